Background: an optimization exercise with open tools, aiming at small area. Do not read the settings as production practice.
RTL that was checked went through simulation tests only; none was proved equivalent to the original.
The runs stand in the order in which they began. Some may have run side by side, so a run need not build on the results above it, and the first need not be the original design.
Not every run is shown, and edits may drop behaviour that the tests do not exercise.
Function not checked in runs 5 to 7: the RTL went through the layout flow alone.

<file path="design/flow/design.v">
`timescale 1ns/1ns
`default_nettype none
module top (input wire clk,
	    input wire rst,
	    input wire mic_data_1,
	    input wire mic_data_2,
            output wire serial_tx,
	    output wire mic_clk_1,
	    output wire mic_clk_2,
	    output wire sel_2,
            output wire serial_split);
assign sel_2 = 1;
wire [31:0] CIC_to_serial_1;
wire [31:0] CIC_to_serial_2;
wire load_data_1;
wire clk_3MHz;
wire pdm_ce;
assign mic_clk_1 = clk_3MHz;
assign mic_clk_2 = clk_3MHz;
wire serial_conn;
assign serial_tx = serial_conn;
assign serial_split = clk_3MHz;
divider #(4) PDM1 ( .clk_in(clk), .rst(rst), .clk_out(clk_3MHz), .rise(pdm_ce));
centralCIC #(24) CIC ( .clk(clk), .ce(pdm_ce), .rst(rst), .d_in_1(mic_data_1),  .d_in_2(mic_data_2), .d_out_1(CIC_to_serial_1), .d_out_2(CIC_to_serial_2), .load(load_data_1));
serialtransmission SERIAL1 (.clk(clk), .rst(rst), .d_clk(load_data_1), .d_in_1(CIC_to_serial_1), .d_in_2(CIC_to_serial_2), .tx(serial_conn));
endmodule
module divider #(parameter M = 4)
                (input wire clk_in, input wire rst, output wire clk_out, output wire rise);
localparam N = $clog2(M);
reg [N-1:0] divcounter;
always @(posedge clk_in)
  if (rst)
    divcounter <= 0;
  else
    divcounter <= (divcounter == M - 1) ? 0 : divcounter + 1;
assign clk_out = divcounter[N-1];
assign rise = (divcounter == (1 << (N-1)) - 1);
endmodule
module centralCIC #(parameter width = 64)
		       (input wire        clk,
			input wire        ce,
			input wire        rst,
			input wire        d_in_1,
			input wire        d_in_2,
			output reg [31:0] d_out_1,
			output reg [31:0] d_out_2,
		        output reg        load);
parameter decimation_ratio = 256;  
reg [9:0] counter;
reg [width-1:0] d_tmp_1, d_d_tmp_1, d_tmp_2, d_d_tmp_2;
reg [width-1:0] d1_1;
reg [width-1:0] d2_1;
reg [width-1:0] d3_1;
reg [width-1:0] d1_2;
reg [width-1:0] d2_2;
reg [width-1:0] d3_2;
reg [width-1:0] d6_1, d_d6_1;
reg [width-1:0] d7_1, d_d7_1;
reg [width-1:0] d8_1;
reg [width-1:0] d6_2, d_d6_2;
reg [width-1:0] d7_2, d_d7_2;
reg [width-1:0] d8_2;
reg [7:0] count;
reg v_comb;   
always @(posedge clk)
begin
  if (rst)
  begin
    d1_1 <= 0;
    d2_1 <= 0;
    d3_1 <= 0;
    d1_2 <= 0;
    d2_2 <= 0;
    d3_2 <= 0;
    d_tmp_1 <= 0;
    d_tmp_2 <= 0;
    count <= 8'b0;
    load <= 1'b1;
    v_comb <= 1'b0;
  end else if (ce)
  begin
  d1_1 <= d1_1 + d_in_1;
  d2_1 <= d1_1 + d2_1;
  d3_1 <= d2_1 + d3_1;
  d1_2 <= d1_2 + d_in_2;
  d2_2 <= d1_2 + d2_2;
  d3_2 <= d2_2 + d3_2;
  if (count == decimation_ratio - 1)
  begin
    count <= 8'b0;
    d_tmp_1 <= d3_1;
    d_tmp_2 <= d3_2;
    load <= 1'b0;  
    v_comb <= 1'b1;
  end else
  begin
    load <= 1'b1;
    count <= count + 1;
    v_comb <= 1'b0;
  end
  end
end
always @(posedge clk)   
begin
  if (rst)
  begin
    counter <= 0;
    d6_1 <= 0;
    d7_1 <= 0;
    d8_1 <= 0;
    d_d_tmp_1 <= 0;
    d_d6_1 <= 0;
    d_d7_1 <= 0;
    d_out_1 <= {32{1'b1}};
    d6_2 <= 0;
    d7_2 <= 0;
    d8_2 <= 0;
    d_d_tmp_2 <= 0;
    d_d6_2 <= 0;
    d_d7_2 <= 0;
    d_out_2 <= {32{1'b1}};
  end else if (ce && v_comb)
  begin
    d_d_tmp_1 <= d_tmp_1;
    d_d_tmp_2 <= d_tmp_2;
    d6_1 <= d_tmp_1 - d_d_tmp_1;
    d6_2 <= d_tmp_2 - d_d_tmp_2;
    d_d6_1 <= d6_1;
    d_d6_2 <= d6_2;
    d7_1 <= d6_1 - d_d6_1;
    d7_2 <= d6_2 - d_d6_2;
    d_d7_1 <= d7_1;
    d_d7_2 <= d7_2;
    d8_1 <= d7_1 - d_d7_1;
    d8_2 <= d7_2 - d_d7_2;
    d_out_2 <= {{(32-width){1'b0}}, d8_2};
    if (counter == 511)
    begin
      d_out_1 <= {32{1'b1}};
      counter <= 10'b0;
    end else begin
      counter <= counter + 1;
      d_out_1 <= {{(32-width){1'b0}}, d8_1};
    end
  end
end
endmodule
module serialtransmission(input wire        clk,     
                          input wire        rst,
                          input wire        d_clk,   
	                  input wire [31:0] d_in_1,  
	                  input wire [31:0] d_in_2,  
                          output wire       tx       
              );
parameter BAUD = 15;
reg [9:0] counter;
reg [39:0] data;
reg load;
reg start;
reg transmitting;
wire baud_ce;
wire clk_baud;
wire start_next = (load == 0 && transmitting == 0) ? 1'b1 :
                  (transmitting == 1) ? 1'b0 : start;
always @(posedge clk)
begin
  if (rst)
  begin
    load <= 1'b1;
    start <= 1'b0;
    data <= 40'b1000000000100000000010000000001000000000;
  end else
  begin
  load <= d_clk;
  if (transmitting == 1) start <= 0;
  if (load == 0)
  begin
    data <= {1'b1, d_in_1[23:16], 1'b0, 1'b1, d_in_1[15:8], 1'b0, 1'b1, d_in_2[23:16], 1'b0, 1'b1, d_in_2[15:8], 1'b0};   
    if (transmitting == 0) start <= 1;
  end
  end
end
always @(posedge clk)
begin
  if (rst)
  begin
    counter <= 0;
    transmitting <= 1'b0;
  end else if (baud_ce)
  begin
  if (start_next == 1)
  begin
    counter <= 0;      
    transmitting <= 1;
  end
  if (transmitting)
  begin
    if (counter < 40) counter <= counter + 1;  
    else
    begin
      transmitting <= 0;
      counter <= 0;
    end
  end
  end
end
assign tx = (transmitting && counter < 40) ? data[counter] : 1;
divider #(BAUD) BAUD0 ( .clk_in(clk), .rst(rst), .clk_out(clk_baud), .rise(baud_ce));
endmodule
</file>
<file path="design/flow/run.sh">
#!/bin/bash
# synth_recipe.tcl (not shown) runs the flow's synth.tcl, then flattens the netlist and writes it again
# the make line also repeats each setting of config.mk as NAME=value (left out here)
make -C /OpenROAD-flow-scripts/flow DESIGN_CONFIG=/design/flow/config.mk WORK_HOME=/design/flow/orfs CLKGATE_MAP_FILE= SYNTH_SCRIPT=/design/flow/synth_recipe.tcl finish
</file>
<file path="design/flow/config.mk">
export PLATFORM = sky130hd
export DESIGN_NAME = top
export DESIGN_NICKNAME = top
export VERILOG_FILES = /design/flow/design.v
export SDC_FILE = /design/flow/constraint.sdc
export NUM_CORES = 4
export LEC_CHECK = 0
export CAP_MARGIN = 20
export CORE_MARGIN = 2
export CORE_UTILIZATION = 40
export SLEW_MARGIN = 20
</file>
<file path="design/flow/constraint.sdc">
create_clock -name core_clock -period 10.0 [get_ports {clk}]
set_input_delay 2.0000 -clock core_clock [delete_from_list [all_inputs] [get_ports {clk}]]
set_output_delay 2.0000 -clock core_clock [all_outputs]
set_load 0.01 [all_outputs]
</file>
==> flow_summary.json, run 1 <==
{
  "worstMarginPinSlew_ns": 1.02,
  "finalCritPeriodShare_pct": 52.0,
  "cts_tree": "done",
  "cp.required_ns": 8.00,
  "period_minus_slack_ns": 5.20,
  "ys_ff_latch": 567,
  "antennaDiodeCount": 0,
  "arrival_ns": 3.20,
  "worstHoldEndpoint": "CIC.d8_1[20]",
  "io_pins": 9,
  "worstSetupStartpointType": "flip-flop",
  "h-tree-depth": 3,
  "synth_area_um2": 31300,
  "yosysUniqueCellTypes": 81,
  "synth-edff-count": 0,
  "die_area_um2": 80600,
  "grt_pass1_wl_um": 111000,
  "start_util_pct": 40.5,
  "post_cts_buffers": 0,
  "first_pass_iters": 5,
  "drv_slew": 0,
  "die_y_um": 284,
  "cts_sinks": 567,
  "rows": 102,
  "status": "timing/DRC/antenna clean",
  "hpwlAfterDp_um": 44000,
  "hp-start": "CIC.d8_1[20]",
  "reg2reg_depth": 10,
  "largest_reg_flops": 32,
  "fin_setup_tns_ns": 0,
  "end_kind": "primary output",
  "clk_path_buf_depth": 3,
  "rsz0062_at_grt": "no",
  "crit_fanout": 17,
  "r2r-start": "PDM1.divcounter[1]",
  "placeableCoreArea_um2": 77500,
  "path_clk_slew_ns": 0.06,
  "cts_hold_buf": 0,
  "final_cell_mix": "nand2_1, dfxtp_1, a21oi_1, nor2_1, ha_1",
  "ys_seq_area_share_pct": 36.2,
  "path_class": "flip-flop to primary output",
  "r2r_end": "CIC.d1_2[23]",
  "vias_per_cell": 5.05,
  "clock_skew_ns": 0.0219,
  "fmax_ghz": 0.192,
  "cts_resized": 0,
  "ant_nets": 0,
  "final_common_cell": "nand2_1",
  "routedWlPerCell_um": 13.0,
  "gp_congestion": 0.863,
  "fin_nets": 4144,
  "drt_iter0_markers": 1355,
  "syn_area_per_cell_um2": 7.86,
  "ys.flop_type": "dfxtp_1",
  "top_register": "SERIAL1.data",
  "synthCells": 3987,
  "die_w_um": 284,
  "root_buffer": "clkbuf_16",
  "grt-ovfl-total": 0,
  "portBuffers": 7,
  "grt_max_degree": 203,
  "wl_um": 64600,
  "whs_path_depth": 2,
  "grtUsageTotal_pct": 15.7,
  "drcViolationCount": 0,
  "clkLatencyLatePin_ns": 0.61,
  "hold_path.class": "flip-flop to flip-flop",
  "synth_nets": 4238,
  "hold_viol_final": 0,
  "cts_buffers": 68,
  "ff2ff_setup_slack_ns": 6.72,
  "slew_headroom_pct": 32.3,
  "drive_gt1_share_pct": 3.88,
  "setup_viol": 0,
  "antenna_found_initial": 0,
  "async_reset_ff_share_pct": 0,
  "num_vias": 25163,
  "maxCapViolCount": 0,
  "grt_pass1_vias": 23260,
  "yosys_warnings": 4,
  "area_delta_synth_final_pct": 9.97
}
## layer usage
layer | routed length [um] | GRT usage [%]
met5 | 0 | 0
met4 | 1460 | 4.39
met3 | 1760 | 2.50
met2 | 28700 | 25.9
met1 | 32700 | 21.3
## worst max-delay path, cell delays in order, from the launching register on
cell,delay (ns)
dfxtp_1,0.74
mux4_2,0.58
mux4_2,0.45
nand2_1,0.08
o21ai_1,0.06
o21ai_1,0.14
nand2_1,0.07
clkdlybuf4s50_1,0.49
## layout make-up
class	count	area (um2)
fillers	7899	43000
multi-input cells	3024	18500
flip-flops and latches	567	11400
clock buffers	96	2030
well taps	1040	1300
inverters	208	781
clock inverters	20	239
repair buffers	24	228
## cells in the mapped netlist, types with 42 or more instances
cell type	n	area, um2
o21ai_0	68	340
a21oi_1	444	2220
nor2_1	296	1110
xnor2_1	103	902
nor3_1	43	215
mux2i_1	78	781
ha_1	239	2990
a31oi_1	42	263
dfxtp_1	567	11400
xor2_1	113	990
a21o_1	93	698
o21ai_1	157	786
nand2_1	754	2830
nand3_1	82	410
a211oi_1	53	398
clkbuf_1	162	608
inv_1	207	777
nand4_1	42	263
## cell families after synthesis
group                      after synthesis  synth area share, %
and+or+nand+nor                       1417                 19.7
AOI/OAI and AO/OA                     1057                 20.3
DFF                                    567                 36.2
buffers and inverters                  396                 4.78
adders and majority gates              247                 10.1
xor gates and xnor gates               216                 6.04
muxes                                   86                 2.96
other                                    1               0.0120
## stage by stage
step	utilization (%)	hold WS (ns)	area, um2	cells	setup WS, ns
floorplan	-	0.411	31300	3987	6.12
global placement	41.6	0.433	32200	4863	5.36
detailed placement	41.6	0.437	32200	4863	5.38
CTS	44.5	0.446	34500	4979	4.74
global route	44.5	0.468	34500	4979	4.59
finish	44.5	0.443	34500	4979	4.80
## worst max-delay path by stage
stage	startpoint	to	slack, ns	depth (start not counted)
finish	SERIAL1.counter[0]	serial_tx	4.80	7
global route	SERIAL1.counter[0]	serial_tx	4.59	7
CTS	SERIAL1.counter[0]	serial_tx	4.74	7
detailed placement	SERIAL1.counter[0]	serial_tx	5.38	7
global placement	SERIAL1.counter[0]	serial_tx	5.36	7
floorplan	SERIAL1.counter[0]	serial_tx	6.12	7
Power of run 1 is not shown: the default activity estimate is doubtful for this run.
==> inputs of run 2 (changes only) <==
==> design/flow/design.v (replaced) <==
`timescale 1ns/1ns
`default_nettype none
module top (input wire clk,
            input wire rst,
            input wire mic_data_1,
            input wire mic_data_2,
            output wire serial_tx,
            output wire mic_clk_1,
            output wire mic_clk_2,
            output wire sel_2,
            output wire serial_split);
assign sel_2 = 1'b1;
reg [18:0] tc;
always @(posedge clk)
  if (rst) tc <= 19'd3;
  else     tc <= tc + 19'd1;
wire [1:0] j  = tc[1:0];
wire [7:0] p  = tc[9:2];
wire       j0 = (j == 2'd0);
wire       p0 = (p == 8'd0);
wire       p255 = (p == 8'hff);
wire pdm_clk = tc[1] ^ tc[0];
assign mic_clk_1 = pdm_clk;
assign mic_clk_2 = pdm_clk;
assign serial_split = pdm_clk;
reg fresh;
always @(posedge clk)
  if (rst) fresh <= 1'b1;
  else if (tc[2:0] == 3'd7) fresh <= 1'b0;
reg init;
always @(posedge clk)
  if (rst) init <= 1'b1;
  else if (tc[12]) init <= 1'b0;
reg u1h, u2h;
always @(posedge clk)
  if (j0) begin
    u1h <= mic_data_1;
    u2h <= mic_data_2;
  end
wire u1 = j0 ? mic_data_1 : u1h;
wire u2 = j0 ? mic_data_2 : u2h;
wire [8:0] q = {1'b0, p} - 9'd127;
reg  [3:0] dH_d, E_d, Hc_d;
always @* begin
  case (j)
    2'd0: begin dH_d = q[3:0];    E_d = 4'h0;             Hc_d = fresh ? 4'h1 : 4'h0; end
    2'd1: begin dH_d = q[7:4];    E_d = {q[0], 3'b100};   Hc_d = fresh ? 4'h4 : 4'hc; end
    2'd2: begin dH_d = {4{q[8]}}; E_d = q[4:1];           Hc_d = 4'hf; end
    default: begin dH_d = {4{q[8]}}; E_d = q[8:5];        Hc_d = 4'h3; end
  endcase
end
reg [15:0] hr;           
reg hcy, fcy, lcy, mcy;  
wire [3:0] hbase = (fresh | p0) ? Hc_d : hr[3:0];
wire [4:0] hsum  = hbase + dH_d + (j0 ? 1'b0 : hcy);
wire [3:0] Hn    = hsum[3:0];
wire [4:0] wfs   = Hn + E_d + (j0 ? 1'b0 : fcy);
wire [3:0] nE    = ~E_d;
wire [4:0] wls   = Hn + nE + (j0 ? 1'b1 : lcy);
wire [3:0] h2    = {Hn[2:0], j0 ? 1'b0 : hr[15]};
wire [3:0] nh2   = ~h2;
wire [4:0] wms   = nh2 + (j0 ? 1'b1 : mcy);
wire [3:0] Wf = wfs[3:0];
wire [3:0] Wl = wls[3:0];
wire [3:0] Wm = wms[3:0];
always @(posedge clk) begin
  hr  <= {Hn, hr[15:4]};
  hcy <= hsum[4];
  fcy <= wfs[4];
  lcy <= wls[4];
  mcy <= wms[4];
end
wire [15:0] c1_hi, c1_lo, c2_hi, c2_lo;
cicwin W1 (.clk(clk), .fresh(fresh), .j0(j0), .p0(p0), .u(u1),
           .Wf(Wf), .Wm(Wm), .Wl(Wl), .c_lo(c1_lo), .c_hi(c1_hi));
cicwin W2 (.clk(clk), .fresh(fresh), .j0(j0), .p0(p0), .u(u2),
           .Wf(Wf), .Wm(Wm), .Wl(Wl), .c_lo(c2_lo), .c_hi(c2_hi));
reg [47:0] sh;    
reg [47:0] sl;    
wire wr_h = p255;
wire wr_l = p255 & j[1];
wire [3:0] sh_in = {c2_hi[1:0], c1_hi[1:0]};
wire [7:0] sl_in = {c2_lo[3:0], c1_lo[3:0]};
always @(posedge clk) begin
  sh <= {wr_h ? sh_in : sh[3:0], sh[47:4]};
  sl <= {wr_l ? sl_in : sl[7:0], sl[47:8]};
end
reg [3:0] th0, th1, th2, th3;
reg [7:0] tl0, tl1;
always @(posedge clk) begin
  if (wr_h && j == 2'd0) th0 <= sh[3:0];
  if (wr_h && j == 2'd1) th1 <= sh[3:0];
  if (wr_h && j == 2'd2) th2 <= sh[3:0];
  if (wr_h && j == 2'd3) th3 <= sh[3:0];
  if (wr_l && j == 2'd2) tl0 <= sl[7:0];
  if (wr_l && j == 2'd3) tl1 <= sl[7:0];
end
wire [7:0] m1_lo = {tl1[3:0], tl0[3:0]};
wire [7:0] m2_lo = {tl1[7:4], tl0[7:4]};
wire [7:0] m1_hi = {th3[1:0], th2[1:0], th1[1:0], th0[1:0]};
wire [7:0] m2_hi = {th3[3:2], th2[3:2], th1[3:2], th0[3:2]};
reg [3:0] baud;
always @(posedge clk)
  if (rst) baud <= 4'd0;
  else     baud <= (baud == 4'd14) ? 4'd0 : baud + 4'd1;
wire baud_ce = (baud == 4'd7);
wire sload_n = ~fresh & ((tc[9:3] == 7'd0) ? (tc[2:1] != 2'd0) : (tc[9:1] == 9'd2));
reg start, transmitting;
reg [5:0] counter;
wire start_next = transmitting ? 1'b0 : (sload_n ? 1'b1 : start);
always @(posedge clk)
  if (rst) start <= 1'b0;
  else     start <= start_next;
always @(posedge clk)
  if (rst) begin
    counter <= 6'd0;
    transmitting <= 1'b0;
  end else if (baud_ce) begin
    if (start_next) begin
      counter <= 6'd0;
      transmitting <= 1'b1;
    end
    if (transmitting) begin
      if (counter < 6'd40) counter <= counter + 6'd1;
      else begin
        transmitting <= 1'b0;
        counter <= 6'd0;
      end
    end
  end
wire mk   = (tc[18:10] == 9'd0);    
wire [7:0] d1_lo = init ? 8'h00 : (mk ? 8'hff : m1_lo);
wire [7:0] d1_hi = init ? 8'h00 : (mk ? 8'hff : m1_hi);
wire [7:0] d2_lo = init ? 8'h00 : m2_lo;
wire [7:0] d2_hi = init ? 8'h00 : m2_hi;
wire [39:0] data = {1'b1, d1_hi, 1'b0, 1'b1, d1_lo, 1'b0, 1'b1, d2_hi, 1'b0, 1'b1, d2_lo, 1'b0};
assign serial_tx = (transmitting && counter < 6'd40) ? data[counter] : 1'b1;
endmodule
module cicwin (input wire clk,
               input wire fresh,
               input wire j0,
               input wire p0,
               input wire u,
               input wire [3:0] Wf,
               input wire [3:0] Wm,
               input wire [3:0] Wl,
               output wire [15:0] c_lo,
               output wire [15:0] c_hi);
reg [15:0] al, bl, cl;        
reg [7:0]  ah, bh, ch;        
reg alc, blc, clc, ahc, bhc, chc;
wire keep = ~fresh & ~p0;
wire move = ~fresh & p0;
wire [3:0] a_b  = keep ? al[3:0] : 4'h0;
wire [3:0] b_b  = keep ? bl[3:0] : (move ? al[3:0] : 4'h0);
wire [3:0] c_b  = keep ? cl[3:0] : (move ? bl[3:0] : 4'h0);
wire [1:0] a_hb = keep ? ah[1:0] : 2'h0;
wire [1:0] b_hb = keep ? bh[1:0] : (move ? ah[1:0] : 2'h0);
wire [1:0] c_hb = keep ? ch[1:0] : (move ? bh[1:0] : 2'h0);
wire a_hci = j0 ? (keep & alc) : ahc;
wire b_hci = j0 ? ((keep & blc) | (move & alc)) : bhc;
wire c_hci = j0 ? ((keep & clc) | (move & blc)) : chc;
wire [4:0] a_s = a_b + (u ? Wf : 4'h0) + (j0 ? 1'b0 : alc);
wire [4:0] b_s = b_b + (u ? Wm : 4'h0) + (j0 ? 1'b0 : blc);
wire [4:0] c_s = c_b + (u ? Wl : 4'h0) + (j0 ? 1'b0 : clc);
wire [2:0] a_hs = a_hb + a_hci;
wire [2:0] b_hs = b_hb + b_hci;
wire [2:0] c_hs = c_hb + c_hci;
always @(posedge clk) begin
  al <= {a_s[3:0], al[15:4]};
  bl <= {b_s[3:0], bl[15:4]};
  cl <= {c_s[3:0], cl[15:4]};
  ah <= {a_hs[1:0], ah[7:2]};
  bh <= {b_hs[1:0], bh[7:2]};
  ch <= {c_hs[1:0], ch[7:2]};
  alc <= a_s[4]; blc <= b_s[4]; clc <= c_s[4];
  ahc <= a_hs[2]; bhc <= b_hs[2]; chc <= c_hs[2];
end
assign c_lo = cl;
assign c_hi = {8'h00, ch};
endmodule
==> run 2 against run 1 <==
Against the previous run: clock skew shrank 0.013 ns; clock-buffer cell count shrank 55; synthesized cell count shrank 77%; wire length shrank 71%; global-route usage shrank 2.3 points; register-to-register slack lost 1.8 ns; via count shrank 76%; setup slack gained 0.084 ns; final cell count shrank 73%; worst hold slack lost 0.13 ns; sequential share of layout area grew 23 points; fmax grew 1.6%.
==> flow_summary.json, run 2 <==
{
  "status": "timing/DRC/antenna clean",
  "slowest_stage": "ha_1",
  "hold_viol_final": 0,
  "area_delta_synth_final_pct": 13.5,
  "cp_top_family": "adder cells",
  "drive_gt1_share_pct": 9.35,
  "path_cells": "inv_1 > ha_1 > inv_1 > o21ai_0 > fa_1 > inv_1 > fa_1 > xnor2_1 > ha_1 > inv_1 > nor2_1 > nor2_1 > xor2_1 > nor2_1 > ha_1 > xnor2_1",
  "grt_pass1_vias": 6006,
  "fin_setup_tns_ns": 0,
  "synth_area_um2": 11100,
  "drt_iter0_markers": 299,
  "start_util_pct": 40.4,
  "clock_skew_ns": 0.00857,
  "clkLatencyLatePin_ns": 0.54,
  "ys_ff_latch": 339,
  "final_cell_mix": "dfxtp_1, nand2_1, inv_1, nor2_1, ha_1",
  "synth_top_area_share_pct": 55.3,
  "yosysMostFrequentCell": "dfxtp_1",
  "grt_pass1_wl_um": 31200,
  "fmax_ghz": 0.195,
  "max_stage_delay_ns": 0.76,
  "hpwlAfterDp_um": 12500,
  "synth_nets": 992,
  "ys.flop_type": "dfxtp_1",
  "antennaDiodeCount": 0,
  "portBuffers": 7,
  "root_buffer": "clkbuf_16",
  "post_cts_buffers": 0,
  "hold_path.class": "flip-flop to flip-flop",
  "cts_hold_buf": 0,
  "rsz0062_at_grt": "no",
  "clk_path_buf_depth": 3,
  "finalCritPeriodShare_pct": 51.2,
  "first_pass_iters": 4,
  "final_common_cell": "dfxtp_1",
  "die_area_um2": 29100,
  "cts_tree": "done",
  "cts_buffers": 31,
  "vias_per_cell": 4.50,
  "setup_viol": 0,
  "drcViolationCount": 0,
  "end_kind": "flip-flop",
  "async_reset_ff_share_pct": 0,
  "slew_headroom_pct": 43.0,
  "io_pins": 9,
  "die_y_um": 171,
  "yosysUniqueCellTypes": 61,
  "yosys_warnings": 2,
  "path_class": "flip-flop to flip-flop",
  "ant_nets": 0,
  "period_minus_slack_ns": 5.12,
  "maxCapViolCount": 0,
  "yosysTopAreaCell": "dfxtp_1",
  "grt_max_degree": 34,
  "routedWlPerCell_um": 13.9,
  "fin_nets": 1003,
  "ff2ff_setup_slack_ns": 4.88,
  "syn_area_per_cell_um2": 12.1,
  "arrival_ns": 5.58,
  "crit_top_cell": "inv_1",
  "rows": 61,
  "reg_top3": "sh: 48 flops, sl: 48 flops, tc: 19 flops",
  "synth_top_cells_by_area": "dfxtp_1, edfxtp_1, ha_1",
  "ys_seq_area_share_pct": 63.9,
  "grtUsageTotal_pct": 13.4,
  "gp_congestion": 0.822,
  "antenna_found_initial": 0,
  "die_w_um": 171,
  "crit_fanout": 18,
  "drv_slew": 0,
  "wl_um": 18400,
  "placeableCoreArea_um2": 27600,
  "cp.required_ns": 10.46,
  "synthCells": 918,
  "cts_resized": 0,
  "worstMarginPinSlew_ns": 0.854,
  "h-tree-depth": 1,
  "cp_num_buf_inv": 4,
  "cts_sinks": 339,
  "worstSetupStartpointType": "flip-flop",
  "grt-ovfl-total": 0,
  "path_clk_slew_ns": 0.06,
  "num_vias": 5979,
  "yosys-top-cells-count": "dfxtp_1, nand2_1, inv_1",
  "synth-edff-count": 32
}
[run 2: changes by cell type after synthesis, sizes merged, moves of 66 or more]
cell	change
a21o	-76
xnor2	-82
inv	-155
nor2	-244
mux2i	-66
clkbuf	-141
xor2	-93
o21ai	-205
nand2	-673
nand3	-68
dfxtp	-260
a21oi	-400
ha	-187
[run 2: area by class of cell]
class / count / area [um2]
fill: 2508 / 14900
clock buffer: 41 / 886
tap: 378 / 473
inverter: 53 / 199
clock inverter: 15 / 196
multi-input combinational: 492 / 3650
timing repair buffer: 12 / 108
sequential: 339 / 7110
[run 2: per-stage QoR]
stage / instances / instance area [um2] / utilization (%) / setup WS (ns) / hold WS, ns
floorplan: 918 / 11100 / - / 5.86 / 0.310
global placement: 1274 / 11500 / 41.9 / 4.92 / 0.310
detailed placement: 1274 / 11500 / 41.9 / 4.82 / 0.312
CTS: 1330 / 12600 / 45.8 / 4.83 / 0.325
global route: 1330 / 12600 / 45.8 / 4.31 / 0.326
finish: 1330 / 12600 / 45.8 / 4.88 / 0.318
[run 2: per-layer routing]
| metal | GRT usage, % | vias up | wire [um] |
|---|---|---|---|
| li1 | - | 3077 | - |
| met1 | 18.7 | 2821 | 9150 |
| met2 | 21.7 | 62 | 8320 |
| met3 | 2.50 | 19 | 720 |
| met4 | 3.20 | 0 | 236 |
| met5 | 0 | - | 0 |
[run 2: logic make-up after synthesis]
| kind of cell | share of synthesized area (%) |
|---|---|
| simple gates | 10.2 |
| compound gates | 6.95 |
| xor+xnor | 3.23 |
| flops | 63.9 |
| mux | 3.31 |
| fa+ha+maj | 9.09 |
| other cells | 0.0337 |
| buf+inv | 3.23 |
[run 2: path summary, 6_finish.rpt]
kind | end | start | depth (start not counted)
worst min-delay path | W1.ch[2] | W1.ch[4] | 0
worst max register to register | W2.al[15] | tc[1] | 16
worst max-delay path | W2.al[15] | tc[1] | 16
worst min register to register | W1.ch[2] | W1.ch[4] | 0
Power of run 2 is not shown: the default activity estimate is doubtful for this run.
==> inputs of run 3 (changes only) <==
--- a/design/flow/config.mk
+++ b/design/flow/config.mk
@@ -10,2 +10,3 @@
 export CORE_UTILIZATION = 40
+export CTS_BUF_LIST = sky130_fd_sc_hd__clkbuf_2
 export SLEW_MARGIN = 20
==> run 3 against run 2 <==
Against the previous run: via count rose by 5.6%; global-route usage rose by 0.47 points; setup slack lost 0.19 ns; synthesized cell count stayed put; non-clock buffer count unchanged; worst hold slack lost 0.025 ns; critical path depth is 11 lower; critical path type is now flip-flop to primary output; largest cell class unchanged; highest routed layer unchanged.
==> flow_summary.json, run 3 <==
{
  "path_class": "flip-flop to primary output",
  "cts_resized": 0,
  "root_buffer": "clkbuf_2",
  "cts_buffers": 80,
  "grtUsageTotal_pct": 13.9,
  "multiInputGateArea_um2": 3650,
  "worstSetupStartpointType": "flip-flop",
  "die_w_um": 171,
  "crit_fanout": 17,
  "gp_congestion": 0.822,
  "rows": 61,
  "ys_ff_latch": 339,
  "maxCapViolCount": 0,
  "fin_area_um2": 12200,
  "ant_nets": 0,
  "max_stage_delay_ns": 0.77,
  "cts_hold_buf": 0,
  "yosys.area_share.simple_pct": 10.2,
  "synth-edff-count": 32,
  "ys.flop_type": "dfxtp_1",
  "drcViolationCount": 0,
  "rsz0062_at_grt": "no",
  "worstMarginPinSlew_ns": 0.869,
  "path_cells": "mux2_2 > a311o_1 > o311ai_0 > o311ai_1 > clkdlybuf4s50_1",
  "nFillCells": 2615,
  "yosys_warnings": 2,
  "period_minus_slack_ns": 5.31,
  "finalCritPeriodShare_pct": 53.1,
  "final_cell_mix": "dfxtp_1, clkbuf_2, nand2_1, inv_1",
  "routedWlPerCell_um": 13.3,
  "synthCells": 918,
  "drt_iter0_markers": 328,
  "place_ws_ns": 4.82,
  "fin_nets": 1052,
  "area_delta_synth_final_pct": 10.1,
  "post_cts_buffers": 0,
  "fmax_ghz": 0.188,
  "yosys-top-cells-count": "dfxtp_1, nand2_1, inv_1",
  "synth_top_cells_by_area": "dfxtp_1, edfxtp_1, ha_1",
  "status": "timing/DRC/antenna clean",
  "hold_path.class": "flip-flop to flip-flop",
  "synthXorXnorAreaFrac_pct": 3.23,
  "fin_ws_ns": 4.69,
  "die_y_um": 171,
  "start_util_pct": 40.4,
  "portBuffers": 7,
  "synth_area_um2": 11100,
  "synth_compound_area_share_pct": 6.95,
  "setup_viol": 0,
  "ys_seq_area_share_pct": 63.9,
  "clkLatencyLatePin_ns": 0.84,
  "drive_gt1_share_pct": 15.7,
  "clock_skew_ns": 0.0482,
  "register_area_um2": 7110,
  "drv_slew": 0,
  "vias_per_cell": 4.46,
  "yosysTopAreaCell": "dfxtp_1",
  "end_kind": "primary output",
  "cts_sinks": 339,
  "synthAdderAreaFrac_pct": 9.09,
  "reg_top3": "sh: 48 flops, sl: 48 flops, tc: 19 flops",
  "antenna_found_initial": 1,
  "die_area_um2": 29100,
  "yosysUniqueCellTypes": 61,
  "grt_pass1_wl_um": 31800,
  "cp.required_ns": 8.00,
  "synth_nets": 992,
  "place_area_um2": 11500,
  "arrival_ns": 3.31,
  "grt_max_degree": 34,
  "async_reset_ff_share_pct": 0,
  "final_common_cell": "dfxtp_1",
  "h-tree-depth": 3,
  "syn_area_per_cell_um2": 12.1,
  "io_pins": 9,
  "fin_setup_tns_ns": 0,
  "first_pass_iters": 4,
  "wl_um": 18800,
  "slowest_stage": "dfxtp_1",
  "path_clk_slew_ns": 0.10,
  "synth_top_area_share_pct": 55.3,
  "grt_pass1_vias": 6476,
  "placeableCoreArea_um2": 27600,
  "hpwlAfterDp_um": 12500,
  "synth_mux_area_share_pct": 3.31,
  "grt-ovfl-total": 0,
  "yosysMostFrequentCell": "dfxtp_1",
  "slew_headroom_pct": 42.1,
  "hold_viol_final": 0,
  "cts_tree": "done",
  "clk_path_buf_depth": 3,
  "synth_top_family_by_area": "simple AND/OR/NAND/NOR gates",
  "num_vias": 6316
}
## run 3: cell counts after synthesis
Identical to the previous run, type by type.
## run 3: cells by family (layout without fill, tap and decap cells)
kind of cell	count (synthesis)	after routing
other cells	1	2
flops	339	339
xor+xnor	41	41
buf+inv	87	205
simple gates	230	230
fa+ha+maj	70	70
compound gates	119	119
mux	31	31
## run 3: critical path, delay by kind of cell (launching register included)
kind                   cells  cell delay (ns)
AO/OA/AOI/OAI              3             0.79
buffers and inverters      1             0.50
flip-flops                 1             0.77
multiplexers               1             0.41
## run 3: routing by layer
layer  routed length (um)  track usage, %
met2                 8630            21.9
met3                  835            4.02
met1                 8990            18.0
met5                    0               0
met4                  312            5.43
## run 3: cell type report
cell class                      instances  share of cell area (%)
Sequential cell                       339                    58.0
Multi-Input combinational cell        492                    29.8
Clock buffer                          116                    4.74
Tap cell                              378                    3.86
Inverter                               53                    1.62
Clock inverter                         24                    1.00
Timing Repair Buffer                   12                   0.879
Antenna cell                            1                  0.0204
## run 3: final timing paths
check	end	start	slack [ns]	cells after the start
worst max-delay path	serial_tx	counter[1]	4.69	5
worst min-delay path	sh[32]	sh[36]	0.29	0
worst max register to register	W2.al[15]	tc[1]	4.81	16
worst min register to register	sh[32]	sh[36]	0.29	0
## run 3: per-stage QoR
step           util, %  hold WS, ns  std cells
2_1_floorplan        -        0.310        918
3_3_place_gp      41.9        0.310       1274
3_5_place_dp      41.9        0.312       1274
4_1_cts           44.4        0.294       1414
5_1_grt           44.4        0.309       1415
6_report          44.4        0.293       1415
Power of run 3 is not shown: the default activity estimate is doubtful for this run.
==> inputs of run 4 (changes only) <==
--- a/design/flow/config.mk
+++ b/design/flow/config.mk
@@ -10,3 +10,3 @@
 export CORE_UTILIZATION = 40
-export CTS_BUF_LIST = sky130_fd_sc_hd__clkbuf_2
+export CTS_BUF_LIST = sky130_fd_sc_hd__clkbuf_4
 export SLEW_MARGIN = 20
==> run 4 against run 3 <==
Against the previous run: setup slack better by 0.14 ns; final cell count shrank 0.28%; register-to-register slack improved by 0.02 ns; synthesized cell count unchanged; fmax increased by 2.7%; worst hold slack worse by 0.0032 ns; via count down 0.11%; sequential share of layout area shrank 1.3 points; critical path depth grew 11; largest cell class unchanged.
==> flow_summary.json, run 4 <==
{
  "drive_gt1_share_pct": 15.5,
  "ys_seq_area_share_pct": 63.9,
  "ys_ff_latch": 339,
  "synth_top_cells_by_area": "dfxtp_1, edfxtp_1, ha_1",
  "rows": 61,
  "reg_top3": "sh: 48 flops, sl: 48 flops, tc: 19 flops",
  "worstMarginPinSlew_ns": 0.858,
  "clk_path_buf_depth": 3,
  "fin_ws_ns": 4.83,
  "setup_viol": 0,
  "cts_resized": 0,
  "worstSetupStartpointType": "flip-flop",
  "grt_pass1_wl_um": 31900,
  "gp_congestion": 0.822,
  "hold_viol_final": 0,
  "hold_path.class": "flip-flop to flip-flop",
  "grt_pass1_vias": 6456,
  "grt-ovfl-total": 0,
  "arrival_ns": 5.73,
  "io_pins": 9,
  "slew_headroom_pct": 42.8,
  "synth-edff-count": 32,
  "clkLatencyLatePin_ns": 0.68,
  "die_y_um": 171,
  "grtUsageTotal_pct": 13.9,
  "first_pass_iters": 4,
  "die_area_um2": 29100,
  "place_ws_ns": 4.82,
  "clock_skew_ns": 0.0405,
  "fmax_ghz": 0.193,
  "hpwlAfterDp_um": 12500,
  "synth_top_area_share_pct": 55.3,
  "syn_area_per_cell_um2": 12.1,
  "status": "timing/DRC/antenna clean",
  "cp.required_ns": 10.56,
  "root_buffer": "clkbuf_4",
  "finalCritPeriodShare_pct": 51.7,
  "post_cts_buffers": 0,
  "yosysUniqueCellTypes": 61,
  "cts_tree": "done",
  "yosysMostFrequentCell": "dfxtp_1",
  "async_reset_ff_share_pct": 0,
  "fin_setup_tns_ns": 0,
  "yosys_warnings": 2,
  "cts_hold_buf": 0,
  "drv_slew": 0,
  "fin_nets": 1052,
  "synth_nets": 992,
  "rsz0062_at_grt": "no",
  "num_vias": 6309,
  "grt_max_degree": 34,
  "synth_area_um2": 11100,
  "yosysTopAreaCell": "dfxtp_1",
  "antenna_found_initial": 1,
  "h-tree-depth": 3,
  "placed_cells": 1274,
  "ys.flop_type": "dfxtp_1",
  "drcViolationCount": 0,
  "stdcell_count": 1411,
  "path_clk_slew_ns": 0.07,
  "placeableCoreArea_um2": 27600,
  "vias_per_cell": 4.47,
  "cts_sinks": 339,
  "period_minus_slack_ns": 5.17,
  "crit_fanout": 18,
  "synthCells": 918,
  "maxCapViolCount": 0,
  "start_util_pct": 40.4,
  "path_class": "flip-flop to flip-flop",
  "final_cell_mix": "dfxtp_1, clkbuf_4, nand2_1, inv_1",
  "wl_um": 18700,
  "end_kind": "flip-flop",
  "final_common_cell": "dfxtp_1",
  "area_delta_synth_final_pct": 12.7,
  "ant_nets": 0,
  "yosys-top-cells-count": "dfxtp_1, nand2_1, inv_1",
  "cts_buffers": 80,
  "die_w_um": 171,
  "drt_iter0_markers": 327,
  "portBuffers": 7,
  "routedWlPerCell_um": 13.3
}
==> run 4: changes by cell type in the layout (fill, tap and decap cells not counted), sizes merged <==
cell,change
clkinv,-1
clkinvlp,-2
bufinv,+1
clkbuf,-2
==> run 4: logic make-up (layout without fill, tap and decap cells) <==
logic type	Yosys count	after routing	synth area share (%)
multiplexers	31	31	3.31
other	1	2	0.0337
buffers and inverters	87	201	3.23
AND/OR/NAND/NOR	230	230	10.2
adder cells (fa/ha/maj)	70	70	9.09
flip-flops	339	339	63.9
AO/OA/AOI/OAI	119	119	6.95
XOR/XNOR	41	41	3.23
==> run 4: worst paths after layout <==
| kind | start | end | slack, ns | cells past startpoint |
|---|---|---|---|---|
| min | W2.ah[7] | W2.ah[5] | 0.29 | 0 |
| max reg2reg | tc[1] | W2.al[15] | 4.83 | 16 |
| min reg2reg | W2.ah[7] | W2.ah[5] | 0.29 | 0 |
| max | tc[1] | W2.al[15] | 4.83 | 16 |
==> run 4: per-layer routing <==
| metal | global-route usage [%] | up-vias | share of wire (%) |
|---|---|---|---|
| met5 | 0 | - | 0 |
| met3 | 3.75 | 38 | 3.9 |
| met4 | 6.02 | 0 | 2.2 |
| met1 | 18.2 | 2937 | 49 |
| met2 | 21.6 | 104 | 45 |
| li1 | - | 3230 | - |
==> run 4: stage by stage <==
step / hold WS [ns] / cell area [um2] / util, %
global placement: 0.310 / 11500 / 41.9
detailed placement: 0.312 / 11500 / 41.9
finish: 0.290 / 12500 / 45.5
floorplan: 0.310 / 11100 / -
global route: 0.295 / 12500 / 45.5
CTS: 0.291 / 12500 / 45.5
==> run 4: cell type report <==
cell class / instances / area [um2]
inverters: 53 / 199
clock inverters: 22 / 138
well taps: 378 / 473
fillers: 2571 / 15000
flip-flops and latches: 339 / 7110
repair buffers: 12 / 108
multi-input cells: 492 / 3650
diodes: 1 / 2.50
clock buffers: 114 / 856
==> run 4: critical path, stage by stage (launching register included) <==
cell	delay, ns
dfxtp_1	0.41
inv_1	0.23
ha_1	0.77
inv_1	0.54
o21ai_0	0.38
fa_1	0.26
inv_1	0.06
fa_1	0.39
xnor2_1	0.53
ha_1	0.41
inv_1	0.12
nor2_1	0.05
nor2_1	0.10
xor2_1	0.22
nor2_1	0.08
ha_1	0.33
xnor2_1	0.19
Power of run 4 is not shown: the default activity estimate is doubtful for this run.
==> inputs of run 5 (changes only) <==
--- a/design/flow/design.v
+++ b/design/flow/design.v
@@ -87,16 +87,8 @@
 end
-reg [3:0] th0, th1, th2, th3;
-reg [7:0] tl0, tl1;
+reg [15:0] th;    
+reg [15:0] tl;    
 always @(posedge clk) begin
-  if (wr_h && j == 2'd0) th0 <= sh[3:0];
-  if (wr_h && j == 2'd1) th1 <= sh[3:0];
-  if (wr_h && j == 2'd2) th2 <= sh[3:0];
-  if (wr_h && j == 2'd3) th3 <= sh[3:0];
-  if (wr_l && j == 2'd2) tl0 <= sl[7:0];
-  if (wr_l && j == 2'd3) tl1 <= sl[7:0];
+  th <= {wr_h ? sh[3:0] : th[3:0], th[15:4]};
+  tl <= {wr_l ? sl[7:0] : tl[7:0], tl[15:8]};
 end
-wire [7:0] m1_lo = {tl1[3:0], tl0[3:0]};
-wire [7:0] m2_lo = {tl1[7:4], tl0[7:4]};
-wire [7:0] m1_hi = {th3[1:0], th2[1:0], th1[1:0], th0[1:0]};
-wire [7:0] m2_hi = {th3[3:2], th2[3:2], th1[3:2], th0[3:2]};
 reg [3:0] baud;
@@ -106,33 +98,42 @@
 wire baud_ce = (baud == 4'd7);
-wire sload_n = ~fresh & ((tc[9:3] == 7'd0) ? (tc[2:1] != 2'd0) : (tc[9:1] == 9'd2));
-reg start, transmitting;
-reg [5:0] counter;
-wire start_next = transmitting ? 1'b0 : (sload_n ? 1'b1 : start);
-always @(posedge clk)
-  if (rst) start <= 1'b0;
-  else     start <= start_next;
+wire start_now = (tc[9:5] == 5'd0) && (tc[4:0] >= 5'd2) && (tc[4:0] <= 5'd16) &&
+                 !(init && tc[18:10] == 9'd0);
+reg transmitting;
+reg [3:0] pos;
+reg [1:0] chr;
 always @(posedge clk)
   if (rst) begin
-    counter <= 6'd0;
     transmitting <= 1'b0;
+    pos <= 4'd0;
+    chr <= 2'd0;
   end else if (baud_ce) begin
-    if (start_next) begin
-      counter <= 6'd0;
+    if (start_now) begin
       transmitting <= 1'b1;
-    end
-    if (transmitting) begin
-      if (counter < 6'd40) counter <= counter + 6'd1;
-      else begin
+      pos <= 4'd0;
+      chr <= 2'd0;
+    end else if (transmitting) begin
+      if (pos == 4'd10) begin
         transmitting <= 1'b0;
-        counter <= 6'd0;
-      end
+        pos <= 4'd0;
+        chr <= 2'd0;
+      end else if (pos == 4'd9 && chr != 2'd3) begin
+        pos <= 4'd0;
+        chr <= chr + 2'd1;
+      end else
+        pos <= pos + 4'd1;
     end
   end
+wire [2:0] b = pos[2:0];
+wire [3:0] tl_lane = chr[1] ? tl[3:0] : tl[7:4];
+wire [1:0] th_lane = chr[1] ? th[1:0] : th[3:2];
+wire fetch = chr[0] ? (j == b[2:1]) : (j[0] == b[2]);
+wire fbit  = chr[0] ? th_lane[b[0]] : tl_lane[b[1:0]];
+reg nb, txb;
+always @(posedge clk) begin
+  if (fetch)   nb  <= fbit;
+  if (baud_ce) txb <= nb;
+end
 wire mk   = (tc[18:10] == 9'd0);    
-wire [7:0] d1_lo = init ? 8'h00 : (mk ? 8'hff : m1_lo);
-wire [7:0] d1_hi = init ? 8'h00 : (mk ? 8'hff : m1_hi);
-wire [7:0] d2_lo = init ? 8'h00 : m2_lo;
-wire [7:0] d2_hi = init ? 8'h00 : m2_hi;
-wire [39:0] data = {1'b1, d1_hi, 1'b0, 1'b1, d1_lo, 1'b0, 1'b1, d2_hi, 1'b0, 1'b1, d2_lo, 1'b0};
-assign serial_tx = (transmitting && counter < 6'd40) ? data[counter] : 1'b1;
+wire dbit = init ? 1'b0 : ((mk & chr[1]) | txb);
+assign serial_tx = !transmitting || (pos >= 4'd9) || ((pos != 4'd0) && dbit);
 endmodule
--- a/design/flow/config.mk
+++ b/design/flow/config.mk
@@ -10,3 +10,2 @@
 export CORE_UTILIZATION = 40
-export CTS_BUF_LIST = sky130_fd_sc_hd__clkbuf_4
 export SLEW_MARGIN = 20
==> run 5 against run 4 <==
Against the previous run: sequential share of layout area is 1.8 points lower; non-clock buffer count is 2 higher; worst hold slack better by 0.032 ns; clock-buffer cell count is 64 lower; register-to-register slack better by 0.53 ns; flip-flop and latch count is 1 higher; highest routed layer unchanged; largest cell class unchanged; die area is 2.5% lower.
==> flow_summary.json, run 5 <==
{
  "crit_top_cell": "ha_1",
  "clkLatencyLatePin_ns": 0.51,
  "portBuffers": 7,
  "yosysMostFrequentCell": "dfxtp_1",
  "ff2ff_setup_slack_ns": 5.36,
  "rows": 60,
  "hpwlAfterDp_um": 12200,
  "grtUsageTotal_pct": 13.1,
  "hold_path.class": "flip-flop to flip-flop",
  "critPathLaunch": "tc[2]",
  "clock_skew_ns": 0.0202,
  "yosysTopAreaCell": "dfxtp_1",
  "io_pins": 9,
  "drive_gt1_share_pct": 10.3,
  "max_stage_delay_ns": 0.46,
  "gp_congestion": 0.824,
  "fin_ws_ns": 5.36,
  "drcViolationCount": 0,
  "synth_nets": 987,
  "period_minus_slack_ns": 4.64,
  "drv_slew": 0,
  "first_pass_iters": 4,
  "rsz0062_at_grt": "no",
  "clk_path_buf_depth": 3,
  "cts_tree": "done",
  "status": "timing/DRC/antenna clean",
  "cp_num_buf_inv": 3,
  "place_ws_ns": 5.27,
  "drt_iter0_markers": 295,
  "h-tree-depth": 2,
  "vias_per_cell": 4.56,
  "start_util_pct": 40.4,
  "post_cts_buffers": 0,
  "synth-edff-count": 2,
  "reg_top3": "sh: 48 flops, sl: 48 flops, tc: 19 flops",
  "antenna_found_initial": 0,
  "end_kind": "flip-flop",
  "grt-ovfl-total": 0,
  "cp_top_family": "adder cells",
  "die_y_um": 169,
  "wl_um": 18200,
  "yosys-top-cells-count": "dfxtp_1, nand2_1, ha_1",
  "setup_viol": 0,
  "r2r_end": "W2.clc",
  "synth_top_cells_by_area": "dfxtp_1, ha_1, fa_1",
  "grt_pass1_wl_um": 29600,
  "async_reset_ff_share_pct": 0,
  "path_cells": "inv_1 > ha_1 > nor2b_1 > and3_1 > buf_4 > nor2_1 > buf_4 > mux2_2 > ha_1 > xor2_1 > ha_1 > xnor2_1 > nor2_1 > ha_1 > nor2b_1 > o21ai_0 > nand2b_1",
  "final_common_cell": "dfxtp_1",
  "path_clk_slew_ns": 0.06,
  "root_buffer": "clkbuf_16",
  "cp.required_ns": 10.41,
  "synth_top_area_share_pct": 62.5,
  "synth_area_um2": 10800,
  "fmax_ghz": 0.216,
  "worstMarginPinSlew_ns": 0.752,
  "ys_seq_area_share_pct": 63.0,
  "maxCapViolCount": 0,
  "syn_area_per_cell_um2": 11.9,
  "hp-start": "W2.bl[15]",
  "fin_setup_tns_ns": 0,
  "cts_resized": 0,
  "ys_ff_latch": 340,
  "cts_hold_buf": 0,
  "r2r-start": "tc[2]",
  "whs_path_depth": 0,
  "cts_buffers": 34,
  "placeableCoreArea_um2": 26800,
  "worstSetupStartpointType": "flip-flop",
  "die_area_um2": 28400,
  "grt_pass1_vias": 5683,
  "hold_viol_final": 0,
  "die_w_um": 169,
  "fin_nets": 1005,
  "ant_nets": 0,
  "cts_sinks": 340,
  "nFillCells": 2430,
  "arrival_ns": 5.05,
  "synthCells": 908,
  "ys.flop_type": "dfxtp_1",
  "slowest_stage": "xor2_1",
  "reg2reg_depth": 17,
  "area_delta_synth_final_pct": 14.8,
  "routedWlPerCell_um": 14.0,
  "slew_headroom_pct": 48.4,
  "grt_max_degree": 31,
  "crit_fanout": 30,
  "finalCritPeriodShare_pct": 46.4,
  "worstHoldEndpoint": "W2.bl[11]",
  "num_vias": 5892,
  "path_class": "flip-flop to flip-flop",
  "antennaDiodeCount": 0,
  "yosysUniqueCellTypes": 56,
  "yosys_warnings": 2,
  "final_cell_mix": "dfxtp_1, nand2_1, ha_1, nor2_1, inv_1"
}
## run 5: changes by cell type after synthesis, sizes merged, moves of 5 or more
cell	previous run	this run
and2	16	11
a21o	17	23
mux2	16	25
nor2b	16	10
inv	53	47
ha	52	57
dfxtp	307	338
nor3	11	3
edfxtp	32	2
## run 5: how the worst max path moves through the flow
| stage | slack (ns) | end | cells past startpoint |
|---|---|---|---|
| after floorplan | 5.89 | W1.alc | 14 |
| after global placement | 5.35 | W2.blc | 9 |
| after detailed placement | 5.27 | W2.blc | 9 |
| after CTS | 5.36 | serial_tx | 5 |
| after global routing | 5.04 | W2.clc | 18 |
| final | 5.36 | W2.clc | 17 |
## run 5: through the flow
step | hold slack, ns | cell area, um2 | std cells | utilization, %
3_3_place_gp | 0.310 | 11200 | 1231 | 41.9
3_5_place_dp | 0.312 | 11200 | 1231 | 41.9
6_report | 0.322 | 12400 | 1293 | 46.4
2_1_floorplan | 0.310 | 10800 | 908 | -
4_1_cts | 0.321 | 12400 | 1293 | 46.4
5_1_grt | 0.325 | 12400 | 1293 | 46.4
## run 5: layout make-up
cell class	count	area [um2]	area share, %
clock buffers	50	1040	8.40
clock inverters	12	144	1.16
inverters	47	176	1.42
multi-input cells	489	3690	29.7
flip-flops and latches	340	6830	54.9
well taps	341	427	3.43
repair buffers	14	123	0.986
## run 5: layer usage
metal	vias up	share of wire, %	GRT usage [%]
met2	88	42	19.8
met5	-	0	0
met4	0	2.6	4.91
li1	3024	-	-
met1	2747	51	18.6
met3	33	4.3	2.81
## run 5: logic make-up after synthesis
family                     count (synthesis)  share of synthesized area, %
DFF                                      340                          63.0
and+or+nand+nor                          224                          10.1
AOI/OAI and AO/OA                        108                          6.34
buffers and inverters                     79                          2.95
adders and majority gates                 75                          9.91
xor gates and xnor gates                  43                          3.48
muxes                                     38                          4.15
other                                      1                        0.0346
## run 5: worst register-to-register path: cells and delay by family (launching register included)
kind,cells,cell delay (ns)
compound gates,1,0.15
simple gates,6,0.86
xor+xnor,2,0.74
fa+ha+maj,4,1.34
mux,1,0.36
buf+inv,3,0.65
flops,1,0.45
Power of run 5 is not shown: the default activity estimate is doubtful for this run.
==> inputs of run 6 (changes only) <==
--- a/design/flow/config.mk
+++ b/design/flow/config.mk
@@ -10,2 +10,5 @@
 export CORE_UTILIZATION = 40
+export CTS_BUF_LIST = sky130_fd_sc_hd__clkbuf_8
+export CTS_CLUSTER_DIAMETER = 60
+export CTS_CLUSTER_SIZE = 20
 export SLEW_MARGIN = 20
==> run 6 against run 5 <==
Against the previous run: setup slack got worse by 0.026 ns; register-to-register slack got worse by 0.02 ns; core utilization decreased by 2.9 points; global-route usage decreased by 0.61 points; cell area decreased by 6.3%; area after synthesis unchanged; clock skew increased by 0.012 ns; critical path type is now flip-flop to primary output; critical endpoint is now serial_tx; largest cell class unchanged.
==> flow_summary.json, run 6 <==
{
  "cts_resized": 0,
  "finalCritPeriodShare_pct": 46.7,
  "hold_path.class": "flip-flop to flip-flop",
  "yosys-top-cells-count": "dfxtp_1, nand2_1, ha_1",
  "clock_skew_ns": 0.0326,
  "yosys_warnings": 2,
  "status": "timing/DRC/antenna clean",
  "reg_top3": "sh: 48 flops, sl: 48 flops, tc: 19 flops",
  "register_area_um2": 6830,
  "end_kind": "primary output",
  "multiInputGateArea_um2": 3690,
  "antenna_found_initial": 0,
  "wl_um": 17600,
  "worstMarginPinSlew_ns": 0.777,
  "h-tree-depth": 1,
  "drv_slew": 0,
  "fin_area_um2": 11600,
  "io_pins": 9,
  "utilization_pct": 43.5,
  "period_minus_slack_ns": 4.67,
  "fin_nets": 994,
  "yosysUniqueCellTypes": 56,
  "cp.required_ns": 8.00,
  "cts_buffers": 23,
  "ant_nets": 0,
  "synthCells": 908,
  "die_y_um": 169,
  "synth_area_um2": 10800,
  "placeableCoreArea_um2": 26800,
  "synth_top_area_share_pct": 62.5,
  "nFillCells": 2528,
  "cts_sinks": 340,
  "grt_pass1_vias": 5481,
  "start_util_pct": 40.4,
  "grt-ovfl-total": 0,
  "grtUsageTotal_pct": 12.5,
  "synth_nets": 987,
  "gp_congestion": 0.824,
  "syn_area_per_cell_um2": 11.9,
  "die_w_um": 169,
  "synth_top_cells_by_area": "dfxtp_1, ha_1, fa_1",
  "ys_ff_latch": 340,
  "slew_headroom_pct": 46.7,
  "routedWlPerCell_um": 13.9,
  "antennaDiodeCount": 0,
  "crit_fanout": 7,
  "arrival_ns": 2.67,
  "worstSetupStartpointType": "flip-flop",
  "drt_iter0_markers": 312,
  "yosysTopAreaCell": "dfxtp_1",
  "maxCapViolCount": 0,
  "path_class": "flip-flop to primary output",
  "final_cell_mix": "dfxtp_1, nand2_1, ha_1, nor2_1, inv_1",
  "hold_viol_final": 0,
  "setup_viol": 0,
  "drive_gt1_share_pct": 7.91,
  "fin_setup_tns_ns": 0,
  "yosysMostFrequentCell": "dfxtp_1",
  "clkLatencyLatePin_ns": 0.56,
  "ys.flop_type": "dfxtp_1",
  "async_reset_ff_share_pct": 0,
  "clk_path_buf_depth": 3,
  "final_common_cell": "dfxtp_1",
  "rsz0062_at_grt": "no",
  "root_buffer": "clkbuf_8",
  "cts_tree": "done",
  "area_delta_synth_final_pct": 7.55,
  "stdcell_count": 1264,
  "num_vias": 5841,
  "cts_hold_buf": 0,
  "drcViolationCount": 0,
  "vias_per_cell": 4.62,
  "synth-edff-count": 2,
  "first_pass_iters": 5,
  "place_area_um2": 11200,
  "placed_cells": 1231,
  "hpwlAfterDp_um": 12200,
  "portBuffers": 7,
  "grt_max_degree": 31,
  "post_cts_buffers": 0,
  "die_area_um2": 28400,
  "rows": 60,
  "ys_seq_area_share_pct": 63.0,
  "grt_pass1_wl_um": 28700,
  "path_clk_slew_ns": 0.12,
  "fmax_ghz": 0.214
}
[run 6: cell counts after synthesis]
No cell type changed its count.
[run 6: per-stage QoR]
step           hold slack, ns  setup slack (ns)
2_1_floorplan           0.310              5.89
3_3_place_gp            0.310              5.35
3_5_place_dp            0.312              5.27
4_1_cts                 0.331              5.28
5_1_grt                 0.331              5.02
6_report                0.329              5.33
[run 6: kinds of logic (layout without fill, tap and decap cells)]
| logic type | count (synthesis) | count (layout) | synth area share (%) |
|---|---|---|---|
| buffers and inverters | 79 | 94 | 2.95 |
| and+or+nand+nor | 224 | 224 | 10.1 |
| AOI/OAI and AO/OA | 108 | 108 | 6.34 |
| DFF | 340 | 340 | 63.0 |
| muxes | 38 | 38 | 4.15 |
| other | 1 | 1 | 0.0346 |
| adders and majority gates | 75 | 75 | 9.91 |
| xor gates and xnor gates | 43 | 43 | 3.48 |
[run 6: critical path, stage by stage, from the launching register on]
cell	delay [ns]
dfxtp_1	0.41
or4_4	0.57
nor2_1	0.11
a31oi_1	0.10
o311ai_1	0.34
clkdlybuf4s50_1	0.61
[run 6: worst paths after layout]
path	startpoint	end	slack [ns]	cells after the start
setup reg to reg	tc[2]	W2.clc	5.34	17
hold / removal	sh[27]	sh[23]	0.33	0
hold reg to reg	sh[27]	sh[23]	0.33	0
setup / recovery	tc[10]	serial_tx	5.33	5
[run 6: cell type report]
cell class / instances / share of cell area (%)
clock inverters: 10 / 0.763
clock buffers: 23 / 2.72
repair buffers: 14 / 1.05
multi-input cells: 489 / 31.7
flip-flops and latches: 340 / 58.6
well taps: 341 / 3.66
inverters: 47 / 1.51
[run 6: metal layers]
| layer | share of wire [%] | up-vias | track usage [%] | wire length [um] |
|---|---|---|---|---|
| li1 | - | 2982 | - | - |
| met5 | 0 | - | 0 | 0 |
| met3 | 3.0 | 23 | 1.96 | 536 |
| met2 | 43 | 74 | 19.0 | 7550 |
| met1 | 52 | 2762 | 18.6 | 9110 |
| met4 | 2.1 | 0 | 3.45 | 371 |
Power of run 6 is not shown: the default activity estimate is doubtful for this run.
==> inputs of run 7 (changes only) <==
--- a/design/flow/config.mk
+++ b/design/flow/config.mk
@@ -9,6 +9,6 @@
 export CORE_MARGIN = 2
-export CORE_UTILIZATION = 40
+export CORE_UTILIZATION = 65
 export CTS_BUF_LIST = sky130_fd_sc_hd__clkbuf_8
-export CTS_CLUSTER_DIAMETER = 60
-export CTS_CLUSTER_SIZE = 20
+export CTS_CLUSTER_DIAMETER = 40
+export CTS_CLUSTER_SIZE = 16
 export SLEW_MARGIN = 20
==> run 7 against run 6 <==
Against the previous run: setup slack improved by 0.056 ns; area after synthesis did not move; still clean; worst hold slack got worse by 0.020 ns; critical path depth increased by 13; first-iteration DRC count shrank 0.96%; core utilization rose by 28 points; non-clock buffer count down 2.
==> flow_summary.json, run 7 <==
{
  "worstSetupStartpointType": "flip-flop",
  "drt_iter0_markers": 309,
  "path_cells": "inv_1 > ha_1 > nor2b_1 > and3_1 > buf_4 > nor2_1 > mux2i_1 > fa_1 > inv_1 > fa_1 > inv_1 > fa_1 > xnor2_1 > nor2_1 > ha_1 > nor2b_1 > o21ai_0 > nand2b_1",
  "cts_resized": 0,
  "finalCritPeriodShare_pct": 46.1,
  "io_pins": 9,
  "reg2reg_depth": 18,
  "grt-ovfl-total": 0,
  "slowest_stage": "fa_1",
  "worstHoldEndpoint": "W1.cl[0]",
  "path_clk_slew_ns": 0.09,
  "root_buffer": "clkbuf_8",
  "h-tree-depth": 2,
  "antenna_found_initial": 0,
  "cts_buffers": 35,
  "yosys-top-cells-count": "dfxtp_1, nand2_1, ha_1",
  "clkLatencyLatePin_ns": 0.54,
  "num_vias": 6057,
  "antennaDiodeCount": 0,
  "slew_headroom_pct": 36.6,
  "ys_seq_area_share_pct": 63.0,
  "synth-edff-count": 2,
  "drv_slew": 0,
  "r2r_end": "W2.clc",
  "gp_congestion": 0.886,
  "path_class": "flip-flop to flip-flop",
  "start_util_pct": 66.0,
  "hold_viol_final": 0,
  "setup_viol": 0,
  "vias_per_cell": 5.20,
  "grtUsageTotal_pct": 20.8,
  "yosys_warnings": 2,
  "cts_hold_buf": 0,
  "wl_um": 17500,
  "synth_top_cells_by_area": "dfxtp_1, ha_1, fa_1",
  "status": "timing/DRC/antenna clean",
  "cts_sinks": 340,
  "grt_pass1_wl_um": 29600,
  "clk_path_buf_depth": 3,
  "routedWlPerCell_um": 15.0,
  "crit_fanout": 30,
  "end_kind": "flip-flop",
  "drcViolationCount": 0,
  "final_common_cell": "dfxtp_1",
  "fmax_ghz": 0.217,
  "syn_area_per_cell_um2": 11.9,
  "maxCapViolCount": 0,
  "cts_tree": "done",
  "ys_ff_latch": 340,
  "worstMarginPinSlew_ns": 0.925,
  "cp_num_buf_inv": 4,
  "hpwlAfterDp_um": 11900,
  "final_cell_mix": "dfxtp_1, nand2_1, ha_1, nor2_1, inv_1",
  "synthCells": 908,
  "drive_gt1_share_pct": 10.3,
  "yosysUniqueCellTypes": 56,
  "yosysMostFrequentCell": "dfxtp_1",
  "rsz0062_at_grt": "no",
  "r2r-start": "tc[2]",
  "clock_skew_ns": 0.0303,
  "arrival_ns": 5.02,
  "post_cts_buffers": 0,
  "async_reset_ff_share_pct": 0,
  "area_delta_synth_final_pct": 8.68,
  "hold_path.class": "flip-flop to flip-flop",
  "period_minus_slack_ns": 4.61,
  "whs_path_depth": 0,
  "placeableCoreArea_um2": 16400,
  "critPathLaunch": "tc[2]",
  "rows": 47,
  "fin_nets": 1004,
  "first_pass_iters": 4,
  "cp.required_ns": 10.41,
  "portBuffers": 7,
  "synth_area_um2": 10800,
  "yosysTopAreaCell": "dfxtp_1",
  "grt_pass1_vias": 6173,
  "grt_max_degree": 31,
  "ant_nets": 0,
  "ys.flop_type": "dfxtp_1",
  "cp_top_family": "adder cells",
  "die_area_um2": 17700,
  "synth_top_area_share_pct": 62.5,
  "ff2ff_setup_slack_ns": 5.39,
  "fin_setup_tns_ns": 0,
  "die_y_um": 133,
  "die_w_um": 133,
  "max_stage_delay_ns": 0.68,
  "reg_top3": "sh: 48 flops, sl: 48 flops, tc: 19 flops",
  "hp-start": "W1.cl[4]",
  "synth_nets": 987
}
-- run 7: cell counts after synthesis --
No cell type changed its count.
-- run 7: worst register-to-register path: cells and delay by family, from the launching register on --
family          cells  cell delay (ns)
mux                 1             0.26
flops               1             0.45
buf+inv             4             0.57
compound gates      1             0.18
xor+xnor            1             0.22
simple gates        6             0.88
fa+ha+maj           5             1.95
-- run 7: stage by stage --
stage          cell area (um2)  util [%]  std cells  hold WS (ns)  setup slack, ns
2_1_floorplan            10800         -        908         0.310             5.89
3_3_place_gp             11100      67.5       1108         0.310             5.37
3_5_place_dp             11100      67.5       1108         0.312             5.34
4_1_cts                  11800      71.7       1165         0.309             5.43
5_1_grt                  11800      71.7       1165         0.315             5.06
6_report                 11800      71.7       1165         0.309             5.39
-- run 7: cell type report --
class / count / area [um2]
clock buffer: 40 / 551
clock inverter: 17 / 148
fill: 1134 / 4640
inverter: 47 / 176
multi-input combinational: 489 / 3690
sequential: 340 / 6830
tap: 220 / 275
timing repair buffer: 12 / 103
-- run 7: per-layer routing --
metal / up-vias / global-route usage (%) / share of wire (%)
met5: - / 0 / 0
met4: 0 / 7.68 / 2.4
met3: 42 / 4.19 / 4.3
met2: 124 / 34.0 / 47
met1: 2869 / 27.8 / 46
li1: 3022 / - / -
-- run 7: worst max path at each step --
stage	slack [ns]	end	cells after the start
2_1_floorplan	5.89	W1.alc	14
3_3_place_gp	5.37	W1.blc	7
3_5_place_dp	5.34	W1.blc	7
4_1_cts	5.43	W2.clc	18
5_1_grt	5.06	W1.alc	18
6_report	5.39	W2.clc	18
-- run 7: cell families (layout without fill, tap and decap cells) --
family	Yosys count	count (layout)	share of synthesized area [%]
simple gates	224	224	10.1
xor+xnor	43	43	3.48
other cells	1	1	0.0346
compound gates	108	108	6.34
fa+ha+maj	75	75	9.91
mux	38	38	4.15
flops	340	340	63.0
buf+inv	79	116	2.95
Power of run 7 is not shown: the default activity estimate is doubtful for this run.
==> inputs of run 8 (changes only) <==
--- a/design/flow/design.v
+++ b/design/flow/design.v
@@ -14,9 +14,8 @@
 always @(posedge clk)
-  if (rst) tc <= 19'd3;
+  if (rst) tc <= 19'd7;
   else     tc <= tc + 19'd1;
 wire [1:0] j  = tc[1:0];
-wire [7:0] p  = tc[9:2];
 wire       j0 = (j == 2'd0);
-wire       p0 = (p == 8'd0);
-wire       p255 = (p == 8'hff);
+wire       p0 = (tc[9:2] == 8'd1);
+wire       p255 = (tc[9:2] == 8'd0);
 wire pdm_clk = tc[1] ^ tc[0];
@@ -28,3 +27,3 @@
   if (rst) fresh <= 1'b1;
-  else if (tc[2:0] == 3'd7) fresh <= 1'b0;
+  else if (tc[2:0] == 3'd3) fresh <= 1'b0;
 reg init;
@@ -41,3 +40,3 @@
 wire u2 = j0 ? mic_data_2 : u2h;
-wire [8:0] q = {1'b0, p} - 9'd127;
+wire [8:0] q = {~tc[9] & (tc[8:2] != 7'd0), ~tc[9], tc[8:2]};
 reg  [3:0] dH_d, E_d, Hc_d;
@@ -52,21 +51,15 @@
 reg [15:0] hr;           
-reg hcy, fcy, lcy, mcy;  
+reg hcy, fcy, lcy;       
 wire [3:0] hbase = (fresh | p0) ? Hc_d : hr[3:0];
-wire [4:0] hsum  = hbase + dH_d + (j0 ? 1'b0 : hcy);
-wire [3:0] Hn    = hsum[3:0];
-wire [4:0] wfs   = Hn + E_d + (j0 ? 1'b0 : fcy);
-wire [3:0] nE    = ~E_d;
-wire [4:0] wls   = Hn + nE + (j0 ? 1'b1 : lcy);
-wire [3:0] h2    = {Hn[2:0], j0 ? 1'b0 : hr[15]};
-wire [3:0] nh2   = ~h2;
-wire [4:0] wms   = nh2 + (j0 ? 1'b1 : mcy);
-wire [3:0] Wf = wfs[3:0];
-wire [3:0] Wl = wls[3:0];
-wire [3:0] Wm = wms[3:0];
+wire [3:0] Hn, Wf, Wl;
+wire hco, fco, lco;
+add4 HU (.a(hbase), .b(dH_d), .ci(~j0 & hcy), .s(Hn), .co(hco));
+add4 FU (.a(Hn), .b(E_d), .ci(~j0 & fcy), .s(Wf), .co(fco));
+add4 LU (.a(Hn), .b(~E_d), .ci(j0 | lcy), .s(Wl), .co(lco));
+wire [3:0] Wm = ~{Hn[2:0], ~j0 & hr[15]};
 always @(posedge clk) begin
   hr  <= {Hn, hr[15:4]};
-  hcy <= hsum[4];
-  fcy <= wfs[4];
-  lcy <= wls[4];
-  mcy <= wms[4];
+  hcy <= hco;
+  fcy <= fco;
+  lcy <= lco;
 end
@@ -98,3 +91,3 @@
 wire baud_ce = (baud == 4'd7);
-wire start_now = (tc[9:5] == 5'd0) && (tc[4:0] >= 5'd2) && (tc[4:0] <= 5'd16) &&
+wire start_now = (tc[9:5] == 5'd0) && (tc[4:0] >= 5'd6) && (tc[4:0] <= 5'd20) &&
                  !(init && tc[18:10] == 9'd0);
@@ -104,7 +97,5 @@
 always @(posedge clk)
-  if (rst) begin
+  if (rst)
     transmitting <= 1'b0;
-    pos <= 4'd0;
-    chr <= 2'd0;
-  end else if (baud_ce) begin
+  else if (baud_ce) begin
     if (start_now) begin
@@ -139,2 +130,12 @@
 endmodule
+module add4 (input wire [3:0] a, input wire [3:0] b, input wire ci, output wire [3:0] s, output wire co);
+wire [4:0] c;
+assign c[0] = ci;
+genvar i;
+generate for (i = 0; i < 4; i = i + 1) begin : g
+  assign s[i] = a[i] ^ b[i] ^ c[i];
+  assign c[i+1] = (a[i] & b[i]) | (c[i] & (a[i] ^ b[i]));
+end endgenerate
+assign co = c[4];
+endmodule
 module cicwin (input wire clk,
@@ -149,4 +150,4 @@
                output wire [15:0] c_hi);
-reg [15:0] al, bl, cl;        
-reg [7:0]  ah, bh, ch;        
+reg [15:0] al, bl, cl;
+reg [7:0]  ah, bh, ch;
 reg alc, blc, clc, ahc, bhc, chc;
@@ -163,17 +164,21 @@
 wire c_hci = j0 ? ((keep & clc) | (move & blc)) : chc;
-wire [4:0] a_s = a_b + (u ? Wf : 4'h0) + (j0 ? 1'b0 : alc);
-wire [4:0] b_s = b_b + (u ? Wm : 4'h0) + (j0 ? 1'b0 : blc);
-wire [4:0] c_s = c_b + (u ? Wl : 4'h0) + (j0 ? 1'b0 : clc);
-wire [2:0] a_hs = a_hb + a_hci;
-wire [2:0] b_hs = b_hb + b_hci;
-wire [2:0] c_hs = c_hb + c_hci;
+wire [3:0] a_s, b_s, c_s;
+wire a_co, b_co, c_co;
+add4 A (.a(a_b), .b(Wf & {4{u}}), .ci(~j0 & alc), .s(a_s), .co(a_co));
+add4 B (.a(b_b), .b(Wm & {4{u}}), .ci(j0 ? u : blc), .s(b_s), .co(b_co));
+add4 C (.a(c_b), .b(Wl & {4{u}}), .ci(~j0 & clc), .s(c_s), .co(c_co));
+wire [1:0] a_hs = {a_hb[1] ^ (a_hb[0] & a_hci), a_hb[0] ^ a_hci};
+wire [1:0] b_hs = {b_hb[1] ^ (b_hb[0] & b_hci), b_hb[0] ^ b_hci};
+wire [1:0] c_hs = {c_hb[1] ^ (c_hb[0] & c_hci), c_hb[0] ^ c_hci};
 always @(posedge clk) begin
-  al <= {a_s[3:0], al[15:4]};
-  bl <= {b_s[3:0], bl[15:4]};
-  cl <= {c_s[3:0], cl[15:4]};
-  ah <= {a_hs[1:0], ah[7:2]};
-  bh <= {b_hs[1:0], bh[7:2]};
-  ch <= {c_hs[1:0], ch[7:2]};
-  alc <= a_s[4]; blc <= b_s[4]; clc <= c_s[4];
-  ahc <= a_hs[2]; bhc <= b_hs[2]; chc <= c_hs[2];
+  al <= {a_s, al[15:4]};
+  bl <= {b_s, bl[15:4]};
+  cl <= {c_s, cl[15:4]};
+  ah <= {a_hs, ah[7:2]};
+  bh <= {b_hs, bh[7:2]};
+  ch <= {c_hs, ch[7:2]};
+  alc <= a_co; blc <= b_co; clc <= c_co;
+  ahc <= a_hb[1] & a_hb[0] & a_hci;
+  bhc <= b_hb[1] & b_hb[0] & b_hci;
+  chc <= c_hb[1] & c_hb[0] & c_hci;
 end
--- a/design/flow/config.mk
+++ b/design/flow/config.mk
@@ -9,6 +9,6 @@
 export CORE_MARGIN = 2
-export CORE_UTILIZATION = 65
+export CORE_UTILIZATION = 40
 export CTS_BUF_LIST = sky130_fd_sc_hd__clkbuf_8
-export CTS_CLUSTER_DIAMETER = 40
-export CTS_CLUSTER_SIZE = 16
+export CTS_CLUSTER_DIAMETER = 60
+export CTS_CLUSTER_SIZE = 20
 export SLEW_MARGIN = 20
==> run 8 against run 7 <==
Against the previous run: via count fell by 12%; core utilization fell by 28 points; synthesized cell count fell by 8.3%.
==> flow_summary.json, run 8 <==
{
  "syn_area_per_cell_um2": 12.6,
  "first_pass_iters": 4,
  "drv_slew": 0,
  "cts_sinks": 339,
  "final_cell_mix": "dfxtp_1, nand2_1, inv_1, fa_1, nor2_1",
  "grt_pass1_vias": 5423,
  "vias_per_cell": 4.54,
  "path_cells": "inv_1 > ha_1 > buf_4 > and3_1 > or4_1 > o21ai_0 > fa_1 > inv_1 > fa_1 > fa_1 > inv_1 > fa_1 > fa_1 > nand2b_1 > fa_1 > inv_1",
  "finalCritPeriodShare_pct": 53.0,
  "worstSetupPathDepth": 16,
  "cp_num_buf_inv": 5,
  "die_w_um": 166,
  "gp_congestion": 0.816,
  "hold_viol_final": 0,
  "r2r_end": "W1.cl[15]",
  "cp.required_ns": 10.45,
  "path_class": "flip-flop to flip-flop",
  "crit_top_cell": "fa_1",
  "portBuffers": 7,
  "ff2ff_setup_slack_ns": 4.70,
  "synth_nets": 892,
  "maxCapViolCount": 0,
  "clk_path_buf_depth": 3,
  "ys.flop_type": "dfxtp_1",
  "fin_setup_tns_ns": 0,
  "async_reset_ff_share_pct": 0,
  "crit_fanout": 27,
  "worstSetupStartpointType": "flip-flop",
  "status": "timing/DRC/antenna clean",
  "reg_top3": "sh: 48 flops, sl: 48 flops, tc: 19 flops",
  "h-tree-depth": 1,
  "register_area_um2": 6870,
  "arrival_ns": 5.75,
  "cts_buffers": 22,
  "slowest_stage": "fa_1",
  "grt_pass1_wl_um": 28200,
  "yosys_warnings": 2,
  "nFillCells": 2407,
  "rsz0062_at_grt": "no",
  "reg2reg_depth": 16,
  "end_kind": "flip-flop",
  "grt_max_degree": 37,
  "wl_um": 16700,
  "yosysMostFrequentCell": "dfxtp_1",
  "multiInputGateArea_um2": 3250,
  "slew_headroom_pct": 44.2,
  "placeableCoreArea_um2": 25900,
  "antenna_found_initial": 0,
  "cts_resized": 0,
  "area_delta_synth_final_pct": 7.35,
  "endpoint": "W1.cl[15]",
  "r2r-start": "tc[1]",
  "antennaDiodeCount": 0,
  "worstMarginPinSlew_ns": 0.828,
  "grt-ovfl-total": 0,
  "grt_use_met3_pct": 2.17,
  "io_pins": 9,
  "post_cts_buffers": 0,
  "max_stage_delay_ns": 0.70,
  "synth_top_cells_by_area": "dfxtp_1, fa_1, nand2_1",
  "setup_viol": 0,
  "yosysTopAreaCell": "dfxtp_1",
  "yosysUniqueCellTypes": 60,
  "met1_usage_pct": 18.3,
  "period_minus_slack_ns": 5.30,
  "cp_top_family": "adder cells",
  "die_y_um": 166,
  "top_usage_layer": "met2",
  "hpwlAfterDp_um": 11600,
  "drcViolationCount": 0,
  "ys_ff_latch": 339,
  "rows": 59,
  "ant_nets": 0,
  "cts_hold_buf": 0,
  "yosys-top-cells-count": "dfxtp_1, nand2_1, inv_1",
  "num_vias": 5348,
  "routedWlPerCell_um": 14.2,
  "critPathLaunch": "tc[1]",
  "ys_seq_area_share_pct": 65.3,
  "drt_iter0_markers": 258,
  "cts_tree": "done",
  "drive_gt1_share_pct": 9.13,
  "start_util_pct": 40.6,
  "clock_skew_ns": 0.0192,
  "die_area_um2": 27600,
  "root_buffer": "clkbuf_8",
  "synth_top_area_share_pct": 63.0,
  "use_met2_pct": 19.2,
  "grtUsageTotal_pct": 12.6,
  "synth_area_um2": 10500,
  "fin_nets": 893,
  "synth-edff-count": 8,
  "synthCells": 833,
  "clkLatencyLatePin_ns": 0.56,
  "final_common_cell": "dfxtp_1",
  "fmax_ghz": 0.189,
  "hold_path.class": "flip-flop to flip-flop",
  "path_clk_slew_ns": 0.11
}
run 8: changes by cell type in the layout (fill, tap and decap cells not counted), moves of 9 or more:
cell	before	now
xor2_1	20	7
fa_1	18	36
a21oi_1	41	27
xnor2_1	23	14
a21o_1	23	8
mux2_4	0	10
clkbuf_8	40	24
nor2_1	52	35
ha_1	57	19
run 8: metrics by stage:
step           cell area, um2  std cells  setup WS [ns]  util, %  hold slack (ns)
6_report                11300       1178           4.70     43.6            0.323
5_1_grt                 11300       1178           4.34     43.6            0.330
4_1_cts                 11300       1178           4.68     43.6            0.334
3_5_place_dp            10800       1145           4.71     41.8            0.312
3_3_place_gp            10800       1145           4.71     41.8            0.310
2_1_floorplan           10500        833           5.31        -            0.310
run 8: layout make-up:
class / count / share of cell area [%]
multi-input combinational: 409 / 28.8
clock buffer: 24 / 2.92
sequential: 339 / 60.8
tap: 335 / 3.71
inverter: 51 / 1.70
clock inverter: 9 / 1.23
timing repair buffer: 11 / 0.886
run 8: worst min path at each step:
stage	startpoint	to	slack, ns	cells after the start
final	W2.cl[15]	W2.cl[11]	0.32	0
after global routing	W2.cl[15]	W2.cl[11]	0.33	0
after CTS	sh[32]	sh[28]	0.33	0
after detailed placement	W1.ch[3]	W1.ch[1]	0.31	0
after global placement	sl[33]	sl[25]	0.31	0
after floorplan	W1.ah[2]	W1.ah[0]	0.31	0
run 8: cell families (layout without fill, tap and decap cells):
| family | after synthesis | after routing | share of synthesized area, % |
|---|---|---|---|
| AO/OA/AOI/OAI | 69 | 69 | 4.19 |
| AND/OR/NAND/NOR | 218 | 218 | 10.4 |
| multiplexers | 45 | 45 | 5.34 |
| buffers and inverters | 85 | 95 | 3.87 |
| other | 1 | 1 | 0.0356 |
| flip-flops | 339 | 339 | 65.3 |
| adder cells (fa/ha/maj) | 55 | 55 | 9.11 |
| XOR/XNOR | 21 | 21 | 1.75 |
run 8: metal layers:
layer	vias to the layer above	part of all wire [%]	wire (um)
met3	25	3.2	538
met2	72	43	7200
li1	2684	-	-
met5	-	0	0
met4	0	2.7	459
met1	2567	51	8490
Power of run 8 is not shown: the default activity estimate is doubtful for this run.
==> inputs of run 9 (changes only) <==
--- a/design/flow/config.mk
+++ b/design/flow/config.mk
@@ -11,4 +11,4 @@
 export CTS_BUF_LIST = sky130_fd_sc_hd__clkbuf_8
-export CTS_CLUSTER_DIAMETER = 60
-export CTS_CLUSTER_SIZE = 20
+export CTS_CLUSTER_DIAMETER = 50
+export CTS_CLUSTER_SIZE = 16
 export SLEW_MARGIN = 20
==> run 9 against run 8 <==
Against the previous run: register-to-register slack hardly changed; wire length is 0.89% higher; clock skew is 0.0022 ns higher; synthesized cell count stayed put; critical path type unchanged; final cell count is 0.42% higher; clock-buffer cell count is 4 higher; still clean on timing, DRC and antenna; area after synthesis stayed put.
==> flow_summary.json, run 9 <==
{
  "status": "timing/DRC/antenna clean",
  "drt_iter0_markers": 271,
  "maxCapViolCount": 0,
  "grt_max_degree": 37,
  "wl_met1_um": 8680,
  "ys.flop_type": "dfxtp_1",
  "r2r-start": "tc[1]",
  "cts_tree": "done",
  "cts_sinks": 339,
  "arrival_ns": 5.77,
  "ff2ff_setup_slack_ns": 4.69,
  "io_pins": 9,
  "worstSetupStartpointType": "flip-flop",
  "fin_ws_ns": 4.69,
  "wl_um": 16800,
  "grt-ovfl-total": 0,
  "final_common_cell": "dfxtp_1",
  "die_w_um": 166,
  "post_cts_buffers": 0,
  "vias_per_cell": 4.53,
  "async_reset_ff_share_pct": 0,
  "synthCells": 833,
  "drive_gt1_share_pct": 9.79,
  "yosys-top-cells-count": "dfxtp_1, nand2_1, inv_1",
  "place_ws_ns": 4.71,
  "yosysMostFrequentCell": "dfxtp_1",
  "crit_fanout": 27,
  "clkLatencyLatePin_ns": 0.56,
  "whs_path_depth": 0,
  "synth_top_area_share_pct": 63.0,
  "synth_area_um2": 10500,
  "drcViolationCount": 0,
  "setup_viol": 0,
  "ys_seq_area_share_pct": 65.3,
  "clk_path_buf_depth": 3,
  "reg2reg_depth": 16,
  "path_clk_slew_ns": 0.09,
  "route.met3.wl_um": 538,
  "placeableCoreArea_um2": 25900,
  "root_buffer": "clkbuf_8",
  "period_minus_slack_ns": 5.31,
  "h-tree-depth": 1,
  "antennaDiodeCount": 0,
  "slew_headroom_pct": 41.3,
  "cts_hold_buf": 0,
  "routed.top_layer": "met4",
  "grtUsageTotal_pct": 12.5,
  "cts_resized": 0,
  "synth_nets": 892,
  "first_pass_iters": 4,
  "fmax_ghz": 0.188,
  "syn_area_per_cell_um2": 12.6,
  "routedWlPerCell_um": 14.2,
  "cts_buffers": 27,
  "area_delta_synth_final_pct": 7.46,
  "die_y_um": 166,
  "synth_top_cells_by_area": "dfxtp_1, fa_1, nand2_1",
  "fin_nets": 898,
  "die_area_um2": 27600,
  "r2r_end": "W1.cl[15]",
  "end_kind": "flip-flop",
  "wl_met2_um": 7140,
  "grt_pass1_vias": 5432,
  "yosysTopAreaCell": "dfxtp_1",
  "hp-start": "W1.al[4]",
  "num_vias": 5363,
  "path_class": "flip-flop to flip-flop",
  "antenna_found_initial": 0,
  "ant_nets": 0,
  "worstMarginPinSlew_ns": 0.872,
  "drv_slew": 0,
  "gp_congestion": 0.816,
  "rsz0062_at_grt": "no",
  "rows": 59,
  "yosys_warnings": 2,
  "reg_top3": "sh: 48 flops, sl: 48 flops, tc: 19 flops",
  "start_util_pct": 40.6,
  "finalCritPeriodShare_pct": 53.1,
  "synth-edff-count": 8,
  "hold_path.class": "flip-flop to flip-flop",
  "fin_setup_tns_ns": 0,
  "worstHoldEndpoint": "W1.al[0]",
  "hold_viol_final": 0,
  "clock_skew_ns": 0.0214,
  "ys_ff_latch": 339,
  "hpwlAfterDp_um": 11600,
  "final_cell_mix": "dfxtp_1, nand2_1, inv_1, fa_1, nor2_1",
  "cp.required_ns": 10.47,
  "yosysUniqueCellTypes": 60,
  "grt_pass1_wl_um": 28200,
  "portBuffers": 7
}
run 9: cell counts after synthesis:
No cell type changed its count.
run 9: worst max path at each step:
| stage | startpoint | to | slack (ns) | cells after the start |
|---|---|---|---|---|
| 2_1_floorplan | tc[7] | W1.cl[15] | 5.31 | 15 |
| 3_3_place_gp | tc[1] | W1.cl[15] | 4.71 | 16 |
| 3_5_place_dp | tc[1] | W1.cl[15] | 4.71 | 16 |
| 4_1_cts | tc[1] | W1.cl[15] | 4.67 | 16 |
| 5_1_grt | tc[1] | W2.cl[15] | 4.36 | 16 |
| 6_report | tc[1] | W1.cl[15] | 4.69 | 16 |
run 9: worst max-delay path: stages, from the launching register on:
cell	delay [ns]
dfxtp_1	0.67
inv_1	0.18
ha_1	0.21
buf_4	0.23
and3_1	0.21
or4_1	0.48
o21ai_0	0.14
fa_1	0.23
inv_1	0.05
fa_1	0.39
fa_1	0.70
inv_1	0.11
fa_1	0.44
fa_1	0.45
nand2b_1	0.18
fa_1	0.51
inv_1	0.03
run 9: metrics by stage:
| step | cell area, um2 | util (%) | instances | hold slack [ns] |
|---|---|---|---|---|
| detailed placement | 10800 | 41.8 | 1145 | 0.312 |
| floorplan | 10500 | - | 833 | 0.310 |
| finish | 11300 | 43.6 | 1183 | 0.324 |
| CTS | 11300 | 43.6 | 1183 | 0.327 |
| global placement | 10800 | 41.8 | 1145 | 0.310 |
| global route | 11300 | 43.6 | 1183 | 0.323 |
run 9: kinds of logic after synthesis:
kind of cell,count (synthesis),synth area share (%)
adders and majority gates,55,9.11
muxes,45,5.34
and+or+nand+nor,218,10.4
xor gates and xnor gates,21,1.75
buffers and inverters,85,3.87
other,1,0.0356
AOI/OAI and AO/OA,69,4.19
DFF,339,65.3
run 9: per-layer routing:
metal  global-route usage, %  vias up
li1                        -     2695
met4                    3.71        0
met2                    18.9       64
met1                    18.5     2573
met5                       0        -
met3                    2.17       31
run 9: final cells by class:
cell class	instances	area, um2
Multi-Input combinational cell	409	3250
Tap cell	335	419
Clock inverter	10	95.1
Timing Repair Buffer	11	100
Inverter	51	191
Sequential cell	339	6870
Clock buffer	28	385
Fill cell	2413	14600
Power of run 9 is not shown: the default activity estimate is doubtful for this run.
==> inputs of run 10 (changes only) <==
--- a/design/flow/design.v
+++ b/design/flow/design.v
@@ -135,4 +135,3 @@
 generate for (i = 0; i < 4; i = i + 1) begin : g
-  assign s[i] = a[i] ^ b[i] ^ c[i];
-  assign c[i+1] = (a[i] & b[i]) | (c[i] & (a[i] ^ b[i]));
+  assign {c[i+1], s[i]} = a[i] + b[i] + c[i];
 end endgenerate
==> run 10 against run 9 <==
Against the previous run: still clean; worst hold slack got worse by 0.0033 ns; fmax fell by 5.6%; sequential share of layout area is 0.13 points lower; final cell count unchanged; critical path depth unchanged; clock-buffer cell count up 4; clock skew grew 0.0036 ns.
==> flow_summary.json, run 10 <==
{
  "status": "timing/DRC/antenna clean",
  "ys_ff_latch": 339,
  "gp_congestion": 0.808,
  "fin_ws_ns": 4.38,
  "hpwlAfterDp_um": 11400,
  "yosysTopAreaCell": "dfxtp_1",
  "die_y_um": 165,
  "clock_skew_ns": 0.0251,
  "nFillCells": 2398,
  "crit_fanout": 27,
  "drcViolationCount": 0,
  "grt_pass1_vias": 5220,
  "synth_nets": 886,
  "path_clk_slew_ns": 0.10,
  "io_pins": 9,
  "crit_top_cell": "fa_1",
  "root_buffer": "clkbuf_8",
  "ant_nets": 0,
  "synth-edff-count": 8,
  "die_w_um": 165,
  "drv_slew": 0,
  "end_kind": "flip-flop",
  "start_util_pct": 40.3,
  "placeableCoreArea_um2": 25800,
  "vias_per_cell": 4.60,
  "antennaDiodeCount": 0,
  "slowest_stage": "nor4_1",
  "cp.required_ns": 10.46,
  "wl_um": 16700,
  "synth_top_cells_by_area": "dfxtp_1, fa_1, nand2_1",
  "die_area_um2": 27300,
  "yosysUniqueCellTypes": 58,
  "slew_headroom_pct": 29.6,
  "hold_viol_final": 0,
  "register_area_um2": 6870,
  "hold_path.class": "flip-flop to flip-flop",
  "rows": 59,
  "yosysMostFrequentCell": "dfxtp_1",
  "maxCapViolCount": 0,
  "drive_gt1_share_pct": 9.20,
  "clkLatencyLatePin_ns": 0.57,
  "path_cells": "inv_1 > ha_1 > nor4_1 > a221oi_1 > fa_1 > fa_1 > inv_1 > xnor2_1 > ha_1 > o21bai_1 > xor2_1 > ha_1 > a21oi_1 > fa_1 > nor2_1 > fa_1",
  "drt_iter0_markers": 283,
  "antenna_found_initial": 0,
  "ys_seq_area_share_pct": 65.9,
  "rsz0062_at_grt": "no",
  "syn_area_per_cell_um2": 12.6,
  "cts_hold_buf": 0,
  "num_vias": 5440,
  "path_class": "flip-flop to flip-flop",
  "synth_area_um2": 10400,
  "first_pass_iters": 4,
  "portBuffers": 7,
  "area_delta_synth_final_pct": 8.77,
  "cts_tree": "done",
  "fmax_ghz": 0.178,
  "grt_max_degree": 28,
  "fin_setup_tns_ns": 0,
  "multiInputGateArea_um2": 3210,
  "fin_nets": 894,
  "grtUsageTotal_pct": 12.8,
  "ys.flop_type": "dfxtp_1",
  "final_cell_mix": "dfxtp_1, nand2_1, inv_1, fa_1, clkbuf_8",
  "place_ws_ns": 4.45,
  "finalCritPeriodShare_pct": 56.2,
  "yosys-top-cells-count": "dfxtp_1, nand2_1, inv_1",
  "arrival_ns": 6.08,
  "final_common_cell": "dfxtp_1",
  "h-tree-depth": 1,
  "worstMarginPinSlew_ns": 1.06,
  "reg_top3": "sh: 48 flops, sl: 48 flops, tc: 19 flops",
  "cts_buffers": 29,
  "grt_pass1_wl_um": 27500,
  "period_minus_slack_ns": 5.62,
  "post_cts_buffers": 0,
  "worstSetupStartpointType": "flip-flop",
  "yosys_warnings": 2,
  "routedWlPerCell_um": 14.1,
  "setup_viol": 0,
  "clk_path_buf_depth": 3,
  "async_reset_ff_share_pct": 0,
  "cts_resized": 0,
  "cts_sinks": 339,
  "synthCells": 826,
  "max_stage_delay_ns": 0.71,
  "synth_top_area_share_pct": 63.6,
  "grt-ovfl-total": 0
}
==> run 10: cell count changes after synthesis, sizes merged, moves of 6 or more <==
cell    delta
nor2       -7
and2      +11
a21o       -7
o21ai      +7
mux2       +6
nand2     -10
nand2b     -9
==> run 10: final cells by class <==
type                       instances  area share, %
inverter                          48           1.59
clock inverter                    13           1.07
timing repair buffer              10          0.817
clock buffer                      32           3.89
multi-input combinational        406           28.3
sequential                       339           60.6
tap                              335           3.70
==> run 10: per-stage QoR <==
step / utilization (%) / area (um2) / hold WS (ns) / std cells
2_1_floorplan: - / 10400 / 0.310 / 826
5_1_grt: 43.8 / 11300 / 0.317 / 1183
6_report: 43.8 / 11300 / 0.321 / 1183
3_5_place_dp: 41.7 / 10800 / 0.312 / 1138
3_3_place_gp: 41.7 / 10800 / 0.310 / 1138
4_1_cts: 43.8 / 11300 / 0.322 / 1183
==> run 10: final timing paths <==
path | startpoint | end | slack, ns | cells after the start
worst min register to register | hr[8] | hr[4] | 0.32 | 0
worst min-delay path | hr[8] | hr[4] | 0.32 | 0
worst max-delay path | tc[1] | W2.al[15] | 4.38 | 16
worst max register to register | tc[1] | W2.al[15] | 4.38 | 16
==> run 10: critical path, delay by kind of cell, from the launching register on <==
| family | cells | cell delay [ns] |
|---|---|---|
| AO/OA/AOI/OAI | 3 | 0.48 |
| XOR/XNOR | 2 | 0.30 |
| adder cells (fa/ha/maj) | 7 | 2.99 |
| buffers and inverters | 2 | 0.28 |
| flip-flops | 1 | 0.56 |
| AND/OR/NAND/NOR | 2 | 0.90 |
==> run 10: logic make-up (layout without fill, tap and decap cells) <==
group                      count (synthesis)  in the layout  synth area share [%]
AOI/OAI and AO/OA                         78             78                  4.60
xor gates and xnor gates                  20             20                  1.68
buffers and inverters                     81            103                  3.27
and+or+nand+nor                          203            203                  9.98
adders and majority gates                 56             56                  9.11
other                                      1              1                0.0360
muxes                                     48             48                  5.39
DFF                                      339            339                  65.9
==> run 10: metal layers <==
layer	wire length, um	GRT usage, %	vias up
met1	8330	18.8	2605
met5	0	0	-
met4	516	4.39	0
met2	7270	19.0	78
met3	579	2.25	38
li1	-	-	2719
Power of run 10 is not shown: the default activity estimate is doubtful for this run.
==> inputs of run 11 (changes only) <==
==> design/flow/flow/run.sh (new file) <==
#!/bin/bash
# Layout flow: the standard layout, except that synthesis maps the logic
# with an area-oriented ABC script (no buffering or upsizing in ABC).  The
# synthesis is otherwise ORFS's own with the standard flow's synthesis script, so the
# registers are the standard synthesis's.
set -euo pipefail
W=$PWD
rm -rf "$W/scripts_area"
cp -r "$FLOW_HOME/scripts" "$W/scripts_area"
printf 'strash\ndc2\ndch -f\namap\n' > "$W/scripts_area/abc_area.script"
make -C "$FLOW_HOME" DESIGN_CONFIG="$W/config.mk" WORK_HOME="$W/orfs" CLKGATE_MAP_FILE= \
  SYNTH_SCRIPT="$W/synth_recipe.tcl" SCRIPTS_DIR="$W/scripts_area" ABC_AREA=1 synth \
  > "$W/synth_area.log" 2>&1
bash standard.sh > "$W/layout.log" 2>&1
==> design/flow/standard.sh (new file) <==
#!/bin/bash
# synth_recipe.tcl (not shown) runs the flow's synth.tcl, then flattens the netlist and writes it again
# the make line also repeats each setting of config.mk as NAME=value (left out here)
make -C /OpenROAD-flow-scripts/flow DESIGN_CONFIG=/design/flow/config.mk WORK_HOME=/design/flow/orfs CLKGATE_MAP_FILE= SYNTH_SCRIPT=/design/flow/synth_recipe.tcl "${@:-finish}"
removed: design/flow/run.sh
==> run 11 against run 10 <==
Against the previous run: still clean on timing, DRC and antenna; critical path depth rose by 8; clock-buffer cell count down 1; core utilization grew 0.96 points; synthesized cell count shrank 0.12%; first-iteration DRC count up 1.8%; fmax is 6.4% lower; wire length down 3.2%; sequential share of layout area up 2.6 points.
==> flow_summary.json, run 11 <==
{
  "ys.flop_type": "dfxtp_1",
  "io_pins": 9,
  "die_w_um": 161,
  "place_area_um2": 10400,
  "cp.required_ns": 10.46,
  "h-tree-depth": 1,
  "synth-edff-count": 8,
  "path_class": "flip-flop to flip-flop",
  "cts_hold_buf": 0,
  "clk_path_buf_depth": 3,
  "arrival_ns": 6.46,
  "synth_top_cells_by_area": "dfxtp_1, fa_1, clkinv_1",
  "yosys-top-cells-count": "dfxtp_1, clkinv_1, nor2_1",
  "fin_setup_tns_ns": 0,
  "start_util_pct": 40.7,
  "synth_area_um2": 9880,
  "num_vias": 5474,
  "fin_nets": 922,
  "fin_ws_ns": 4.00,
  "first_pass_iters": 4,
  "finalCritPeriodShare_pct": 60.0,
  "drive_gt1_share_pct": 4.81,
  "rows": 57,
  "place_ws_ns": 3.98,
  "yosys_warnings": 2,
  "fmax_ghz": 0.167,
  "grt_pass1_wl_um": 26600,
  "grt_use_met3_pct": 2.34,
  "maxCapViolCount": 0,
  "async_reset_ff_share_pct": 0,
  "yosysMostFrequentCell": "dfxtp_1",
  "area_delta_synth_final_pct": 10.0,
  "drv_slew": 0,
  "drcViolationCount": 0,
  "reg_top3": "sh: 48 flops, sl: 48 flops, tc: 19 flops",
  "period_minus_slack_ns": 6.00,
  "fin_area_um2": 10900,
  "placeableCoreArea_um2": 24200,
  "end_kind": "flip-flop",
  "synthCells": 825,
  "hold_viol_final": 0,
  "yosysUniqueCellTypes": 33,
  "clock_skew_ns": 0.0341,
  "antenna_found_initial": 0,
  "final_cell_mix": "dfxtp_1, clkinv_1, nor2_1, nand2_1, o22ai_1",
  "cts_resized": 0,
  "grtUsageTotal_pct": 12.7,
  "ys_seq_area_share_pct": 69.5,
  "path_clk_slew_ns": 0.09,
  "routedWlPerCell_um": 13.5,
  "cts_sinks": 339,
  "grt-ovfl-total": 0,
  "hold_path.class": "flip-flop to flip-flop",
  "final_common_cell": "dfxtp_1",
  "vias_per_cell": 4.57,
  "drt_iter0_markers": 288,
  "yosysTopAreaCell": "dfxtp_1",
  "met1_usage_pct": 18.5,
  "synth_top_area_share_pct": 67.1,
  "grt_pass1_vias": 5205,
  "ys_ff_latch": 339,
  "syn_area_per_cell_um2": 12.0,
  "die_area_um2": 26000,
  "setup_viol": 0,
  "status": "timing/DRC/antenna clean",
  "root_buffer": "clkbuf_8",
  "use_met2_pct": 19.3,
  "cts_tree": "done",
  "synth_nets": 885,
  "portBuffers": 7,
  "whs_path_depth": 0,
  "wl_um": 16200,
  "worstSetupStartpointType": "flip-flop",
  "worstMarginPinSlew_ns": 0.993,
  "gp_congestion": 0.889,
  "top_usage_layer": "met2",
  "die_y_um": 161,
  "reg2reg_depth": 24,
  "slew_headroom_pct": 33.7,
  "post_cts_buffers": 0,
  "grt_max_degree": 34,
  "antennaDiodeCount": 0,
  "ant_nets": 0,
  "rsz0062_at_grt": "no",
  "clkLatencyLatePin_ns": 0.58,
  "hpwlAfterDp_um": 11000,
  "cts_buffers": 28,
  "crit_fanout": 33
}
==> run 11: cell count changes in the layout (fill, tap and decap cells not counted), sizes merged, moves of 25 or more <==
cell    delta
nor2      +52
nand2     -25
inv       -48
mux2      -35
clkinv   +112
o22ai     +37
==> run 11: layout make-up <==
class | count | area, um2
fill | 2305 | 13400
sequential | 339 | 6870
multi-input combinational | 369 | 2560
inverter | 114 | 428
clock buffer | 31 | 427
tap | 324 | 405
timing repair buffer | 10 | 92.6
clock inverter | 11 | 87.6
==> run 11: critical path: stages, from the launching register on <==
cell	delay, ns
dfxtp_1	0.32
clkinv_1	0.11
nand3_1	0.11
nor3_1	0.25
nor3b_1	0.85
nor2_1	0.08
buf_4	0.26
clkinv_1	0.06
buf_4	0.34
o22ai_1	0.16
fa_1	0.61
nor2_1	0.20
a21oi_1	0.06
ha_1	0.19
nor2_1	0.15
a22oi_1	0.09
ha_1	0.19
a21oi_1	0.18
clkinv_1	0.12
a22oi_1	0.21
ha_1	0.17
a21oi_1	0.05
fa_1	0.51
nor2_1	0.17
fa_1	0.44
==> run 11: final timing paths <==
check	from	end	slack, ns
setup / recovery	tc[7]	W1.al[15]	4.00
hold / removal	W1.cl[14]	W1.cl[10]	0.30
setup reg to reg	tc[7]	W1.al[15]	4.00
hold reg to reg	W1.cl[14]	W1.cl[10]	0.30
==> run 11: routing by layer <==
layer,vias to the layer above,part of all wire (%)
met3,39,3.5
met1,2579,51
met4,0,3.0
met5,-,0
li1,2769,-
met2,87,43
==> run 11: stage by stage <==
step	util [%]	instances	hold WS (ns)
floorplan	-	825	0.310
global placement	42.7	1156	0.310
detailed placement	42.7	1156	0.312
CTS	44.8	1198	0.314
global route	44.8	1198	0.331
finish	44.8	1198	0.304
==> run 11: kinds of logic after synthesis <==
| family | after synthesis | synth area share (%) |
|---|---|---|
| DFF | 339 | 69.5 |
| and+or+nand+nor | 173 | 7.34 |
| AOI/OAI and AO/OA | 139 | 8.93 |
| buffers and inverters | 117 | 4.56 |
| adders and majority gates | 56 | 9.60 |
| other | 1 | 0.0380 |
Power of run 11 is not shown: the default activity estimate is doubtful for this run.
==> inputs of run 12 (changes only) <==
==> design/flow/flow/run.sh (replaced) <==
#!/bin/bash
# Layout flow: the standard layout, except that
#  - synthesis maps the logic with an area-oriented ABC script (no buffering
#    or upsizing in ABC); it is otherwise ORFS's synthesis with the standard flow's
#    synthesis script, so the registers are the standard synthesis's;
#  - clock tree synthesis inserts no dummy loads.
set -euo pipefail
W=$PWD
rm -rf "$W/scripts_area"
cp -r "$FLOW_HOME/scripts" "$W/scripts_area"
printf 'strash\ndc2\ndch -f\namap\n' > "$W/scripts_area/abc_area.script"
make -C "$FLOW_HOME" DESIGN_CONFIG="$W/config.mk" WORK_HOME="$W/orfs" CLKGATE_MAP_FILE= \
  SYNTH_SCRIPT="$W/synth_recipe.tcl" SCRIPTS_DIR="$W/scripts_area" ABC_AREA=1 synth \
  > "$W/synth_area.log" 2>&1
export CTS_ARGS="-sink_clustering_enable -repair_clock_nets -sink_clustering_size 16 -sink_clustering_max_diameter 50 -buf_list sky130_fd_sc_hd__clkbuf_8 -dont_use_dummy_load"
bash standard.sh > "$W/layout.log" 2>&1
==> run 12 against run 11 <==
Against the previous run: first-iteration DRC count down 11%; critical path depth unchanged; fmax down 0.89%; register-to-register slack worse by 0.05 ns; wire length down 0.75%.
==> flow_summary.json, run 12 <==
{
  "top_usage_layer": "met2",
  "portBuffers": 7,
  "use_met2_pct": 19.3,
  "fmax_ghz": 0.165,
  "h-tree-depth": 1,
  "slew_headroom_pct": 32.7,
  "post_cts_buffers": 0,
  "worstMarginPinSlew_ns": 1.01,
  "yosysMostFrequentCell": "dfxtp_1",
  "final_common_cell": "dfxtp_1",
  "crit_fanout": 33,
  "placed_cells": 1156,
  "synth_nets": 885,
  "drt_iter0_markers": 257,
  "synth_area_um2": 9880,
  "syn_area_per_cell_um2": 12.0,
  "start_util_pct": 40.7,
  "num_vias": 5423,
  "fin_nets": 922,
  "io_pins": 9,
  "grt_pass1_wl_um": 26600,
  "hpwlAfterDp_um": 11000,
  "vias_per_cell": 4.58,
  "worstSetupStartpointType": "flip-flop",
  "synth_top_area_share_pct": 67.1,
  "register_area_um2": 6870,
  "finalCritPeriodShare_pct": 60.6,
  "maxCapViolCount": 0,
  "cts_buffers": 28,
  "path_clk_slew_ns": 0.09,
  "grt_max_degree": 34,
  "ys_seq_area_share_pct": 69.5,
  "cts_tree": "done",
  "synth_top_cells_by_area": "dfxtp_1, fa_1, clkinv_1",
  "placeableCoreArea_um2": 24200,
  "grtUsageTotal_pct": 12.7,
  "ys.flop_type": "dfxtp_1",
  "end_kind": "flip-flop",
  "first_pass_iters": 4,
  "synth-edff-count": 8,
  "gp_congestion": 0.889,
  "antennaDiodeCount": 0,
  "yosys-top-cells-count": "dfxtp_1, clkinv_1, nor2_1",
  "met1_usage_pct": 18.5,
  "grt_pass1_vias": 5185,
  "final_cell_mix": "dfxtp_1, clkinv_1, nor2_1, nand2_1, o22ai_1",
  "multiInputGateArea_um2": 2560,
  "rsz0062_at_grt": "no",
  "clkLatencyLatePin_ns": 0.58,
  "cp.required_ns": 10.42,
  "wl_um": 16000,
  "cts_sinks": 339,
  "yosysUniqueCellTypes": 33,
  "antenna_found_initial": 0,
  "yosysTopAreaCell": "dfxtp_1",
  "die_area_um2": 26000,
  "rows": 57,
  "drive_gt1_share_pct": 3.60,
  "hold_path.class": "flip-flop to flip-flop",
  "grt_use_met3_pct": 2.26,
  "ant_nets": 0,
  "grt-ovfl-total": 0,
  "clk_path_buf_depth": 3,
  "period_minus_slack_ns": 6.06,
  "fin_setup_tns_ns": 0,
  "drcViolationCount": 0,
  "arrival_ns": 6.48,
  "synthCells": 825,
  "die_y_um": 161,
  "routedWlPerCell_um": 13.5,
  "die_w_um": 161,
  "drv_slew": 0,
  "cts_resized": 0,
  "async_reset_ff_share_pct": 0,
  "area_delta_synth_final_pct": 8.72,
  "ff2ff_setup_slack_ns": 3.94,
  "clock_skew_ns": 0.0449,
  "path_class": "flip-flop to flip-flop",
  "ys_ff_latch": 339,
  "cts_hold_buf": 0,
  "hold_viol_final": 0,
  "stdcell_count": 1184,
  "setup_viol": 0,
  "nFillCells": 2315,
  "yosys_warnings": 2,
  "root_buffer": "clkbuf_8",
  "reg_top3": "sh: 48 flops, sl: 48 flops, tc: 19 flops",
  "status": "timing/DRC/antenna clean"
}
run 12: layout make-up:
class	count	area share (%)
well taps	324	3.78
clock buffers	28	3.59
flip-flops and latches	339	64.0
repair buffers	10	0.862
multi-input cells	369	23.8
inverters	114	3.99
run 12: path summary, 6_finish.rpt:
check,start,end,depth (start not counted)
setup / recovery,tc[6],W1.al[15],24
setup reg to reg,tc[6],W1.al[15],24
hold reg to reg,W1.cl[14],W1.cl[10],0
hold / removal,W1.cl[14],W1.cl[10],0
run 12: cells by family (layout without fill, tap and decap cells):
group | after synthesis | count (layout) | share of synthesized area [%]
fa+ha+maj | 56 | 56 | 9.60
flops | 339 | 339 | 69.5
buf+inv | 117 | 152 | 4.56
other cells | 1 | 1 | 0.0380
compound gates | 139 | 139 | 8.93
simple gates | 173 | 173 | 7.34
run 12: through the flow:
stage                     utilization, %  hold WS (ns)  setup slack (ns)  area (um2)
after floorplan                        -         0.310              4.19        9880
after global placement              42.7         0.310              4.12       10400
after detailed placement            42.7         0.312              3.98       10400
after CTS                           44.3         0.298              3.92       10700
after global routing                44.3         0.309              3.30       10700
final                               44.3         0.301              3.94       10700
run 12: critical path, stage by stage (launching register included):
cell and delay (ns):
dfxtp_1 0.32, clkinv_1 0.12, nand3_1 0.11, nor3_1 0.26, nor3b_1 0.86, nor2_1 0.08
buf_4 0.26, clkinv_1 0.06, buf_4 0.34, o22ai_1 0.16, fa_1 0.61, nor2_1 0.20
a21oi_1 0.06, ha_1 0.19, nor2_1 0.15, a22oi_1 0.09, ha_1 0.19, a21oi_1 0.18
clkinv_1 0.11, a22oi_1 0.21, ha_1 0.17, a21oi_1 0.05, fa_1 0.51, nor2_1 0.17
fa_1 0.44
run 12: routing by layer:
metal / part of all wire (%) / up-vias / wire length, um
li1: - / 2760 / -
met1: 51 / 2531 / 8160
met2: 43 / 96 / 6830
met3: 3.8 / 36 / 609
met4: 2.7 / 0 / 437
met5: 0 / - / 0
Power of run 12 is not shown: the default activity estimate is doubtful for this run.
==> inputs of run 13 (changes only) <==
==> design/flow/config.mk (replaced) <==
export PLATFORM = sky130hd
export DESIGN_NAME = top
export DESIGN_NICKNAME = top
export VERILOG_FILES = /design/flow/design.v
export SDC_FILE = /design/flow/constraint.sdc
export NUM_CORES = 4
export LEC_CHECK = 0
export CAP_MARGIN = 0
export CORE_MARGIN = 2
export CORE_UTILIZATION = 40
export SLEW_MARGIN = 0
==> run 13 against run 12 <==
Against the previous run: clock-buffer cell count unchanged; die area unchanged; final cell count unchanged; synthesized cell count unchanged; setup slack unchanged; global-route usage unchanged; core utilization unchanged; fmax unchanged; sequential share of layout area unchanged.
==> flow_summary.json, run 13 <==
{
  "fin_nets": 922,
  "drive_gt1_share_pct": 3.60,
  "path_class": "flip-flop to flip-flop",
  "hold_viol_final": 0,
  "ant_nets": 0,
  "status": "timing/DRC/antenna clean",
  "grt_pass1_vias": 5185,
  "area_delta_synth_final_pct": 8.72,
  "ys_ff_latch": 339,
  "h-tree-depth": 1,
  "crit_fanout": 33,
  "antennaDiodeCount": 0,
  "synthCells": 825,
  "first_pass_iters": 4,
  "route.met3.wl_um": 609,
  "end_kind": "flip-flop",
  "synth_top_family_by_area": "adder cells",
  "rsz0062_at_grt": "no",
  "gp_congestion": 0.889,
  "drt_iter0_markers": 257,
  "fmax_ghz": 0.165,
  "final_common_cell": "dfxtp_1",
  "grtUsageTotal_pct": 12.7,
  "yosysUniqueCellTypes": 33,
  "root_buffer": "clkbuf_8",
  "finalCritPeriodShare_pct": 60.6,
  "antenna_found_initial": 0,
  "synth_top_area_share_pct": 67.1,
  "routed.top_layer": "met4",
  "synth_nets": 885,
  "worstMarginPinSlew_ns": 1.01,
  "yosys-top-cells-count": "dfxtp_1, clkinv_1, nor2_1",
  "clkLatencyLatePin_ns": 0.58,
  "clk_path_buf_depth": 3,
  "wl_met1_um": 8160,
  "placeableCoreArea_um2": 24200,
  "yosys_warnings": 2,
  "wl_met2_um": 6830,
  "hold_path.class": "flip-flop to flip-flop",
  "ys_seq_area_share_pct": 69.5,
  "rows": 57,
  "period_minus_slack_ns": 6.06,
  "yosysMostFrequentCell": "dfxtp_1",
  "post_cts_buffers": 0,
  "wl_um": 16000,
  "vias_per_cell": 4.58,
  "routedWlPerCell_um": 13.5,
  "cts_buffers": 28,
  "die_w_um": 161,
  "critPathLaunch": "tc[6]",
  "hpwlAfterDp_um": 11000,
  "final_cell_mix": "dfxtp_1, clkinv_1, nor2_1, nand2_1, o22ai_1",
  "portBuffers": 7,
  "setup_viol": 0,
  "cp.required_ns": 10.42,
  "die_area_um2": 26000,
  "nFillCells": 2315,
  "synth_compound_area_share_pct": 8.93,
  "reg_top3": "sh: 48 flops, sl: 48 flops, tc: 19 flops",
  "start_util_pct": 40.7,
  "synth_area_um2": 9880,
  "synth-edff-count": 8,
  "worstSetupStartpointType": "flip-flop",
  "drv_slew": 0,
  "synth_mux_area_share_pct": 0,
  "path_clk_slew_ns": 0.09,
  "yosys.area_share.simple_pct": 7.34,
  "grt-ovfl-total": 0,
  "die_y_um": 161,
  "cts_sinks": 339,
  "synth_top_cells_by_area": "dfxtp_1, fa_1, clkinv_1",
  "yosysTopAreaCell": "dfxtp_1",
  "maxCapViolCount": 0,
  "grt_max_degree": 34,
  "async_reset_ff_share_pct": 0,
  "clock_skew_ns": 0.0449,
  "hp-start": "W1.cl[14]",
  "synthAdderAreaFrac_pct": 9.60,
  "cts_resized": 0,
  "arrival_ns": 6.48,
  "cts_hold_buf": 0,
  "slew_headroom_pct": 32.7,
  "ys.flop_type": "dfxtp_1",
  "syn_area_per_cell_um2": 12.0,
  "r2r-start": "tc[6]",
  "synthXorXnorAreaFrac_pct": 0,
  "num_vias": 5423,
  "drcViolationCount": 0,
  "cts_tree": "done",
  "fin_setup_tns_ns": 0,
  "grt_pass1_wl_um": 26600,
  "io_pins": 9
}
## run 13: kinds of logic (layout without fill, tap and decap cells)
family | Yosys count | in the layout
AO/OA/AOI/OAI | 139 | 139
adder cells (fa/ha/maj) | 56 | 56
buffers and inverters | 117 | 152
flip-flops | 339 | 339
other | 1 | 1
AND/OR/NAND/NOR | 173 | 173
## run 13: metrics by stage
step                      std cells  utilization, %  hold slack (ns)  worst slack, ns  area, um2
after global routing           1184            44.3            0.309             3.30      10700
after global placement         1156            42.7            0.310             4.12      10400
after floorplan                 825               -            0.310             4.19       9880
final                          1184            44.3            0.301             3.94      10700
after CTS                      1184            44.3            0.298             3.92      10700
after detailed placement       1156            42.7            0.312             3.98      10400
## run 13: final timing paths
kind               end  slack [ns]  cells past startpoint
max          W1.al[15]        3.94                     24
min          W1.cl[10]        0.30                      0
max reg2reg  W1.al[15]        3.94                     24
min reg2reg  W1.cl[10]        0.30                      0
## run 13: per-layer routing
layer | vias to the layer above | global-route usage (%)
met5 | - | 0
met1 | 2531 | 18.5
met4 | 0 | 4.06
met3 | 36 | 2.26
met2 | 96 | 19.3
li1 | 2760 | -
## run 13: cell type report
cell class                      instances  area, um2  area share (%)
Sequential cell                       339       6870            64.0
Multi-Input combinational cell        369       2560            23.8
Inverter                              114        428            3.99
Tap cell                              324        405            3.78
Clock buffer                           28        385            3.59
Timing Repair Buffer                   10       92.6           0.862
## run 13: critical path: stages, from the launching register on
cell and delay, ns:
dfxtp_1 0.32, clkinv_1 0.12, nand3_1 0.11, nor3_1 0.26, nor3b_1 0.86, nor2_1 0.08
buf_4 0.26, clkinv_1 0.06, buf_4 0.34, o22ai_1 0.16, fa_1 0.61, nor2_1 0.20
a21oi_1 0.06, ha_1 0.19, nor2_1 0.15, a22oi_1 0.09, ha_1 0.19, a21oi_1 0.18
clkinv_1 0.11, a22oi_1 0.21, ha_1 0.17, a21oi_1 0.05, fa_1 0.51, nor2_1 0.17
fa_1 0.44
Power of run 13 is not shown: the default activity estimate is doubtful for this run.
==> inputs of run 14 (changes only) <==
--- a/design/flow/flow/run.sh
+++ b/design/flow/flow/run.sh
@@ -14,3 +14,3 @@
   > "$W/synth_area.log" 2>&1
-export CTS_ARGS="-sink_clustering_enable -repair_clock_nets -sink_clustering_size 16 -sink_clustering_max_diameter 50 -buf_list sky130_fd_sc_hd__clkbuf_8 -dont_use_dummy_load"
+export CTS_ARGS="-sink_clustering_enable -repair_clock_nets -sink_clustering_size 24 -sink_clustering_max_diameter 60 -buf_list sky130_fd_sc_hd__clkbuf_16 -dont_use_dummy_load"
 bash standard.sh > "$W/layout.log" 2>&1
--- a/design/flow/config.mk
+++ b/design/flow/config.mk
@@ -7,5 +7,8 @@
 export LEC_CHECK = 0
-export CAP_MARGIN = 0
+export CAP_MARGIN = 20
 export CORE_MARGIN = 2
 export CORE_UTILIZATION = 40
-export SLEW_MARGIN = 0
+export CTS_BUF_LIST = sky130_fd_sc_hd__clkbuf_8
+export CTS_CLUSTER_DIAMETER = 50
+export CTS_CLUSTER_SIZE = 16
+export SLEW_MARGIN = 20
==> run 14 against run 13 <==
Against the previous run: clock-buffer cell count shrank 8; critical path depth is the same; clock skew shrank 0.0071 ns; global-route usage shrank 0.19 points; register-to-register slack gained 0.08 ns; still clean on timing, DRC and antenna; sequential share of layout area shrank 0.68 points.
==> flow_summary.json, run 14 <==
{
  "status": "timing/DRC/antenna clean",
  "yosys-top-cells-count": "dfxtp_1, clkinv_1, nor2_1",
  "drive_gt1_share_pct": 2.70,
  "end_kind": "flip-flop",
  "worstMarginPinSlew_ns": 0.974,
  "start_util_pct": 40.7,
  "crit_fanout": 33,
  "reg_top3": "sh: 48 flops, sl: 48 flops, tc: 19 flops",
  "antenna_found_initial": 0,
  "die_w_um": 161,
  "drv_slew": 0,
  "grt_pass1_wl_um": 26200,
  "reg2reg_depth": 24,
  "grt_pass1_vias": 5066,
  "hpwlAfterDp_um": 11000,
  "cts_hold_buf": 0,
  "num_vias": 5419,
  "synth-edff-count": 8,
  "nFillCells": 2300,
  "wl_um": 15900,
  "slew_headroom_pct": 34.9,
  "setup_viol": 0,
  "clkLatencyLatePin_ns": 0.52,
  "ys.flop_type": "dfxtp_1",
  "endpoint": "W1.al[15]",
  "synthCells": 825,
  "arrival_ns": 6.38,
  "yosys.area_share.simple_pct": 7.34,
  "r2r-start": "tc[7]",
  "critPathLaunch": "tc[7]",
  "clk_path_buf_depth": 3,
  "r2r_end": "W1.al[15]",
  "routedWlPerCell_um": 13.5,
  "drt_iter0_markers": 262,
  "rows": 57,
  "fin_setup_tns_ns": 0,
  "vias_per_cell": 4.61,
  "gp_congestion": 0.889,
  "final_common_cell": "dfxtp_1",
  "synth_top_area_share_pct": 67.1,
  "yosys_warnings": 2,
  "io_pins": 9,
  "fmax_ghz": 0.167,
  "path_clk_slew_ns": 0.09,
  "finalCritPeriodShare_pct": 59.8,
  "cts_tree": "done",
  "fin_nets": 914,
  "synth_top_family_by_area": "adder cells",
  "yosysUniqueCellTypes": 33,
  "ys_seq_area_share_pct": 69.5,
  "die_area_um2": 26000,
  "portBuffers": 7,
  "area_delta_synth_final_pct": 9.88,
  "hold_viol_final": 0,
  "path_class": "flip-flop to flip-flop",
  "grt-ovfl-total": 0,
  "hold_path.class": "flip-flop to flip-flop",
  "cts_buffers": 20,
  "grt_max_degree": 34,
  "grtUsageTotal_pct": 12.5,
  "die_y_um": 161,
  "final_cell_mix": "dfxtp_1, clkinv_1, nor2_1, nand2_1, o22ai_1",
  "first_pass_iters": 5,
  "ant_nets": 0,
  "synth_nets": 885,
  "placeableCoreArea_um2": 24200,
  "period_minus_slack_ns": 5.98,
  "drcViolationCount": 0,
  "post_cts_buffers": 0,
  "maxCapViolCount": 0,
  "synth_mux_area_share_pct": 0,
  "async_reset_ff_share_pct": 0,
  "antennaDiodeCount": 0,
  "worstSetupStartpointType": "flip-flop",
  "cts_resized": 0,
  "synth_compound_area_share_pct": 8.93,
  "synth_area_um2": 9880,
  "root_buffer": "clkbuf_16",
  "cts_sinks": 339,
  "ff2ff_setup_slack_ns": 4.02,
  "yosysMostFrequentCell": "dfxtp_1",
  "synth_top_cells_by_area": "dfxtp_1, fa_1, clkinv_1",
  "rsz0062_at_grt": "no",
  "h-tree-depth": 1,
  "synthAdderAreaFrac_pct": 9.60,
  "ys_ff_latch": 339,
  "clock_skew_ns": 0.0377,
  "syn_area_per_cell_um2": 12.0,
  "synthXorXnorAreaFrac_pct": 0,
  "cp.required_ns": 10.40,
  "yosysTopAreaCell": "dfxtp_1"
}
-- run 14: routing by layer --
| metal | vias up | wire, um | track usage [%] |
|---|---|---|---|
| li1 | 2748 | - | - |
| met1 | 2554 | 8070 | 18.6 |
| met2 | 93 | 6850 | 19.1 |
| met3 | 24 | 597 | 2.08 |
| met4 | 0 | 364 | 3.25 |
| met5 | - | 0 | 0 |
-- run 14: stage by stage --
stage          util, %  std cells  hold WS, ns  setup WS (ns)  instance area (um2)
3_5_place_dp      42.7       1156        0.312           3.98                10400
2_1_floorplan        -        825        0.310           4.19                 9880
3_3_place_gp      42.7       1156        0.310           4.12                10400
6_report          44.8       1176        0.305           4.02                10900
4_1_cts           44.8       1176        0.304           3.99                10900
5_1_grt           44.8       1176        0.306           3.37                10900
-- run 14: how the worst min path moves through the flow --
stage | start | end | slack [ns] | cells after the start
2_1_floorplan | W1.ah[2] | W1.ah[0] | 0.31 | 0
3_3_place_gp | W2.bl[10] | W2.bl[6] | 0.31 | 0
3_5_place_dp | W2.bh[6] | W2.bh[4] | 0.31 | 0
4_1_cts | sh[30] | sh[26] | 0.30 | 0
5_1_grt | sh[38] | sh[34] | 0.31 | 0
6_report | sh[38] | sh[34] | 0.30 | 0
-- run 14: area by class of cell --
class / instances / area, um2 / share of cell area [%]
Multi-Input combinational cell: 369 / 2560 / 23.6
Inverter: 114 / 428 / 3.94
Sequential cell: 339 / 6870 / 63.3
Clock buffer: 20 / 500 / 4.61
Tap cell: 324 / 405 / 3.74
Timing Repair Buffer: 10 / 92.6 / 0.853
-- run 14: kinds of logic after synthesis --
group | after synthesis
AOI/OAI and AO/OA | 139
adders and majority gates | 56
and+or+nand+nor | 173
other | 1
DFF | 339
buffers and inverters | 117
-- run 14: critical path, cell delays in order, from the launching register on --
cell and delay (ns):
dfxtp_1 0.31, clkinv_1 0.11, nand3_1 0.11, nor3_1 0.26, nor3b_1 0.83, nor2_1 0.09
buf_4 0.26, clkinv_1 0.06, buf_4 0.33, o22ai_1 0.16, fa_1 0.61, nor2_1 0.20
a21oi_1 0.07, ha_1 0.19, nor2_1 0.15, a22oi_1 0.09, ha_1 0.19, a21oi_1 0.18
clkinv_1 0.12, a22oi_1 0.21, ha_1 0.17, a21oi_1 0.05, fa_1 0.51, nor2_1 0.17
fa_1 0.44
Power of run 14 is not shown: the default activity estimate is doubtful for this run.
==> inputs of run 15 (changes only) <==
--- a/design/flow/flow/run.sh
+++ b/design/flow/flow/run.sh
@@ -14,3 +14,3 @@
   > "$W/synth_area.log" 2>&1
-export CTS_ARGS="-sink_clustering_enable -repair_clock_nets -sink_clustering_size 24 -sink_clustering_max_diameter 60 -buf_list sky130_fd_sc_hd__clkbuf_16 -dont_use_dummy_load"
+export CTS_ARGS="-sink_clustering_enable -repair_clock_nets -sink_clustering_size 20 -sink_clustering_max_diameter 60 -buf_list sky130_fd_sc_hd__clkbuf_8 -dont_use_dummy_load"
 bash standard.sh > "$W/layout.log" 2>&1
==> run 15 against run 14 <==
Against the previous run: worst hold slack lost 0.0049 ns; clock-buffer cell count grew 1; flip-flop and latch count is the same; core utilization shrank 0.87 points; final cell count is essentially flat; die area is the same; setup slack lost 0.037 ns; critical path depth is the same; synthesized cell count is the same; clock skew grew 0.0051 ns; via count shrank 0.52%; critical endpoint unchanged.
==> flow_summary.json, run 15 <==
{
  "clkLatencyLatePin_ns": 0.55,
  "drv_slew": 0,
  "antennaDiodeCount": 0,
  "wl_um": 15900,
  "grt_pass1_vias": 5055,
  "setup_viol": 0,
  "h-tree-depth": 1,
  "fin_setup_tns_ns": 0,
  "cts_sinks": 339,
  "yosysUniqueCellTypes": 33,
  "area_delta_synth_final_pct": 7.74,
  "status": "timing/DRC/antenna clean",
  "num_vias": 5391,
  "synth-edff-count": 8,
  "rsz0062_at_grt": "no",
  "portBuffers": 7,
  "path_class": "flip-flop to flip-flop",
  "hpwlAfterDp_um": 11000,
  "period_minus_slack_ns": 6.01,
  "antenna_found_initial": 0,
  "clock_skew_ns": 0.0428,
  "drive_gt1_share_pct": 2.81,
  "cts_buffers": 21,
  "arrival_ns": 6.45,
  "synth_nets": 885,
  "drcViolationCount": 0,
  "yosys_warnings": 2,
  "multiInputGateArea_um2": 2560,
  "path_cells": "clkinv_1 > nand3_1 > nor3_1 > nor3b_1 > nor2_1 > buf_4 > clkinv_1 > buf_4 > o22ai_1 > fa_1 > nor2_1 > a21oi_1 > ha_1 > nor2_1 > a22oi_1 > ha_1 > a21oi_1 > clkinv_1 > a22oi_1 > ha_1 > a21oi_1 > fa_1 > nor2_1 > fa_1",
  "fin_nets": 915,
  "grtUsageTotal_pct": 12.5,
  "ys_ff_latch": 339,
  "post_cts_buffers": 0,
  "routedWlPerCell_um": 13.5,
  "grt-ovfl-total": 0,
  "slowest_stage": "nor3b_1",
  "async_reset_ff_share_pct": 0,
  "drt_iter0_markers": 213,
  "hold_path.class": "flip-flop to flip-flop",
  "grt_max_degree": 34,
  "final_common_cell": "dfxtp_1",
  "cts_tree": "done",
  "rows": 57,
  "worstMarginPinSlew_ns": 0.975,
  "fmax_ghz": 0.166,
  "path_clk_slew_ns": 0.12,
  "ant_nets": 0,
  "yosysMostFrequentCell": "dfxtp_1",
  "synth_area_um2": 9880,
  "holdWs_ns": 0.300,
  "root_buffer": "clkbuf_8",
  "crit_top_cell": "nor2_1",
  "nFillCells": 2327,
  "gp_congestion": 0.889,
  "grt_pass1_wl_um": 26000,
  "ys.flop_type": "dfxtp_1",
  "die_y_um": 161,
  "yosysTopAreaCell": "dfxtp_1",
  "yosys-top-cells-count": "dfxtp_1, clkinv_1, nor2_1",
  "crit_fanout": 33,
  "max_stage_delay_ns": 0.83,
  "finalCritPeriodShare_pct": 60.1,
  "io_pins": 9,
  "hold_viol_final": 0,
  "vias_per_cell": 4.58,
  "reg_top3": "sh: 48 flops, sl: 48 flops, tc: 19 flops",
  "ys_seq_area_share_pct": 69.5,
  "slew_headroom_pct": 34.9,
  "synth_top_area_share_pct": 67.1,
  "register_area_um2": 6870,
  "placeableCoreArea_um2": 24200,
  "final_cell_mix": "dfxtp_1, clkinv_1, nor2_1, nand2_1, o22ai_1",
  "start_util_pct": 40.7,
  "die_area_um2": 26000,
  "syn_area_per_cell_um2": 12.0,
  "clk_path_buf_depth": 3,
  "end_kind": "flip-flop",
  "die_w_um": 161,
  "first_pass_iters": 4,
  "synth_top_cells_by_area": "dfxtp_1, fa_1, clkinv_1",
  "cts_hold_buf": 0,
  "cp.required_ns": 10.44,
  "maxCapViolCount": 0,
  "worstSetupStartpointType": "flip-flop",
  "synthCells": 825,
  "cts_resized": 0
}
[run 15: final timing paths]
check / start / to / slack [ns] / cells after the start
hold / removal: sh[38] / sh[34] / 0.30 / 0
hold reg to reg: sh[38] / sh[34] / 0.30 / 0
setup / recovery: tc[7] / W1.al[15] / 3.99 / 24
setup reg to reg: tc[7] / W1.al[15] / 3.99 / 24
[run 15: critical path, delay by kind of cell (launching register included)]
kind,cells,cell delay (ns)
flops,1,0.33
simple gates,7,1.81
compound gates,6,0.75
buf+inv,5,0.90
fa+ha+maj,6,2.10
[run 15: per-layer routing]
| layer | vias to the layer above | GRT usage [%] | part of all wire [%] |
|---|---|---|---|
| li1 | 2746 | - | - |
| met1 | 2535 | 18.5 | 51 |
| met2 | 89 | 19.0 | 43 |
| met3 | 21 | 2.13 | 3.4 |
| met4 | 0 | 3.33 | 2.3 |
| met5 | - | 0 | 0 |
[run 15: layout make-up]
cell class,count,share of cell area [%]
tap,324,3.81
inverter,114,4.02
sequential,339,64.5
timing repair buffer,10,0.870
multi-input combinational,369,24.0
clock buffer,21,2.72
[run 15: cells by family (layout without fill, tap and decap cells)]
logic type | count (synthesis) | after routing | synth area share [%]
flip-flops | 339 | 339 | 69.5
AND/OR/NAND/NOR | 173 | 173 | 7.34
AO/OA/AOI/OAI | 139 | 139 | 8.93
buffers and inverters | 117 | 145 | 4.56
adder cells (fa/ha/maj) | 56 | 56 | 9.60
other | 1 | 1 | 0.0380
[run 15: through the flow]
| step | util [%] | instances | worst slack [ns] | area, um2 |
|---|---|---|---|---|
| after floorplan | - | 825 | 4.19 | 9880 |
| after global placement | 42.7 | 1156 | 4.12 | 10400 |
| after detailed placement | 42.7 | 1156 | 3.98 | 10400 |
| after CTS | 43.9 | 1177 | 3.95 | 10600 |
| after global routing | 43.9 | 1177 | 3.33 | 10600 |
| final | 43.9 | 1177 | 3.99 | 10600 |
Power of run 15 is not shown: the default activity estimate is doubtful for this run.
==> inputs of run 16 (changes only) <==
--- a/design/flow/flow/run.sh
+++ b/design/flow/flow/run.sh
@@ -14,3 +14,3 @@
   > "$W/synth_area.log" 2>&1
-export CTS_ARGS="-sink_clustering_enable -repair_clock_nets -sink_clustering_size 20 -sink_clustering_max_diameter 60 -buf_list sky130_fd_sc_hd__clkbuf_8 -dont_use_dummy_load"
+export CTS_ARGS="-sink_clustering_enable -repair_clock_nets -sink_clustering_size 8 -sink_clustering_max_diameter 30 -buf_list sky130_fd_sc_hd__clkbuf_4 -dont_use_dummy_load"
 bash standard.sh > "$W/layout.log" 2>&1
==> run 16 against run 15 <==
Against the previous run: wire length is 2.5% higher; critical path depth stayed put; global-route usage is 0.58 points higher; synthesized cell count stayed put; area after synthesis stayed put; clock-buffer cell count is 34 higher; worst hold slack worse by 0.030 ns; critical path type unchanged; largest cell class unchanged; highest routed layer unchanged.
==> flow_summary.json, run 16 <==
{
  "status": "timing/DRC/antenna clean",
  "h-tree-depth": 2,
  "hold_viol_final": 0,
  "clock_skew_ns": 0.0934,
  "cts_buffers": 55,
  "drive_gt1_share_pct": 6.54,
  "fmax_ghz": 0.166,
  "routedWlPerCell_um": 13.4,
  "die_area_um2": 26000,
  "yosysUniqueCellTypes": 33,
  "num_vias": 5568,
  "grtUsageTotal_pct": 13.0,
  "max_stage_delay_ns": 0.85,
  "period_minus_slack_ns": 6.03,
  "ys_ff_latch": 339,
  "synth_area_um2": 9880,
  "ff2ff_setup_slack_ns": 3.97,
  "hold_path.class": "flip-flop to flip-flop",
  "cts_tree": "done",
  "first_pass_iters": 4,
  "worstSetupStartpointType": "flip-flop",
  "fin_area_um2": 10800,
  "grt-ovfl-total": 0,
  "grt_max_degree": 34,
  "place_area_um2": 10400,
  "clkLatencyLatePin_ns": 0.68,
  "die_w_um": 161,
  "synth_top_cells_by_area": "dfxtp_1, fa_1, clkinv_1",
  "drcViolationCount": 0,
  "async_reset_ff_share_pct": 0,
  "die_y_um": 161,
  "ys_seq_area_share_pct": 69.5,
  "ys.flop_type": "dfxtp_1",
  "grt_pass1_wl_um": 26900,
  "yosysMostFrequentCell": "dfxtp_1",
  "fin_setup_tns_ns": 0,
  "drv_slew": 0,
  "final_cell_mix": "dfxtp_1, clkinv_1, nor2_1, clkbuf_4, nand2_1",
  "arrival_ns": 6.52,
  "crit_top_cell": "nor2_1",
  "cts_hold_buf": 0,
  "setup_viol": 0,
  "endpoint": "W1.al[15]",
  "yosys-top-cells-count": "dfxtp_1, clkinv_1, nor2_1",
  "r2r_end": "W1.al[15]",
  "path_clk_slew_ns": 0.08,
  "finalCritPeriodShare_pct": 60.3,
  "cp.required_ns": 10.49,
  "crit_fanout": 33,
  "rows": 57,
  "start_util_pct": 40.7,
  "slew_headroom_pct": 33.6,
  "area_delta_synth_final_pct": 9.02,
  "yosysTopAreaCell": "dfxtp_1",
  "vias_per_cell": 4.59,
  "reg2reg_depth": 24,
  "holdWs_ns": 0.269,
  "worstMarginPinSlew_ns": 0.994,
  "r2r-start": "tc[6]",
  "grt_pass1_vias": 5415,
  "rsz0062_at_grt": "no",
  "clk_path_buf_depth": 3,
  "yosys_warnings": 2,
  "path_class": "flip-flop to flip-flop",
  "synth_nets": 885,
  "synth-edff-count": 8,
  "synthCells": 825,
  "placeableCoreArea_um2": 24200,
  "wl_um": 16300,
  "post_cts_buffers": 0,
  "nFillCells": 2322,
  "cts_resized": 0,
  "end_kind": "flip-flop",
  "hpwlAfterDp_um": 11000,
  "drt_iter0_markers": 207,
  "maxCapViolCount": 0,
  "fin_nets": 949,
  "ant_nets": 0,
  "cts_sinks": 339,
  "slowest_stage": "nor3b_1",
  "final_common_cell": "dfxtp_1",
  "io_pins": 9,
  "portBuffers": 7,
  "synth_top_area_share_pct": 67.1,
  "critPathLaunch": "tc[6]",
  "root_buffer": "clkbuf_4",
  "antenna_found_initial": 1,
  "gp_congestion": 0.889,
  "reg_top3": "sh: 48 flops, sl: 48 flops, tc: 19 flops",
  "path_cells": "clkinv_1 > nand3_1 > nor3_1 > nor3b_1 > nor2_1 > buf_4 > clkinv_1 > buf_4 > o22ai_1 > fa_1 > nor2_1 > a21oi_1 > ha_1 > nor2_1 > a22oi_1 > ha_1 > a21oi_1 > clkinv_1 > a22oi_1 > ha_1 > a21oi_1 > fa_1 > nor2_1 > fa_1",
  "syn_area_per_cell_um2": 12.0
}
run 16: cell counts after synthesis:
No cell type changed its count.
run 16: worst max-delay path: cells and delay by family, from the launching register on:
kind / cells / cell delay (ns)
buf+inv: 5 / 0.90
compound gates: 6 / 0.76
flops: 1 / 0.31
fa+ha+maj: 6 / 2.11
simple gates: 7 / 1.83
run 16: layout make-up:
class                           count  area (um2)  area share (%)
Multi-Input combinational cell    369        2560            23.8
Timing Repair Buffer               10        92.6           0.860
Clock buffer                       55         413            3.83
Inverter                          114         428            3.97
Sequential cell                   339        6870            63.8
Antenna cell                        1        2.50          0.0232
Tap cell                          324         405            3.77
run 16: kinds of logic (layout without fill, tap and decap cells):
kind of cell               after synthesis  in the layout  share of synthesized area (%)
DFF                                    339            339                           69.5
and+or+nand+nor                        173            173                           7.34
AOI/OAI and AO/OA                      139            139                           8.93
buffers and inverters                  117            179                           4.56
adders and majority gates               56             56                           9.60
other                                    1              2                         0.0380
run 16: per-stage QoR:
stage / utilization [%] / setup slack [ns] / std cells
floorplan: - / 4.19 / 825
global placement: 42.7 / 4.12 / 1156
detailed placement: 42.7 / 3.98 / 1156
CTS: 44.4 / 3.95 / 1211
global route: 44.4 / 3.34 / 1212
finish: 44.4 / 3.97 / 1212
run 16: metal layers:
metal	up-vias	share of wire (%)	track usage, %
met5	-	0	0
met4	0	2.3	5.03
met3	31	4.2	3.72
met2	93	43	19.3
met1	2612	50	18.1
li1	2832	-	-
run 16: worst min path at each step:
stage	start	endpoint	slack, ns	cells after the start
2_1_floorplan	W1.ah[2]	W1.ah[0]	0.31	0
3_3_place_gp	W2.bl[10]	W2.bl[6]	0.31	0
3_5_place_dp	W2.bh[6]	W2.bh[4]	0.31	0
4_1_cts	W1.al[6]	W1.al[2]	0.28	0
5_1_grt	W1.al[6]	W1.al[2]	0.28	0
6_report	W1.al[6]	W1.al[2]	0.27	0
Power of run 16 is not shown: the default activity estimate is doubtful for this run.
==> inputs of run 17 (changes only) <==
--- a/design/flow/flow/run.sh
+++ b/design/flow/flow/run.sh
@@ -14,3 +14,3 @@
   > "$W/synth_area.log" 2>&1
-export CTS_ARGS="-sink_clustering_enable -repair_clock_nets -sink_clustering_size 8 -sink_clustering_max_diameter 30 -buf_list sky130_fd_sc_hd__clkbuf_4 -dont_use_dummy_load"
+export CTS_ARGS="-sink_clustering_enable -repair_clock_nets -sink_clustering_size 20 -sink_clustering_max_diameter 45 -buf_list sky130_fd_sc_hd__clkbuf_8 -dont_use_dummy_load"
 bash standard.sh > "$W/layout.log" 2>&1
==> run 17 against run 16 <==
Against the previous run: first-iteration DRC count is 32% higher; core utilization decreased by 0.18 points; clock skew shrank 0.034 ns; worst hold slack improved by 0.025 ns; final cell count down 2.4%; non-clock buffer count is the same.
==> flow_summary.json, run 17 <==
{
  "first_pass_iters": 4,
  "cp.required_ns": 10.40,
  "fin_ws_ns": 3.99,
  "grt_pass1_vias": 5133,
  "grt_max_degree": 34,
  "cts_tree": "done",
  "setup_viol": 0,
  "hold_path.class": "flip-flop to flip-flop",
  "slew_headroom_pct": 33.4,
  "worstMarginPinSlew_ns": 0.996,
  "hpwlAfterDp_um": 11000,
  "path_class": "flip-flop to flip-flop",
  "synthCells": 825,
  "ys_ff_latch": 339,
  "async_reset_ff_share_pct": 0,
  "cts_sinks": 339,
  "status": "timing/DRC/antenna clean",
  "place_ws_ns": 3.98,
  "drv_slew": 0,
  "grt-ovfl-total": 0,
  "yosys-top-cells-count": "dfxtp_1, clkinv_1, nor2_1",
  "gp_congestion": 0.889,
  "area_delta_synth_final_pct": 8.58,
  "ys_seq_area_share_pct": 69.5,
  "worstSetupStartpointType": "flip-flop",
  "root_buffer": "clkbuf_8",
  "vias_per_cell": 4.57,
  "crit_fanout": 33,
  "reg_top3": "sh: 48 flops, sl: 48 flops, tc: 19 flops",
  "die_area_um2": 26000,
  "synth_area_um2": 9880,
  "ff2ff_setup_slack_ns": 3.99,
  "antennaDiodeCount": 0,
  "cts_hold_buf": 0,
  "period_minus_slack_ns": 6.01,
  "rows": 57,
  "placed_cells": 1156,
  "fmax_ghz": 0.166,
  "stdcell_count": 1183,
  "yosysMostFrequentCell": "dfxtp_1",
  "start_util_pct": 40.7,
  "wl_um": 15900,
  "ys.flop_type": "dfxtp_1",
  "fin_nets": 921,
  "drt_iter0_markers": 274,
  "cts_resized": 0,
  "clock_skew_ns": 0.0598,
  "synth-edff-count": 8,
  "path_clk_slew_ns": 0.09,
  "slowest_stage": "nor3b_1",
  "grtUsageTotal_pct": 12.5,
  "syn_area_per_cell_um2": 12.0,
  "arrival_ns": 6.41,
  "num_vias": 5407,
  "final_cell_mix": "dfxtp_1, clkinv_1, nor2_1, nand2_1, o22ai_1",
  "synth_nets": 885,
  "rsz0062_at_grt": "no",
  "reg2reg_depth": 25,
  "routedWlPerCell_um": 13.4,
  "die_w_um": 161,
  "ant_nets": 0,
  "synth_top_cells_by_area": "dfxtp_1, fa_1, clkinv_1",
  "grt_pass1_wl_um": 26200,
  "clk_path_buf_depth": 3,
  "synth_top_area_share_pct": 67.1,
  "endpoint": "W1.al[15]",
  "final_common_cell": "dfxtp_1",
  "drive_gt1_share_pct": 3.49,
  "io_pins": 9,
  "r2r_end": "W1.al[15]",
  "yosysTopAreaCell": "dfxtp_1",
  "antenna_found_initial": 0,
  "yosys_warnings": 2,
  "clkLatencyLatePin_ns": 0.57,
  "max_stage_delay_ns": 0.85,
  "portBuffers": 7,
  "fin_setup_tns_ns": 0,
  "h-tree-depth": 1,
  "r2r-start": "tc[7]",
  "die_y_um": 161,
  "hold_viol_final": 0,
  "post_cts_buffers": 0,
  "end_kind": "flip-flop",
  "finalCritPeriodShare_pct": 60.1,
  "yosysUniqueCellTypes": 33,
  "critPathLaunch": "tc[7]",
  "drcViolationCount": 0,
  "cts_buffers": 27,
  "placeableCoreArea_um2": 24200,
  "maxCapViolCount": 0
}
-- run 17: area by class of cell --
cell class	instances	area (um2)
repair buffers	10	92.6
flip-flops and latches	339	6870
fillers	2308	13500
well taps	324	405
inverters	114	428
multi-input cells	369	2560
clock buffers	27	372
-- run 17: routing by layer --
metal	wire length, um	share of wire (%)	vias up	GRT usage [%]
met5	0	0	-	0
met4	445	2.8	0	3.73
met3	572	3.6	31	2.29
met2	6740	42	82	19.0
met1	8140	51	2537	18.3
li1	-	-	2757	-
-- run 17: how the worst min path moves through the flow --
stage / startpoint / endpoint / slack, ns / cells past startpoint
5_1_grt: hr[13] / hr[9] / 0.30 / 0
4_1_cts: W1.cl[15] / W1.cl[11] / 0.29 / 0
3_5_place_dp: W2.bh[6] / W2.bh[4] / 0.31 / 0
2_1_floorplan: W1.ah[2] / W1.ah[0] / 0.31 / 0
6_report: W1.cl[15] / W1.cl[11] / 0.29 / 0
3_3_place_gp: W2.bl[10] / W2.bl[6] / 0.31 / 0
-- run 17: kinds of logic (layout without fill, tap and decap cells) --
| logic type | Yosys count | after routing | synth area share [%] |
|---|---|---|---|
| buf+inv | 117 | 151 | 4.56 |
| compound gates | 139 | 139 | 8.93 |
| fa+ha+maj | 56 | 56 | 9.60 |
| other cells | 1 | 1 | 0.0380 |
| flops | 339 | 339 | 69.5 |
| simple gates | 173 | 173 | 7.34 |
-- run 17: worst max-delay path, delay by kind of cell (launching register included) --
family / cells / cell delay [ns]
fa+ha+maj: 6 / 2.16
simple gates: 7 / 1.65
buf+inv: 6 / 0.94
compound gates: 6 / 0.82
flops: 1 / 0.31
-- run 17: stage by stage --
stage | hold slack [ns] | util [%] | instance area [um2]
finish | 0.294 | 44.2 | 10700
global route | 0.297 | 44.2 | 10700
CTS | 0.290 | 44.2 | 10700
detailed placement | 0.312 | 42.7 | 10400
global placement | 0.310 | 42.7 | 10400
floorplan | 0.310 | - | 9880
Power of run 17 is not shown: the default activity estimate is doubtful for this run.
==> inputs of run 18 (changes only) <==
--- a/design/flow/flow/run.sh
+++ b/design/flow/flow/run.sh
@@ -14,3 +14,3 @@
   > "$W/synth_area.log" 2>&1
-export CTS_ARGS="-sink_clustering_enable -repair_clock_nets -sink_clustering_size 20 -sink_clustering_max_diameter 45 -buf_list sky130_fd_sc_hd__clkbuf_8 -dont_use_dummy_load"
+export CTS_ARGS="-sink_clustering_enable -repair_clock_nets -sink_clustering_size 10 -sink_clustering_max_diameter 40 -buf_list sky130_fd_sc_hd__clkbuf_8 -sink_clustering_buffer sky130_fd_sc_hd__clkbuf_4 -dont_use_dummy_load"
 bash standard.sh > "$W/layout.log" 2>&1
==> run 18 against run 17 <==
Against the previous run: critical path depth decreased by 1; register-to-register slack got worse by 0.02 ns; critical path type unchanged; via count increased by 1.9%; area after synthesis unchanged.
==> flow_summary.json, run 18 <==
{
  "grt_pass1_vias": 5319,
  "grt_max_degree": 34,
  "path_class": "flip-flop to flip-flop",
  "ys.flop_type": "dfxtp_1",
  "root_buffer": "clkbuf_8",
  "area_delta_synth_final_pct": 8.32,
  "synthCells": 825,
  "ant_nets": 0,
  "grt-ovfl-total": 0,
  "final_common_cell": "dfxtp_1",
  "cts_sinks": 339,
  "antenna_found_initial": 0,
  "crit_fanout": 33,
  "worstMarginPinSlew_ns": 1.01,
  "drive_gt1_share_pct": 5.15,
  "cts_tree": "done",
  "hpwlAfterDp_um": 11000,
  "synth_nets": 885,
  "path_clk_slew_ns": 0.11,
  "cts_resized": 0,
  "finalCritPeriodShare_pct": 60.3,
  "gp_congestion": 0.889,
  "slew_headroom_pct": 32.6,
  "rsz0062_at_grt": "no",
  "first_pass_iters": 4,
  "io_pins": 9,
  "yosysTopAreaCell": "dfxtp_1",
  "hold_viol_final": 0,
  "start_util_pct": 40.7,
  "yosysUniqueCellTypes": 33,
  "clock_skew_ns": 0.0622,
  "worstSetupStartpointType": "flip-flop",
  "placeableCoreArea_um2": 24200,
  "portBuffers": 7,
  "synth_top_area_share_pct": 67.1,
  "fin_setup_tns_ns": 0,
  "hold_path.class": "flip-flop to flip-flop",
  "drt_iter0_markers": 248,
  "yosysMostFrequentCell": "dfxtp_1",
  "routedWlPerCell_um": 13.5,
  "ys_seq_area_share_pct": 69.5,
  "final_cell_mix": "dfxtp_1, clkinv_1, nor2_1, nand2_1",
  "vias_per_cell": 4.60,
  "h-tree-depth": 2,
  "reg_top3": "sh: 48 flops, sl: 48 flops, tc: 19 flops",
  "wl_um": 16200,
  "grt_pass1_wl_um": 26800,
  "fin_nets": 936,
  "async_reset_ff_share_pct": 0,
  "setup_viol": 0,
  "period_minus_slack_ns": 6.03,
  "antennaDiodeCount": 0,
  "clk_path_buf_depth": 3,
  "cts_buffers": 42,
  "post_cts_buffers": 0,
  "cp.required_ns": 10.38,
  "cts_hold_buf": 0,
  "ys_ff_latch": 339,
  "fmax_ghz": 0.166,
  "arrival_ns": 6.41,
  "drv_slew": 0,
  "synth_top_cells_by_area": "dfxtp_1, fa_1, clkinv_1",
  "synth_area_um2": 9880,
  "die_area_um2": 26000,
  "syn_area_per_cell_um2": 12.0,
  "die_w_um": 161,
  "rows": 57,
  "num_vias": 5512,
  "yosys_warnings": 2,
  "drcViolationCount": 0,
  "whs_path_depth": 0,
  "grtUsageTotal_pct": 12.9,
  "yosys-top-cells-count": "dfxtp_1, clkinv_1, nor2_1",
  "maxCapViolCount": 0,
  "status": "timing/DRC/antenna clean",
  "clkLatencyLatePin_ns": 0.54,
  "reg2reg_depth": 24,
  "synth-edff-count": 8,
  "end_kind": "flip-flop",
  "die_y_um": 161
}
-- run 18: final timing paths --
check / startpoint / endpoint / slack [ns]
max reg2reg: tc[7] / W1.al[15] / 3.97
min: sl[46] / sl[38] / 0.29
max: tc[7] / W1.al[15] / 3.97
min reg2reg: sl[46] / sl[38] / 0.29
-- run 18: worst max-delay path: stages (launching register included) --
cell	delay, ns
dfxtp_1	0.33
clkinv_1	0.12
nand3_1	0.11
nor3_1	0.25
nor3b_1	0.86
nor2_1	0.08
buf_4	0.26
clkinv_1	0.06
buf_4	0.34
o22ai_1	0.16
fa_1	0.61
nor2_1	0.19
a21oi_1	0.06
ha_1	0.19
nor2_1	0.15
a22oi_1	0.09
ha_1	0.19
a21oi_1	0.18
clkinv_1	0.12
a22oi_1	0.21
ha_1	0.17
a21oi_1	0.05
fa_1	0.50
nor2_1	0.17
fa_1	0.44
-- run 18: cells by family (layout without fill, tap and decap cells) --
family	after synthesis	in the layout	synth area share (%)
flip-flops	339	339	69.5
AO/OA/AOI/OAI	139	139	8.93
AND/OR/NAND/NOR	173	173	7.34
adder cells (fa/ha/maj)	56	56	9.60
buffers and inverters	117	166	4.56
other	1	1	0.0380
-- run 18: area by class of cell --
class | count | area (um2)
Tap cell | 324 | 405
Fill cell | 2334 | 13600
Sequential cell | 339 | 6870
Inverter | 114 | 428
Clock buffer | 42 | 347
Timing Repair Buffer | 10 | 92.6
Multi-Input combinational cell | 369 | 2560
-- run 18: per-stage QoR --
stage | hold WS [ns] | cell area, um2 | cells | utilization, % | setup slack (ns)
finish | 0.292 | 10700 | 1198 | 44.1 | 3.97
global route | 0.295 | 10700 | 1198 | 44.1 | 3.31
CTS | 0.295 | 10700 | 1198 | 44.1 | 3.94
detailed placement | 0.312 | 10400 | 1156 | 42.7 | 3.98
global placement | 0.310 | 10400 | 1156 | 42.7 | 4.12
floorplan | 0.310 | 9880 | 825 | - | 4.19
-- run 18: routing by layer --
metal  share of wire (%)  global-route usage, %  vias to the layer above
li1                    -                      -                     2799
met1                  51                   18.4                     2590
met2                  43                   19.4                       90
met3                 3.4                   2.82                       33
met4                 2.2                   4.99                        0
met5                   0                      0                        -
Power of run 18 is not shown: the default activity estimate is doubtful for this run.
==> inputs of run 19 (changes only) <==
--- a/design/flow/flow/run.sh
+++ b/design/flow/flow/run.sh
@@ -14,3 +14,3 @@
   > "$W/synth_area.log" 2>&1
-export CTS_ARGS="-sink_clustering_enable -repair_clock_nets -sink_clustering_size 10 -sink_clustering_max_diameter 40 -buf_list sky130_fd_sc_hd__clkbuf_8 -sink_clustering_buffer sky130_fd_sc_hd__clkbuf_4 -dont_use_dummy_load"
+export CTS_ARGS="-sink_clustering_enable -repair_clock_nets -sink_clustering_size 20 -sink_clustering_max_diameter 60 -buf_list sky130_fd_sc_hd__clkbuf_8 -dont_use_dummy_load"
 bash standard.sh > "$W/layout.log" 2>&1
--- a/design/flow/config.mk
+++ b/design/flow/config.mk
@@ -9,6 +9,4 @@
 export CORE_MARGIN = 2
-export CORE_UTILIZATION = 40
-export CTS_BUF_LIST = sky130_fd_sc_hd__clkbuf_8
-export CTS_CLUSTER_DIAMETER = 50
-export CTS_CLUSTER_SIZE = 16
+export CORE_UTILIZATION = 60
+export PLACE_DENSITY = 0.75
 export SLEW_MARGIN = 20
==> run 19 against run 18 <==
Against the previous run: cell area fell by 1.9%; clock skew decreased by 0.030 ns; flip-flop and latch count is the same; global-route usage up 6.2 points; critical path depth decreased by 3; critical path type unchanged.
==> flow_summary.json, run 19 <==
{
  "antenna_found_initial": 0,
  "synth_top_cells_by_area": "dfxtp_1, fa_1, clkinv_1",
  "antennaDiodeCount": 0,
  "maxCapViolCount": 0,
  "r2r-start": "tc[7]",
  "arrival_ns": 6.50,
  "start_util_pct": 61.7,
  "rsz0062_at_grt": "no",
  "fin_nets": 913,
  "rows": 46,
  "h-tree-depth": 1,
  "grt_max_degree": 34,
  "grt_pass1_wl_um": 27000,
  "cts_buffers": 21,
  "clk_path_buf_depth": 3,
  "status": "timing/DRC/antenna clean",
  "clkLatencyLatePin_ns": 0.54,
  "whs_path_depth": 0,
  "io_pins": 9,
  "yosys_warnings": 2,
  "ys_seq_area_share_pct": 69.5,
  "drv_slew": 0,
  "yosysTopAreaCell": "dfxtp_1",
  "first_pass_iters": 5,
  "r2r_end": "W2.al[15]",
  "cp.required_ns": 10.40,
  "wl_um": 16300,
  "path_class": "flip-flop to flip-flop",
  "final_cell_mix": "dfxtp_1, clkinv_1, nor2_1, nand2_1, o22ai_1",
  "path_cells": "clkinv_1 > nand3_1 > nor3_1 > nor3b_1 > nor2_1 > buf_4 > clkinv_1 > o22ai_1 > fa_1 > fa_1 > clkinv_1 > a22oi_1 > ha_1 > a21oi_1 > clkinv_1 > a22oi_1 > ha_1 > a21oi_1 > fa_1 > nor2_1 > fa_1",
  "hold_viol_final": 0,
  "max_stage_delay_ns": 0.78,
  "worstHoldEndpoint": "W2.cl[1]",
  "hp-start": "W2.cl[5]",
  "reg2reg_depth": 21,
  "worstMarginPinSlew_ns": 0.967,
  "die_y_um": 132,
  "drt_iter0_markers": 382,
  "end_kind": "flip-flop",
  "drcViolationCount": 0,
  "ff2ff_setup_slack_ns": 3.90,
  "multiInputGateArea_um2": 2560,
  "nFillCells": 1261,
  "die_w_um": 132,
  "yosys-top-cells-count": "dfxtp_1, clkinv_1, nor2_1",
  "synth-edff-count": 8,
  "synth_area_um2": 9880,
  "yosysUniqueCellTypes": 33,
  "hold_path.class": "flip-flop to flip-flop",
  "synth_nets": 885,
  "gp_congestion": 0.955,
  "ant_nets": 0,
  "reg_top3": "sh: 48 flops, sl: 48 flops, tc: 19 flops",
  "grtUsageTotal_pct": 19.2,
  "die_area_um2": 17500,
  "worstSetupStartpointType": "flip-flop",
  "cts_resized": 0,
  "final_common_cell": "dfxtp_1",
  "setup_viol": 0,
  "cts_hold_buf": 0,
  "fmax_ghz": 0.164,
  "yosysMostFrequentCell": "dfxtp_1",
  "period_minus_slack_ns": 6.10,
  "placeableCoreArea_um2": 16000,
  "ys.flop_type": "dfxtp_1",
  "finalCritPeriodShare_pct": 61.0,
  "portBuffers": 7,
  "routedWlPerCell_um": 15.3,
  "clock_skew_ns": 0.0322,
  "post_cts_buffers": 0,
  "root_buffer": "clkbuf_8",
  "grt_pass1_vias": 5565,
  "fin_setup_tns_ns": 0,
  "grt-ovfl-total": 0,
  "crit_fanout": 33,
  "cts_tree": "done",
  "vias_per_cell": 5.25,
  "drive_gt1_share_pct": 2.59,
  "synthCells": 825,
  "slew_headroom_pct": 35.1,
  "path_clk_slew_ns": 0.11,
  "area_delta_synth_final_pct": 6.22,
  "cts_sinks": 339,
  "cp_top_family": "adder cells",
  "ys_ff_latch": 339,
  "num_vias": 5607,
  "cp_num_buf_inv": 5,
  "slowest_stage": "nor3b_1",
  "hpwlAfterDp_um": 11600,
  "register_area_um2": 6870,
  "synth_top_area_share_pct": 67.1,
  "syn_area_per_cell_um2": 12.0,
  "async_reset_ff_share_pct": 0
}
run 19: cell counts after synthesis:
Identical to the previous run, type by type.
run 19: metrics by stage:
| step | util [%] | cells | area [um2] | hold slack (ns) | setup WS, ns |
|---|---|---|---|---|---|
| 6_report | 65.6 | 1067 | 10500 | 0.313 | 3.90 |
| 5_1_grt | 65.6 | 1067 | 10500 | 0.318 | 3.34 |
| 4_1_cts | 65.6 | 1067 | 10500 | 0.317 | 3.98 |
| 3_5_place_dp | 63.8 | 1046 | 10200 | 0.312 | 3.99 |
| 3_3_place_gp | 63.8 | 1046 | 10200 | 0.310 | 4.24 |
| 2_1_floorplan | - | 825 | 9880 | 0.310 | 4.19 |
run 19: cell type report:
| type | count | share of cell area, % |
|---|---|---|
| Clock buffer | 21 | 2.76 |
| Timing Repair Buffer | 8 | 0.740 |
| Sequential cell | 339 | 65.5 |
| Inverter | 114 | 4.08 |
| Tap cell | 216 | 2.58 |
| Multi-Input combinational cell | 369 | 24.4 |
run 19: layer usage:
metal	global-route usage (%)	part of all wire [%]	up-vias	wire length (um)
li1	-	-	2747	-
met1	26.4	46	2684	7490
met2	31.0	46	136	7540
met3	3.15	4.6	40	758
met4	6.93	3.2	0	521
met5	0	0	-	0
run 19: kinds of logic (layout without fill, tap and decap cells):
group / Yosys count / after routing / share of synthesized area (%)
flops: 339 / 339 / 69.5
compound gates: 139 / 139 / 8.93
buf+inv: 117 / 143 / 4.56
other cells: 1 / 1 / 0.0380
fa+ha+maj: 56 / 56 / 9.60
simple gates: 173 / 173 / 7.34
run 19: how the worst max path moves through the flow:
stage,endpoint,startpoint,cells past startpoint,slack [ns]
3_5_place_dp,W2.al[15],tc[7],21,3.99
3_3_place_gp,W2.al[15],tc[6],24,4.24
6_report,W2.al[15],tc[7],21,3.90
2_1_floorplan,W1.al[15],tc[7],23,4.19
5_1_grt,W2.al[15],tc[7],24,3.34
4_1_cts,W2.al[15],tc[7],21,3.98
Power of run 19 is not shown: the default activity estimate is doubtful for this run.
==> inputs of run 20 (changes only) <==
--- a/design/flow/config.mk
+++ b/design/flow/config.mk
@@ -9,4 +9,4 @@
 export CORE_MARGIN = 2
-export CORE_UTILIZATION = 60
-export PLACE_DENSITY = 0.75
+export CORE_UTILIZATION = 40
+export PLACE_DENSITY = 0.8
 export SLEW_MARGIN = 20
==> run 20 against run 19 <==
Against the previous run: clock skew grew 0.015 ns; non-clock buffer count grew 1; critical path depth grew 2; clock-buffer cell count shrank 1; worst hold slack gained 0.0028 ns; fmax grew 0.20%; via count shrank 0.96%; area after synthesis is the same; global-route usage shrank 6.7 points; first-iteration DRC count grew 1.8%.
==> flow_summary.json, run 20 <==
{
  "crit_top_cell": "nor2_1",
  "syn_area_per_cell_um2": 12.0,
  "antenna_found_initial": 0,
  "ys_seq_area_share_pct": 69.5,
  "max_stage_delay_ns": 0.80,
  "portBuffers": 7,
  "drive_gt1_share_pct": 2.59,
  "worstSetupStartpointType": "flip-flop",
  "path_clk_slew_ns": 0.12,
  "grtUsageTotal_pct": 12.4,
  "clock_skew_ns": 0.0470,
  "synth_top_cells_by_area": "dfxtp_1, fa_1, clkinv_1",
  "hpwlAfterDp_um": 11400,
  "cp_top_family": "adder cells",
  "yosysMostFrequentCell": "dfxtp_1",
  "gp_congestion": 0.905,
  "synth_top_area_share_pct": 67.1,
  "clk_path_buf_depth": 3,
  "placeableCoreArea_um2": 24200,
  "synth-edff-count": 8,
  "cts_hold_buf": 0,
  "antennaDiodeCount": 0,
  "finalCritPeriodShare_pct": 60.9,
  "hold_path.class": "flip-flop to flip-flop",
  "cp_num_buf_inv": 4,
  "ys_ff_latch": 339,
  "placed_cells": 1155,
  "path_cells": "clkinv_1 > nand3_1 > nor3_1 > nor3b_1 > nor2_1 > buf_4 > clkinv_1 > o22ai_1 > fa_1 > nor2_1 > a21oi_1 > ha_1 > nor2_1 > a22oi_1 > ha_1 > a21oi_1 > clkinv_1 > a22oi_1 > ha_1 > a21oi_1 > fa_1 > nor2_1 > fa_1",
  "end_kind": "flip-flop",
  "cts_tree": "done",
  "utilization_pct": 43.8,
  "stdcell_count": 1175,
  "holdWs_ns": 0.315,
  "grt_pass1_vias": 5417,
  "routedWlPerCell_um": 13.6,
  "vias_per_cell": 4.73,
  "fin_setup_tns_ns": 0,
  "cts_buffers": 20,
  "arrival_ns": 6.51,
  "h-tree-depth": 1,
  "fin_nets": 913,
  "cp.required_ns": 10.42,
  "yosys-top-cells-count": "dfxtp_1, clkinv_1, nor2_1",
  "start_util_pct": 40.7,
  "yosys_warnings": 2,
  "ys.flop_type": "dfxtp_1",
  "post_cts_buffers": 0,
  "ant_nets": 0,
  "cts_sinks": 339,
  "first_pass_iters": 5,
  "fmax_ghz": 0.164,
  "die_w_um": 161,
  "async_reset_ff_share_pct": 0,
  "synthCells": 825,
  "yosysUniqueCellTypes": 33,
  "final_cell_mix": "dfxtp_1, clkinv_1, nor2_1, nand2_1, o22ai_1",
  "path_class": "flip-flop to flip-flop",
  "period_minus_slack_ns": 6.09,
  "grt-ovfl-total": 0,
  "synth_area_um2": 9880,
  "setup_viol": 0,
  "wl_um": 16000,
  "hold_viol_final": 0,
  "slew_headroom_pct": 35.5,
  "root_buffer": "clkbuf_8",
  "yosysTopAreaCell": "dfxtp_1",
  "final_common_cell": "dfxtp_1",
  "grt_max_degree": 34,
  "die_area_um2": 26000,
  "slowest_stage": "clkinv_1",
  "reg_top3": "sh: 48 flops, sl: 48 flops, tc: 19 flops",
  "worstMarginPinSlew_ns": 0.962,
  "area_delta_synth_final_pct": 7.53,
  "io_pins": 9,
  "drcViolationCount": 0,
  "maxCapViolCount": 0,
  "rows": 57,
  "num_vias": 5553,
  "status": "timing/DRC/antenna clean",
  "synth_nets": 885,
  "die_y_um": 161,
  "clkLatencyLatePin_ns": 0.55,
  "cts_resized": 0,
  "crit_fanout": 33,
  "rsz0062_at_grt": "no",
  "drt_iter0_markers": 389,
  "grt_pass1_wl_um": 26500,
  "drv_slew": 0
}
==> run 20: cells by family after synthesis <==
family | after synthesis | share of synthesized area, %
and+or+nand+nor | 173 | 7.34
DFF | 339 | 69.5
AOI/OAI and AO/OA | 139 | 8.93
buffers and inverters | 117 | 4.56
other | 1 | 0.0380
adders and majority gates | 56 | 9.60
==> run 20: layout make-up <==
class	count	area (um2)
Inverter	114	428
Sequential cell	339	6870
Fill cell	2196	13600
Multi-Input combinational cell	369	2560
Tap cell	324	405
Timing Repair Buffer	9	85.1
Clock buffer	20	275
==> run 20: per-layer routing <==
layer	vias to the layer above	wire length [um]	GRT usage, %
met1	2618	7470	17.7
li1	2732	-	-
met5	-	0	0
met2	169	7270	19.9
met3	34	914	2.03
met4	0	365	2.96
==> run 20: worst paths after layout <==
check,startpoint,endpoint,slack [ns],depth (start not counted)
worst max-delay path,tc[6],W2.al[15],3.91,23
worst min-delay path,W1.cl[8],W1.cl[4],0.32,0
worst max register to register,tc[6],W2.al[15],3.91,23
worst min register to register,W1.cl[8],W1.cl[4],0.32,0
==> run 20: through the flow <==
stage               area (um2)  setup slack, ns
global placement         10300             4.31
floorplan                 9880             4.19
CTS                      10600             3.97
detailed placement       10300             3.99
global route             10600             3.51
finish                   10600             3.91
==> run 20: worst reg2reg max path: stages (launching register included) <==
cell and delay, ns:
dfxtp_1 0.36, clkinv_1 0.17, nand3_1 0.17, nor3_1 0.08, nor3b_1 0.22, nor2_1 0.12
buf_4 0.26, clkinv_1 0.81, o22ai_1 0.47, fa_1 0.59, nor2_1 0.19, a21oi_1 0.06
ha_1 0.19, nor2_1 0.16, a22oi_1 0.09, ha_1 0.21, a21oi_1 0.19, clkinv_1 0.12
a22oi_1 0.21, ha_1 0.17, a21oi_1 0.05, fa_1 0.50, nor2_1 0.16, fa_1 0.44
Power of run 20 is not shown: the default activity estimate is doubtful for this run.
==> inputs of run 21 (changes only) <==
--- a/design/flow/design.v
+++ b/design/flow/design.v
@@ -77,4 +77,4 @@
 always @(posedge clk) begin
-  sh <= {wr_h ? sh_in : sh[3:0], sh[47:4]};
-  sl <= {wr_l ? sl_in : sl[7:0], sl[47:8]};
+  sh <= {~(wr_h ? sh_in : sh[3:0]), sh[47:4]};
+  sl <= {~(wr_l ? sl_in : sl[7:0]), sl[47:8]};
 end
@@ -83,4 +83,4 @@
 always @(posedge clk) begin
-  th <= {wr_h ? sh[3:0] : th[3:0], th[15:4]};
-  tl <= {wr_l ? sl[7:0] : tl[7:0], tl[15:8]};
+  th <= {~(wr_h ? sh[3:0] : th[3:0]), th[15:4]};
+  tl <= {~(wr_l ? sl[7:0] : tl[7:0]), tl[15:8]};
 end
@@ -120,3 +120,3 @@
 wire fetch = chr[0] ? (j == b[2:1]) : (j[0] == b[2]);
-wire fbit  = chr[0] ? th_lane[b[0]] : tl_lane[b[1:0]];
+wire fbit  = chr[0] ? (th_lane[b[0]] ^ tc[2]) : (tl_lane[b[1:0]] ^ ~tc[1]);
 reg nb, txb;
--- a/design/flow/config.mk
+++ b/design/flow/config.mk
@@ -9,4 +9,4 @@
 export CORE_MARGIN = 2
-export CORE_UTILIZATION = 40
-export PLACE_DENSITY = 0.8
+export CORE_UTILIZATION = 60
+export PLACE_DENSITY = 0.75
 export SLEW_MARGIN = 20
==> run 21 against run 20 <==
Against the previous run: fmax increased by 2.6%; highest routed layer unchanged; still clean; wire length up 2.6%; via count is 1.1% lower; final cell count shrank 12%.
==> flow_summary.json, run 21 <==
{
  "status": "timing/DRC/antenna clean",
  "grt_pass1_vias": 5509,
  "rsz0062_at_grt": "no",
  "finalCritPeriodShare_pct": 59.3,
  "ant_nets": 0,
  "root_buffer": "clkbuf_8",
  "gp_congestion": 0.900,
  "syn_area_per_cell_um2": 12.4,
  "slew_headroom_pct": 47.0,
  "cp_num_buf_inv": 4,
  "portBuffers": 7,
  "yosysUniqueCellTypes": 34,
  "grt-ovfl-total": 0,
  "fin_setup_tns_ns": 0,
  "fin_nets": 882,
  "synth-edff-count": 8,
  "yosys-top-cells-count": "dfxtp_1, clkinv_1, nor2_1",
  "placeableCoreArea_um2": 15900,
  "hpwlAfterDp_um": 11600,
  "h-tree-depth": 1,
  "cts_buffers": 21,
  "area_delta_synth_final_pct": 6.45,
  "die_y_um": 132,
  "io_pins": 9,
  "num_vias": 5491,
  "reg_top3": "sh: 48 flops, sl: 48 flops, tc: 19 flops",
  "cts_sinks": 339,
  "clock_skew_ns": 0.0391,
  "cts_tree": "done",
  "synthCells": 792,
  "drcViolationCount": 0,
  "synth_top_area_share_pct": 67.6,
  "arrival_ns": 6.35,
  "cp.required_ns": 10.42,
  "antenna_found_initial": 0,
  "grtUsageTotal_pct": 19.3,
  "cts_hold_buf": 0,
  "ys.flop_type": "dfxtp_1",
  "path_cells": "clkinv_1 > ha_1 > clkinv_1 > nand2_1 > o21ai_0 > o22ai_1 > fa_1 > clkinv_1 > a22oi_1 > ha_1 > a21oi_1 > clkinv_1 > a22oi_1 > ha_1 > a21oi_1 > nor2_1 > a21oi_1 > ha_1 > nor2_1 > fa_1 > nor2_1 > fa_1",
  "cp_top_family": "adder cells",
  "die_area_um2": 17400,
  "grt_max_degree": 33,
  "crit_fanout": 22,
  "drt_iter0_markers": 469,
  "grt_pass1_wl_um": 27300,
  "first_pass_iters": 5,
  "antennaDiodeCount": 0,
  "wl_um": 16400,
  "async_reset_ff_share_pct": 0,
  "path_class": "flip-flop to flip-flop",
  "max_stage_delay_ns": 0.70,
  "cts_resized": 0,
  "ys_ff_latch": 339,
  "end_kind": "flip-flop",
  "path_clk_slew_ns": 0.10,
  "final_cell_mix": "dfxtp_1, clkinv_1, nor2_1, o22ai_1, a21oi_1",
  "rows": 46,
  "fmax_ghz": 0.169,
  "period_minus_slack_ns": 5.93,
  "start_util_pct": 61.5,
  "drv_slew": 0,
  "drive_gt1_share_pct": 3.05,
  "worstMarginPinSlew_ns": 0.796,
  "hold_path.class": "flip-flop to flip-flop",
  "maxCapViolCount": 0,
  "synth_area_um2": 9800,
  "synth_nets": 852,
  "hold_viol_final": 0,
  "worstSetupStartpointType": "flip-flop",
  "clkLatencyLatePin_ns": 0.54,
  "synth_top_cells_by_area": "dfxtp_1, fa_1, clkinv_1",
  "yosysTopAreaCell": "dfxtp_1",
  "clk_path_buf_depth": 3,
  "slowest_stage": "clkinv_1",
  "vias_per_cell": 5.30,
  "post_cts_buffers": 0,
  "yosysMostFrequentCell": "dfxtp_1",
  "ys_seq_area_share_pct": 70.0,
  "die_w_um": 132,
  "yosys_warnings": 2,
  "setup_viol": 0,
  "final_common_cell": "dfxtp_1",
  "routedWlPerCell_um": 15.9
}
## run 21: cell families (layout without fill, tap and decap cells)
family          Yosys count  in the layout  share of synthesized area, %
compound gates          142            142                          9.47
fa+ha+maj                56             56                          9.67
buf+inv                  91            119                          3.60
flops                   339            339                          70.0
other cells               1              1                        0.0383
simple gates            163            163                          7.17
## run 21: per-stage QoR
step                util [%]  cell area [um2]  cells  hold slack [ns]  setup slack (ns)
finish                  65.5            10400   1036            0.323              4.07
global route            65.5            10400   1036            0.315              3.64
CTS                     65.5            10400   1036            0.308              4.26
detailed placement      63.6            10100   1015            0.312              4.25
global placement        63.6            10100   1015            0.310              4.52
floorplan                  -             9800    792            0.310              3.91
## run 21: final timing paths
check	depth (start not counted)	start	end	slack [ns]
min reg2reg	0	W1.cl[15]	W1.cl[11]	0.32
max reg2reg	22	tc[1]	W1.al[15]	4.07
max	22	tc[1]	W1.al[15]	4.07
min	0	W1.cl[15]	W1.cl[11]	0.32
## run 21: per-layer routing
layer	up-vias	global-route usage (%)	share of wire, %
met5	-	0	0
met4	0	5.56	2.6
met3	42	3.69	6.5
met2	167	31.9	47
met1	2598	26.3	44
li1	2684	-	-
## run 21: area by class of cell
| class | instances | area (um2) |
|---|---|---|
| multi-input combinational | 362 | 2590 |
| tap | 216 | 270 |
| clock buffer | 21 | 289 |
| fill | 1205 | 5510 |
| timing repair buffer | 10 | 92.6 |
| sequential | 339 | 6870 |
| inverter | 88 | 330 |
Power of run 21 is not shown: the default activity estimate is doubtful for this run.
==> inputs of run 22 (changes only) <==
--- a/design/flow/design.v
+++ b/design/flow/design.v
@@ -57,4 +57,10 @@
 add4 FU (.a(Hn), .b(E_d), .ci(~j0 & fcy), .s(Wf), .co(fco));
-add4 LU (.a(Hn), .b(~E_d), .ci(j0 | lcy), .s(Wl), .co(lco));
-wire [3:0] Wm = ~{Hn[2:0], ~j0 & hr[15]};
+wire [4:0] lb;
+assign lb[0] = ~j0 & lcy;
+genvar m;
+generate for (m = 0; m < 4; m = m + 1) begin : sl_
+  assign {lb[m+1], Wl[m]} = {1'b0, Hn[m]} - {1'b0, E_d[m]} - {1'b0, lb[m]};
+end endgenerate
+assign lco = lb[4];
+wire [3:0] Wm = {Hn[2:0], ~j0 & hr[15]};
 always @(posedge clk) begin
@@ -66,5 +72,5 @@
 wire [15:0] c1_hi, c1_lo, c2_hi, c2_lo;
-cicwin W1 (.clk(clk), .fresh(fresh), .j0(j0), .p0(p0), .u(u1),
+cicwin W1 (.clk(clk), .fresh(fresh), .j0(j0), .p0(p0), .u(u1), .uh(u1h),
            .Wf(Wf), .Wm(Wm), .Wl(Wl), .c_lo(c1_lo), .c_hi(c1_hi));
-cicwin W2 (.clk(clk), .fresh(fresh), .j0(j0), .p0(p0), .u(u2),
+cicwin W2 (.clk(clk), .fresh(fresh), .j0(j0), .p0(p0), .u(u2), .uh(u2h),
            .Wf(Wf), .Wm(Wm), .Wl(Wl), .c_lo(c2_lo), .c_hi(c2_hi));
@@ -88,5 +94,5 @@
 always @(posedge clk)
-  if (rst) baud <= 4'd0;
-  else     baud <= (baud == 4'd14) ? 4'd0 : baud + 4'd1;
-wire baud_ce = (baud == 4'd7);
+  if (rst) baud <= 4'd1;
+  else     baud <= {baud[2:0], baud[3] ^ baud[2]};
+wire baud_ce = (baud == 4'd10);
 wire start_now = (tc[9:5] == 5'd0) && (tc[4:0] >= 5'd6) && (tc[4:0] <= 5'd20) &&
@@ -144,2 +150,3 @@
                input wire u,
+               input wire uh,
                input wire [3:0] Wf,
@@ -161,4 +168,5 @@
 wire a_hci = j0 ? (keep & alc) : ahc;
-wire b_hci = j0 ? ((keep & blc) | (move & alc)) : bhc;
-wire c_hci = j0 ? ((keep & clc) | (move & blc)) : chc;
+wire b_pend = uh & ~blc;
+wire b_hci = j0 ? ((keep & b_pend) | (move & alc)) : bhc;
+wire c_hci = j0 ? ((keep & clc) | (move & b_pend)) : chc;
 wire [3:0] a_s, b_s, c_s;
@@ -166,3 +174,9 @@
 add4 A (.a(a_b), .b(Wf & {4{u}}), .ci(~j0 & alc), .s(a_s), .co(a_co));
-add4 B (.a(b_b), .b(Wm & {4{u}}), .ci(j0 ? u : blc), .s(b_s), .co(b_co));
+wire [4:0] bb;
+assign bb[0] = ~j0 & blc;
+genvar k;
+generate for (k = 0; k < 4; k = k + 1) begin : sb
+  assign {bb[k+1], b_s[k]} = {1'b0, b_b[k]} - {1'b0, Wm[k] & u} - {1'b0, bb[k]};
+end endgenerate
+assign b_co = bb[4];
 add4 C (.a(c_b), .b(Wl & {4{u}}), .ci(~j0 & clc), .s(c_s), .co(c_co));
==> run 22 against run 21 <==
Against the previous run: setup slack worse by 0.11 ns; largest cell class unchanged; worst hold slack worse by 0.020 ns; final cell count is 0.19% lower; highest routed layer unchanged; non-clock buffer count stayed put; cell area is 0.46% lower; fmax is 1.7% lower; clock skew is 0.0068 ns lower; die area is 0.44% lower; area after synthesis is 0.46% lower; critical path depth is 1 higher.
==> flow_summary.json, run 22 <==
{
  "multiInputGateArea_um2": 2520,
  "maxCapViolCount": 0,
  "io_pins": 9,
  "syn_area_per_cell_um2": 12.4,
  "path_class": "flip-flop to flip-flop",
  "rsz0062_at_grt": "no",
  "arrival_ns": 6.45,
  "synth_top_family_by_area": "adder cells",
  "slowest_stage": "clkinv_1",
  "first_pass_iters": 5,
  "final_cell_mix": "dfxtp_1, clkinv_1, nor2_1, o22ai_1, nand2_1",
  "synth-edff-count": 8,
  "worstMarginPinSlew_ns": 0.939,
  "yosys_warnings": 2,
  "worstSetupStartpointType": "flip-flop",
  "die_w_um": 132,
  "synth_mux_area_share_pct": 0,
  "die_area_um2": 17300,
  "yosysMostFrequentCell": "dfxtp_1",
  "yosysTopAreaCell": "dfxtp_1",
  "wl_um": 16000,
  "ant_nets": 0,
  "h-tree-depth": 1,
  "gp_congestion": 0.906,
  "cts_hold_buf": 0,
  "yosys.area_share.simple_pct": 7.30,
  "max_stage_delay_ns": 0.65,
  "hold_path.class": "flip-flop to flip-flop",
  "hpwlAfterDp_um": 11100,
  "path_clk_slew_ns": 0.12,
  "grtUsageTotal_pct": 19.0,
  "grt_pass1_vias": 5485,
  "crit_fanout": 19,
  "area_delta_synth_final_pct": 6.45,
  "cts_buffers": 21,
  "cp_num_buf_inv": 3,
  "post_cts_buffers": 0,
  "reg_top3": "sh: 48 flops, sl: 48 flops, tc: 19 flops",
  "die_y_um": 132,
  "status": "timing/DRC/antenna clean",
  "placeableCoreArea_um2": 15900,
  "async_reset_ff_share_pct": 0,
  "stdcell_count": 1034,
  "cts_resized": 0,
  "grt-ovfl-total": 0,
  "antenna_found_initial": 0,
  "cp_top_family": "adder cells",
  "start_util_pct": 61.4,
  "synth_top_area_share_pct": 67.9,
  "utilization_pct": 65.4,
  "register_area_um2": 6870,
  "cts_tree": "done",
  "synthAdderAreaFrac_pct": 9.59,
  "clkLatencyLatePin_ns": 0.54,
  "slew_headroom_pct": 37.3,
  "grt_max_degree": 30,
  "cp.required_ns": 10.42,
  "ys_ff_latch": 339,
  "cts_sinks": 339,
  "portBuffers": 7,
  "clk_path_buf_depth": 3,
  "drt_iter0_markers": 409,
  "rows": 46,
  "clock_skew_ns": 0.0323,
  "fmax_ghz": 0.166,
  "vias_per_cell": 5.20,
  "final_common_cell": "dfxtp_1",
  "nFillCells": 1210,
  "path_cells": "clkinv_1 > ha_1 > clkinv_1 > nand2_1 > o21ai_0 > a21oi_1 > or2_0 > fa_1 > nor2_1 > a21oi_1 > ha_1 > or2_0 > nor2_1 > a21oi_1 > ha_1 > a21oi_1 > a21oi_1 > ha_1 > or2_0 > fa_1 > nand2_1 > fa_1 > clkinv_1",
  "ys.flop_type": "dfxtp_1",
  "synthXorXnorAreaFrac_pct": 0,
  "root_buffer": "clkbuf_8",
  "routedWlPerCell_um": 15.5,
  "end_kind": "flip-flop",
  "ys_seq_area_share_pct": 70.4,
  "period_minus_slack_ns": 6.04,
  "synth_compound_area_share_pct": 8.94,
  "antennaDiodeCount": 0,
  "yosys-top-cells-count": "dfxtp_1, clkinv_1, nor2_1",
  "synth_area_um2": 9760,
  "yosysUniqueCellTypes": 36,
  "hold_viol_final": 0,
  "crit_top_cell": "a21oi_1",
  "synth_top_cells_by_area": "dfxtp_1, fa_1, clkinv_1",
  "num_vias": 5372,
  "fin_nets": 879,
  "setup_viol": 0,
  "fin_setup_tns_ns": 0,
  "drv_slew": 0,
  "finalCritPeriodShare_pct": 60.4,
  "synth_nets": 849,
  "grt_pass1_wl_um": 26600,
  "drcViolationCount": 0,
  "synthCells": 790,
  "drive_gt1_share_pct": 2.93,
  "placed_cells": 1013
}
==> run 22: changes by cell type after synthesis, sizes merged, moves of 4 or more <==
cell	previous run	this run
a211oi	11	7
a21oi	37	33
o21ai	16	29
a32oi	7	2
and3	4	14
clkinv	88	92
nor2	83	64
a22oi	6	1
o22ai	38	47
nand2	35	40
==> run 22: worst reg2reg max path, stage by stage, from the launching register on <==
cell and delay [ns]:
dfxtp_1 0.43, clkinv_1 0.16, ha_1 0.61, clkinv_1 0.65
nand2_1 0.27, o21ai_0 0.13, a21oi_1 0.13, or2_0 0.16
fa_1 0.50, nor2_1 0.17, a21oi_1 0.06, ha_1 0.18
or2_0 0.26, nor2_1 0.12, a21oi_1 0.07, ha_1 0.20
a21oi_1 0.16, a21oi_1 0.10, ha_1 0.18, or2_0 0.24
fa_1 0.53, nand2_1 0.07, fa_1 0.49, clkinv_1 0.05
==> run 22: per-layer routing <==
layer / share of wire [%] / vias up / track usage (%)
met5: 0 / - / 0
met4: 2.1 / 0 / 4.23
met3: 4.2 / 24 / 3.40
met2: 47 / 121 / 31.8
met1: 47 / 2562 / 26.0
li1: - / 2665 / -
==> run 22: worst paths after layout <==
check                                  to  cells past startpoint  startpoint  slack (ns)
worst max register to register  W1.al[15]                     23       tc[1]        3.96
worst min register to register     sh[36]                      0      sh[40]        0.30
worst max-delay path            W1.al[15]                     23       tc[1]        3.96
worst min-delay path               sh[36]                      0      sh[40]        0.30
==> run 22: metrics by stage <==
step	setup WS (ns)	cell area, um2	hold slack, ns
4_1_cts	4.03	10400	0.296
3_5_place_dp	4.10	10100	0.312
6_report	3.96	10400	0.302
3_3_place_gp	4.32	10100	0.310
5_1_grt	3.51	10400	0.301
2_1_floorplan	3.98	9760	0.310
==> run 22: kinds of logic (layout without fill, tap and decap cells) <==
family	Yosys count	after routing
flip-flops	339	339
AND/OR/NAND/NOR	159	159
AO/OA/AOI/OAI	141	141
buffers and inverters	95	123
adder cells (fa/ha/maj)	55	55
other	1	1
==> run 22: area by class of cell <==
| class | count | area share (%) |
|---|---|---|
| timing repair buffer | 10 | 0.891 |
| multi-input combinational | 356 | 24.3 |
| clock buffer | 21 | 2.78 |
| tap | 216 | 2.60 |
| sequential | 339 | 66.1 |
| inverter | 92 | 3.32 |
Power of run 22 is not shown: the default activity estimate is doubtful for this run.
==> inputs of run 23 (changes only) <==
--- a/design/flow/flow/run.sh
+++ b/design/flow/flow/run.sh
@@ -14,3 +14,3 @@
   > "$W/synth_area.log" 2>&1
-export CTS_ARGS="-sink_clustering_enable -repair_clock_nets -sink_clustering_size 20 -sink_clustering_max_diameter 60 -buf_list sky130_fd_sc_hd__clkbuf_8 -dont_use_dummy_load"
+export CTS_ARGS="-sink_clustering_enable -repair_clock_nets -sink_clustering_size 22 -sink_clustering_max_diameter 55 -buf_list sky130_fd_sc_hd__clkbuf_8 -dont_use_dummy_load"
 bash standard.sh > "$W/layout.log" 2>&1
==> run 23 against run 22 <==
Against the previous run: still clean; worst hold slack got worse by 0.015 ns; wire length decreased by 1.1%; area after synthesis unchanged; critical path type unchanged.
==> flow_summary.json, run 23 <==
{
  "die_area_um2": 17300,
  "routedWlPerCell_um": 15.3,
  "final_common_cell": "dfxtp_1",
  "ys_ff_latch": 339,
  "path_class": "flip-flop to flip-flop",
  "gp_congestion": 0.906,
  "yosys-top-cells-count": "dfxtp_1, clkinv_1, nor2_1",
  "synth-edff-count": 8,
  "finalCritPeriodShare_pct": 60.1,
  "yosysUniqueCellTypes": 36,
  "drv_slew": 0,
  "antennaDiodeCount": 0,
  "crit_top_cell": "a21oi_1",
  "crit_fanout": 19,
  "synth_top_cells_by_area": "dfxtp_1, fa_1, clkinv_1",
  "die_y_um": 132,
  "antenna_found_initial": 0,
  "slowest_stage": "clkinv_1",
  "hpwlAfterDp_um": 11100,
  "portBuffers": 7,
  "slew_headroom_pct": 38.7,
  "clk_path_buf_depth": 3,
  "cp_top_family": "adder cells",
  "ant_nets": 0,
  "die_w_um": 132,
  "arrival_ns": 6.42,
  "ys_seq_area_share_pct": 70.4,
  "cts_hold_buf": 0,
  "clock_skew_ns": 0.0476,
  "reg_top3": "sh: 48 flops, sl: 48 flops, tc: 19 flops",
  "yosysMostFrequentCell": "dfxtp_1",
  "wl_um": 15800,
  "cp.required_ns": 10.41,
  "rsz0062_at_grt": "no",
  "cp_num_buf_inv": 3,
  "placeableCoreArea_um2": 15900,
  "vias_per_cell": 5.17,
  "worstMarginPinSlew_ns": 0.918,
  "fin_setup_tns_ns": 0,
  "final_cell_mix": "dfxtp_1, clkinv_1, nor2_1, o22ai_1, nand2_1",
  "root_buffer": "clkbuf_8",
  "start_util_pct": 61.4,
  "path_clk_slew_ns": 0.11,
  "io_pins": 9,
  "area_delta_synth_final_pct": 6.45,
  "grt_max_degree": 30,
  "synth_nets": 849,
  "yosys_warnings": 2,
  "yosysTopAreaCell": "dfxtp_1",
  "post_cts_buffers": 0,
  "path_cells": "clkinv_1 > ha_1 > clkinv_1 > nand2_1 > o21ai_0 > a21oi_1 > or2_0 > fa_1 > nor2_1 > a21oi_1 > ha_1 > or2_0 > nor2_1 > a21oi_1 > ha_1 > a21oi_1 > a21oi_1 > ha_1 > or2_0 > fa_1 > nand2_1 > fa_1 > clkinv_1",
  "synth_area_um2": 9760,
  "grt_pass1_wl_um": 26400,
  "clkLatencyLatePin_ns": 0.54,
  "drt_iter0_markers": 412,
  "grt-ovfl-total": 0,
  "grtUsageTotal_pct": 18.9,
  "max_stage_delay_ns": 0.65,
  "worstSetupStartpointType": "flip-flop",
  "setup_viol": 0,
  "drcViolationCount": 0,
  "rows": 46,
  "drive_gt1_share_pct": 2.93,
  "fin_nets": 879,
  "ys.flop_type": "dfxtp_1",
  "syn_area_per_cell_um2": 12.4,
  "status": "timing/DRC/antenna clean",
  "first_pass_iters": 4,
  "synth_top_area_share_pct": 67.9,
  "hold_viol_final": 0,
  "grt_pass1_vias": 5466,
  "cts_resized": 0,
  "end_kind": "flip-flop",
  "maxCapViolCount": 0,
  "cts_tree": "done",
  "async_reset_ff_share_pct": 0,
  "period_minus_slack_ns": 6.01,
  "fmax_ghz": 0.166,
  "num_vias": 5341,
  "cts_buffers": 21,
  "hold_path.class": "flip-flop to flip-flop",
  "cts_sinks": 339,
  "h-tree-depth": 1,
  "synthCells": 790
}
[run 23: per-stage QoR]
| step | worst slack [ns] | utilization, % | cells | cell area, um2 | hold slack (ns) |
|---|---|---|---|---|---|
| global route | 3.52 | 65.4 | 1034 | 10400 | 0.284 |
| detailed placement | 4.10 | 63.6 | 1013 | 10100 | 0.312 |
| global placement | 4.32 | 63.6 | 1013 | 10100 | 0.310 |
| finish | 3.99 | 65.4 | 1034 | 10400 | 0.287 |
| floorplan | 3.98 | - | 790 | 9760 | 0.310 |
| CTS | 4.06 | 65.4 | 1034 | 10400 | 0.288 |
[run 23: cells by family after synthesis]
| logic type | count (synthesis) | share of synthesized area (%) |
|---|---|---|
| adder cells (fa/ha/maj) | 55 | 9.59 |
| buffers and inverters | 95 | 3.77 |
| AO/OA/AOI/OAI | 141 | 8.94 |
| AND/OR/NAND/NOR | 159 | 7.30 |
| flip-flops | 339 | 70.4 |
| other | 1 | 0.0384 |
[run 23: final timing paths]
path | endpoint | depth (start not counted) | from | slack, ns
worst max register to register | W1.al[15] | 23 | tc[1] | 3.99
worst min-delay path | W1.ch[5] | 0 | W1.ch[7] | 0.29
worst min register to register | W1.ch[5] | 0 | W1.ch[7] | 0.29
worst max-delay path | W1.al[15] | 23 | tc[1] | 3.99
[run 23: cell type report]
| class | count | area, um2 |
|---|---|---|
| well taps | 216 | 270 |
| fillers | 1211 | 5500 |
| flip-flops and latches | 339 | 6870 |
| inverters | 92 | 345 |
| multi-input cells | 356 | 2520 |
| clock buffers | 21 | 289 |
| repair buffers | 10 | 92.6 |
[run 23: routing by layer]
layer  share of wire [%]  wire [um]  GRT usage (%)
met1                  46       7320           25.2
met2                  47       7490           32.3
met3                 4.3        687           3.01
met4                 2.1        325           4.89
met5                   0          0              0
Power of run 23 is not shown: the default activity estimate is doubtful for this run.
==> inputs of run 24 (changes only) <==
--- a/design/flow/flow/run.sh
+++ b/design/flow/flow/run.sh
@@ -5,3 +5,4 @@
 #    synthesis script, so the registers are the standard synthesis's;
-#  - clock tree synthesis inserts no dummy loads.
+#  - clock tree synthesis inserts no dummy loads;
+#  - every input and output port is buffered with the smallest buffer.
 set -euo pipefail
@@ -14,3 +15,4 @@
   > "$W/synth_area.log" 2>&1
-export CTS_ARGS="-sink_clustering_enable -repair_clock_nets -sink_clustering_size 22 -sink_clustering_max_diameter 55 -buf_list sky130_fd_sc_hd__clkbuf_8 -dont_use_dummy_load"
+export CTS_ARGS="-sink_clustering_enable -repair_clock_nets -sink_clustering_size 20 -sink_clustering_max_diameter 60 -buf_list sky130_fd_sc_hd__clkbuf_8 -dont_use_dummy_load"
+export BUFFER_PORTS_ARGS="-buffer_cell sky130_fd_sc_hd__buf_1"
 bash standard.sh > "$W/layout.log" 2>&1
==> run 24 against run 23 <==
Against the previous run: core utilization is 0.36 points lower; synthesized cell count unchanged; first-iteration DRC count grew 2.2%; cell area is 0.55% lower; die area unchanged; critical path depth decreased by 2; area after synthesis stayed put; worst hold slack gained 0.024 ns; clock-buffer cell count decreased by 1; wire length is 2.2% higher; largest cell class unchanged.
==> flow_summary.json, run 24 <==
{
  "area_delta_synth_final_pct": 5.86,
  "cts_resized": 0,
  "root_buffer": "clkbuf_8",
  "vias_per_cell": 5.27,
  "die_area_um2": 17300,
  "grtUsageTotal_pct": 19.1,
  "clock_skew_ns": 0.0434,
  "first_pass_iters": 6,
  "path_clk_slew_ns": 0.12,
  "endpoint": "W1.al[15]",
  "fin_setup_tns_ns": 0,
  "setup_viol": 0,
  "multiInputGateArea_um2": 2520,
  "cts_sinks": 339,
  "gp_congestion": 0.921,
  "drive_gt1_share_pct": 2.82,
  "syn_area_per_cell_um2": 12.4,
  "ys.flop_type": "dfxtp_1",
  "synth_top_area_share_pct": 67.9,
  "io_pins": 9,
  "rsz0062_at_grt": "no",
  "portBuffers": 7,
  "clkLatencyLatePin_ns": 0.56,
  "cts_hold_buf": 0,
  "h-tree-depth": 1,
  "grt_pass1_wl_um": 26600,
  "die_w_um": 132,
  "r2r_end": "W1.al[15]",
  "die_y_um": 132,
  "synthCells": 790,
  "async_reset_ff_share_pct": 0,
  "yosysUniqueCellTypes": 36,
  "antennaDiodeCount": 0,
  "antenna_found_initial": 0,
  "arrival_ns": 6.50,
  "crit_fanout": 19,
  "synth_nets": 849,
  "worstMarginPinSlew_ns": 0.948,
  "hpwlAfterDp_um": 11200,
  "end_kind": "flip-flop",
  "yosysMostFrequentCell": "dfxtp_1",
  "reg_top3": "sh: 48 flops, sl: 48 flops, tc: 19 flops",
  "cp.required_ns": 10.45,
  "yosysTopAreaCell": "dfxtp_1",
  "fmax_ghz": 0.165,
  "clk_path_buf_depth": 3,
  "grt-ovfl-total": 0,
  "drt_iter0_markers": 421,
  "status": "timing/DRC/antenna clean",
  "grt_pass1_vias": 5478,
  "register_area_um2": 6870,
  "ant_nets": 0,
  "final_cell_mix": "dfxtp_1, clkinv_1, nor2_1, o22ai_1, nand2_1",
  "maxCapViolCount": 0,
  "cts_tree": "done",
  "slew_headroom_pct": 36.7,
  "critPathLaunch": "tc[1]",
  "ys_ff_latch": 339,
  "wl_um": 16200,
  "path_class": "flip-flop to flip-flop",
  "ff2ff_setup_slack_ns": 3.95,
  "hold_viol_final": 0,
  "grt_max_degree": 30,
  "post_cts_buffers": 0,
  "num_vias": 5444,
  "synth_top_cells_by_area": "dfxtp_1, fa_1, clkinv_1",
  "placeableCoreArea_um2": 15900,
  "rows": 46,
  "r2r-start": "tc[1]",
  "yosys-top-cells-count": "dfxtp_1, clkinv_1, nor2_1",
  "synth-edff-count": 8,
  "ys_seq_area_share_pct": 70.4,
  "yosys_warnings": 2,
  "cts_buffers": 20,
  "synth_area_um2": 9760,
  "reg2reg_depth": 21,
  "drcViolationCount": 0,
  "hold_path.class": "flip-flop to flip-flop",
  "period_minus_slack_ns": 6.05,
  "finalCritPeriodShare_pct": 60.5,
  "routedWlPerCell_um": 15.6,
  "fin_nets": 878,
  "final_common_cell": "dfxtp_1",
  "drv_slew": 0,
  "worstSetupStartpointType": "flip-flop",
  "start_util_pct": 61.4,
  "nFillCells": 1235
}
==> run 24: through the flow <==
stage	area [um2]	instances	utilization, %	setup slack [ns]	hold WS (ns)
2_1_floorplan	9760	790	-	3.98	0.310
3_3_place_gp	10100	1013	63.3	4.31	0.310
3_5_place_dp	10100	1013	63.3	4.06	0.312
4_1_cts	10300	1033	65.0	3.99	0.314
5_1_grt	10300	1033	65.0	3.49	0.309
6_report	10300	1033	65.0	3.95	0.312
==> run 24: layer usage <==
layer  GRT usage [%]  vias to the layer above  wire length, um  share of wire, %
met5               0                        -                0                 0
met4            6.34                        0              479               3.0
met3            2.89                       36              546               3.4
met2            31.2                      119             7550                47
met1            26.2                     2626             7590                47
li1                -                     2663                -                 -
==> run 24: area by class of cell <==
class                           instances  area share [%]
Sequential cell                       339            66.5
Multi-Input combinational cell        356            24.4
Inverter                               92            3.34
Clock buffer                           20            2.66
Tap cell                              216            2.62
Timing Repair Buffer                   10           0.472
==> run 24: cells by family after synthesis <==
logic type,after synthesis,synth area share (%)
flops,339,70.4
other cells,1,0.0384
simple gates,159,7.30
buf+inv,95,3.77
fa+ha+maj,55,9.59
compound gates,141,8.94
==> run 24: worst min path at each step <==
stage          endpoint  slack, ns     start  cells past startpoint
6_report         sh[37]       0.31    sh[41]                      0
5_1_grt        W2.bh[0]       0.31  W2.bh[2]                      0
4_1_cts        W2.bh[0]       0.31  W2.bh[2]                      0
3_5_place_dp   W1.bl[4]       0.31  W1.bl[8]                      0
3_3_place_gp     sl[33]       0.31    sl[41]                      0
2_1_floorplan  W1.ah[0]       0.31  W1.ah[2]                      0
==> run 24: worst max-delay path, stage by stage, from the launching register on <==
cell and delay (ns):
dfxtp_1 0.44, clkinv_1 0.18, ha_1 0.64, clkinv_1 0.67
and3_1 0.38, or2_0 0.24, fa_1 0.53, nor2_1 0.17
a21oi_1 0.06, ha_1 0.17, or2_0 0.25, nor2_1 0.10
a21oi_1 0.06, ha_1 0.21, a21oi_1 0.17, a21oi_1 0.10
ha_1 0.18, or2_0 0.23, fa_1 0.52, nand2_1 0.08
fa_1 0.48, clkinv_1 0.05
Power of run 24 is not shown: the default activity estimate is doubtful for this run.
==> inputs of run 25 (changes only) <==
--- a/design/flow/flow/run.sh
+++ b/design/flow/flow/run.sh
@@ -15,3 +15,3 @@
   > "$W/synth_area.log" 2>&1
-export CTS_ARGS="-sink_clustering_enable -repair_clock_nets -sink_clustering_size 20 -sink_clustering_max_diameter 60 -buf_list sky130_fd_sc_hd__clkbuf_8 -dont_use_dummy_load"
+export CTS_ARGS="-sink_clustering_enable -repair_clock_nets -sink_clustering_size 24 -sink_clustering_max_diameter 45 -buf_list sky130_fd_sc_hd__clkbuf_8 -dont_use_dummy_load"
 export BUFFER_PORTS_ARGS="-buffer_cell sky130_fd_sc_hd__buf_1"
--- a/design/flow/config.mk
+++ b/design/flow/config.mk
@@ -10,3 +10,3 @@
 export CORE_UTILIZATION = 60
-export PLACE_DENSITY = 0.75
+export PLACE_DENSITY = 0.9
 export SLEW_MARGIN = 20
==> run 25 against run 24 <==
Against the previous run: critical path depth is 3 higher; worst hold slack worse by 0.049 ns; critical endpoint unchanged; flip-flop and latch count stayed put; core utilization is 0.48 points higher; non-clock buffer count stayed put; via count is 2.5% higher; largest cell class unchanged; die area stayed put.
==> flow_summary.json, run 25 <==
{
  "synth-edff-count": 8,
  "placeableCoreArea_um2": 15900,
  "path_clk_slew_ns": 0.12,
  "grt_pass1_vias": 5614,
  "ys.flop_type": "dfxtp_1",
  "first_pass_iters": 7,
  "grt_max_degree": 30,
  "end_kind": "flip-flop",
  "synth_area_um2": 9760,
  "finalCritPeriodShare_pct": 61.1,
  "post_cts_buffers": 0,
  "synth_top_cells_by_area": "dfxtp_1, fa_1, clkinv_1",
  "wl_um": 16500,
  "yosysTopAreaCell": "dfxtp_1",
  "maxCapViolCount": 0,
  "arrival_ns": 6.54,
  "cts_tree": "done",
  "status": "timing/DRC/antenna clean",
  "yosys-top-cells-count": "dfxtp_1, clkinv_1, nor2_1",
  "root_buffer": "clkbuf_8",
  "crit_top_cell": "a21oi_1",
  "cp_num_buf_inv": 4,
  "endpoint": "W1.al[15]",
  "path_cells": "clkinv_1 > nand3_1 > or3_1 > nor4_1 > nor2_1 > buf_4 > clkinv_1 > o32ai_1 > fa_1 > nor2_1 > a21oi_1 > ha_1 > or2_0 > nor2_1 > a21oi_1 > ha_1 > a21oi_1 > a21oi_1 > ha_1 > or2_0 > fa_1 > nand2_1 > fa_1 > clkinv_1",
  "reg2reg_depth": 24,
  "clkLatencyLatePin_ns": 0.56,
  "area_delta_synth_final_pct": 6.64,
  "worstMarginPinSlew_ns": 0.867,
  "portBuffers": 7,
  "worstSetupStartpointType": "flip-flop",
  "whs_path_depth": 0,
  "final_cell_mix": "dfxtp_1, clkinv_1, nor2_1, o22ai_1, nand2_1",
  "rsz0062_at_grt": "no",
  "hpwlAfterDp_um": 11600,
  "cts_resized": 0,
  "max_stage_delay_ns": 0.59,
  "io_pins": 9,
  "async_reset_ff_share_pct": 0,
  "antenna_found_initial": 0,
  "num_vias": 5578,
  "fin_setup_tns_ns": 0,
  "fmax_ghz": 0.164,
  "clock_skew_ns": 0.0592,
  "grt-ovfl-total": 0,
  "drcViolationCount": 0,
  "die_y_um": 132,
  "ant_nets": 0,
  "cts_hold_buf": 0,
  "start_util_pct": 61.4,
  "setup_viol": 0,
  "ys_ff_latch": 339,
  "drt_iter0_markers": 368,
  "slowest_stage": "fa_1",
  "r2r-start": "tc[8]",
  "routed.top_layer": "met4",
  "rows": 46,
  "reg_top3": "sh: 48 flops, sl: 48 flops, tc: 19 flops",
  "drive_gt1_share_pct": 3.65,
  "route.met3.wl_um": 919,
  "die_area_um2": 17300,
  "clk_path_buf_depth": 3,
  "critPathLaunch": "tc[8]",
  "cp_top_family": "adder cells",
  "wl_met1_um": 7150,
  "fin_area_um2": 10400,
  "r2r_end": "W1.al[15]",
  "final_common_cell": "dfxtp_1",
  "fin_nets": 883,
  "slew_headroom_pct": 42.1,
  "place_area_um2": 10100,
  "yosys_warnings": 2,
  "die_w_um": 132,
  "vias_per_cell": 5.37,
  "grtUsageTotal_pct": 19.5,
  "ff2ff_setup_slack_ns": 3.89,
  "syn_area_per_cell_um2": 12.4,
  "synthCells": 790,
  "cts_buffers": 25,
  "cts_sinks": 339,
  "grt_pass1_wl_um": 27300,
  "drv_slew": 0,
  "antennaDiodeCount": 0,
  "yosysMostFrequentCell": "dfxtp_1",
  "yosysUniqueCellTypes": 36,
  "wl_met2_um": 7980,
  "h-tree-depth": 1,
  "worstSetupPathDepth": 24,
  "cp.required_ns": 10.43,
  "gp_congestion": 0.880,
  "hold_path.class": "flip-flop to flip-flop",
  "holdWs_ns": 0.263,
  "ys_seq_area_share_pct": 70.4,
  "period_minus_slack_ns": 6.11,
  "path_class": "flip-flop to flip-flop",
  "synth_top_area_share_pct": 67.9,
  "hold_viol_final": 0,
  "routedWlPerCell_um": 15.9,
  "synth_nets": 849,
  "crit_fanout": 29
}
==> run 25: stage by stage <==
stage | utilization, % | std cells | worst slack [ns]
final | 65.5 | 1038 | 3.89
after global placement | 63.3 | 1013 | 4.40
after floorplan | - | 790 | 3.98
after CTS | 65.5 | 1038 | 4.00
after global routing | 65.5 | 1038 | 3.54
after detailed placement | 63.3 | 1013 | 4.06
==> run 25: kinds of logic (layout without fill, tap and decap cells) <==
family	after synthesis	in the layout	share of synthesized area, %
flip-flops	339	339	70.4
AND/OR/NAND/NOR	159	159	7.30
AO/OA/AOI/OAI	141	141	8.94
buffers and inverters	95	127	3.77
adder cells (fa/ha/maj)	55	55	9.59
other	1	1	0.0384
==> run 25: worst min path at each step <==
stage | from | slack (ns) | end
floorplan | W1.ah[2] | 0.31 | W1.ah[0]
global placement | th[9] | 0.31 | th[5]
detailed placement | W1.bl[11] | 0.31 | W1.bl[7]
CTS | hr[13] | 0.26 | hr[9]
global route | hr[13] | 0.26 | hr[9]
finish | hr[13] | 0.26 | hr[9]
==> run 25: final cells by class <==
cell class,instances,area (um2)
multi-input cells,356,2530
well taps,216,270
repair buffers,10,48.8
clock buffers,25,344
inverters,92,345
flip-flops and latches,339,6870
fillers,1138,5480
==> run 25: routing by layer <==
metal	GRT usage, %	vias to the layer above
met4	6.58	0
met5	0	-
met2	33.0	180
met1	25.6	2686
met3	3.40	44
li1	-	2668
Power of run 25 is not shown: the default activity estimate is doubtful for this run.
==> inputs of run 26 (changes only) <==
--- a/design/flow/flow/run.sh
+++ b/design/flow/flow/run.sh
@@ -15,3 +15,3 @@
   > "$W/synth_area.log" 2>&1
-export CTS_ARGS="-sink_clustering_enable -repair_clock_nets -sink_clustering_size 24 -sink_clustering_max_diameter 45 -buf_list sky130_fd_sc_hd__clkbuf_8 -dont_use_dummy_load"
+export CTS_ARGS="-sink_clustering_enable -repair_clock_nets -sink_clustering_size 22 -sink_clustering_max_diameter 50 -buf_list sky130_fd_sc_hd__clkbuf_8 -dont_use_dummy_load"
 export BUFFER_PORTS_ARGS="-buffer_cell sky130_fd_sc_hd__buf_1"
--- a/design/flow/config.mk
+++ b/design/flow/config.mk
@@ -9,4 +9,4 @@
 export CORE_MARGIN = 2
-export CORE_UTILIZATION = 60
-export PLACE_DENSITY = 0.9
+export CORE_UTILIZATION = 70
+export PLACE_DENSITY = 0.85
 export SLEW_MARGIN = 20
==> run 26 against run 25 <==
Against the previous run: wire length up 2.7%; global-route usage up 4.4 points; clock skew up 0.0048 ns; first-iteration DRC count up 75%; final cell count down 3.5%; flip-flop and latch count unchanged; critical path depth down 1; core utilization up 9.7 points; area after synthesis unchanged; critical path type unchanged.
==> flow_summary.json, run 26 <==
{
  "max_stage_delay_ns": 0.67,
  "antennaDiodeCount": 0,
  "ant_nets": 0,
  "num_vias": 5562,
  "ys.flop_type": "dfxtp_1",
  "first_pass_iters": 5,
  "fmax_ghz": 0.166,
  "drive_gt1_share_pct": 3.41,
  "multiInputGateArea_um2": 2520,
  "final_cell_mix": "dfxtp_1, clkinv_1, nor2_1, o22ai_1, nand2_1",
  "crit_top_cell": "a21oi_1",
  "hold_viol_final": 0,
  "gp_congestion": 0.954,
  "synthXorXnorAreaFrac_pct": 0,
  "path_clk_slew_ns": 0.12,
  "die_y_um": 122,
  "syn_area_per_cell_um2": 12.4,
  "cts_resized": 0,
  "worstMarginPinSlew_ns": 0.874,
  "root_buffer": "clkbuf_8",
  "path_cells": "clkinv_1 > ha_1 > clkinv_1 > nand2_1 > o21ai_0 > a21oi_1 > or2_0 > fa_1 > nor2_1 > a21oi_1 > ha_1 > or2_0 > nor2_1 > a21oi_1 > ha_1 > a21oi_1 > a21oi_1 > ha_1 > or2_0 > fa_1 > nand2_1 > fa_1 > clkinv_1",
  "finalCritPeriodShare_pct": 60.2,
  "maxCapViolCount": 0,
  "setup_viol": 0,
  "period_minus_slack_ns": 6.02,
  "whs_path_depth": 0,
  "register_area_um2": 6870,
  "grt-ovfl-total": 0,
  "yosys_warnings": 2,
  "synth_top_cells_by_area": "dfxtp_1, fa_1, clkinv_1",
  "cp_top_family": "adder cells",
  "grt_max_degree": 30,
  "status": "timing/DRC/antenna clean",
  "synth_nets": 849,
  "yosysMostFrequentCell": "dfxtp_1",
  "clock_skew_ns": 0.0640,
  "synth_area_um2": 9760,
  "die_area_um2": 14900,
  "fin_setup_tns_ns": 0,
  "synth_mux_area_share_pct": 0,
  "clkLatencyLatePin_ns": 0.56,
  "synth_top_family_by_area": "adder cells",
  "ff2ff_setup_slack_ns": 3.98,
  "io_pins": 9,
  "path_class": "flip-flop to flip-flop",
  "worstSetupStartpointType": "flip-flop",
  "post_cts_buffers": 0,
  "hpwlAfterDp_um": 12100,
  "reg_top3": "sh: 48 flops, sl: 48 flops, tc: 19 flops",
  "reg2reg_depth": 23,
  "yosys.area_share.simple_pct": 7.30,
  "placeableCoreArea_um2": 13800,
  "synth_compound_area_share_pct": 8.94,
  "synth_top_area_share_pct": 67.9,
  "yosysTopAreaCell": "dfxtp_1",
  "hold_path.class": "flip-flop to flip-flop",
  "cts_buffers": 25,
  "cts_sinks": 339,
  "wl_um": 17000,
  "slew_headroom_pct": 41.6,
  "end_kind": "flip-flop",
  "synthAdderAreaFrac_pct": 9.59,
  "grtUsageTotal_pct": 23.9,
  "routedWlPerCell_um": 16.9,
  "nFillCells": 880,
  "cp.required_ns": 10.40,
  "crit_fanout": 19,
  "yosys-top-cells-count": "dfxtp_1, clkinv_1, nor2_1",
  "clk_path_buf_depth": 3,
  "ys_ff_latch": 339,
  "rsz0062_at_grt": "no",
  "cp_num_buf_inv": 3,
  "cts_tree": "done",
  "r2r-start": "tc[1]",
  "yosysUniqueCellTypes": 36,
  "vias_per_cell": 5.55,
  "drv_slew": 0,
  "async_reset_ff_share_pct": 0,
  "hp-start": "hr[11]",
  "start_util_pct": 70.8,
  "die_w_um": 122,
  "slowest_stage": "clkinv_1",
  "cts_hold_buf": 0,
  "final_common_cell": "dfxtp_1",
  "drcViolationCount": 0,
  "arrival_ns": 6.42,
  "area_delta_synth_final_pct": 6.10,
  "antenna_found_initial": 0,
  "synth-edff-count": 8,
  "portBuffers": 7,
  "grt_pass1_vias": 5605,
  "grt_pass1_wl_um": 27600,
  "worstHoldEndpoint": "hr[7]",
  "h-tree-depth": 1,
  "synthCells": 790,
  "fin_nets": 883,
  "drt_iter0_markers": 644,
  "rows": 43,
  "r2r_end": "W1.al[15]",
  "ys_seq_area_share_pct": 70.4
}
[run 26: cell counts after synthesis]
No cell type changed its count.
[run 26: final cells by class]
cell class | instances | area share (%)
Multi-Input combinational cell | 356 | 24.4
Tap cell | 180 | 2.18
Clock buffer | 25 | 3.32
Sequential cell | 339 | 66.3
Inverter | 92 | 3.34
Timing Repair Buffer | 10 | 0.471
[run 26: cell families (layout without fill, tap and decap cells)]
family / after synthesis / in the layout
flip-flops: 339 / 339
AO/OA/AOI/OAI: 141 / 141
other: 1 / 1
AND/OR/NAND/NOR: 159 / 159
adder cells (fa/ha/maj): 55 / 55
buffers and inverters: 95 / 127
[run 26: worst max path at each step]
stage,start,endpoint,slack [ns],cells after the start
after CTS,tc[1],W1.al[15],4.08,20
final,tc[1],W1.al[15],3.98,23
after global placement,tc[1],W2.al[15],4.33,21
after detailed placement,tc[1],W2.al[15],4.11,23
after floorplan,tc[7],W1.cl[15],3.98,17
after global routing,tc[1],W1.al[15],3.60,23
[run 26: metrics by stage]
stage	cell area [um2]	instances	util, %	hold WS (ns)	setup slack, ns
floorplan	9760	790	-	0.310	3.98
global placement	10000	977	72.7	0.310	4.33
detailed placement	10000	977	72.7	0.312	4.11
CTS	10400	1002	75.2	0.271	4.08
global route	10400	1002	75.2	0.263	3.60
finish	10400	1002	75.2	0.260	3.98
[run 26: worst register-to-register path: stages (launching register included)]
cell      delay, ns
dfxtp_1        0.41
clkinv_1       0.16
ha_1           0.62
clkinv_1       0.67
nand2_1        0.30
o21ai_0        0.12
a21oi_1        0.14
or2_0          0.15
fa_1           0.50
nor2_1         0.17
a21oi_1        0.06
ha_1           0.18
or2_0          0.25
nor2_1         0.10
a21oi_1        0.06
ha_1           0.19
a21oi_1        0.17
a21oi_1        0.10
ha_1           0.19
or2_0          0.24
fa_1           0.53
nand2_1        0.08
fa_1           0.48
clkinv_1       0.05
[run 26: per-layer routing]
layer  part of all wire, %  vias up  global-route usage, %
met1                    44     2655                   31.7
met4                   2.7        0                   7.26
met3                   4.5       36                   3.65
met5                     0        -                      0
li1                      -     2680                      -
met2                    48      191                   40.8
Power of run 26 is not shown: the default activity estimate is doubtful for this run.
==> inputs of run 27 (changes only) <==
--- a/design/flow/flow/run.sh
+++ b/design/flow/flow/run.sh
@@ -15,3 +15,3 @@
   > "$W/synth_area.log" 2>&1
-export CTS_ARGS="-sink_clustering_enable -repair_clock_nets -sink_clustering_size 22 -sink_clustering_max_diameter 50 -buf_list sky130_fd_sc_hd__clkbuf_8 -dont_use_dummy_load"
+export CTS_ARGS="-sink_clustering_enable -repair_clock_nets -sink_clustering_size 18 -sink_clustering_max_diameter 50 -buf_list sky130_fd_sc_hd__clkbuf_8 -dont_use_dummy_load"
 export BUFFER_PORTS_ARGS="-buffer_cell sky130_fd_sc_hd__buf_1"
--- a/design/flow/config.mk
+++ b/design/flow/config.mk
@@ -9,4 +9,4 @@
 export CORE_MARGIN = 2
-export CORE_UTILIZATION = 70
-export PLACE_DENSITY = 0.85
+export CORE_UTILIZATION = 60
+export PLACE_DENSITY = 0.75
 export SLEW_MARGIN = 20
==> run 27 against run 26 <==
Against the previous run: still clean on timing, DRC and antenna; clock-buffer cell count increased by 1; critical path depth decreased by 2; flip-flop and latch count unchanged; non-clock buffer count unchanged; fmax decreased by 1.6%; area after synthesis unchanged; worst hold slack improved by 0.016 ns; setup slack got worse by 0.095 ns; global-route usage decreased by 5.1 points.
==> flow_summary.json, run 27 <==
{
  "grtUsageTotal_pct": 18.8,
  "drv_slew": 0,
  "grt_max_degree": 30,
  "start_util_pct": 61.4,
  "yosysUniqueCellTypes": 36,
  "route.met3.wl_um": 576,
  "path_class": "flip-flop to flip-flop",
  "setup_viol": 0,
  "drt_iter0_markers": 383,
  "clkLatencyLatePin_ns": 0.56,
  "path_clk_slew_ns": 0.10,
  "multiInputGateArea_um2": 2520,
  "yosysTopAreaCell": "dfxtp_1",
  "die_y_um": 132,
  "wl_met1_um": 7520,
  "arrival_ns": 6.51,
  "yosysMostFrequentCell": "dfxtp_1",
  "async_reset_ff_share_pct": 0,
  "yosys_warnings": 2,
  "die_w_um": 132,
  "grt-ovfl-total": 0,
  "reg_top3": "sh: 48 flops, sl: 48 flops, tc: 19 flops",
  "cts_hold_buf": 0,
  "portBuffers": 7,
  "syn_area_per_cell_um2": 12.4,
  "period_minus_slack_ns": 6.12,
  "synth_nets": 849,
  "worstSetupStartpointType": "flip-flop",
  "hold_viol_final": 0,
  "crit_fanout": 19,
  "cts_buffers": 26,
  "synth_top_area_share_pct": 67.9,
  "cts_resized": 0,
  "post_cts_buffers": 0,
  "cts_tree": "done",
  "hold_path.class": "flip-flop to flip-flop",
  "reg2reg_depth": 21,
  "final_common_cell": "dfxtp_1",
  "placeableCoreArea_um2": 15900,
  "drcViolationCount": 0,
  "clk_path_buf_depth": 3,
  "slew_headroom_pct": 36.9,
  "nFillCells": 1223,
  "slowest_stage": "clkinv_1",
  "cp_num_buf_inv": 3,
  "antenna_found_initial": 0,
  "ys_ff_latch": 339,
  "io_pins": 9,
  "routed.top_layer": "met4",
  "synth_area_um2": 9760,
  "wl_met2_um": 7530,
  "hpwlAfterDp_um": 11200,
  "worstSetupPathDepth": 21,
  "ant_nets": 0,
  "wl_um": 16100,
  "cp.required_ns": 10.40,
  "fmax_ghz": 0.164,
  "max_stage_delay_ns": 0.68,
  "clock_skew_ns": 0.0567,
  "end_kind": "flip-flop",
  "final_cell_mix": "dfxtp_1, clkinv_1, nor2_1, o22ai_1, nand2_1",
  "place_ws_ns": 4.06,
  "rows": 46,
  "cts_sinks": 339,
  "status": "timing/DRC/antenna clean",
  "antennaDiodeCount": 0,
  "worstMarginPinSlew_ns": 0.944,
  "synthCells": 790,
  "grt_pass1_wl_um": 26400,
  "yosys-top-cells-count": "dfxtp_1, clkinv_1, nor2_1",
  "root_buffer": "clkbuf_8",
  "fin_ws_ns": 3.88,
  "register_area_um2": 6870,
  "finalCritPeriodShare_pct": 61.2,
  "synth-edff-count": 8,
  "maxCapViolCount": 0,
  "cp_top_family": "adder cells",
  "path_cells": "clkinv_1 > ha_1 > clkinv_1 > and3_1 > or2_0 > fa_1 > nor2_1 > a21oi_1 > ha_1 > or2_0 > nor2_1 > a21oi_1 > ha_1 > a21oi_1 > a21oi_1 > ha_1 > or2_0 > fa_1 > nand2_1 > fa_1 > clkinv_1",
  "first_pass_iters": 5,
  "utilization_pct": 65.5,
  "ys.flop_type": "dfxtp_1",
  "drive_gt1_share_pct": 3.52,
  "synth_top_cells_by_area": "dfxtp_1, fa_1, clkinv_1",
  "whs_path_depth": 0,
  "num_vias": 5471,
  "ys_seq_area_share_pct": 70.4,
  "gp_congestion": 0.921,
  "h-tree-depth": 1,
  "fin_setup_tns_ns": 0,
  "fin_nets": 884,
  "rsz0062_at_grt": "no",
  "die_area_um2": 17300,
  "area_delta_synth_final_pct": 6.71,
  "grt_pass1_vias": 5470,
  "vias_per_cell": 5.27,
  "routedWlPerCell_um": 15.5
}
run 27: cells by family after synthesis:
| kind of cell | Yosys count | synth area share [%] |
|---|---|---|
| compound gates | 141 | 8.94 |
| fa+ha+maj | 55 | 9.59 |
| buf+inv | 95 | 3.77 |
| flops | 339 | 70.4 |
| simple gates | 159 | 7.30 |
| other cells | 1 | 0.0384 |
run 27: final cells by class:
cell class                      count  area share (%)
Sequential cell                   339            65.9
Multi-Input combinational cell    356            24.2
Clock buffer                       26            3.44
Inverter                           92            3.32
Tap cell                          216            2.60
Timing Repair Buffer               10           0.469
run 27: layer usage:
layer / vias up / global-route usage, %
met5: - / 0
met1: 2642 / 25.6
met3: 39 / 2.89
met4: 0 / 6.04
li1: 2671 / -
met2: 119 / 31.2
run 27: worst register-to-register path: stages, from the launching register on:
cell,delay [ns]
dfxtp_1,0.43
clkinv_1,0.17
ha_1,0.64
clkinv_1,0.68
and3_1,0.38
or2_0,0.24
fa_1,0.53
nor2_1,0.18
a21oi_1,0.06
ha_1,0.18
or2_0,0.25
nor2_1,0.10
a21oi_1,0.06
ha_1,0.22
a21oi_1,0.17
a21oi_1,0.10
ha_1,0.18
or2_0,0.24
fa_1,0.52
nand2_1,0.08
fa_1,0.48
clkinv_1,0.05
run 27: path summary, 6_finish.rpt:
check                               from   endpoint  slack, ns
worst max-delay path               tc[1]  W1.al[15]       3.88
worst max register to register     tc[1]  W1.al[15]       3.88
worst min-delay path            W1.cl[8]   W1.cl[4]       0.28
worst min register to register  W1.cl[8]   W1.cl[4]       0.28
run 27: per-stage QoR:
| step | hold WS (ns) | cells | cell area, um2 |
|---|---|---|---|
| 5_1_grt | 0.276 | 1039 | 10400 |
| 3_3_place_gp | 0.310 | 1013 | 10100 |
| 2_1_floorplan | 0.310 | 790 | 9760 |
| 4_1_cts | 0.279 | 1039 | 10400 |
| 6_report | 0.276 | 1039 | 10400 |
| 3_5_place_dp | 0.312 | 1013 | 10100 |
Power of run 27 is not shown: the default activity estimate is doubtful for this run.
==> inputs of run 28 (changes only) <==
--- a/design/flow/design.v
+++ b/design/flow/design.v
@@ -168,3 +168,3 @@
 wire a_hci = j0 ? (keep & alc) : ahc;
-wire b_pend = uh & ~blc;
+wire b_pend = uh & ~blc;    
 wire b_hci = j0 ? ((keep & b_pend) | (move & alc)) : bhc;
==> run 28 against run 27 <==
Against the previous run: still clean; fmax did not move; cell area stayed put; final cell count unchanged; area after synthesis unchanged; wire length unchanged; sequential share of layout area did not move; setup slack did not move; via count unchanged; largest cell class unchanged.
==> flow_summary.json, run 28 <==
{
  "arrival_ns": 6.51,
  "r2r-start": "tc[1]",
  "synth_nets": 849,
  "area_delta_synth_final_pct": 6.71,
  "io_pins": 9,
  "die_w_um": 132,
  "num_vias": 5471,
  "yosysUniqueCellTypes": 36,
  "synth_top_cells_by_area": "dfxtp_1, fa_1, clkinv_1",
  "fin_nets": 884,
  "drive_gt1_share_pct": 3.52,
  "setup_viol": 0,
  "path_class": "flip-flop to flip-flop",
  "fin_setup_tns_ns": 0,
  "yosys.area_share.simple_pct": 7.30,
  "final_common_cell": "dfxtp_1",
  "synthCells": 790,
  "drcViolationCount": 0,
  "end_kind": "flip-flop",
  "cts_resized": 0,
  "drv_slew": 0,
  "holdWs_ns": 0.276,
  "synth_compound_area_share_pct": 8.94,
  "cp.required_ns": 10.40,
  "antenna_found_initial": 0,
  "yosysMostFrequentCell": "dfxtp_1",
  "crit_fanout": 19,
  "reg2reg_depth": 21,
  "wl_um": 16100,
  "period_minus_slack_ns": 6.12,
  "synth_top_area_share_pct": 67.9,
  "hpwlAfterDp_um": 11200,
  "grt-ovfl-total": 0,
  "grtUsageTotal_pct": 18.8,
  "worstMarginPinSlew_ns": 0.944,
  "ys_seq_area_share_pct": 70.4,
  "syn_area_per_cell_um2": 12.4,
  "clock_skew_ns": 0.0567,
  "portBuffers": 7,
  "path_clk_slew_ns": 0.10,
  "cts_hold_buf": 0,
  "post_cts_buffers": 0,
  "fmax_ghz": 0.164,
  "ant_nets": 0,
  "rsz0062_at_grt": "no",
  "synth_top_family_by_area": "adder cells",
  "drt_iter0_markers": 383,
  "final_cell_mix": "dfxtp_1, clkinv_1, nor2_1, o22ai_1, nand2_1",
  "antennaDiodeCount": 0,
  "maxCapViolCount": 0,
  "yosys_warnings": 2,
  "hold_viol_final": 0,
  "start_util_pct": 61.4,
  "cts_tree": "done",
  "cts_sinks": 339,
  "worstHoldEndpoint": "W1.cl[4]",
  "grt_pass1_wl_um": 26400,
  "synthAdderAreaFrac_pct": 9.59,
  "ff2ff_setup_slack_ns": 3.88,
  "die_y_um": 132,
  "utilization_pct": 65.5,
  "synthXorXnorAreaFrac_pct": 0,
  "clkLatencyLatePin_ns": 0.56,
  "r2r_end": "W1.al[15]",
  "grt_max_degree": 30,
  "synth-edff-count": 8,
  "cts_buffers": 26,
  "slew_headroom_pct": 36.9,
  "reg_top3": "sh: 48 flops, sl: 48 flops, tc: 19 flops",
  "h-tree-depth": 1,
  "yosys-top-cells-count": "dfxtp_1, clkinv_1, nor2_1",
  "rows": 46,
  "hold_path.class": "flip-flop to flip-flop",
  "grt_pass1_vias": 5470,
  "worstSetupStartpointType": "flip-flop",
  "yosysTopAreaCell": "dfxtp_1",
  "first_pass_iters": 5,
  "placeableCoreArea_um2": 15900,
  "routedWlPerCell_um": 15.5,
  "finalCritPeriodShare_pct": 61.2,
  "die_area_um2": 17300,
  "ys_ff_latch": 339,
  "whs_path_depth": 0,
  "root_buffer": "clkbuf_8",
  "async_reset_ff_share_pct": 0,
  "synth_mux_area_share_pct": 0,
  "ys.flop_type": "dfxtp_1",
  "status": "timing/DRC/antenna clean",
  "gp_congestion": 0.921,
  "hp-start": "W1.cl[8]",
  "synth_area_um2": 9760,
  "vias_per_cell": 5.27,
  "clk_path_buf_depth": 3
}
run 28: kinds of logic (layout without fill, tap and decap cells):
group           Yosys count  count (layout)
compound gates          141             141
simple gates            159             159
flops                   339             339
buf+inv                  95             128
fa+ha+maj                55              55
other cells               1               1
run 28: cell type report:
cell class / count / area, um2
clock buffer: 26 / 358
fill: 1223 / 5470
inverter: 92 / 345
multi-input combinational: 356 / 2520
sequential: 339 / 6870
tap: 216 / 270
timing repair buffer: 10 / 48.8
run 28: worst max-delay path by stage:
stage | start | to | slack, ns | depth (start not counted)
2_1_floorplan | tc[7] | W1.cl[15] | 3.98 | 17
3_3_place_gp | tc[1] | W1.al[15] | 4.31 | 21
3_5_place_dp | tc[1] | W1.al[15] | 4.06 | 21
4_1_cts | tc[1] | W2.al[15] | 3.95 | 21
5_1_grt | tc[1] | W1.al[15] | 3.45 | 23
6_report | tc[1] | W1.al[15] | 3.88 | 21
run 28: per-layer routing:
layer / GRT usage, % / share of wire [%] / routed length, um
met2: 31.2 / 47 / 7530
met3: 2.89 / 3.6 / 576
met4: 6.04 / 2.9 / 473
met1: 25.6 / 47 / 7520
met5: 0 / 0 / 0
run 28: worst max-delay path, stage by stage (launching register included):
cell and delay (ns):
dfxtp_1 0.43, clkinv_1 0.17, ha_1 0.64, clkinv_1 0.68, and3_1 0.38, or2_0 0.24, fa_1 0.53, nor2_1 0.18
a21oi_1 0.06, ha_1 0.18, or2_0 0.25, nor2_1 0.10, a21oi_1 0.06, ha_1 0.22, a21oi_1 0.17, a21oi_1 0.10
ha_1 0.18, or2_0 0.24, fa_1 0.52, nand2_1 0.08, fa_1 0.48, clkinv_1 0.05
run 28: through the flow:
| step | worst slack [ns] | instances | cell area (um2) |
|---|---|---|---|
| after floorplan | 3.98 | 790 | 9760 |
| after global placement | 4.31 | 1013 | 10100 |
| after detailed placement | 4.06 | 1013 | 10100 |
| after CTS | 3.95 | 1039 | 10400 |
| after global routing | 3.45 | 1039 | 10400 |
| final | 3.88 | 1039 | 10400 |
Power of run 28 is not shown: the default activity estimate is doubtful for this run.
==> inputs of run 29 (changes only) <==
--- a/design/flow/flow/run.sh
+++ b/design/flow/flow/run.sh
@@ -15,3 +15,3 @@
   > "$W/synth_area.log" 2>&1
-export CTS_ARGS="-sink_clustering_enable -repair_clock_nets -sink_clustering_size 18 -sink_clustering_max_diameter 50 -buf_list sky130_fd_sc_hd__clkbuf_8 -dont_use_dummy_load"
+export CTS_ARGS="-sink_clustering_enable -repair_clock_nets -sink_clustering_size 20 -sink_clustering_max_diameter 60 -buf_list sky130_fd_sc_hd__clkbuf_8 -dont_use_dummy_load"
 export BUFFER_PORTS_ARGS="-buffer_cell sky130_fd_sc_hd__buf_1"
==> run 29 against run 28 <==
Against the previous run: cell area fell by 0.79%; worst hold slack improved by 0.036 ns; area after synthesis did not move; critical path type unchanged; largest cell class unchanged; final cell count fell by 0.58%; highest routed layer unchanged; first-iteration DRC count rose by 9.9%; sequential share of layout area rose by 0.53 points; via count fell by 0.49%.
==> flow_summary.json, run 29 <==
{
  "post_cts_buffers": 0,
  "reg2reg_depth": 21,
  "cts_buffers": 20,
  "clk_path_buf_depth": 3,
  "placeableCoreArea_um2": 15900,
  "whs_path_depth": 0,
  "yosys.area_share.simple_pct": 7.30,
  "cts_sinks": 339,
  "drcViolationCount": 0,
  "drive_gt1_share_pct": 2.82,
  "clkLatencyLatePin_ns": 0.56,
  "antenna_found_initial": 0,
  "max_stage_delay_ns": 0.67,
  "ant_nets": 0,
  "die_area_um2": 17300,
  "num_vias": 5444,
  "yosysTopAreaCell": "dfxtp_1",
  "setup_viol": 0,
  "async_reset_ff_share_pct": 0,
  "synthAdderAreaFrac_pct": 9.59,
  "crit_fanout": 19,
  "maxCapViolCount": 0,
  "arrival_ns": 6.50,
  "start_util_pct": 61.4,
  "ys_ff_latch": 339,
  "worstSetupStartpointType": "flip-flop",
  "cts_hold_buf": 0,
  "path_cells": "clkinv_1 > ha_1 > clkinv_1 > and3_1 > or2_0 > fa_1 > nor2_1 > a21oi_1 > ha_1 > or2_0 > nor2_1 > a21oi_1 > ha_1 > a21oi_1 > a21oi_1 > ha_1 > or2_0 > fa_1 > nand2_1 > fa_1 > clkinv_1",
  "grt_pass1_wl_um": 26600,
  "period_minus_slack_ns": 6.05,
  "antennaDiodeCount": 0,
  "die_y_um": 132,
  "ys.flop_type": "dfxtp_1",
  "rsz0062_at_grt": "no",
  "portBuffers": 7,
  "synthCells": 790,
  "die_w_um": 132,
  "worstMarginPinSlew_ns": 0.948,
  "synth-edff-count": 8,
  "utilization_pct": 65.0,
  "first_pass_iters": 6,
  "syn_area_per_cell_um2": 12.4,
  "cts_resized": 0,
  "end_kind": "flip-flop",
  "wl_um": 16200,
  "synth_nets": 849,
  "finalCritPeriodShare_pct": 60.5,
  "ys_seq_area_share_pct": 70.4,
  "synthXorXnorAreaFrac_pct": 0,
  "yosys_warnings": 2,
  "synth_compound_area_share_pct": 8.94,
  "slew_headroom_pct": 36.7,
  "grt_max_degree": 30,
  "synth_mux_area_share_pct": 0,
  "routedWlPerCell_um": 15.6,
  "reg_top3": "sh: 48 flops, sl: 48 flops, tc: 19 flops",
  "root_buffer": "clkbuf_8",
  "fin_setup_tns_ns": 0,
  "yosysUniqueCellTypes": 36,
  "drt_iter0_markers": 421,
  "hold_path.class": "flip-flop to flip-flop",
  "clock_skew_ns": 0.0434,
  "final_cell_mix": "dfxtp_1, clkinv_1, nor2_1, o22ai_1, nand2_1",
  "path_clk_slew_ns": 0.12,
  "synth_top_cells_by_area": "dfxtp_1, fa_1, clkinv_1",
  "vias_per_cell": 5.27,
  "yosys-top-cells-count": "dfxtp_1, clkinv_1, nor2_1",
  "fmax_ghz": 0.165,
  "hpwlAfterDp_um": 11200,
  "synth_top_area_share_pct": 67.9,
  "io_pins": 9,
  "final_common_cell": "dfxtp_1",
  "synth_top_family_by_area": "adder cells",
  "h-tree-depth": 1,
  "area_delta_synth_final_pct": 5.86,
  "yosysMostFrequentCell": "dfxtp_1",
  "synth_area_um2": 9760,
  "drv_slew": 0,
  "grt-ovfl-total": 0,
  "status": "timing/DRC/antenna clean",
  "fin_nets": 878,
  "grtUsageTotal_pct": 19.1,
  "hold_viol_final": 0,
  "grt_pass1_vias": 5478,
  "slowest_stage": "clkinv_1",
  "gp_congestion": 0.921,
  "cts_tree": "done",
  "cp.required_ns": 10.45,
  "nFillCells": 1235,
  "path_class": "flip-flop to flip-flop",
  "rows": 46
}
-- run 29: cell counts after synthesis --
No cell type changed its count.
-- run 29: final timing paths --
check,slack [ns],startpoint,endpoint
setup / recovery,3.95,tc[1],W1.al[15]
hold / removal,0.31,sh[41],sh[37]
setup reg to reg,3.95,tc[1],W1.al[15]
hold reg to reg,0.31,sh[41],sh[37]
-- run 29: metal layers --
metal / up-vias / routed length [um] / track usage, % / share of wire, %
li1: 2663 / - / - / -
met1: 2626 / 7590 / 26.2 / 47
met2: 119 / 7550 / 31.2 / 47
met3: 36 / 546 / 2.89 / 3.4
met4: 0 / 479 / 6.34 / 3.0
met5: - / 0 / 0 / 0
-- run 29: kinds of logic (layout without fill, tap and decap cells) --
group,count (synthesis),after routing
flip-flops,339,339
AO/OA/AOI/OAI,141,141
buffers and inverters,95,122
adder cells (fa/ha/maj),55,55
AND/OR/NAND/NOR,159,159
other,1,1
-- run 29: area by class of cell --
type	instances	area [um2]	area share, %
clock buffers	20	275	2.66
multi-input cells	356	2520	24.4
flip-flops and latches	339	6870	66.5
inverters	92	345	3.34
repair buffers	10	48.8	0.472
well taps	216	270	2.62
-- run 29: worst max-delay path: cells and delay by family, from the launching register on --
kind	cells	cell delay [ns]
compound gates	4	0.39
buf+inv	3	0.90
flops	1	0.44
fa+ha+maj	7	2.73
simple gates	7	1.45
-- run 29: metrics by stage --
step,hold slack (ns),worst slack (ns),area [um2],std cells
finish,0.312,3.95,10300,1033
global route,0.309,3.49,10300,1033
CTS,0.314,3.99,10300,1033
detailed placement,0.312,4.06,10100,1013
global placement,0.310,4.31,10100,1013
floorplan,0.310,3.98,9760,790
Power of run 29 is not shown: the default activity estimate is doubtful for this run.
==> inputs of run 30 (changes only) <==
--- a/design/flow/flow/run.sh
+++ b/design/flow/flow/run.sh
@@ -15,3 +15,3 @@
   > "$W/synth_area.log" 2>&1
-export CTS_ARGS="-sink_clustering_enable -repair_clock_nets -sink_clustering_size 20 -sink_clustering_max_diameter 60 -buf_list sky130_fd_sc_hd__clkbuf_8 -dont_use_dummy_load"
+export CTS_ARGS="-sink_clustering_enable -sink_clustering_size 20 -sink_clustering_max_diameter 60 -buf_list sky130_fd_sc_hd__clkbuf_8 -dont_use_dummy_load"
 export BUFFER_PORTS_ARGS="-buffer_cell sky130_fd_sc_hd__buf_1"
==> run 30 against run 29 <==
Against the previous run: register-to-register slack is essentially flat; critical path depth is the same; setup slack is the same; cell area is the same; worst hold slack is the same; final cell count is the same; die area is the same.
==> flow_summary.json, run 30 <==
{
  "cts_sinks": 339,
  "drive_gt1_share_pct": 2.82,
  "synth_mux_area_share_pct": 0,
  "num_vias": 5444,
  "route.met3.wl_um": 546,
  "rsz0062_at_grt": "no",
  "cp.required_ns": 10.45,
  "path_clk_slew_ns": 0.12,
  "cts_hold_buf": 0,
  "path_class": "flip-flop to flip-flop",
  "hold_viol_final": 0,
  "crit_fanout": 19,
  "maxCapViolCount": 0,
  "ant_nets": 0,
  "antenna_found_initial": 0,
  "start_util_pct": 61.4,
  "die_y_um": 132,
  "wl_met2_um": 7550,
  "fin_nets": 878,
  "die_w_um": 132,
  "h-tree-depth": 1,
  "cts_tree": "done",
  "rows": 46,
  "yosys-top-cells-count": "dfxtp_1, clkinv_1, nor2_1",
  "hpwlAfterDp_um": 11200,
  "ys_seq_area_share_pct": 70.4,
  "gp_congestion": 0.921,
  "wl_met1_um": 7590,
  "fmax_ghz": 0.165,
  "clock_skew_ns": 0.0434,
  "clkLatencyLatePin_ns": 0.56,
  "grtUsageTotal_pct": 19.1,
  "synth_compound_area_share_pct": 8.94,
  "synth_top_family_by_area": "adder cells",
  "end_kind": "flip-flop",
  "period_minus_slack_ns": 6.05,
  "first_pass_iters": 6,
  "grt_pass1_vias": 5478,
  "ys_ff_latch": 339,
  "synthCells": 790,
  "io_pins": 9,
  "root_buffer": "clkbuf_8",
  "synth_nets": 849,
  "wl_um": 16200,
  "grt_max_degree": 30,
  "hold_path.class": "flip-flop to flip-flop",
  "final_common_cell": "dfxtp_1",
  "slew_headroom_pct": 36.7,
  "syn_area_per_cell_um2": 12.4,
  "final_cell_mix": "dfxtp_1, clkinv_1, nor2_1, o22ai_1, nand2_1",
  "yosysMostFrequentCell": "dfxtp_1",
  "synthAdderAreaFrac_pct": 9.59,
  "ys.flop_type": "dfxtp_1",
  "fin_setup_tns_ns": 0,
  "routed.top_layer": "met4",
  "portBuffers": 7,
  "yosys_warnings": 2,
  "async_reset_ff_share_pct": 0,
  "synth_area_um2": 9760,
  "cp_num_buf_inv": 3,
  "routedWlPerCell_um": 15.6,
  "setup_viol": 0,
  "drt_iter0_markers": 421,
  "area_delta_synth_final_pct": 5.86,
  "max_stage_delay_ns": 0.67,
  "clk_path_buf_depth": 3,
  "placeableCoreArea_um2": 15900,
  "cp_top_family": "adder cells",
  "status": "timing/DRC/antenna clean",
  "die_area_um2": 17300,
  "yosysUniqueCellTypes": 36,
  "synth_top_area_share_pct": 67.9,
  "yosys.area_share.simple_pct": 7.30,
  "reg_top3": "sh: 48 flops, sl: 48 flops, tc: 19 flops",
  "synthXorXnorAreaFrac_pct": 0,
  "finalCritPeriodShare_pct": 60.5,
  "path_cells": "clkinv_1 > ha_1 > clkinv_1 > and3_1 > or2_0 > fa_1 > nor2_1 > a21oi_1 > ha_1 > or2_0 > nor2_1 > a21oi_1 > ha_1 > a21oi_1 > a21oi_1 > ha_1 > or2_0 > fa_1 > nand2_1 > fa_1 > clkinv_1",
  "worstSetupStartpointType": "flip-flop",
  "worstMarginPinSlew_ns": 0.948,
  "vias_per_cell": 5.27,
  "drv_slew": 0,
  "yosysTopAreaCell": "dfxtp_1",
  "post_cts_buffers": 0,
  "antennaDiodeCount": 0,
  "slowest_stage": "clkinv_1",
  "cts_resized": 0,
  "arrival_ns": 6.50,
  "synth-edff-count": 8,
  "cts_buffers": 20,
  "drcViolationCount": 0,
  "grt_pass1_wl_um": 26600,
  "grt-ovfl-total": 0,
  "synth_top_cells_by_area": "dfxtp_1, fa_1, clkinv_1"
}
run 30: logic make-up after synthesis:
group | Yosys count
simple gates | 159
other cells | 1
flops | 339
compound gates | 141
buf+inv | 95
fa+ha+maj | 55
run 30: layout make-up:
| type | instances | area (um2) |
|---|---|---|
| Inverter | 92 | 345 |
| Multi-Input combinational cell | 356 | 2520 |
| Clock buffer | 20 | 275 |
| Timing Repair Buffer | 10 | 48.8 |
| Sequential cell | 339 | 6870 |
| Tap cell | 216 | 270 |
| Fill cell | 1235 | 5560 |
run 30: final timing paths:
kind | to | slack (ns) | cells past startpoint | startpoint
min | sh[37] | 0.31 | 0 | sh[41]
max reg2reg | W1.al[15] | 3.95 | 21 | tc[1]
max | W1.al[15] | 3.95 | 21 | tc[1]
min reg2reg | sh[37] | 0.31 | 0 | sh[41]
run 30: stage by stage:
step	utilization (%)	hold WS (ns)	setup slack, ns	instances	instance area [um2]
after floorplan	-	0.310	3.98	790	9760
after global placement	63.3	0.310	4.31	1013	10100
after detailed placement	63.3	0.312	4.06	1013	10100
after CTS	65.0	0.314	3.99	1033	10300
after global routing	65.0	0.309	3.49	1033	10300
final	65.0	0.312	3.95	1033	10300
run 30: routing by layer:
metal / GRT usage [%] / vias to the layer above
li1: - / 2663
met1: 26.2 / 2626
met2: 31.2 / 119
met3: 2.89 / 36
met4: 6.34 / 0
met5: 0 / -
Power of run 30 is not shown: the default activity estimate is doubtful for this run.
==> inputs of run 31 (changes only) <==
--- a/design/flow/flow/run.sh
+++ b/design/flow/flow/run.sh
@@ -15,3 +15,3 @@
   > "$W/synth_area.log" 2>&1
-export CTS_ARGS="-sink_clustering_enable -sink_clustering_size 20 -sink_clustering_max_diameter 60 -buf_list sky130_fd_sc_hd__clkbuf_8 -dont_use_dummy_load"
+export CTS_ARGS="-sink_clustering_enable -repair_clock_nets -sink_clustering_size 21 -sink_clustering_max_diameter 55 -buf_list sky130_fd_sc_hd__clkbuf_8 -dont_use_dummy_load"
 export BUFFER_PORTS_ARGS="-buffer_cell sky130_fd_sc_hd__buf_1"
==> run 31 against run 30 <==
Against the previous run: register-to-register slack got worse by 0.15 ns; worst hold slack got worse by 0.013 ns; synthesized cell count did not move; clock skew fell by 0.0085 ns; still clean; area after synthesis did not move; setup slack got worse by 0.15 ns; final cell count barely moved; die area did not move; first-iteration DRC count rose by 3.3%.
==> flow_summary.json, run 31 <==
{
  "h-tree-depth": 1,
  "antennaDiodeCount": 0,
  "root_buffer": "clkbuf_8",
  "cts_buffers": 21,
  "period_minus_slack_ns": 6.21,
  "fin_ws_ns": 3.79,
  "cp.required_ns": 10.42,
  "die_area_um2": 17300,
  "fin_nets": 879,
  "synth_top_family_by_area": "adder cells",
  "num_vias": 5446,
  "yosysMostFrequentCell": "dfxtp_1",
  "routedWlPerCell_um": 15.6,
  "wl_um": 16200,
  "rows": 46,
  "antenna_found_initial": 0,
  "drcViolationCount": 0,
  "synthCells": 790,
  "path_cells": "clkinv_1 > ha_1 > clkinv_1 > and3_1 > or2_0 > fa_1 > nor2_1 > a21oi_1 > ha_1 > or2_0 > nor2_1 > a21oi_1 > ha_1 > a21oi_1 > a21oi_1 > ha_1 > or2_0 > fa_1 > nand2_1 > fa_1 > clkinv_1",
  "clock_skew_ns": 0.0349,
  "slew_headroom_pct": 36.7,
  "yosys-top-cells-count": "dfxtp_1, clkinv_1, nor2_1",
  "clkLatencyLatePin_ns": 0.55,
  "hold_viol_final": 0,
  "synth_top_area_share_pct": 67.9,
  "gp_congestion": 0.921,
  "reg_top3": "sh: 48 flops, sl: 48 flops, tc: 19 flops",
  "hold_path.class": "flip-flop to flip-flop",
  "place_ws_ns": 4.06,
  "ys_seq_area_share_pct": 70.4,
  "syn_area_per_cell_um2": 12.4,
  "clk_path_buf_depth": 3,
  "hpwlAfterDp_um": 11200,
  "ys_ff_latch": 339,
  "arrival_ns": 6.63,
  "slowest_stage": "clkinv_1",
  "synthXorXnorAreaFrac_pct": 0,
  "drt_iter0_markers": 435,
  "worstSetupStartpointType": "flip-flop",
  "cts_resized": 0,
  "yosys_warnings": 2,
  "crit_fanout": 19,
  "cts_sinks": 339,
  "synth_mux_area_share_pct": 0,
  "fin_setup_tns_ns": 0,
  "grt-ovfl-total": 0,
  "cts_tree": "done",
  "area_delta_synth_final_pct": 6.00,
  "rsz0062_at_grt": "no",
  "worstMarginPinSlew_ns": 0.947,
  "fmax_ghz": 0.161,
  "die_w_um": 132,
  "holdWs_ns": 0.298,
  "ys.flop_type": "dfxtp_1",
  "synthAdderAreaFrac_pct": 9.59,
  "synth_area_um2": 9760,
  "portBuffers": 7,
  "ant_nets": 0,
  "start_util_pct": 61.4,
  "synth_compound_area_share_pct": 8.94,
  "final_cell_mix": "dfxtp_1, clkinv_1, nor2_1, o22ai_1, nand2_1",
  "end_kind": "flip-flop",
  "cts_hold_buf": 0,
  "final_common_cell": "dfxtp_1",
  "fin_area_um2": 10300,
  "path_class": "flip-flop to flip-flop",
  "yosysUniqueCellTypes": 36,
  "drv_slew": 0,
  "first_pass_iters": 5,
  "placeableCoreArea_um2": 15900,
  "status": "timing/DRC/antenna clean",
  "maxCapViolCount": 0,
  "grt_max_degree": 30,
  "async_reset_ff_share_pct": 0,
  "yosys.area_share.simple_pct": 7.30,
  "synth_nets": 849,
  "synth-edff-count": 8,
  "die_y_um": 132,
  "grt_pass1_vias": 5439,
  "grtUsageTotal_pct": 19.1,
  "max_stage_delay_ns": 0.69,
  "setup_viol": 0,
  "post_cts_buffers": 0,
  "path_clk_slew_ns": 0.11,
  "io_pins": 9,
  "yosysTopAreaCell": "dfxtp_1",
  "synth_top_cells_by_area": "dfxtp_1, fa_1, clkinv_1",
  "finalCritPeriodShare_pct": 62.1,
  "grt_pass1_wl_um": 26700,
  "vias_per_cell": 5.27,
  "drive_gt1_share_pct": 2.93,
  "place_area_um2": 10100
}
-- run 31: cell counts after synthesis --
No cell type changed its count.
-- run 31: metrics by stage --
stage / utilization [%] / instances
after floorplan: - / 790
after global routing: 65.1 / 1034
final: 65.1 / 1034
after CTS: 65.1 / 1034
after detailed placement: 63.3 / 1013
after global placement: 63.3 / 1013
-- run 31: per-layer routing --
| metal | vias to the layer above | track usage [%] | wire, um |
|---|---|---|---|
| met5 | - | 0 | 0 |
| met4 | 0 | 5.86 | 446 |
| met3 | 39 | 3.13 | 709 |
| met2 | 122 | 31.2 | 7540 |
| met1 | 2624 | 26.3 | 7490 |
| li1 | 2661 | - | - |
-- run 31: final cells by class --
class	count	area (um2)
sequential	339	6870
fill	1232	5540
multi-input combinational	356	2520
inverter	92	345
tap	216	270
clock buffer	21	289
timing repair buffer	10	48.8
-- run 31: logic make-up after synthesis --
kind of cell | count (synthesis)
other cells | 1
buf+inv | 95
fa+ha+maj | 55
flops | 339
compound gates | 141
simple gates | 159
-- run 31: critical path: cells and delay by family (launching register included) --
kind                     cells  cell delay (ns)
AND/OR/NAND/NOR              7             1.50
flip-flops                   1             0.44
AO/OA/AOI/OAI                4             0.44
adder cells (fa/ha/maj)      7             2.78
buffers and inverters        3             0.91
-- run 31: path summary, 6_finish.rpt --
check	from	end	slack, ns	depth (start not counted)
min	W2.cl[13]	W2.cl[9]	0.30	0
min reg2reg	W2.cl[13]	W2.cl[9]	0.30	0
max	tc[1]	W1.al[15]	3.79	21
max reg2reg	tc[1]	W1.al[15]	3.79	21
Power of run 31 is not shown: the default activity estimate is doubtful for this run.

==> separate check: timing with driven ports <==
How much do the figures lean on ideal ports? The routed layouts below were timed once more, with nothing changed but the port constraints.
Step 1: set_driving_cell puts a clkbuf_16 on clk and a buf_2 on each other input, an assumption about the parent block.
Step 2 moves the port delays by t, midway between the first and last clock arrival at a register: inputs arrive t later, outputs are due t later. That takes back most of the time a late clock gives input paths.
Three values: ideal ports, drivers, drivers and shift; two values: the first two.
| run | t, ns | setup slack, ns | worst hold slack (ns) | slew at the worst register clock pin (ns) | worst slew at a driven data input, ns |
|---|---|---|---|---|---|
| run 1 | 0.660 | 4.796 / 4.732 / 5.392 | 0.443 / 0.443 / 0.443 | 0.06 / 0.06 | 0.06 |
| run 2 | 0.587 | 4.880 / 4.880 / 4.880 | 0.318 / 0.318 / 0.318 | 0.07 / 0.07 | 0.03 |
| run 3 | 0.858 | 4.689 / 4.651 / 4.806 | 0.293 / 0.293 / 0.293 | 0.12 / 0.12 | 0.03 |
| run 4 | 0.697 | 4.830 / 4.812 / 4.830 | 0.290 / 0.290 / 0.290 | 0.07 / 0.07 | 0.03 |
| run 5 | 0.548 | 5.360 / 5.341 / 5.310 | 0.322 / 0.322 / 0.322 | 0.06 / 0.06 | 0.03 |
| run 6 | 0.583 | 5.334 / 5.294 / 5.292 | 0.329 / 0.329 / 0.329 | 0.12 / 0.12 | 0.03 |
| run 7 | 0.557 | 5.390 / 5.390 / 5.338 | 0.309 / 0.309 / 0.309 | 0.09 / 0.09 | 0.04 |
| run 8 | 0.591 | 4.704 / 4.704 / 4.704 | 0.323 / 0.323 / 0.323 | 0.12 / 0.12 | 0.03 |
| run 9 | 0.595 | 4.695 / 4.695 / 4.695 | 0.324 / 0.324 / 0.324 | 0.10 / 0.10 | 0.03 |
| run 10 | 0.600 | 4.377 / 4.377 / 4.377 | 0.321 / 0.321 / 0.321 | 0.10 / 0.10 | 0.03 |
| run 11 | 0.603 | 3.996 / 3.996 / 3.996 | 0.304 / 0.304 / 0.304 | 0.10 / 0.10 | 0.03 |
| run 12 | 0.591 | 3.941 / 3.941 / 3.941 | 0.301 / 0.301 / 0.301 | 0.09 / 0.09 | 0.03 |
| run 13 | 0.591 | 3.941 / 3.941 / 3.941 | 0.301 / 0.301 / 0.301 | 0.09 / 0.09 | 0.03 |
| run 14 | 0.539 | 4.024 / 4.024 / 4.024 | 0.305 / 0.305 / 0.305 | 0.09 / 0.09 | 0.03 |
| run 15 | 0.570 | 3.987 / 3.987 / 3.987 | 0.300 / 0.300 / 0.300 | 0.12 / 0.12 | 0.03 |
| run 16 | 0.674 | 3.973 / 3.973 / 3.973 | 0.269 / 0.269 / 0.269 | 0.09 / 0.09 | 0.03 |
| run 17 | 0.583 | 3.992 / 3.992 / 3.992 | 0.294 / 0.294 / 0.294 | 0.11 / 0.11 | 0.03 |
| run 18 | 0.544 | 3.970 / 3.970 / 3.970 | 0.292 / 0.292 / 0.292 | 0.11 / 0.11 | 0.03 |
| run 19 | 0.561 | 3.901 / 3.901 / 3.901 | 0.313 / 0.313 / 0.313 | 0.11 / 0.11 | 0.04 |
| run 20 | 0.560 | 3.913 / 3.913 / 3.913 | 0.315 / 0.315 / 0.315 | 0.12 / 0.12 | 0.03 |
| run 21 | 0.554 | 4.067 / 4.067 / 4.067 | 0.323 / 0.323 / 0.323 | 0.11 / 0.11 | 0.04 |
| run 22 | 0.561 | 3.961 / 3.961 / 3.961 | 0.302 / 0.302 / 0.302 | 0.12 / 0.12 | 0.03 |
| run 23 | 0.555 | 3.987 / 3.987 / 3.987 | 0.287 / 0.287 / 0.287 | 0.12 / 0.12 | 0.04 |
| run 24 | 0.571 | 3.948 / 3.948 / 3.948 | 0.312 / 0.312 / 0.312 | 0.12 / 0.12 | 0.04 |
| run 25 | 0.570 | 3.891 / 3.891 / 3.891 | 0.263 / 0.263 / 0.263 | 0.12 / 0.12 | 0.03 |
| run 26 | 0.568 | 3.980 / 3.980 / 3.980 | 0.260 / 0.260 / 0.260 | 0.12 / 0.12 | 0.06 |
| run 27 | 0.566 | 3.885 / 3.885 / 3.885 | 0.276 / 0.276 / 0.276 | 0.10 / 0.10 | 0.04 |
| run 28 | 0.566 | 3.885 / 3.885 / 3.885 | 0.276 / 0.276 / 0.276 | 0.10 / 0.10 | 0.04 |
| run 29 | 0.571 | 3.948 / 3.948 / 3.948 | 0.312 / 0.312 / 0.312 | 0.12 / 0.12 | 0.04 |
| run 30 | 0.571 | 3.948 / 3.948 / 3.948 | 0.312 / 0.312 / 0.312 | 0.12 / 0.12 | 0.04 |
| run 31 | 0.572 | 3.794 / 3.794 / 3.794 | 0.298 / 0.298 / 0.298 | 0.11 / 0.11 | 0.04 |
After both steps every run listed still meets setup and hold. For run 7, which loses most, drivers alone change the setup slack by 0.000 ns; drivers and shift together by -0.052 ns.
